Context: an optimization exercise on an open-source flow, tuned for small area and a short achievable clock period. The choices shown serve that exercise and are no tape-out recipe.
Where RTL was checked, it was by simulation tests only, not by an equivalence proof against the original.
Order is by start time. A run may have started before the one above it ended, and the first run may already hold edits.
Not every run is shown, and edits may drop behaviour that the tests do not exercise.
The RTL of runs 1 to 3 and 5 was laid out without a check of its function.

==> design.v <==
module radd #(parameter W = 8) (input [W-1:0] a, input [W-1:0] b, input ci, output [W-1:0] s, output co);
  wire [W:0] c;
  assign c[0] = ci;
  genvar i;
  generate for (i = 0; i < W; i = i + 1) begin : g
    assign s[i]   = a[i] ^ b[i] ^ c[i];
    assign c[i+1] = (a[i] & b[i]) | (a[i] & c[i]) | (b[i] & c[i]);
  end endgenerate
  assign co = c[W];
endmodule
module fadd (
    input  wire [31:0] a,
    input  wire [31:0] b,
    input  wire        sub,
    output wire [31:0] r
);
  wire        sa = a[31];
  wire        sb = b[31] ^ sub;
  wire [30:0] dummy0;
  wire        gt;
  radd #(31) cmp(.a(a[30:0]), .b(~b[30:0]), .ci(1'b0), .s(dummy0), .co(gt));
  wire [30:0] big = gt ? a[30:0] : b[30:0];
  wire [30:0] sml = gt ? b[30:0] : a[30:0];
  wire [7:0]  d; wire dco;
  radd #(8) ed0(.a(big[30:23]), .b(~sml[30:23]), .ci(1'b1), .s(d), .co(dco));
  wire [23:0] al  = (|d[7:5]) ? 24'd0 : ({1'b1, sml[22:0]} >> d[4:0]);
  wire        es  = sa ^ sb;
  wire [24:0] s; wire sco;
  radd #(25) ad(.a({2'b01, big[22:0]}), .b({1'b0, al} ^ {25{es}}), .ci(es), .s(s), .co(sco));
  wire        z16 = ~|s[24:9];
  wire [24:0] n1  = z16 ? {s[8:0], 16'd0} : s;
  wire        z8  = ~|n1[24:17];
  wire [24:0] n2  = z8 ? {n1[16:0], 8'd0} : n1;
  wire        z4  = ~|n2[24:21];
  wire [24:0] n3  = z4 ? {n2[20:0], 4'd0} : n2;
  wire        z2  = ~|n3[24:23];
  wire [24:0] n4  = z2 ? {n3[22:0], 2'd0} : n3;
  wire        z1  = ~n4[24];
  wire [24:0] n5  = z1 ? {n4[23:0], 1'd0} : n4;
  wire [4:0]  z   = {z16, z8, z4, z2, z1};
  wire [9:0]  ed; wire edco;
  radd #(10) ed1(.a({2'b00, big[30:23]}), .b(~{5'd0, z}), .ci(1'b1), .s(ed), .co(edco));
  wire [9:0]  ee = ed + 10'd1;
  wire [30:0] mag = ee[9] ? 31'd0 : {ee[7:0], n5[23:1]};
  wire zero = ~|s;
  wire sign = gt ? sa : sb;
  assign r = zero ? 32'd0 : {sign, mag};
endmodule
module fmul (
    input  wire [31:0] a,
    input  wire [31:0] b,
    output wire [31:0] r
);
  wire [13:0] ma = {1'b1, a[22:10]};
  wire [13:0] mb = {1'b1, b[22:10]};
  wire [27:0] p;
  wire [13:0] sum [0:13];
  wire [13:0] car [0:13];
  genvar i, j;
  generate
    for (j = 0; j < 14; j = j + 1) begin : r0
      assign sum[0][j] = ma[j] & mb[0];
      assign car[0][j] = 1'b0;
    end
    for (i = 1; i < 14; i = i + 1) begin : rows
      for (j = 0; j < 14; j = j + 1) begin : cols
        wire x = ma[j] & mb[i];
        wire y = (j == 13) ? 1'b0 : sum[i-1][j+1];
        wire z = car[i-1][j];
        assign sum[i][j] = x ^ y ^ z;
        assign car[i][j] = (x & y) | (x & z) | (y & z);
      end
    end
    for (i = 0; i < 14; i = i + 1) begin : lo
      assign p[i] = sum[i][0];
    end
  endgenerate
  wire [14:0] c;
  assign c[0] = 1'b0;
  generate
    for (j = 0; j < 13; j = j + 1) begin : fin
      wire y = sum[13][j+1];
      wire z = car[13][j];
      assign p[14+j] = y ^ z ^ c[j];
      assign c[j+1] = (y & z) | (y & c[j]) | (z & c[j]);
    end
  endgenerate
  assign p[27] = car[13][13] ^ c[13];
  wire [8:0]  es = {1'b0, a[30:23]} + {1'b0, b[30:23]};
  wire [7:0]  e  = p[27] ? (es[7:0] - 8'd126) : (es[7:0] - 8'd127);
  assign r = {a[31] ^ b[31], e, p[27] ? p[26:4] : p[25:3]};
endmodule
module FFT_R4_16p (
    input wire clk, reset,
    input wire in_valid,
    input wire signed [31:0] in_data_real,
    input wire signed [31:0] in_data_im,
    output wire out_valid,
    output wire signed [31:0] bf2_output_0_real, bf2_output_1_real, bf2_output_2_real, bf2_output_3_real,
    output wire signed [31:0] bf2_output_0_im, bf2_output_1_im, bf2_output_2_im, bf2_output_3_im
);
  reg  [3:0]  cnt;                  
  reg  [63:0] t0d, t1d, t2d, t3d;   
  reg  [3:0]  t0n, t1n, t2n, t3n;   
  reg         t0v, t1v, t2v, t3v;
  reg  [1:0]  hc;                   
  always @(posedge clk or posedge reset) begin
    if (reset) begin
      cnt <= 4'd0;
      t0v <= 1'b0; t1v <= 1'b0; t2v <= 1'b0; t3v <= 1'b0;
      hc  <= 2'd0;
    end else begin
      if (in_valid) cnt <= cnt + 4'd1;
      t0v <= in_valid;
      t1v <= t0v; t2v <= t1v; t3v <= t2v;
      hc  <= hc + 2'd1;
    end
  end
  always @(posedge clk) begin
    t0d <= {in_data_real, in_data_im};
    t0n <= cnt;
    t1d <= t0d; t1n <= t0n;
    t2d <= t1d; t2n <= t1n;
    t3d <= t2d; t3n <= t2n;
  end
  wire s0 = t0v & (t0n[1:0] == hc);
  wire s1 = t1v & (t1n[1:0] == hc);
  wire s2 = t2v & (t2n[1:0] == hc);
  wire s3 = t3v & (t3n[1:0] == hc);
  wire        sv  = s0 | s1 | s2 | s3;
  wire [63:0] sx  = s0 ? t0d : s1 ? t1d : s2 ? t2d : t3d;
  wire [1:0]  sn1 = s0 ? t0n[3:2] : s1 ? t1n[3:2] : s2 ? t2n[3:2] : t3n[3:2];
  reg [63:0] r0_0, r0_1, r0_2, r0_3;
  reg [63:0] r1_0, r1_1, r1_2, r1_3;
  reg [63:0] r2_0, r2_1, r2_2, r2_3;
  reg [63:0] r3_0, r3_1, r3_2, r3_3;    
  reg [63:0] y2_0, y2_1, y2_2, y2_3;    
  reg [63:0] y3_0, y3_1, y3_2, y3_3;    
  wire [31:0] xr = sx[63:32], xi = sx[31:0];
  wire first = (sn1 == 2'd1);
  wire [63:0] a0 = r3_0;
  wire [63:0] a1 = first ? r3_0 : r3_1;
  wire [63:0] a2 = first ? r3_0 : r3_2;
  wire [63:0] a3 = first ? r3_0 : r3_3;
  wire [31:0] u0r, u0i, u1r, u1i, u2r, u2i, u3r, u3i;
  fadd f1_0r(.a(a0[63:32]), .b(xr), .sub(1'b0), .r(u0r));
  fadd f1_0i(.a(a0[31:0]),  .b(xi), .sub(1'b0), .r(u0i));
  fadd f1_1r(.a(a1[63:32]), .b(sn1[0] ? xi : xr), .sub(sn1 != 2'd1), .r(u1r));
  fadd f1_1i(.a(a1[31:0]),  .b(sn1[0] ? xr : xi), .sub(sn1 != 2'd3), .r(u1i));
  fadd f1_2r(.a(a2[63:32]), .b(xr), .sub(sn1[0]), .r(u2r));
  fadd f1_2i(.a(a2[31:0]),  .b(xi), .sub(sn1[0]), .r(u2i));
  fadd f1_3r(.a(a3[63:32]), .b(sn1[0] ? xi : xr), .sub(sn1 != 2'd3), .r(u3r));
  fadd f1_3i(.a(a3[31:0]),  .b(sn1[0] ? xr : xi), .sub(sn1 != 2'd1), .r(u3i));
  wire upd  = sv & (sn1 != 2'd0);
  wire init = sv & (sn1 == 2'd0);
  wire last = sv & (sn1 == 2'd3);
  always @(posedge clk) begin
    r1_0 <= r0_0; r1_1 <= r0_1; r1_2 <= r0_2; r1_3 <= r0_3;
    r2_0 <= r1_0; r2_1 <= r1_1; r2_2 <= r1_2; r2_3 <= r1_3;
    r3_0 <= r2_0; r3_1 <= r2_1; r3_2 <= r2_2; r3_3 <= r2_3;
    r0_0 <= upd ? {u0r, u0i} : init ? sx : r3_0;
    r0_1 <= upd ? {u1r, u1i} : r3_1;
    r0_2 <= upd ? {u2r, u2i} : r3_2;
    r0_3 <= upd ? {u3r, u3i} : r3_3;
    y2_1 <= y2_0; y2_2 <= y2_1; y2_3 <= y2_2;
    y3_1 <= y3_0; y3_2 <= y3_1; y3_3 <= y3_2;
    y2_0 <= last ? {u2r, u2i} : y2_3;
    y3_0 <= last ? {u3r, u3i} : y3_3;
  end
  reg        dact;        
  reg [3:0]  dc;          
  wire done = last & (hc == 2'd3);    
  always @(posedge clk or posedge reset) begin
    if (reset) begin
      dact <= 1'b0;
      dc   <= 4'd0;
    end else begin
      if (done) begin
        dact <= 1'b1;
        dc   <= 4'd0;
      end else if (dact) begin
        dc <= dc + 4'd1;
        if (dc == 4'd15) dact <= 1'b0;
      end
    end
  end
  reg [63:0] yv;
  always @(*) begin
    case (dc[3:2])
      2'd0: yv = r3_0;
      2'd1: yv = r3_1;
      2'd2: yv = y2_3;
      default: yv = y3_3;
    endcase
  end
  reg [31:0] c_lmm, c_lpm, c_l;
  always @(*) begin
    case (dc)
      4'd5:  begin c_lmm = 32'h3fa73eab; c_lpm = 32'h3f0a8c16; c_l = 32'h3f6c84b6; end  
      4'd6,
      4'd9:  begin c_lmm = 32'h3fb50481; c_lpm = 32'h00000000; c_l = 32'h3f350481; end  
      4'd7,
      4'd13: begin c_lmm = 32'h3fa73eab; c_lpm = 32'hbf0a8c16; c_l = 32'h3ec3f141; end  
      4'd10: begin c_lmm = 32'h3f800000; c_lpm = 32'hbf800000; c_l = 32'h00000000; end  
      4'd11,
      4'd14: begin c_lmm = 32'h00000000; c_lpm = 32'hbfb50481; c_l = 32'hbf350481; end  
      4'd15: begin c_lmm = 32'hbfa73eab; c_lpm = 32'hbf0a8c16; c_l = 32'hbf6c84b6; end  
      default: begin c_lmm = 32'h3f800000; c_lpm = 32'h3f800000; c_l = 32'h3f800000; end  
    endcase
  end
  wire [31:0] w_diff, w_m1, w_m2;
  fadd tw_d (.a(yv[63:32]), .b(yv[31:0]), .sub(1'b1), .r(w_diff));    
  fmul tw_m1(.a(c_lmm), .b(yv[31:0]),  .r(w_m1));                     
  fmul tw_m2(.a(c_lpm), .b(yv[63:32]), .r(w_m2));                     
  reg [31:0] p_diff, p_m1, p_m2, p_l;
  reg        p_v;
  reg [1:0]  p_q;
  always @(posedge clk or posedge reset) begin
    if (reset) p_v <= 1'b0;
    else       p_v <= dact;
  end
  always @(posedge clk) begin
    p_diff <= w_diff; p_m1 <= w_m1; p_m2 <= w_m2; p_l <= c_l; p_q <= dc[1:0];
  end
  wire [31:0] w_m3, w_zr, w_zi;
  fmul tw_m3(.a(p_diff), .b(p_l), .r(w_m3));                           
  reg [31:0] q_m1, q_m2, q_m3;
  reg        q_v;
  reg [1:0]  q_q;
  always @(posedge clk or posedge reset) begin
    if (reset) q_v <= 1'b0;
    else       q_v <= p_v;
  end
  always @(posedge clk) begin
    q_m1 <= p_m1; q_m2 <= p_m2; q_m3 <= w_m3; q_q <= p_q;
  end
  fadd tw_r (.a(q_m1), .b(q_m3), .sub(1'b0), .r(w_zr));
  fadd tw_i (.a(q_m2), .b(q_m3), .sub(1'b1), .r(w_zi));
  reg [31:0] zr, zi;
  reg        z_v;
  reg [1:0]  z_q;
  always @(posedge clk or posedge reset) begin
    if (reset) z_v <= 1'b0;
    else       z_v <= q_v;
  end
  always @(posedge clk) begin
    zr <= w_zr; zi <= w_zi; z_q <= q_q;
  end
  reg [63:0] o0, o1, o2, o3;
  reg        ov;
  wire sfirst = (z_q == 2'd1);
  wire [63:0] b0 = o0;
  wire [63:0] b1 = sfirst ? o0 : o1;
  wire [63:0] b2 = sfirst ? o0 : o2;
  wire [63:0] b3 = sfirst ? o0 : o3;
  wire [31:0] v0r, v0i, v1r, v1i, v2r, v2i, v3r, v3i;
  fadd f2_0r(.a(b0[63:32]), .b(zr), .sub(1'b0), .r(v0r));
  fadd f2_0i(.a(b0[31:0]),  .b(zi), .sub(1'b0), .r(v0i));
  fadd f2_1r(.a(b1[63:32]), .b(z_q[0] ? zi : zr), .sub(z_q != 2'd1), .r(v1r));
  fadd f2_1i(.a(b1[31:0]),  .b(z_q[0] ? zr : zi), .sub(z_q != 2'd3), .r(v1i));
  fadd f2_2r(.a(b2[63:32]), .b(zr), .sub(z_q[0]), .r(v2r));
  fadd f2_2i(.a(b2[31:0]),  .b(zi), .sub(z_q[0]), .r(v2i));
  fadd f2_3r(.a(b3[63:32]), .b(z_q[0] ? zi : zr), .sub(z_q != 2'd3), .r(v3r));
  fadd f2_3i(.a(b3[31:0]),  .b(z_q[0] ? zr : zi), .sub(z_q != 2'd1), .r(v3i));
  wire supd = z_v & (z_q != 2'd0);
  wire sini = z_v & (z_q == 2'd0);
  always @(posedge clk) begin
    if (supd) begin
      o0 <= {v0r, v0i}; o1 <= {v1r, v1i}; o2 <= {v2r, v2i}; o3 <= {v3r, v3i};
    end else if (sini) begin
      o0 <= {zr, zi};
    end
  end
  always @(posedge clk or posedge reset) begin
    if (reset) ov <= 1'b0;
    else       ov <= z_v & (z_q == 2'd3);
  end
  assign out_valid = ov;
  assign bf2_output_0_real = o0[63:32];
  assign bf2_output_0_im   = o0[31:0];
  assign bf2_output_1_real = o1[63:32];
  assign bf2_output_1_im   = o1[31:0];
  assign bf2_output_2_real = o2[63:32];
  assign bf2_output_2_im   = o2[31:0];
  assign bf2_output_3_real = o3[63:32];
  assign bf2_output_3_im   = o3[31:0];
endmodule
==> run.sh <==
#!/bin/bash
# synth_recipe.tcl (not shown) runs the flow's synth.tcl, then flattens the netlist and writes it again
# the make line also repeats each setting of config.mk as NAME=value (left out here)
make -C /OpenROAD-flow-scripts/flow DESIGN_CONFIG=/design/flow/config.mk WORK_HOME=/design/flow/orfs CLKGATE_MAP_FILE= SYNTH_SCRIPT=/design/flow/synth_recipe.tcl finish
==> config.mk <==
export PLATFORM = sky130hd
export DESIGN_NAME = FFT_R4_16p
export DESIGN_NICKNAME = FFT_R4_16p
export VERILOG_FILES = /design/flow/design.v
export SDC_FILE = /design/flow/constraint.sdc
export NUM_CORES = 8
export LEC_CHECK = 0
export ABC_AREA = 1
export CAP_MARGIN = 50
export CORE_MARGIN = 2
export CORE_UTILIZATION = 40
export PLACE_DENSITY = 0.45
export SETUP_SLACK_MARGIN = 0.5
export SLEW_MARGIN = 50
==> constraint.sdc <==
create_clock -name core_clock -period 100.0 [get_ports {clk}]
set_input_delay 20.0000 -clock core_clock [delete_from_list [all_inputs] [get_ports {clk}]]
set_output_delay 20.0000 -clock core_clock [all_outputs]
set_load 0.01 [all_outputs]
==> summary.txt, run 1 <==
Setup path
  – CP peak stage delay: 0.50 ns
  – Highest fanout seen on the critical path: 111
  – WS Path Type: flop to flop
  – Most frequent CP cell: nand2_1
  – CP Capture Type: flop
  – Crit-path slowest cell: nand2_1
  – CP required: 100.85 ns
  – Worst r2r path cells: 120
  – CP arrival: 27.15 ns
  – Launching element type of the critical path: flop

Global route
  – Largest net degree at the start of global routing: 113
  – Total grt overflow: 0
  – Gr usage total: 34.29%
  – Vias in the first global route: 158,800
  – First-pass GRT wire length: 1,116,000 µm
  – Initial antenna violation count: 41

Detailed routing
  – Number of remaining DRC errors: 0
  – Uppermost layer routed: met5
  – Drt wl/cell: 24.40 µm
  – Drt first-iter violations: 16,430
  – Routed met2 length: 351,500 µm
  – Post-DRT Antenna Nets: 0
  – Vias: 170,500
  – Vias/cell: 5.318
  – DR WL met3: 49,540 µm
  – WL final: 782,600 µm
  – DR pass1 iterations: 8
  – Met1 wire length: 323,900 µm

CTS
  – TritonCTS Sinks: 2,345
  – Cts hold-fix bufs: 0
  – Reg clk slew, reported paths: 0.07 ns
  – Post-cts resize count: 0
  – Clk buf depth: 4
  – Total number of H-tree levels: 5
  – CTS Root Cell: clkbuf_16
  – Clock Latency Late Sink: 0.99 ns
  – CTS tree: yes
  – Total clock buffers created by CTS: 270
  – Setup bufs post-CTS: 0

STA
  – Worst slew pin tran: 0.8235 ns
  – Final Skew: 0.1096 ns
  – Relative slew margins: 44.73%
  – Number of setup violations in the final report: 0
  – Final period utilization: 26.31%
  – Setup TNS: 0 ns
  – RSZ-0062 raised after global routing: no
  – Achievable Freq: 38.01 MHz
  – Slew Viols, Final: 0
  – Crit path time final: 26.31 ns
  – Fin. Hold Viols: 0

Place
  – Post-placement cell count: 31,560
  – Port bufs: 323
  – Dpl hpwl: 644,800 µm
  – Placed cell area: 183,700 µm²
  – Final estimated routing congestion in global placement: 1.014

Synth
  – Ys Warns: 2
  – Yosys top cell by area: dfxtp_1
  – Synth async-reset ratio: 0.8102%
  – Synth Net Count: 27,620
  – Most frequent cell after synthesis: nand2_1
  – Syn Inst Count: 26,340
  – Seq cells post-synth: 2,345
  – Leading post-synthesis cells by cell area: dfxtp_1, nand2_1, fa_1, o21ai_0, inv_1
  – Post-synthesis sequential area ratio: 28.37%
  – Synth cell types: 80
  – Avg Cell Area, Syn: 6.638 µm²
  – Post-synth top flop: dfxtp_1
  – Yosys top cell area share: 23.70%
  – Commonest cells post-synth: nand2_1, inv_1, o21ai_0
  – Mapped Area: 174,800 µm²
  – Number of synthesized flops with an enable pin: 256

Floorplanning
  – Site row count: 242
  – Initial Utilization: 40.21%
  – Die area: 442,400 µm²
  – Core Area: 434,800 µm²
  – Chip height: 665.1 µm
  – Io pins: 324
  – Die Width: 665.1 µm

Final layout
  – Filler cells: 46,490
  – Fin cells: 32,070
  – Area growth, synth to finish: 10.56%
  – Final nets: 27,390
  – Layout cells sized above 1: 6.065%
  – Final instance area: 193,300 µm²

Flow run
  – Max-cap viol count: 0

Hold path
  – Worst Hold Class: flop to flop
  – Hold depth: 0

Outcome
  – Outcome: timing/DRC/antenna clean
-- area by class of cell --
cell class	instances	area [µm²]	share of cell area (%)
Sequential cell	2345	49630	25.68
Clock buffer	359	7664	3.965
Tap cell	5734	7174	3.712
Clock inverter	122	1608	0.8319
Inverter	3660	13780	7.128
Timing Repair Buffer	715	6437	3.331
Antenna cell	21	52.55	0.02719
Multi-Input combinational cell	19110	106900	55.33
-- final timing paths --
kind / to / slack, ns / from
hold / removal: r3_3[53] / 0.29 / r2_3[53]
max in group asynchronous: dc[3] / 80.08 / reset
min in group asynchronous: z_v / 19.47 / reset
setup / recovery: r0_2[22] / 73.69 / hc[0]
hold reg to reg: r3_3[53] / 0.29 / r2_3[53]
setup reg to reg: r0_2[22] / 73.69 / hc[0]
-- cell families (layout without fill, tap and decap cells) --
group	Yosys count	count (layout)	synth area share (%)
other	0	21	0
muxes	147	147	0.8832
and+or+nand+nor	12810	12810	30.15
AOI/OAI and AO/OA	4287	4287	13.93
DFF	2345	2345	28.37
buffers and inverters	4879	4856	11.01
xor gates and xnor gates	646	646	3.275
adders and majority gates	1219	1219	12.38
-- critical path: cells and delay by family (launching register included) --
kind | cells | cell delay (ns)
adder cells (fa/ha/maj) | 29 | 10.84
AND/OR/NAND/NOR | 61 | 8.21
buffers and inverters | 16 | 3.73
AO/OA/AOI/OAI | 11 | 1.91
XOR/XNOR | 2 | 0.62
flip-flops | 1 | 0.42
multiplexers | 1 | 0.34
-- metal layers --
| metal | vias to the layer above | track usage, % |
|---|---|---|
| li1 | 83340 | - |
| met1 | 80000 | 43.09 |
| met2 | 5750 | 55.43 |
| met3 | 1422 | 5.226 |
| met4 | 18 | 20.88 |
| met5 | - | 0 |
-- cells in the final DEF, fill, tap and decap left out, drive strengths merged, types with 47 or more instances in the layout --
master	Yosys	routed
nand2	8539	8539
inv	3627	3653
o21ai	2963	2963
dfxtp	2070	2070
nand3	1805	1805
nor2	1730	1730
fa	851	851
xor2	567	567
buf	476	389
ha	368	368
clkbuf	743	362
o211ai	331	331
nand4	331	331
clkdlybuf4s50	0	323
o22ai	305	305
edfxtp	256	256
a21oi	227	227
or2	174	174
a211oi	112	112
nor3	109	109
clkinv	33	96
mux2i	89	89
o221ai	85	85
xnor2	79	79
a31oi	74	74
mux2	58	58
nor4	56	56
a221oi	54	54
o21a	47	47
-- stage by stage --
stage	hold slack (ns)	util, %	setup slack (ns)
floorplan	0.3096	-	79.52
global placement	0.3095	42.06	72.60
detailed placement	0.3121	42.24	73.63
CTS	0.2869	44.38	73.50
global route	0.2934	44.44	71.44
finish	0.2906	44.45	73.69
Power of run 1 is not shown: default switching activity piles up to over one toggle a cycle in this logic, so the estimate is an artifact.
==> run 2: changes to the inputs <==
==> design.v (replaced) <==
module radd #(parameter W = 8) (input [W-1:0] a, input [W-1:0] b, input ci, output [W-1:0] s, output co);
  wire [W:0] c;
  assign c[0] = ci;
  genvar i;
  generate for (i = 0; i < W; i = i + 1) begin : g
    assign s[i]   = a[i] ^ b[i] ^ c[i];
    assign c[i+1] = (a[i] & b[i]) | (a[i] & c[i]) | (b[i] & c[i]);
  end endgenerate
  assign co = c[W];
endmodule
module cmpgt31(input [30:0] a, input [30:0] b, output gt);
  wire [31:0] aa = {1'b0, a}, bb = {1'b0, b};
  wire [3:0] g, e;
  genvar k;
  generate for (k = 0; k < 4; k = k + 1) begin : blk
    wire [7:0] x = aa[8*k+7:8*k], y = bb[8*k+7:8*k];
    wire [7:0] d; wire co;
    radd #(8) r(.a(x), .b(~y), .ci(1'b0), .s(d), .co(co));    
    assign g[k] = co;
    assign e[k] = (x == y);
  end endgenerate
  assign gt = g[3] | (e[3] & (g[2] | (e[2] & (g[1] | (e[1] & g[0])))));
endmodule
module csel3 (input [24:0] a, input [24:0] b, input ci, output [24:0] s);
  wire c8, c16;
  wire [7:0] s1a, s1b; wire c1a, c1b;
  wire [8:0] s2a, s2b; wire c2a, c2b;
  radd #(8) lo(.a(a[7:0]), .b(b[7:0]), .ci(ci), .s(s[7:0]), .co(c8));
  radd #(8) m0(.a(a[15:8]), .b(b[15:8]), .ci(1'b0), .s(s1a), .co(c1a));
  radd #(8) m1(.a(a[15:8]), .b(b[15:8]), .ci(1'b1), .s(s1b), .co(c1b));
  radd #(9) h0(.a(a[24:16]), .b(b[24:16]), .ci(1'b0), .s(s2a), .co(c2a));
  radd #(9) h1(.a(a[24:16]), .b(b[24:16]), .ci(1'b1), .s(s2b), .co(c2b));
  assign s[15:8] = c8 ? s1b : s1a;
  assign c16 = c8 ? c1b : c1a;
  assign s[24:16] = c16 ? s2b : s2a;
endmodule
module fadd (
    input  wire [31:0] a,
    input  wire [31:0] b,
    input  wire        sub,
    output wire [31:0] r
);
  wire        sa = a[31];
  wire        sb = b[31] ^ sub;
  wire        gt;
  cmpgt31 cmp(.a(a[30:0]), .b(b[30:0]), .gt(gt));
  wire [30:0] big = gt ? a[30:0] : b[30:0];
  wire [22:0] smm = gt ? b[22:0] : a[22:0];
  wire [7:0]  dab, dba; wire dco1, dco2;
  radd #(8) ed0(.a(a[30:23]), .b(~b[30:23]), .ci(1'b1), .s(dab), .co(dco1));
  radd #(8) ed2(.a(b[30:23]), .b(~a[30:23]), .ci(1'b1), .s(dba), .co(dco2));
  wire [7:0]  d = gt ? dab : dba;
  wire [23:0] al = (|d[7:5]) ? 24'd0 : ({1'b1, smm} >> d[4:0]);
  wire        es = sa ^ sb;
  wire [24:0] s;
  csel3 ad(.a({2'b01, big[22:0]}), .b({1'b0, al} ^ {25{es}}), .ci(es), .s(s));
  reg [4:0] z;
  integer i;
  always @(*) begin
    z = 5'd24;
    for (i = 0; i <= 24; i = i + 1)
      if (s[i]) z = 5'd24 - i[4:0];
  end
  wire [24:0] n5 = s << z;
  wire [8:0]  e1 = {1'b0, big[30:23]} + 9'd1;
  wire [9:0]  ed; wire edco;
  radd #(10) ed1(.a({1'b0, e1}), .b(~{5'd0, z}), .ci(1'b1), .s(ed), .co(edco));
  wire [30:0] mag = ed[9] ? 31'd0 : {ed[7:0], n5[23:1]};
  assign r = (~|s) ? 32'd0 : {gt ? sa : sb, mag};
endmodule
module fadd_a (
    input  wire [31:0] a,
    input  wire [31:0] b,
    input  wire        sub,
    output wire [33:0] m
);
  wire        sa = a[31];
  wire        sb = b[31] ^ sub;
  wire [30:0] dummy0;
  wire        gt;
  radd #(31) cmp(.a(a[30:0]), .b(~b[30:0]), .ci(1'b0), .s(dummy0), .co(gt));
  wire [30:0] big = gt ? a[30:0] : b[30:0];
  wire [22:0] smm = gt ? b[22:0] : a[22:0];
  wire [7:0]  dab, dba; wire dco1, dco2;
  radd #(8) ed0(.a(a[30:23]), .b(~b[30:23]), .ci(1'b1), .s(dab), .co(dco1));
  radd #(8) ed2(.a(b[30:23]), .b(~a[30:23]), .ci(1'b1), .s(dba), .co(dco2));
  wire [7:0]  d = gt ? dab : dba;
  wire [23:0] al = (|d[7:5]) ? 24'd0 : ({1'b1, smm} >> d[4:0]);
  wire        es = sa ^ sb;
  wire [24:0] s; wire sco;
  csel3 ad(.a({2'b01, big[22:0]}), .b({1'b0, al} ^ {25{es}}), .ci(es), .s(s));
  assign m = {gt ? sa : sb, big[30:23], s};
endmodule
module fadd_b (
    input  wire [33:0] m,
    output wire [31:0] r
);
  wire [24:0] s = m[24:0];
  wire [7:0]  eb = m[32:25];
  wire        z16 = ~|s[24:9];
  wire [24:0] n1  = z16 ? {s[8:0], 16'd0} : s;
  wire        z8  = ~|n1[24:17];
  wire [24:0] n2  = z8 ? {n1[16:0], 8'd0} : n1;
  wire        z4  = ~|n2[24:21];
  wire [24:0] n3  = z4 ? {n2[20:0], 4'd0} : n2;
  wire        z2  = ~|n3[24:23];
  wire [24:0] n4  = z2 ? {n3[22:0], 2'd0} : n3;
  wire        z1  = ~n4[24];
  wire [24:0] n5  = z1 ? {n4[23:0], 1'd0} : n4;
  wire [4:0]  z   = {z16, z8, z4, z2, z1};
  wire [9:0]  ed; wire edco;
  radd #(10) ed1(.a({2'b00, eb}), .b(~{5'd0, z}), .ci(1'b1), .s(ed), .co(edco));
  wire [9:0]  ee = ed + 10'd1;
  wire [30:0] mag = ee[9] ? 31'd0 : {ee[7:0], n5[23:1]};
  assign r = (~|s) ? 32'd0 : {m[33], mag};
endmodule
module fmul (
    input  wire [31:0] a,
    input  wire [31:0] b,
    output wire [31:0] r
);
  wire [13:0] ma = {1'b1, a[22:10]};
  wire [13:0] mb = {1'b1, b[22:10]};
  wire [27:0] p;
  wire [13:0] sum [0:13];
  wire [13:0] car [0:13];
  genvar i, j;
  generate
    for (j = 0; j < 14; j = j + 1) begin : r0
      assign sum[0][j] = ma[j] & mb[0];
      assign car[0][j] = 1'b0;
    end
    for (i = 1; i < 14; i = i + 1) begin : rows
      for (j = 0; j < 14; j = j + 1) begin : cols
        wire x = ma[j] & mb[i];
        wire y = (j == 13) ? 1'b0 : sum[i-1][j+1];
        wire z = car[i-1][j];
        assign sum[i][j] = x ^ y ^ z;
        assign car[i][j] = (x & y) | (x & z) | (y & z);
      end
    end
    for (i = 0; i < 14; i = i + 1) begin : lo
      assign p[i] = sum[i][0];
    end
  endgenerate
  wire [14:0] c;
  assign c[0] = 1'b0;
  generate
    for (j = 0; j < 13; j = j + 1) begin : fin
      wire y = sum[13][j+1];
      wire z = car[13][j];
      assign p[14+j] = y ^ z ^ c[j];
      assign c[j+1] = (y & z) | (y & c[j]) | (z & c[j]);
    end
  endgenerate
  assign p[27] = car[13][13] ^ c[13];
  wire [8:0]  es = {1'b0, a[30:23]} + {1'b0, b[30:23]};
  wire [7:0]  e  = p[27] ? (es[7:0] - 8'd126) : (es[7:0] - 8'd127);
  assign r = {a[31] ^ b[31], e, p[27] ? p[26:4] : p[25:3]};
endmodule
module FFT_R4_16p (
    input wire clk, reset,
    input wire in_valid,
    input wire signed [31:0] in_data_real,
    input wire signed [31:0] in_data_im,
    output wire out_valid,
    output wire signed [31:0] bf2_output_0_real, bf2_output_1_real, bf2_output_2_real, bf2_output_3_real,
    output wire signed [31:0] bf2_output_0_im, bf2_output_1_im, bf2_output_2_im, bf2_output_3_im
);
  reg  [3:0]  cnt;                  
  reg  [63:0] t0d, t1d, t2d, t3d;   
  reg  [3:0]  t0n, t1n, t2n;        
  reg         t0v, t1v, t2v;
  reg  [1:0]  hc;                   
  reg  [3:0]  sel;                  
  reg  [1:0]  sn1;                  
  wire [1:0] hn = hc + 2'd1;
  wire ns0 = in_valid & (cnt[1:0] == hn);
  wire ns1 = t0v & (t0n[1:0] == hn);
  wire ns2 = t1v & (t1n[1:0] == hn);
  wire ns3 = t2v & (t2n[1:0] == hn);
  always @(posedge clk or posedge reset) begin
    if (reset) begin
      cnt <= 4'd0;
      t0v <= 1'b0; t1v <= 1'b0; t2v <= 1'b0;
      hc  <= 2'd0;
      sel <= 4'd0;
    end else begin
      if (in_valid) cnt <= cnt + 4'd1;
      t0v <= in_valid;
      t1v <= t0v; t2v <= t1v;
      hc  <= hn;
      sel <= {ns3, ns2, ns1, ns0};
    end
  end
  always @(posedge clk) begin
    t0d <= {in_data_real, in_data_im};
    t0n <= cnt;
    t1d <= t0d; t1n <= t0n;
    t2d <= t1d; t2n <= t1n;
    t3d <= t2d;
    sn1 <= ns0 ? cnt[3:2] : ns1 ? t0n[3:2] : ns2 ? t1n[3:2] : t2n[3:2];
  end
  wire        sv = |sel;
  wire [63:0] sx = ({64{sel[0]}} & t0d) | ({64{sel[1]}} & t1d) |
                   ({64{sel[2]}} & t2d) | ({64{sel[3]}} & t3d);
  reg [67:0] m0_0, m0_1, m0_2, m0_3;
  reg [63:0] r1_0, r1_1, r1_2, r1_3;
  reg [63:0] r2_0, r2_1, r2_2, r2_3;
  reg [63:0] r3_0, r3_1, r3_2, r3_3;    
  reg [63:0] y2_0, y2_1, y2_2, y2_3;    
  reg [63:0] y3_0, y3_1, y3_2, y3_3;    
  wire [31:0] xr = sx[63:32], xi = sx[31:0];
  wire first = (sn1 == 2'd1);
  wire [63:0] a0 = r3_0;
  wire [63:0] a1 = first ? r3_0 : r3_1;
  wire [63:0] a2 = first ? r3_0 : r3_2;
  wire [63:0] a3 = first ? r3_0 : r3_3;
  wire [33:0] u0r, u0i, u1r, u1i, u2r, u2i, u3r, u3i;
  fadd_a f1_0r(.a(a0[63:32]), .b(xr), .sub(1'b0), .m(u0r));
  fadd_a f1_0i(.a(a0[31:0]),  .b(xi), .sub(1'b0), .m(u0i));
  fadd_a f1_1r(.a(a1[63:32]), .b(sn1[0] ? xi : xr), .sub(sn1 != 2'd1), .m(u1r));
  fadd_a f1_1i(.a(a1[31:0]),  .b(sn1[0] ? xr : xi), .sub(sn1 != 2'd3), .m(u1i));
  fadd_a f1_2r(.a(a2[63:32]), .b(xr), .sub(sn1[0]), .m(u2r));
  fadd_a f1_2i(.a(a2[31:0]),  .b(xi), .sub(sn1[0]), .m(u2i));
  fadd_a f1_3r(.a(a3[63:32]), .b(sn1[0] ? xi : xr), .sub(sn1 != 2'd3), .m(u3r));
  fadd_a f1_3i(.a(a3[31:0]),  .b(sn1[0] ? xr : xi), .sub(sn1 != 2'd1), .m(u3i));
  wire upd  = sv & (sn1 != 2'd0);
  wire init = sv & (sn1 == 2'd0);
  wire last = sv & (sn1 == 2'd3);
  reg  last_d;
  wire [63:0] p0 = init ? sx : r3_0;
  wire [31:0] w0r, w0i, w1r, w1i, w2r, w2i, w3r, w3i;
  fadd_b g0r(.m(m0_0[67:34]), .r(w0r));
  fadd_b g0i(.m(m0_0[33:0]),  .r(w0i));
  fadd_b g1r(.m(m0_1[67:34]), .r(w1r));
  fadd_b g1i(.m(m0_1[33:0]),  .r(w1i));
  fadd_b g2r(.m(m0_2[67:34]), .r(w2r));
  fadd_b g2i(.m(m0_2[33:0]),  .r(w2i));
  fadd_b g3r(.m(m0_3[67:34]), .r(w3r));
  fadd_b g3i(.m(m0_3[33:0]),  .r(w3i));
  always @(posedge clk) begin
    m0_0 <= upd ? {u0r, u0i} : {p0[63:55], 2'b01, p0[54:32], p0[31:23], 2'b01, p0[22:0]};
    m0_1 <= upd ? {u1r, u1i} : {r3_1[63:55], 2'b01, r3_1[54:32], r3_1[31:23], 2'b01, r3_1[22:0]};
    m0_2 <= upd ? {u2r, u2i} : {r3_2[63:55], 2'b01, r3_2[54:32], r3_2[31:23], 2'b01, r3_2[22:0]};
    m0_3 <= upd ? {u3r, u3i} : {r3_3[63:55], 2'b01, r3_3[54:32], r3_3[31:23], 2'b01, r3_3[22:0]};
    r1_0 <= {w0r, w0i}; r1_1 <= {w1r, w1i}; r1_2 <= {w2r, w2i}; r1_3 <= {w3r, w3i};
    r2_0 <= r1_0; r2_1 <= r1_1; r2_2 <= r1_2; r2_3 <= r1_3;
    r3_0 <= r2_0; r3_1 <= r2_1; r3_2 <= r2_2; r3_3 <= r2_3;
    last_d <= last;
    y2_0 <= y2_3; y3_0 <= y3_3;
    y2_1 <= last_d ? {w2r, w2i} : y2_0;
    y3_1 <= last_d ? {w3r, w3i} : y3_0;
    y2_2 <= y2_1; y3_2 <= y3_1;
    y2_3 <= y2_2; y3_3 <= y3_2;
  end
  reg        dact;        
  reg [3:0]  dc;          
  wire done = last & (hc == 2'd3);    
  always @(posedge clk or posedge reset) begin
    if (reset) begin
      dact <= 1'b0;
      dc   <= 4'd0;
    end else begin
      if (done) begin
        dact <= 1'b1;
        dc   <= 4'd0;
      end else if (dact) begin
        dc <= dc + 4'd1;
        if (dc == 4'd15) dact <= 1'b0;
      end
    end
  end
  reg [63:0] yv;
  always @(*) begin
    case (dc[3:2])
      2'd0: yv = r3_0;
      2'd1: yv = r3_1;
      2'd2: yv = y2_3;
      default: yv = y3_3;
    endcase
  end
  reg [31:0] c_lmm, c_lpm;
  always @(*) begin
    case (dc)
      4'd5:  begin c_lmm = 32'h3fa73eab; c_lpm = 32'h3f0a8c16; end  
      4'd6,
      4'd9:  begin c_lmm = 32'h3fb50481; c_lpm = 32'h00000000; end  
      4'd7,
      4'd13: begin c_lmm = 32'h3fa73eab; c_lpm = 32'hbf0a8c16; end  
      4'd10: begin c_lmm = 32'h3f800000; c_lpm = 32'hbf800000; end  
      4'd11,
      4'd14: begin c_lmm = 32'h00000000; c_lpm = 32'hbfb50481; end  
      4'd15: begin c_lmm = 32'hbfa73eab; c_lpm = 32'hbf0a8c16; end  
      default: begin c_lmm = 32'h3f800000; c_lpm = 32'h3f800000; end  
    endcase
  end
  wire [31:0] w_diff, w_m1, w_m2;
  fadd tw_d (.a(yv[63:32]), .b(yv[31:0]), .sub(1'b1), .r(w_diff));    
  fmul tw_m1(.a(c_lmm), .b(yv[31:0]),  .r(w_m1));                     
  fmul tw_m2(.a(c_lpm), .b(yv[63:32]), .r(w_m2));                     
  reg [31:0] p_diff, p_m1, p_m2;
  reg [3:0]  p_dc;
  reg        p_v;
  reg [1:0]  p_q;
  always @(posedge clk or posedge reset) begin
    if (reset) p_v <= 1'b0;
    else       p_v <= dact;
  end
  always @(posedge clk) begin
    p_diff <= w_diff; p_m1 <= w_m1; p_m2 <= w_m2; p_dc <= dc; p_q <= dc[1:0];
  end
  wire [31:0] w_m3, w_zr, w_zi;
  reg [31:0] p_l;
  always @(*) begin
    case (p_dc)
      4'd5, 4'd15:  p_l = {p_dc[3], 31'h3f6c84b6};    
      4'd6, 4'd9:   p_l = 32'h3f350481;               
      4'd7, 4'd13:  p_l = 32'h3ec3f141;               
      4'd10:        p_l = 32'h00000000;               
      4'd11, 4'd14: p_l = 32'hbf350481;               
      default:      p_l = 32'h3f800000;               
    endcase
  end
  fmul tw_m3(.a(p_l), .b(p_diff), .r(w_m3));                           
  reg [31:0] q_m1, q_m2, q_m3;
  reg        q_v;
  reg [1:0]  q_q;
  always @(posedge clk or posedge reset) begin
    if (reset) q_v <= 1'b0;
    else       q_v <= p_v;
  end
  always @(posedge clk) begin
    q_m1 <= p_m1; q_m2 <= p_m2; q_m3 <= w_m3; q_q <= p_q;
  end
  fadd tw_r (.a(q_m1), .b(q_m3), .sub(1'b0), .r(w_zr));
  fadd tw_i (.a(q_m2), .b(q_m3), .sub(1'b1), .r(w_zi));
  reg [31:0] zr, zi;
  reg        z_v;
  reg [1:0]  z_q;
  always @(posedge clk or posedge reset) begin
    if (reset) z_v <= 1'b0;
    else       z_v <= q_v;
  end
  always @(posedge clk) begin
    zr <= w_zr; zi <= w_zi; z_q <= q_q;
  end
  reg [63:0] o0, o1, o2, o3;
  reg        ov;
  wire [31:0] v0r, v0i, v1r, v1i, v2r, v2i, v3r, v3i;
  fadd f2_0r(.a(o0[63:32]), .b(zr), .sub(1'b0), .r(v0r));
  fadd f2_0i(.a(o0[31:0]),  .b(zi), .sub(1'b0), .r(v0i));
  fadd f2_1r(.a(o1[63:32]), .b(z_q[0] ? zi : zr), .sub(z_q != 2'd1), .r(v1r));
  fadd f2_1i(.a(o1[31:0]),  .b(z_q[0] ? zr : zi), .sub(z_q != 2'd3), .r(v1i));
  fadd f2_2r(.a(o2[63:32]), .b(zr), .sub(z_q[0]), .r(v2r));
  fadd f2_2i(.a(o2[31:0]),  .b(zi), .sub(z_q[0]), .r(v2i));
  fadd f2_3r(.a(o3[63:32]), .b(z_q[0] ? zi : zr), .sub(z_q != 2'd3), .r(v3r));
  fadd f2_3i(.a(o3[31:0]),  .b(z_q[0] ? zr : zi), .sub(z_q != 2'd1), .r(v3i));
  wire sini = (z_q == 2'd0);
  always @(posedge clk) begin
    o0 <= sini ? {zr, zi} : {v0r, v0i};
    o1 <= sini ? {zr, zi} : {v1r, v1i};
    o2 <= sini ? {zr, zi} : {v2r, v2i};
    o3 <= sini ? {zr, zi} : {v3r, v3i};
  end
  always @(posedge clk or posedge reset) begin
    if (reset) ov <= 1'b0;
    else       ov <= z_v & (z_q == 2'd3);
  end
  assign out_valid = ov;
  assign bf2_output_0_real = o0[63:32];
  assign bf2_output_0_im   = o0[31:0];
  assign bf2_output_1_real = o1[63:32];
  assign bf2_output_1_im   = o1[31:0];
  assign bf2_output_2_real = o2[63:32];
  assign bf2_output_2_im   = o2[31:0];
  assign bf2_output_3_real = o3[63:32];
  assign bf2_output_3_im   = o3[31:0];
endmodule
==> summary.txt, run 2 <==
Floorplanning
  – Initial Utilization: 40.12% (was 40.21%)
  – Die area: 458,900 µm² (was 442,400 µm²)
  – Io pins: 324 (unchanged)
  – Chip height: 677.4 µm (was 665.1 µm)
  – Site row count: 247 (was 242)
  – Core Area: 452,100 µm² (was 434,800 µm²)
  – Die Width: 677.4 µm (was 665.1 µm)

Detailed routing
  – Post-DRT Antenna Nets: 0 (unchanged)
  – Drt wl/cell: 25.11 µm (was 24.40 µm)
  – Number of remaining DRC errors: 0 (unchanged)
  – Vias: 181,300 (was 170,500)
  – WL final: 832,300 µm (was 782,600 µm)
  – DR pass1 iterations: 7 (was 8)
  – Drt first-iter violations: 17,680 (was 16,430)
  – Vias/cell: 5.469 (was 5.318)

STA
  – Final Worst Setup Slack: 77.57 ns (was 73.69 ns)
  – Number of setup violations in the final report: 0 (unchanged)
  – Final Skew: 0.08855 ns (was 0.1096 ns)
  – Final period utilization: 22.44% (was 26.31%)
  – Worst slew pin tran: 0.8392 ns (was 0.8235 ns)
  – Crit path time final: 22.44 ns (was 26.31 ns)
  – Achievable Freq: 44.57 MHz (was 38.01 MHz)
  – Relative slew margins: 43.46% (was 44.73%)
  – Slew Viols, Final: 0 (unchanged)
  – Setup TNS: 0 ns (unchanged)
  – RSZ-0062 raised after global routing: no (unchanged)
  – Fin. Hold Viols: 0 (unchanged)

Synth
  – Mapped Area: 181,400 µm² (was 174,800 µm²)
  – Leading post-synthesis cells by cell area: dfxtp_1, nand2_1, fa_1, o21ai_0, inv_1 (unchanged)
  – Post-synthesis sequential area ratio: 26.09% (was 28.37%)
  – Yosys top cell area share: 25.66% (was 23.70%)
  – Syn Inst Count: 27,030 (was 26,340)
  – Synth cell types: 83 (was 80)
  – Number of synthesized flops with an enable pin: 8 (was 256)
  – Commonest cells post-synth: nand2_1, inv_1, o21ai_0 (unchanged)
  – Most frequent cell after synthesis: nand2_1 (unchanged)
  – Post-synth top flop: dfxtp_1 (unchanged)
  – Synth async-reset ratio: 0.9342% (was 0.8102%)
  – Seq cells post-synth: 2,355 (was 2,345)
  – Ys Warns: 3 (was 2)
  – Yosys top cell by area: dfxtp_1 (unchanged)
  – Synth Net Count: 28,840 (was 27,620)
  – Avg Cell Area, Syn: 6.711 µm² (was 6.638 µm²)

Global route
  – Total grt overflow: 0 (unchanged)
  – First-pass GRT wire length: 1,188,000 µm (was 1,116,000 µm)
  – Gr usage total: 34.94% (was 34.29%)
  – Vias in the first global route: 169,800 (was 158,800)
  – Initial antenna violation count: 67 (was 41)
  – Largest net degree at the start of global routing: 110 (was 113)

CTS
  – TritonCTS Sinks: 2,355 (was 2,345)
  – Clk buf depth: 4 (unchanged)
  – Total clock buffers created by CTS: 277 (was 270)
  – Total number of H-tree levels: 5 (unchanged)
  – CTS Root Cell: clkbuf_16 (unchanged)
  – Reg clk slew, reported paths: 0.06 ns (was 0.07 ns)
  – CTS tree: yes (unchanged)
  – Cts hold-fix bufs: 0 (unchanged)
  – Post-cts resize count: 0 (unchanged)
  – Clock Latency Late Sink: 0.99 ns (about the same)
  – Setup bufs post-CTS: 0 (unchanged)

Setup path
  – WS Path Type: flop to output pin (was flop to flop)
  – CP required: 80.00 ns (was 100.85 ns)
  – CP peak stage delay: 0.76 ns (was 0.50 ns)
  – Worst path buffer plus inverter count: 1 (was 16)
  – CP arrival: 2.43 ns (was 27.15 ns)
  – Worst Setup SP: o3[33] (was hc[0])
  – Crit Reg-Reg Startpoint: z_q[0] (was hc[0])
  – Internal reg-to-reg setup slack: 82.18 ns (was 73.69 ns)
  – Launching element type of the critical path: flop (unchanged)
  – CP Cell Sequence: clkdlybuf4s50_1
  – Highest fanout seen on the critical path: 4 (was 111)
  – CP Capture Type: output pin (was flop)
  – Crit-path slowest cell: clkdlybuf4s50_1 (was nand2_1)
  – Cell family with most CP delay: buffers and inverters (was adder cells)

Place
  – Dpl hpwl: 682,100 µm (was 644,800 µm)
  – Post-placement cell count: 32,600 (was 31,560)
  – Port bufs: 323 (unchanged)
  – Final estimated routing congestion in global placement: 1.013 (was 1.014)
  – Dpl ws: 78.56 ns (was 73.63 ns)

Final layout
  – Area growth, synth to finish: 10.74% (was 10.56%)
  – Final core utilization: 44.43% (was 44.45%)
  – Final nets: 28,730 (was 27,390)
  – Area of the multi-input gates: 116,800 µm² (was 106,900 µm²)
  – Filler cells: 48,110 (was 46,490)
  – Register area: 47,360 µm² (was 49,630 µm²)
  – Fin cells: 33,140 (was 32,070)
  – Most common cell after layout, fill and taps aside: nand2_1 (unchanged)
  – Leading cell types in the layout, fill and taps excluded: nand2_1, inv_1, o21ai_0 (unchanged)
  – Layout cells sized above 1: 5.734% (was 6.065%)

Hold path
  – Worst Hold Class: flop to flop (unchanged)
  – Min-delay src: p_m1[8] (was r2_3[53])

Flow run
  – Max-cap viol count: 0 (unchanged)

Outcome
  – Outcome: timing/DRC/antenna clean (unchanged)
==> run 2: changes by cell type in the layout (fill, tap and decap cells not counted), sizes merged, moves of 242 or more <==
cell    before   now
a21oi      227   679
nor2      1730  1488
ha         368   933
nand3     1805  2302
edfxtp     256     8
nand2     8539  7732
dfxtp     2070  2325
==> run 2: worst paths after layout <==
check                      cells after the start                    to
max                                            1  bf2_output_3_real[1]
min                                            0               q_m1[8]
max reg2reg                                   73                o1[12]
min reg2reg                                    0               q_m1[8]
max in group asynchronous                      2                   z_v
min in group asynchronous                      2                cnt[1]
==> run 2: cell families (layout without fill, tap and decap cells) <==
kind of cell	Yosys count	after routing	share of synthesized area, %
muxes	130	130	0.7180
and+or+nand+nor	12310	12310	28.34
adders and majority gates	1744	1744	15.37
other	1	31	0.002067
buffers and inverters	4637	4743	9.960
AOI/OAI and AO/OA	5165	5165	16.15
xor gates and xnor gates	688	688	3.357
DFF	2355	2355	26.09
==> run 2: area by class of cell <==
class | instances | area share (%)
repair buffers | 792 | 3.449
clock inverters | 127 | 0.7511
clock buffers | 369 | 3.868
well taps | 5976 | 3.722
multi-input cells | 20040 | 58.13
inverters | 3455 | 6.467
diodes | 30 | 0.03737
flip-flops and latches | 2355 | 23.57
==> run 2: per-layer routing <==
metal | global-route usage [%] | up-vias | wire length [µm]
li1 | - | 87480 | -
met5 | 0 | - | 231
met2 | 55.86 | 6504 | 370200
met3 | 5.285 | 1650 | 54120
met1 | 44.80 | 85600 | 350500
met4 | 20.19 | 34 | 57200
==> run 2: per-stage QoR <==
step	hold slack [ns]	instance area (µm²)
2_1_floorplan	0.3096	181400
3_3_place_gp	0.3096	190600
3_5_place_dp	0.3121	191300
4_1_cts	0.2900	200500
5_1_grt	0.2963	200800
6_report	0.2919	200900
Power of run 2 is left out for the same reason.
==> run 3: changes to the inputs <==
--- a/design.v
+++ b/design.v
@@ -34,6 +34,13 @@
   assign c16 = c8 ? c1b : c1a;
   assign s[24:16] = c16 ? s2b : s2a;
 endmodule
+module csel2 #(parameter L = 13, parameter H = 12) (input [L+H-1:0] a, input [L+H-1:0] b, input ci, output [L+H-1:0] s);
+  wire cl; wire [H-1:0] s0, s1; wire c0, c1;
+  radd #(L) lo(.a(a[L-1:0]), .b(b[L-1:0]), .ci(ci), .s(s[L-1:0]), .co(cl));
+  radd #(H) h0(.a(a[L+H-1:L]), .b(b[L+H-1:L]), .ci(1'b0), .s(s0), .co(c0));
+  radd #(H) h1(.a(a[L+H-1:L]), .b(b[L+H-1:L]), .ci(1'b1), .s(s1), .co(c1));
+  assign s[L+H-1:L] = cl ? s1 : s0;
+endmodule
 module fadd (
     input  wire [31:0] a,
     input  wire [31:0] b,
@@ -42,31 +49,38 @@
 );
   wire        sa = a[31];
   wire        sb = b[31] ^ sub;
+  wire [30:0] dummy0;
   wire        gt;
-  cmpgt31 cmp(.a(a[30:0]), .b(b[30:0]), .gt(gt));
+  radd #(31) cmp(.a(a[30:0]), .b(~b[30:0]), .ci(1'b0), .s(dummy0), .co(gt));
   wire [30:0] big = gt ? a[30:0] : b[30:0];
   wire [22:0] smm = gt ? b[22:0] : a[22:0];
+  wire [30:23] sml;
   wire [7:0]  dab, dba; wire dco1, dco2;
   radd #(8) ed0(.a(a[30:23]), .b(~b[30:23]), .ci(1'b1), .s(dab), .co(dco1));
   radd #(8) ed2(.a(b[30:23]), .b(~a[30:23]), .ci(1'b1), .s(dba), .co(dco2));
   wire [7:0]  d = gt ? dab : dba;
-  wire [23:0] al = (|d[7:5]) ? 24'd0 : ({1'b1, smm} >> d[4:0]);
-  wire        es = sa ^ sb;
-  wire [24:0] s;
-  csel3 ad(.a({2'b01, big[22:0]}), .b({1'b0, al} ^ {25{es}}), .ci(es), .s(s));
-  reg [4:0] z;
-  integer i;
-  always @(*) begin
-    z = 5'd24;
-    for (i = 0; i <= 24; i = i + 1)
-      if (s[i]) z = 5'd24 - i[4:0];
-  end
-  wire [24:0] n5 = s << z;
-  wire [8:0]  e1 = {1'b0, big[30:23]} + 9'd1;
+  wire [23:0] al  = (|d[7:5]) ? 24'd0 : ({1'b1, smm} >> d[4:0]);
+  wire        es  = sa ^ sb;
+  wire [24:0] s; wire sco;
+  csel2 #(13,12) ad(.a({2'b01, big[22:0]}), .b({1'b0, al} ^ {25{es}}), .ci(es), .s(s));
+  wire        z16 = ~|s[24:9];
+  wire [24:0] n1  = z16 ? {s[8:0], 16'd0} : s;
+  wire        z8  = ~|n1[24:17];
+  wire [24:0] n2  = z8 ? {n1[16:0], 8'd0} : n1;
+  wire        z4  = ~|n2[24:21];
+  wire [24:0] n3  = z4 ? {n2[20:0], 4'd0} : n2;
+  wire        z2  = ~|n3[24:23];
+  wire [24:0] n4  = z2 ? {n3[22:0], 2'd0} : n3;
+  wire        z1  = ~n4[24];
+  wire [24:0] n5  = z1 ? {n4[23:0], 1'd0} : n4;
+  wire [4:0]  z   = {z16, z8, z4, z2, z1};
   wire [9:0]  ed; wire edco;
-  radd #(10) ed1(.a({1'b0, e1}), .b(~{5'd0, z}), .ci(1'b1), .s(ed), .co(edco));
-  wire [30:0] mag = ed[9] ? 31'd0 : {ed[7:0], n5[23:1]};
-  assign r = (~|s) ? 32'd0 : {gt ? sa : sb, mag};
+  radd #(10) ed1(.a({2'b00, big[30:23]}), .b(~{5'd0, z}), .ci(1'b1), .s(ed), .co(edco));
+  wire [9:0]  ee = ed + 10'd1;
+  wire [30:0] mag = ee[9] ? 31'd0 : {ee[7:0], n5[23:1]};
+  wire zero = ~|s;
+  wire sign = gt ? sa : sb;
+  assign r = zero ? 32'd0 : {sign, mag};
 endmodule
 module fadd_a (
     input  wire [31:0] a,
@@ -88,7 +102,7 @@
   wire [23:0] al = (|d[7:5]) ? 24'd0 : ({1'b1, smm} >> d[4:0]);
   wire        es = sa ^ sb;
   wire [24:0] s; wire sco;
-  csel3 ad(.a({2'b01, big[22:0]}), .b({1'b0, al} ^ {25{es}}), .ci(es), .s(s));
+  csel2 #(13,12) ad(.a({2'b01, big[22:0]}), .b({1'b0, al} ^ {25{es}}), .ci(es), .s(s));
   assign m = {gt ? sa : sb, big[30:23], s};
 endmodule
 module fadd_b (
==> flow/run.sh (new file) <==
#!/bin/bash
# Own layout flow: the standard flow (standard.sh, unchanged synthesis),
# with two changes to how the layout is made:
#  - the port buffers are buf_4 cells instead of the resizer's default pick;
#  - timing repair (floorplan, CTS, global route) works to a setup slack
#    margin, so that it speeds up the slowest paths although the 100 ns
#    clock is met anyway. The SDC (clock period, I/O delays) is the standard flow's.
# Each tool's full output goes to a log file in this folder.
set -euo pipefail
export BUFFER_PORTS_ARGS="-buffer_cell sky130_fd_sc_hd__buf_4"
export SETUP_SLACK_MARGIN=78.5
bash standard.sh synth > synth.log 2>&1
bash standard.sh > layout.log 2>&1
==> standard.sh (new file) <==
#!/bin/bash
# synth_recipe.tcl (not shown) runs the flow's synth.tcl, then flattens the netlist and writes it again
# the make line also repeats each setting of config.mk as NAME=value (left out here)
make -C /OpenROAD-flow-scripts/flow DESIGN_CONFIG=/design/flow/config.mk WORK_HOME=/design/flow/orfs CLKGATE_MAP_FILE= SYNTH_SCRIPT=/design/flow/synth_recipe.tcl "${@:-finish}"
--- a/config.mk
+++ b/config.mk
@@ -10,5 +10,4 @@
 export CORE_MARGIN = 2
 export CORE_UTILIZATION = 40
 export PLACE_DENSITY = 0.45
-export SETUP_SLACK_MARGIN = 0.5
 export SLEW_MARGIN = 50
removed: run.sh
==> summary.txt, run 3 <==
STA
  – Slew Viols, Final: 0 (unchanged)
  – Relative slew margins: 44.70% (was 43.46%)
  – Final Skew: 0.1254 ns (was 0.08855 ns)
  – RSZ-0062 raised after global routing: yes (was no)
  – Worst slew pin tran: 0.8286 ns (was 0.8392 ns)
  – Crit path time final: 21.59 ns (was 22.44 ns)
  – Number of setup violations in the final report: 0 (unchanged)
  – Achievable Freq: 46.31 MHz (was 44.57 MHz)
  – Setup TNS: 0 ns (unchanged)
  – Final period utilization: 21.59% (was 22.44%)
  – Fin. Hold Viols: 0 (unchanged)

Setup path
  – WS Path Type: flop to output pin (unchanged)
  – Internal reg-to-reg setup slack: 79.95 ns (was 82.18 ns)
  – Cell family with most CP delay: flip-flops (was buffers and inverters)
  – Crit-path slowest cell: edfxtp_1 (was clkdlybuf4s50_1)
  – Highest fanout seen on the critical path: 2 (was 4)
  – CP Cell Sequence: buf_6 (was clkdlybuf4s50_1)
  – CP peak stage delay: 0.52 ns (was 0.76 ns)
  – CP required: 80.00 ns (about the same)
  – Crit Reg-Reg Startpoint: z_q[0] (unchanged)
  – Launching element type of the critical path: flop (unchanged)
  – CP Capture Type: output pin (unchanged)
  – Worst r2r path cells: 122 (was 73)
  – Worst path buffer plus inverter count: 1 (unchanged)
  – Reg2reg end: o3[0] (was o1[12])
  – CP arrival: 1.59 ns (was 2.43 ns)

Floorplanning
  – Die Width: 662.8 µm (was 677.4 µm)
  – Core Area: 431,500 µm² (was 452,100 µm²)
  – Chip height: 662.8 µm (was 677.4 µm)
  – Die area: 439,400 µm² (was 458,900 µm²)
  – Io pins: 324 (unchanged)
  – Initial Utilization: 40.24% (was 40.12%)
  – Site row count: 241 (was 247)

Final layout
  – Layout cells sized above 1: 9.276% (was 5.734%)
  – Filler cells: 45,780 (was 48,110)
  – Leading cell types in the layout, fill and taps excluded: nand2_1, inv_1, o21ai_0 (unchanged)
  – Final nets: 27,190 (was 28,730)
  – Area growth, synth to finish: 12.27% (was 10.74%)
  – Final core utilization: 45.18% (was 44.43%)
  – Register area: 48,180 µm² (was 47,360 µm²)
  – Area of the multi-input gates: 109,900 µm² (was 116,800 µm²)
  – Most common cell after layout, fill and taps aside: nand2_1 (unchanged)

Synth
  – Most frequent cell after synthesis: nand2_1 (unchanged)
  – Commonest cells post-synth: nand2_1, inv_1, o21ai_0 (unchanged)
  – Synth cell types: 92 (was 83)
  – Seq cells post-synth: 2,355 (unchanged)
  – Number of synthesized flops with an enable pin: 8 (unchanged)
  – Synth async-reset ratio: 0.9342% (unchanged)
  – Synth Net Count: 27,130 (was 28,840)
  – Yosys top cell area share: 26.81% (was 25.66%)
  – Ys Warns: 2 (was 3)
  – Post-synth top flop: dfxtp_1 (unchanged)
  – Leading post-synthesis cells by cell area: dfxtp_1, nand2_1, fa_1, o21ai_0, inv_1 (unchanged)
  – Avg Cell Area, Syn: 6.797 µm² (was 6.711 µm²)
  – Mapped Area: 173,600 µm² (was 181,400 µm²)
  – Post-synthesis sequential area ratio: 27.26% (was 26.09%)
  – Yosys top cell by area: dfxtp_1 (unchanged)
  – Syn Inst Count: 25,550 (was 27,030)

Place
  – Dpl hpwl: 605,800 µm (was 682,100 µm)
  – Port bufs: 323 (unchanged)
  – Final estimated routing congestion in global placement: 1.010 (was 1.013)

Detailed routing
  – DR pass1 iterations: 7 (unchanged)
  – Routed met2 length: 335,300 µm (was 370,200 µm)
  – Number of remaining DRC errors: 0 (unchanged)
  – DR WL met3: 47,220 µm (was 54,120 µm)
  – Uppermost layer routed: met5 (unchanged)
  – Post-DRT Antenna Nets: 0 (unchanged)
  – WL final: 752,000 µm (was 832,300 µm)
  – Drt wl/cell: 23.83 µm (was 25.11 µm)
  – Drt first-iter violations: 15,910 (was 17,680)
  – Vias/cell: 5.393 (was 5.469)
  – Met1 wire length: 318,500 µm (was 350,500 µm)
  – Vias: 170,200 (was 181,300)

Global route
  – Largest net degree at the start of global routing: 136 (was 110)
  – Total grt overflow: 0 (unchanged)
  – Initial antenna violation count: 23 (was 67)
  – Gr usage total: 32.98% (was 34.94%)
  – Vias in the first global route: 160,900 (was 169,800)
  – First-pass GRT wire length: 1,087,000 µm (was 1,188,000 µm)

Hold path
  – Hold depth: 0 (unchanged)
  – Min-delay src: y3_2[43] (was p_m1[8])
  – Worst Hold Class: flop to flop (unchanged)
  – Hold endpoint: y3_3[43] (was q_m1[8])

CTS
  – Total number of H-tree levels: 5 (unchanged)
  – Clock Latency Late Sink: 0.99 ns (about the same)
  – CTS tree: yes (unchanged)
  – CTS Root Cell: clkbuf_16 (unchanged)
  – Reg clk slew, reported paths: 0.06 ns (about the same)
  – Clk buf depth: 4 (unchanged)
  – TritonCTS Sinks: 2,355 (unchanged)
  – Total clock buffers created by CTS: 277 (unchanged)

Outcome
  – Outcome: timing/DRC/antenna clean (unchanged)

Flow run
  – Max-cap viol count: 0 (unchanged)
-- run 3: cell count changes after synthesis, sizes merged, moves of 56 or more --
cell,before,now
nor2,1488,1594
o221ai,158,214
inv,3412,3135
a21oi,679,549
nand3,2302,1936
ha,933,607
a22oi,68,11
nand2,7732,7508
fa,809,904
nand4,211,110
o211ai,299,224
-- run 3: timing repair --
item                                    CTS  global route
buffers inserted                        163             1
gates cloned                              0             2
hold buffers                              0             0
endpoints found under the setup margin  253           174
resized for setup                       566            40
pin swaps                                 0             1
-- run 3: how the worst max path moves through the flow --
stage | start | to | cells after the start
final | o0[63] | bf2_output_0_real[31] | 1
after global routing | o0[63] | bf2_output_0_real[31] | 1
after CTS | o0[63] | bf2_output_0_real[31] | 1
after detailed placement | in_valid | sn1[0] | 4
after global placement | z_q[0] | o1[2] | 100
after floorplan | in_valid | sn1[0] | 3
-- run 3: metrics by stage --
| stage | setup slack, ns | area (µm²) | hold WS (ns) | std cells |
|---|---|---|---|---|
| final | 78.41 | 194900 | 0.2957 | 31560 |
| after global routing | 78.38 | 194900 | 0.3069 | 31550 |
| after floorplan | 79.28 | 173600 | 0.3096 | 25550 |
| after CTS | 78.33 | 194400 | 0.2959 | 31520 |
| after detailed placement | 78.96 | 182300 | 0.3121 | 30860 |
| after global placement | 78.35 | 181600 | 0.3095 | 30840 |
-- run 3: area by class of cell --
| class | instances | area share [%] |
|---|---|---|
| Multi-Input combinational cell | 18830 | 56.40 |
| Sequential cell | 2355 | 24.72 |
| Inverter | 3186 | 6.158 |
| Timing Repair Buffer | 958 | 4.080 |
| Clock buffer | 368 | 3.982 |
| Tap cell | 5710 | 3.665 |
| Clock inverter | 134 | 0.9666 |
| Antenna cell | 23 | 0.02952 |
| Timing Repair inverter | 1 | 0.003851 |
-- run 3: logic make-up (layout without fill, tap and decap cells) --
family	after synthesis	in the layout	share of synthesized area, %
simple gates	11680	11680	28.02
compound gates	4790	4790	15.62
buf+inv	4365	4647	9.937
flops	2355	2355	27.26
fa+ha+maj	1522	1522	14.86
xor+xnor	735	735	3.716
mux	99	99	0.5736
other cells	1	24	0.002160
-- run 3: per-layer routing --
metal,global-route usage (%),vias up
li1,-,82310
met1,42.59,80440
met2,52.89,6082
met3,4.309,1381
met4,19.15,6
met5,0,-
Power of run 3 is left out for the same reason.
==> run 4: changes to the inputs <==
--- a/design.v
+++ b/design.v
@@ -1,12 +1,13 @@
-module radd #(parameter W = 8) (input [W-1:0] a, input [W-1:0] b, input ci, output [W-1:0] s, output co);
-  wire [W:0] c;
+module radd #(parameter W = 8, parameter K = 2) (input [W-1:0] a, input [W-1:0] b, input ci, output [W-1:0] s, output co);
+  localparam N = (W + K - 1) / K;
+  wire [N:0] c;
   assign c[0] = ci;
   genvar i;
-  generate for (i = 0; i < W; i = i + 1) begin : g
-    assign s[i]   = a[i] ^ b[i] ^ c[i];
-    assign c[i+1] = (a[i] & b[i]) | (a[i] & c[i]) | (b[i] & c[i]);
+  generate for (i = 0; i < N; i = i + 1) begin : g
+    localparam L = (i == N-1) ? (W - K*(N-1)) : K;
+    assign {c[i+1], s[i*K +: L]} = {1'b0, a[i*K +: L]} + {1'b0, b[i*K +: L]} + {{L{1'b0}}, c[i]};
   end endgenerate
-  assign co = c[W];
+  assign co = c[N];
 endmodule
 module cmpgt31(input [30:0] a, input [30:0] b, output gt);
   wire [31:0] aa = {1'b0, a}, bb = {1'b0, b};
==> summary.txt, run 4 <==
Outcome
  – Outcome: timing/DRC/antenna clean (unchanged)

CTS
  – Reg clk slew, reported paths: 0.06 ns (about the same)
  – Total number of H-tree levels: 5 (unchanged)
  – Total clock buffers created by CTS: 276 (was 277)
  – Clk buf depth: 4 (unchanged)
  – Clock Latency Late Sink: 0.98 ns (was 0.99 ns)
  – CTS tree: yes (unchanged)
  – TritonCTS Sinks: 2,355 (unchanged)
  – CTS Root Cell: clkbuf_16 (unchanged)

Setup path
  – CP peak stage delay: 0.53 ns (was 0.52 ns)
  – Reg2reg end: o3[38] (was o3[0])
  – Worst Setup SP: o3[31] (was o0[63])
  – CP Capture Type: output pin (unchanged)
  – Setup crit end: bf2_output_3_im[31] (was bf2_output_0_real[31])
  – Highest fanout seen on the critical path: 2 (unchanged)
  – WS Path Type: flop to output pin (unchanged)
  – CP Cell Sequence: buf_6 (unchanged)
  – Crit Reg-Reg Startpoint: z_q[0] (unchanged)
  – CP required: 80.00 ns (about the same)
  – Launching element type of the critical path: flop (unchanged)
  – Critical path depth: 1 (unchanged)
  – Worst r2r path cells: 120 (was 122)
  – Worst path buffer plus inverter count: 1 (unchanged)
  – CP arrival: 1.65 ns (was 1.59 ns)
  – Crit-path slowest cell: edfxtp_1 (unchanged)
  – Internal reg-to-reg setup slack: 80.23 ns (was 79.95 ns)
  – Cell family with most CP delay: flip-flops (unchanged)

Flow run
  – Max-cap viol count: 0 (unchanged)

Global route
  – Vias in the first global route: 155,900 (was 160,900)
  – Total grt overflow: 0 (unchanged)
  – Initial antenna violation count: 56 (was 23)
  – First-pass GRT wire length: 1,074,000 µm (was 1,087,000 µm)
  – Largest net degree at the start of global routing: 121 (was 136)
  – Gr usage total: 32.52% (was 32.98%)

STA
  – Final Skew: 0.1057 ns (was 0.1254 ns)
  – Number of setup violations in the final report: 0 (unchanged)
  – Crit path time final: 21.65 ns (was 21.59 ns)
  – Slew Viols, Final: 0 (unchanged)
  – Final period utilization: 21.65% (was 21.59%)
  – RSZ-0062 raised after global routing: yes (unchanged)
  – Final Worst Setup Slack: 78.35 ns (was 78.41 ns)
  – Worst slew pin tran: 0.8534 ns (was 0.8286 ns)
  – Setup TNS: 0 ns (unchanged)
  – Relative slew margins: 42.51% (was 44.70%)
  – Achievable Freq: 46.19 MHz (was 46.31 MHz)
  – Fin. Hold Viols: 0 (unchanged)

Synth
  – Seq cells post-synth: 2,355 (unchanged)
  – Synth cell types: 85 (was 92)
  – Ys Warns: 2 (unchanged)
  – Main combinational cell family by area after synthesis: adder cells (was simple AND/OR/NAND/NOR gates)
  – Syn Inst Count: 24,770 (was 25,550)
  – Synth Net Count: 27,170 (was 27,130)
  – Synth async-reset ratio: 0.9342% (unchanged)
  – Post-synthesis adder-cell area fraction: 20.84% (was 14.86%)
  – Avg Cell Area, Syn: 7.116 µm² (was 6.797 µm²)
  – Post-synthesis sequential area ratio: 26.86% (was 27.26%)
  – Simple-gate share of the synthesized area: 20.05% (was 28.02%)
  – Yosys top cell by area: dfxtp_1 (unchanged)
  – Post-synthesis mux area share: 1.101% (was 0.5736%)
  – Most frequent cell after synthesis: nand2_1 (unchanged)
  – Commonest cells post-synth: nand2_1, o21ai_0, inv_1 (was nand2_1, inv_1, o21ai_0)
  – Xor/xnor share of the synthesized area: 3.885% (was 3.716%)
  – Yosys top cell area share: 26.41% (was 26.81%)
  – Mapped Area: 176,200 µm² (was 173,600 µm²)
  – Leading post-synthesis cells by cell area: dfxtp_1, nand2_1, fa_1, o21ai_0, ha_1 (was dfxtp_1, nand2_1, fa_1, o21ai_0, inv_1)
  – Number of synthesized flops with an enable pin: 8 (unchanged)
  – Post-synth top flop: dfxtp_1 (unchanged)
  – Post-synthesis compound-gate area fraction: 17.55% (was 15.62%)

Detailed routing
  – Drt first-iter violations: 14,620 (was 15,910)
  – Vias/cell: 5.246 (was 5.393)
  – Number of remaining DRC errors: 0 (unchanged)
  – DR pass1 iterations: 7 (unchanged)
  – Post-DRT Antenna Nets: 0 (unchanged)
  – WL final: 744,300 µm (was 752,000 µm)
  – Vias: 163,000 (was 170,200)
  – Drt wl/cell: 23.96 µm (was 23.83 µm)

Floorplanning
  – Io pins: 324 (unchanged)
  – Chip height: 667.8 µm (was 662.8 µm)
  – Core Area: 438,400 µm² (was 431,500 µm²)
  – Initial Utilization: 40.20% (was 40.24%)
  – Site row count: 243 (was 241)
  – Die Width: 667.8 µm (was 662.8 µm)
  – Die area: 446,000 µm² (was 439,400 µm²)

Final layout
  – Leading cell types in the layout, fill and taps excluded: nand2_1, o21ai_0, inv_1 (was nand2_1, inv_1, o21ai_0)
  – Final core utilization: 45.42% (was 45.18%)
  – Area growth, synth to finish: 12.99% (was 12.27%)
  – Final nets: 27,350 (was 27,190)
  – Layout cells sized above 1: 9.195% (was 9.276%)
  – Most common cell after layout, fill and taps aside: nand2_1 (unchanged)
  – Fin cells: 31,060 (was 31,560)

Place
  – Dpl ws: 78.56 ns (was 78.96 ns)
  – Port bufs: 323 (unchanged)
  – Final estimated routing congestion in global placement: 0.9607 (was 1.010)
  – Post-placement cell count: 30,310 (was 30,860)
  – Dpl hpwl: 602,100 µm (was 605,800 µm)

Hold path
  – Worst Hold Class: flop to flop (unchanged)
run 4: stage by stage:
stage               hold slack [ns]  area, µm²
finish                       0.2725     199100
global route                 0.2968     199100
CTS                          0.2734     198500
detailed placement           0.3121     186000
global placement             0.3096     185200
floorplan                    0.3096     176200
run 4: layout make-up:
type | count | area [µm²]
repair inverters | 2 | 12.51
flip-flops and latches | 2355 | 48280
inverters | 3339 | 12610
repair buffers | 1071 | 8855
well taps | 5880 | 7357
clock buffers | 376 | 7923
diodes | 18 | 45.04
multi-input cells | 17910 | 112600
fillers | 46040 | 239300
clock inverters | 118 | 1471
run 4: cells by family (layout without fill, tap and decap cells):
family | Yosys count | in the layout
AOI/OAI and AO/OA | 5631 | 5631
buffers and inverters | 4509 | 4906
muxes | 190 | 190
DFF | 2355 | 2355
and+or+nand+nor | 8969 | 8970
xor gates and xnor gates | 777 | 777
other | 1 | 19
adders and majority gates | 2336 | 2336
run 4: worst min path at each step:
stage / from / to / slack [ns] / cells after the start
2_1_floorplan: p_m1[0] / q_m1[0] / 0.31 / 0
3_3_place_gp: y3_2[8] / y3_3[8] / 0.31 / 0
3_5_place_dp: r1_2[7] / r2_2[7] / 0.31 / 0
4_1_cts: r2_0[44] / r3_0[44] / 0.27 / 0
5_1_grt: r2_0[44] / r3_0[44] / 0.30 / 0
6_report: r1_1[63] / r2_1[63] / 0.27 / 0
run 4: per-layer routing:
layer  part of all wire [%]  global-route usage (%)  up-vias
li1                       -                       -    79690
met1                     43                   41.82    76990
met2                     45                   53.26     5001
met3                    5.4                   4.112     1254
met4                    6.3                   17.10       20
met5                  0.017                       0        -
run 4: what timing repair did:
item,in CTS,in global routing
gates cloned,0,3
hold buffers,0,0
setup buffers,221,9
resized for setup,620,62
setup endpoints to repair,266,281
pin swaps,0,1
Power of run 4 is left out for the same reason.
==> run 5: changes to the inputs <==
--- a/design.v
+++ b/design.v
@@ -1,117 +1,27 @@
-module radd #(parameter W = 8, parameter K = 2) (input [W-1:0] a, input [W-1:0] b, input ci, output [W-1:0] s, output co);
-  localparam N = (W + K - 1) / K;
-  wire [N:0] c;
-  assign c[0] = ci;
-  genvar i;
-  generate for (i = 0; i < N; i = i + 1) begin : g
-    localparam L = (i == N-1) ? (W - K*(N-1)) : K;
-    assign {c[i+1], s[i*K +: L]} = {1'b0, a[i*K +: L]} + {1'b0, b[i*K +: L]} + {{L{1'b0}}, c[i]};
-  end endgenerate
-  assign co = c[N];
-endmodule
-module cmpgt31(input [30:0] a, input [30:0] b, output gt);
-  wire [31:0] aa = {1'b0, a}, bb = {1'b0, b};
-  wire [3:0] g, e;
-  genvar k;
-  generate for (k = 0; k < 4; k = k + 1) begin : blk
-    wire [7:0] x = aa[8*k+7:8*k], y = bb[8*k+7:8*k];
-    wire [7:0] d; wire co;
-    radd #(8) r(.a(x), .b(~y), .ci(1'b0), .s(d), .co(co));    
-    assign g[k] = co;
-    assign e[k] = (x == y);
-  end endgenerate
-  assign gt = g[3] | (e[3] & (g[2] | (e[2] & (g[1] | (e[1] & g[0])))));
-endmodule
-module csel3 (input [24:0] a, input [24:0] b, input ci, output [24:0] s);
-  wire c8, c16;
-  wire [7:0] s1a, s1b; wire c1a, c1b;
-  wire [8:0] s2a, s2b; wire c2a, c2b;
-  radd #(8) lo(.a(a[7:0]), .b(b[7:0]), .ci(ci), .s(s[7:0]), .co(c8));
-  radd #(8) m0(.a(a[15:8]), .b(b[15:8]), .ci(1'b0), .s(s1a), .co(c1a));
-  radd #(8) m1(.a(a[15:8]), .b(b[15:8]), .ci(1'b1), .s(s1b), .co(c1b));
-  radd #(9) h0(.a(a[24:16]), .b(b[24:16]), .ci(1'b0), .s(s2a), .co(c2a));
-  radd #(9) h1(.a(a[24:16]), .b(b[24:16]), .ci(1'b1), .s(s2b), .co(c2b));
-  assign s[15:8] = c8 ? s1b : s1a;
-  assign c16 = c8 ? c1b : c1a;
-  assign s[24:16] = c16 ? s2b : s2a;
-endmodule
-module csel2 #(parameter L = 13, parameter H = 12) (input [L+H-1:0] a, input [L+H-1:0] b, input ci, output [L+H-1:0] s);
-  wire cl; wire [H-1:0] s0, s1; wire c0, c1;
-  radd #(L) lo(.a(a[L-1:0]), .b(b[L-1:0]), .ci(ci), .s(s[L-1:0]), .co(cl));
-  radd #(H) h0(.a(a[L+H-1:L]), .b(b[L+H-1:L]), .ci(1'b0), .s(s0), .co(c0));
-  radd #(H) h1(.a(a[L+H-1:L]), .b(b[L+H-1:L]), .ci(1'b1), .s(s1), .co(c1));
-  assign s[L+H-1:L] = cl ? s1 : s0;
-endmodule
-module fadd (
-    input  wire [31:0] a,
-    input  wire [31:0] b,
-    input  wire        sub,
-    output wire [31:0] r
-);
-  wire        sa = a[31];
-  wire        sb = b[31] ^ sub;
-  wire [30:0] dummy0;
-  wire        gt;
-  radd #(31) cmp(.a(a[30:0]), .b(~b[30:0]), .ci(1'b0), .s(dummy0), .co(gt));
-  wire [30:0] big = gt ? a[30:0] : b[30:0];
-  wire [22:0] smm = gt ? b[22:0] : a[22:0];
-  wire [30:23] sml;
-  wire [7:0]  dab, dba; wire dco1, dco2;
-  radd #(8) ed0(.a(a[30:23]), .b(~b[30:23]), .ci(1'b1), .s(dab), .co(dco1));
-  radd #(8) ed2(.a(b[30:23]), .b(~a[30:23]), .ci(1'b1), .s(dba), .co(dco2));
-  wire [7:0]  d = gt ? dab : dba;
-  wire [23:0] al  = (|d[7:5]) ? 24'd0 : ({1'b1, smm} >> d[4:0]);
-  wire        es  = sa ^ sb;
-  wire [24:0] s; wire sco;
-  csel2 #(13,12) ad(.a({2'b01, big[22:0]}), .b({1'b0, al} ^ {25{es}}), .ci(es), .s(s));
-  wire        z16 = ~|s[24:9];
-  wire [24:0] n1  = z16 ? {s[8:0], 16'd0} : s;
-  wire        z8  = ~|n1[24:17];
-  wire [24:0] n2  = z8 ? {n1[16:0], 8'd0} : n1;
-  wire        z4  = ~|n2[24:21];
-  wire [24:0] n3  = z4 ? {n2[20:0], 4'd0} : n2;
-  wire        z2  = ~|n3[24:23];
-  wire [24:0] n4  = z2 ? {n3[22:0], 2'd0} : n3;
-  wire        z1  = ~n4[24];
-  wire [24:0] n5  = z1 ? {n4[23:0], 1'd0} : n4;
-  wire [4:0]  z   = {z16, z8, z4, z2, z1};
-  wire [9:0]  ed; wire edco;
-  radd #(10) ed1(.a({2'b00, big[30:23]}), .b(~{5'd0, z}), .ci(1'b1), .s(ed), .co(edco));
-  wire [9:0]  ee = ed + 10'd1;
-  wire [30:0] mag = ee[9] ? 31'd0 : {ee[7:0], n5[23:1]};
-  wire zero = ~|s;
-  wire sign = gt ? sa : sb;
-  assign r = zero ? 32'd0 : {sign, mag};
-endmodule
 module fadd_a (
     input  wire [31:0] a,
     input  wire [31:0] b,
     input  wire        sub,
     output wire [33:0] m
 );
-  wire        sa = a[31];
-  wire        sb = b[31] ^ sub;
-  wire [30:0] dummy0;
-  wire        gt;
-  radd #(31) cmp(.a(a[30:0]), .b(~b[30:0]), .ci(1'b0), .s(dummy0), .co(gt));
+  wire        sa  = a[31];
+  wire        sb  = b[31] ^ sub;
+  wire        gt  = a[30:0] > b[30:0];
   wire [30:0] big = gt ? a[30:0] : b[30:0];
   wire [22:0] smm = gt ? b[22:0] : a[22:0];
-  wire [7:0]  dab, dba; wire dco1, dco2;
-  radd #(8) ed0(.a(a[30:23]), .b(~b[30:23]), .ci(1'b1), .s(dab), .co(dco1));
-  radd #(8) ed2(.a(b[30:23]), .b(~a[30:23]), .ci(1'b1), .s(dba), .co(dco2));
-  wire [7:0]  d = gt ? dab : dba;
-  wire [23:0] al = (|d[7:5]) ? 24'd0 : ({1'b1, smm} >> d[4:0]);
-  wire        es = sa ^ sb;
-  wire [24:0] s; wire sco;
-  csel2 #(13,12) ad(.a({2'b01, big[22:0]}), .b({1'b0, al} ^ {25{es}}), .ci(es), .s(s));
+  wire [7:0]  dab = a[30:23] - b[30:23];
+  wire [7:0]  dba = b[30:23] - a[30:23];
+  wire [7:0]  d   = gt ? dab : dba;
+  wire [23:0] al  = (|d[7:5]) ? 24'd0 : ({1'b1, smm} >> d[4:0]);
+  wire        es  = sa ^ sb;
+  wire [24:0] s   = {2'b01, big[22:0]} + ({1'b0, al} ^ {25{es}}) + {24'd0, es};
   assign m = {gt ? sa : sb, big[30:23], s};
 endmodule
 module fadd_b (
     input  wire [33:0] m,
     output wire [31:0] r
 );
-  wire [24:0] s = m[24:0];
-  wire [7:0]  eb = m[32:25];
+  wire [24:0] s   = m[24:0];
   wire        z16 = ~|s[24:9];
   wire [24:0] n1  = z16 ? {s[8:0], 16'd0} : s;
   wire        z8  = ~|n1[24:17];
@@ -122,13 +32,20 @@
   wire [24:0] n4  = z2 ? {n3[22:0], 2'd0} : n3;
   wire        z1  = ~n4[24];
   wire [24:0] n5  = z1 ? {n4[23:0], 1'd0} : n4;
-  wire [4:0]  z   = {z16, z8, z4, z2, z1};
-  wire [9:0]  ed; wire edco;
-  radd #(10) ed1(.a({2'b00, eb}), .b(~{5'd0, z}), .ci(1'b1), .s(ed), .co(edco));
-  wire [9:0]  ee = ed + 10'd1;
+  wire [9:0]  ee  = {2'b00, m[32:25]} + 10'd1 - {5'd0, z16, z8, z4, z2, z1};
   wire [30:0] mag = ee[9] ? 31'd0 : {ee[7:0], n5[23:1]};
   assign r = (~|s) ? 32'd0 : {m[33], mag};
 endmodule
+module fadd (
+    input  wire [31:0] a,
+    input  wire [31:0] b,
+    input  wire        sub,
+    output wire [31:0] r
+);
+  wire [33:0] m;
+  fadd_a u_a(.a(a), .b(b), .sub(sub), .m(m));
+  fadd_b u_b(.m(m), .r(r));
+endmodule
 module fmul (
     input  wire [31:0] a,
     input  wire [31:0] b,
==> flow/run.sh (replaced) <==
#!/bin/bash
# Own layout flow: the standard flow (standard.sh) with these changes to
# how the layout is made:
#  - synthesis is ORFS's, run through synth_recipe.tcl as standard (so
#    -nofsm -noshare, flattening and renaming as standard), with two
#    changes to the mapping of the combinational logic: ABC uses
#    flow/abc_area.script (area-oriented amap) instead of ORFS's
#    abc_area.script, and adders keep Yosys's default carry network
#    (SYNTH_OPERATIONS_ARGS set, so no Kogge-Stone -extra-map). Registers
#    are mapped before either step, as in the standard synthesis, so they
#    keep their names, count and cell types;
#  - the port buffers are buf_4 cells instead of the resizer's default pick;
#  - timing repair (floorplan, CTS, global route) works to a setup slack
#    margin, so that it speeds up the slowest paths although the 100 ns
#    clock is met anyway. The SDC (clock period, I/O delays) is the standard flow's.
# Each tool's full output goes to a log file in this folder.
set -euo pipefail
HERE=$(pwd)
rm -rf "$HERE/scripts_abc"
cp -r "$FLOW_HOME/scripts" "$HERE/scripts_abc"
cp "$HERE/flow/abc_area.script" "$HERE/scripts_abc/abc_area.script"
SCRIPTS_DIR="$HERE/scripts_abc" SYNTH_OPERATIONS_ARGS="-nofsm" bash standard.sh synth > synth.log 2>&1
export BUFFER_PORTS_ARGS="-buffer_cell sky130_fd_sc_hd__buf_4"
export SETUP_SLACK_MARGIN=78.4
bash standard.sh > layout.log 2>&1
==> flow/abc_area.script (new file) <==
&get -n
&st
&syn3
&dch -f
&put
amap
strash
dch -f
amap
topo
stime -c
buffer -c
upsize -c
dnsize -c
==> summary.txt, run 5 <==
Outcome
  – Outcome: timing/DRC/antenna clean (unchanged)

Final layout
  – Final core utilization: 45.24% (was 45.42%)
  – Final instance area: 181,000 µm² (was 199,100 µm²)
  – Most common cell after layout, fill and taps aside: o22ai_1 (was nand2_1)
  – Layout cells sized above 1: 10.14% (was 9.195%)
  – Final nets: 22,100 (was 27,350)
  – Leading cell types in the layout, fill and taps excluded: o22ai_1, dfxtp_1, inv_1 (was nand2_1, o21ai_0, inv_1)
  – Area growth, synth to finish: 12.48% (was 12.99%)

Floorplanning
  – Site row count: 232 (was 243)
  – Die Width: 638.2 µm (was 667.8 µm)
  – Die area: 407,300 µm² (was 446,000 µm²)
  – Core Area: 400,000 µm² (was 438,400 µm²)
  – Initial Utilization: 40.22% (was 40.20%)
  – Io pins: 324 (unchanged)
  – Chip height: 638.2 µm (was 667.8 µm)

Global route
  – Total grt overflow: 0 (unchanged)
  – Initial antenna violation count: 33 (was 56)
  – Gr usage total: 33.77% (was 32.52%)
  – Largest net degree at the start of global routing: 121 (unchanged)
  – Vias in the first global route: 144,000 (was 155,900)
  – First-pass GRT wire length: 1,021,000 µm (was 1,074,000 µm)

Synth
  – Seq cells post-synth: 2,355 (unchanged)
  – Yosys top cell by area: dfxtp_1 (unchanged)
  – Yosys top cell area share: 28.93% (was 26.41%)
  – Post-synth top flop: dfxtp_1 (unchanged)
  – Ys Warns: 2 (unchanged)
  – Synth cell types: 104 (was 85)
  – Synth Net Count: 22,080 (was 27,170)
  – Avg Cell Area, Syn: 8.137 µm² (was 7.116 µm²)
  – Syn Inst Count: 19,770 (was 24,770)
  – Synth async-reset ratio: 0.9342% (unchanged)
  – Commonest cells post-synth: o22ai_1, dfxtp_1, inv_1 (was nand2_1, o21ai_0, inv_1)
  – Post-synthesis sequential area ratio: 29.42% (was 26.86%)
  – Mapped Area: 160,900 µm² (was 176,200 µm²)
  – Number of synthesized flops with an enable pin: 8 (unchanged)
  – Leading post-synthesis cells by cell area: dfxtp_1, o22ai_1, ha_1, fa_1, inv_1 (was dfxtp_1, nand2_1, fa_1, o21ai_0, ha_1)
  – Most frequent cell after synthesis: o22ai_1 (was nand2_1)

Place
  – Final estimated routing congestion in global placement: 1.012 (was 0.9607)
  – Dpl hpwl: 577,600 µm (was 602,100 µm)
  – Port bufs: 323 (unchanged)
  – Placed cell area: 171,100 µm² (was 186,000 µm²)

STA
  – Slew Viols, Final: 0 (unchanged)
  – Final Skew: 0.06745 ns (was 0.1057 ns)
  – Worst slew pin tran: 0.8328 ns (was 0.8534 ns)
  – Final period utilization: 21.59% (was 21.65%)
  – Setup TNS: 0 ns (unchanged)
  – Achievable Freq: 46.32 MHz (was 46.19 MHz)
  – Crit path time final: 21.59 ns (was 21.65 ns)
  – Number of setup violations in the final report: 0 (unchanged)
  – RSZ-0062 raised after global routing: no (was yes)
  – Fin. Hold Viols: 0 (unchanged)
  – Relative slew margins: 44.48% (was 42.51%)

CTS
  – TritonCTS Sinks: 2,355 (unchanged)
  – Total number of H-tree levels: 5 (unchanged)
  – Cts hold-fix bufs: 0 (unchanged)
  – Clock Latency Late Sink: 0.96 ns (was 0.98 ns)
  – CTS tree: yes (unchanged)
  – Reg clk slew, reported paths: 0.06 ns (about the same)
  – CTS Root Cell: clkbuf_16 (unchanged)
  – Total clock buffers created by CTS: 273 (was 276)
  – Clk buf depth: 4 (unchanged)

Detailed routing
  – DR pass1 iterations: 7 (unchanged)
  – Drt wl/cell: 28.20 µm (was 23.96 µm)
  – Post-DRT Antenna Nets: 0 (unchanged)
  – WL final: 713,000 µm (was 744,300 µm)
  – Number of remaining DRC errors: 0 (unchanged)
  – Vias/cell: 6.024 (was 5.246)
  – Drt first-iter violations: 15,460 (was 14,620)
  – Vias: 152,300 (was 163,000)

Setup path
  – CP peak stage delay: 0.48 ns (was 0.53 ns)
  – Worst path buffer plus inverter count: 1 (unchanged)
  – CP arrival: 1.59 ns (was 1.65 ns)
  – CP Cell Sequence: buf_4 (was buf_6)
  – CP required: 80.00 ns (about the same)
  – Launching element type of the critical path: flop (unchanged)
  – CP Capture Type: output pin (unchanged)
  – Highest fanout seen on the critical path: 4 (was 2)
  – Worst r2r path cells: 83 (was 120)
  – Critical path depth: 1 (unchanged)
  – WS Path Type: flop to output pin (unchanged)
  – Cell family with most CP delay: flip-flops (unchanged)
  – Crit-path slowest cell: dfxtp_1 (was edfxtp_1)

Hold path
  – Worst Hold Class: flop to flop (unchanged)
  – Hold depth: 0 (unchanged)

Flow run
  – Max-cap viol count: 0 (unchanged)
==> run 5: cell types whose count changed after synthesis, moves of 637 or more <==
| cell | before | now |
|---|---|---|
| a21oi_1 | 622 | 1352 |
| inv_1 | 3195 | 2131 |
| nand2_1 | 6489 | 1175 |
| o21ai_0 | 3681 | 1192 |
| o22ai_1 | 27 | 3008 |
| xor2_1 | 644 | 7 |
==> run 5: kinds of logic after synthesis <==
logic type	count (synthesis)	share of synthesized area [%]
fa+ha+maj	2244	21.27
buf+inv	3340	7.853
xor+xnor	8	0.04355
flops	2355	29.42
compound gates	7501	29.72
other cells	1	0.002331
simple gates	4322	11.69
==> run 5: repair_timing <==
| item | 4_1_cts | 5_1_grt |
|---|---|---|
| cloned | 0 | 0 |
| gates resized for setup | 46 | 3 |
| setup endpoints to repair | 47 | 3 |
| buffers inserted | 1 | 1 |
==> run 5: area by class of cell <==
type	instances	area (µm²)
flip-flops and latches	2355	47420
inverters	2236	8431
repair buffers	848	6479
well taps	5265	6588
diodes	13	32.53
clock inverters	124	1704
clock buffers	369	7801
multi-input cells	14080	102500
fillers	40430	219100
==> run 5: worst paths after layout <==
kind / start / to / slack [ns]
setup / recovery: o3[34] / bf2_output_3_real[2] / 78.41
hold reg to reg: r2_3[53] / r3_3[53] / 0.28
min in group asynchronous: reset / dc[2] / 19.19
hold / removal: r2_3[53] / r3_3[53] / 0.28
setup reg to reg: z_q[0] / o1[32] / 80.42
max in group asynchronous: reset / dc[3] / 80.44
==> run 5: metal layers <==
layer / GRT usage (%) / vias to the layer above / share of wire [%]
met5: 0 / - / 0.013
met4: 20.61 / 10 / 7.2
met3: 5.222 / 1436 / 6.8
met2: 52.10 / 6208 / 43
met1: 44.41 / 72700 / 43
li1: - / 71970 / -
==> run 5: through the flow <==
step / hold slack (ns) / instances / setup WS [ns]
2_1_floorplan: 0.3096 / 19770 / 78.95
3_3_place_gp: 0.3096 / 24750 / 78.76
3_5_place_dp: 0.3121 / 24770 / 78.96
4_1_cts: 0.2891 / 25260 / 78.36
5_1_grt: 0.2992 / 25280 / 78.40
6_report: 0.2827 / 25290 / 78.41
Power of run 5 is left out for the same reason.
==> run 6: changes to the inputs <==
--- a/design.v
+++ b/design.v
@@ -15,7 +15,7 @@
   wire [23:0] al  = (|d[7:5]) ? 24'd0 : ({1'b1, smm} >> d[4:0]);
   wire        es  = sa ^ sb;
   wire [24:0] s   = {2'b01, big[22:0]} + ({1'b0, al} ^ {25{es}}) + {24'd0, es};
-  assign m = {gt ? sa : sb, big[30:23], s};
+  assign m = {sa ^ (~gt & es), big[30:23], s};
 endmodule
 module fadd_b (
     input  wire [33:0] m,
==> summary.txt, run 6 <==
CTS
  – Clk buf depth: 4 (unchanged)
  – TritonCTS Sinks: 2,355 (unchanged)
  – CTS Root Cell: clkbuf_16 (unchanged)
  – CTS tree: yes (unchanged)
  – Reg clk slew, reported paths: 0.06 ns (about the same)
  – Total number of H-tree levels: 5 (unchanged)
  – Clock Latency Late Sink: 0.97 ns (was 0.96 ns)
  – Total clock buffers created by CTS: 273 (unchanged)

Setup path
  – CP peak stage delay: 0.50 ns (was 0.48 ns)
  – Launching element type of the critical path: flop (unchanged)
  – Worst path buffer plus inverter count: 1 (unchanged)
  – CP required: 80.00 ns (about the same)
  – Highest fanout seen on the critical path: 4 (unchanged)
  – Internal reg-to-reg setup slack: 80.55 ns (was 80.42 ns)
  – CP Capture Type: output pin (unchanged)
  – WS Path Type: flop to output pin (unchanged)
  – Cell family with most CP delay: flip-flops (unchanged)
  – Crit-path slowest cell: dfxtp_1 (unchanged)
  – CP arrival: 1.57 ns (was 1.59 ns)
  – CP Cell Sequence: buf_4 (unchanged)

Synth
  – Post-synth top flop: dfxtp_1 (unchanged)
  – Syn Inst Count: 19,830 (was 19,770)
  – Yosys top cell area share: 28.89% (was 28.93%)
  – Leading post-synthesis cells by cell area: dfxtp_1, o22ai_1, ha_1, fa_1, nor2_1 (was dfxtp_1, o22ai_1, ha_1, fa_1, inv_1)
  – Yosys top cell by area: dfxtp_1 (unchanged)
  – Synth cell types: 118 (was 104)
  – Ys Warns: 2 (unchanged)
  – Mapped Area: 161,600 µm² (was 160,900 µm²)
  – Most frequent cell after synthesis: o22ai_1 (unchanged)
  – Avg Cell Area, Syn: 8.152 µm² (was 8.137 µm²)
  – Commonest cells post-synth: o22ai_1, dfxtp_1, nor2_1 (was o22ai_1, dfxtp_1, inv_1)
  – Synth async-reset ratio: 0.9342% (unchanged)
  – Post-synthesis sequential area ratio: 29.23% (was 29.42%)
  – Number of synthesized flops with an enable pin: 0 (was 8)
  – Seq cells post-synth: 2,355 (unchanged)
  – Synth Net Count: 22,140 (was 22,080)

Hold path
  – Worst Hold Class: flop to flop (unchanged)

Global route
  – Vias in the first global route: 142,400 (was 144,000)
  – First-pass GRT wire length: 1,005,000 µm (was 1,021,000 µm)
  – Initial antenna violation count: 34 (was 33)
  – Largest net degree at the start of global routing: 148 (was 121)
  – Total grt overflow: 0 (unchanged)
  – Gr usage total: 33.10% (was 33.77%)

Place
  – Final estimated routing congestion in global placement: 0.9919 (was 1.012)
  – Post-placement cell count: 24,940 (was 24,770)
  – Dpl hpwl: 569,900 µm (was 577,600 µm)
  – Port bufs: 323 (unchanged)

Detailed routing
  – Vias/cell: 5.928 (was 6.024)
  – Vias: 150,900 (was 152,300)
  – Drt first-iter violations: 14,440 (was 15,460)
  – Drt wl/cell: 27.59 µm (was 28.20 µm)
  – Post-DRT Antenna Nets: 0 (unchanged)
  – DR pass1 iterations: 10 (was 7)
  – Number of remaining DRC errors: 0 (unchanged)
  – WL final: 702,400 µm (was 713,000 µm)

STA
  – Slew Viols, Final: 0 (unchanged)
  – Fin. Hold Viols: 0 (unchanged)
  – Final period utilization: 21.57% (was 21.59%)
  – RSZ-0062 raised after global routing: no (unchanged)
  – Final Skew: 0.09000 ns (was 0.06745 ns)
  – Number of setup violations in the final report: 0 (unchanged)
  – Worst slew pin tran: 0.7938 ns (was 0.8328 ns)
  – Setup TNS: 0 ns (unchanged)
  – Relative slew margins: 46.52% (was 44.48%)
  – Achievable Freq: 46.35 MHz (was 46.32 MHz)
  – Crit path time final: 21.57 ns (was 21.59 ns)

Final layout
  – Most common cell after layout, fill and taps aside: o22ai_1 (unchanged)
  – Area growth, synth to finish: 12.23% (was 12.48%)
  – Leading cell types in the layout, fill and taps excluded: o22ai_1, dfxtp_1, nor2_1 (was o22ai_1, dfxtp_1, inv_1)
  – Fin cells: 25,450 (was 25,290)
  – Layout cells sized above 1: 9.968% (was 10.14%)
  – Final nets: 22,140 (was 22,100)

Floorplanning
  – Site row count: 233 (was 232)
  – Io pins: 324 (unchanged)
  – Initial Utilization: 40.15% (was 40.22%)
  – Core Area: 402,600 µm² (was 400,000 µm²)
  – Die Width: 639.7 µm (was 638.2 µm)
  – Chip height: 639.7 µm (was 638.2 µm)
  – Die area: 409,200 µm² (was 407,300 µm²)

Flow run
  – Max-cap viol count: 0 (unchanged)

Outcome
  – Outcome: timing/DRC/antenna clean (unchanged)
## run 6: cell types whose count changed in the layout (fill, tap and decap cells not counted), sizes merged, moves of 25 or more
cell and change:
o22ai -62, nor3 -29, o22a -32, o21ai +26
nand2 -37, nand4 +25, nand3 -34, nor2 +129
## run 6: logic make-up after synthesis
family          synth area share [%]
compound gates                 29.68
xor+xnor                     0.04335
fa+ha+maj                      21.15
buf+inv                        7.953
flops                          29.23
other cells                 0.002320
simple gates                   11.93
## run 6: area by class of cell
cell class | instances | area (µm²)
inverter | 2228 | 8427
multi-input combinational | 14140 | 103100
clock inverter | 123 | 1733
timing repair buffer | 831 | 6399
clock buffer | 358 | 7677
sequential | 2355 | 47320
antenna | 14 | 35.03
tap | 5405 | 6763
fill | 40370 | 221200
## run 6: repair_timing
item / 4_1_cts / 5_1_grt
hold buffers: 0 / 0
buffers inserted: 0 / 0
setup endpoints to repair: 35 / 0
gates resized for setup: 35 / 0
## run 6: final timing paths
kind | startpoint | endpoint | depth (start not counted)
hold / removal | r1_1[32] | r2_1[32] | 0
setup reg to reg | z_q[0] | o3[51] | 86
setup / recovery | o3[42] | bf2_output_3_real[10] | 1
max in group asynchronous | reset | dc[2] | 3
hold reg to reg | r1_1[32] | r2_1[32] | 0
min in group asynchronous | reset | t1v | 3
## run 6: metrics by stage
| stage | setup slack, ns | util, % | hold WS, ns | cell area, µm² |
|---|---|---|---|---|
| floorplan | 79.37 | - | 0.3096 | 161600 |
| global placement | 79.08 | 42.38 | 0.3095 | 170600 |
| detailed placement | 79.04 | 42.61 | 0.3120 | 171500 |
| CTS | 78.38 | 44.96 | 0.2865 | 181000 |
| global route | 78.41 | 45.05 | 0.3058 | 181400 |
| finish | 78.43 | 45.06 | 0.2815 | 181400 |
## run 6: routing by layer
layer  up-vias  wire length [µm]  share of wire, %  global-route usage [%]
met2      5699            313700                45                   52.79
met5         -               166             0.024                       0
met3      1314             43490               6.2                   4.203
met1     71710            295500                42                   42.77
li1      72150                 -                 -                       -
met4        24             49600               7.1                   19.89
Power of run 6 is left out for the same reason.
==> run 7: changes to the inputs <==
--- a/config.mk
+++ b/config.mk
@@ -6,8 +6,10 @@
 export NUM_CORES = 8
 export LEC_CHECK = 0
 export ABC_AREA = 1
-export CAP_MARGIN = 50
+export CAP_MARGIN = 20
 export CORE_MARGIN = 2
 export CORE_UTILIZATION = 40
+export CTS_CLUSTER_DIAMETER = 60
+export CTS_CLUSTER_SIZE = 30
 export PLACE_DENSITY = 0.45
-export SLEW_MARGIN = 50
+export SLEW_MARGIN = 20
==> summary.txt, run 7 <==
Outcome
  – Outcome: timing/DRC/antenna clean (unchanged)

STA
  – Setup TNS: 0 ns (unchanged)
  – Worst slew pin tran: 1.314 ns (was 0.7938 ns)
  – Crit path time final: 21.60 ns (was 21.57 ns)
  – Fin. Hold Viols: 0 (unchanged)
  – Achievable Freq: 46.30 MHz (was 46.35 MHz)
  – Number of setup violations in the final report: 0 (unchanged)
  – Slew Viols, Final: 0 (unchanged)
  – Final Worst Setup Slack: 78.40 ns (was 78.43 ns)
  – Final Skew: 0.1303 ns (was 0.09000 ns)
  – RSZ-0062 raised after global routing: no (unchanged)
  – Final period utilization: 21.60% (was 21.57%)
  – Relative slew margins: 12.43% (was 46.52%)

Setup path
  – CP arrival: 1.60 ns (was 1.57 ns)
  – Crit Reg-Reg Startpoint: z_q[0] (unchanged)
  – Crit-path slowest cell: dfxtp_2 (was dfxtp_1)
  – WS Path Type: flop to output pin (unchanged)
  – CP required: 80.00 ns (about the same)
  – CP Capture Type: output pin (unchanged)
  – Critical path depth: 1 (unchanged)
  – Cell family with most CP delay: flip-flops (unchanged)
  – Reg2reg end: o3[12] (was o3[51])
  – Highest fanout seen on the critical path: 4 (unchanged)
  – CP peak stage delay: 0.42 ns (was 0.50 ns)
  – Worst path buffer plus inverter count: 1 (unchanged)
  – Worst r2r path cells: 80 (was 86)
  – Launching element type of the critical path: flop (unchanged)
  – Internal reg-to-reg setup slack: 79.99 ns (was 80.55 ns)
  – CP Cell Sequence: buf_4 (unchanged)

Place
  – Dpl ws: 79.06 ns (was 79.04 ns)
  – Placed cell area: 170,600 µm² (was 171,500 µm²)
  – Port bufs: 323 (unchanged)
  – Dpl hpwl: 569,100 µm (was 569,900 µm)
  – Final estimated routing congestion in global placement: 0.9919 (unchanged)

CTS
  – CTS tree: yes (unchanged)
  – Cts hold-fix bufs: 0 (unchanged)
  – Reg clk slew, reported paths: 0.09 ns (was 0.06 ns)
  – TritonCTS Sinks: 2,355 (unchanged)
  – Total clock buffers created by CTS: 225 (was 273)
  – Total number of H-tree levels: 4 (was 5)
  – CTS Root Cell: clkbuf_16 (unchanged)
  – Clk buf depth: 4 (unchanged)
  – Clock Latency Late Sink: 1.00 ns (was 0.97 ns)

Synth
  – Avg Cell Area, Syn: 8.152 µm² (unchanged)
  – Leading post-synthesis cells by cell area: dfxtp_1, o22ai_1, ha_1, fa_1, nor2_1 (unchanged)
  – Post-synth top flop: dfxtp_1 (unchanged)
  – Most frequent cell after synthesis: o22ai_1 (unchanged)
  – Mapped Area: 161,600 µm² (unchanged)
  – Post-synthesis sequential area ratio: 29.23% (unchanged)
  – Ys Warns: 2 (unchanged)
  – Commonest cells post-synth: o22ai_1, dfxtp_1, nor2_1 (unchanged)
  – Seq cells post-synth: 2,355 (unchanged)
  – Syn Inst Count: 19,830 (unchanged)
  – Yosys top cell area share: 28.89% (unchanged)
  – Synth Net Count: 22,140 (unchanged)
  – Synth cell types: 118 (unchanged)
  – Yosys top cell by area: dfxtp_1 (unchanged)
  – Number of synthesized flops with an enable pin: 0 (unchanged)
  – Synth async-reset ratio: 0.9342% (unchanged)

Global route
  – Total grt overflow: 0 (unchanged)
  – Vias in the first global route: 141,900 (was 142,400)
  – Largest net degree at the start of global routing: 148 (unchanged)
  – Initial antenna violation count: 27 (was 34)
  – Gr usage total: 33.01% (was 33.10%)
  – First-pass GRT wire length: 1,003,000 µm (was 1,005,000 µm)

Hold path
  – Worst Hold Class: flop to flop (unchanged)
  – Hold depth: 0 (unchanged)
  – Hold endpoint: r2_2[32] (was r2_1[32])
  – Min-delay src: r1_2[32] (was r1_1[32])

Floorplanning
  – Io pins: 324 (unchanged)
  – Site row count: 233 (unchanged)
  – Die Width: 639.7 µm (unchanged)
  – Initial Utilization: 40.15% (unchanged)
  – Core Area: 402,600 µm² (unchanged)
  – Die area: 409,200 µm² (unchanged)
  – Chip height: 639.7 µm (unchanged)

Detailed routing
  – WL final: 699,700 µm (was 702,400 µm)
  – Post-DRT Antenna Nets: 0 (unchanged)
  – Number of remaining DRC errors: 0 (unchanged)
  – Drt wl/cell: 27.59 µm (about the same)
  – Vias/cell: 5.950 (was 5.928)
  – DR pass1 iterations: 7 (was 10)
  – Vias: 150,900 (about the same)
  – Drt first-iter violations: 15,290 (was 14,440)

Final layout
  – Most common cell after layout, fill and taps aside: o22ai_1 (unchanged)
  – Final core utilization: 44.61% (was 45.06%)
  – Layout cells sized above 1: 9.183% (was 9.968%)
  – Filler cells: 40,720 (was 40,370)
  – Final nets: 22,060 (was 22,140)
  – Register area: 47,390 µm² (was 47,320 µm²)
  – Area growth, synth to finish: 11.11% (was 12.23%)
  – Final instance area: 179,600 µm² (was 181,400 µm²)
  – Area of the multi-input gates: 102,300 µm² (was 103,100 µm²)
  – Leading cell types in the layout, fill and taps excluded: o22ai_1, dfxtp_1, nor2_1 (unchanged)

Flow run
  – Max-cap viol count: 0 (unchanged)
==> run 7: cell counts after synthesis <==
Identical to the previous run, type by type.
==> run 7: worst max-delay path by stage <==
stage / start / end / slack [ns]
floorplan: in_valid / sn1[0] / 79.37
global placement: in_valid / sn1[0] / 79.08
detailed placement: in_valid / sn1[1] / 79.06
CTS: o1[54] / bf2_output_1_real[22] / 78.36
global route: o3[10] / bf2_output_3_im[10] / 78.40
finish: o1[54] / bf2_output_1_real[22] / 78.40
==> run 7: cells by family (layout without fill, tap and decap cells) <==
kind of cell	after synthesis	count (layout)	synth area share, %
AO/OA/AOI/OAI	7501	7501	29.68
XOR/XNOR	8	8	0.04335
adder cells (fa/ha/maj)	2242	2242	21.15
buffers and inverters	3334	3444	7.953
flip-flops	2355	2355	29.23
other	1	18	0.002320
AND/OR/NAND/NOR	4388	4388	11.93
==> run 7: through the flow <==
step	hold slack, ns	std cells
2_1_floorplan	0.3096	19830
3_3_place_gp	0.3095	24910
3_5_place_dp	0.3121	24920
4_1_cts	0.2586	25340
5_1_grt	0.2623	25350
6_report	0.2680	25360
==> run 7: repair_timing <==
| item | in CTS | in global routing |
|---|---|---|
| buffers inserted | 0 | 5 |
| resized for setup | 89 | 6 |
| pin swaps | 0 | 1 |
| setup endpoints to repair | 81 | 29 |
| gates cloned | 0 | 1 |
==> run 7: metal layers <==
metal  up-vias  part of all wire, %  track usage (%)
met5         -               0.0087                0
met4         8                  7.1            19.81
met3      1308                  6.1            3.830
met2      5715                   45            52.71
met1     71890                   42            42.84
li1      71980                    -                -
==> run 7: cell type report <==
class | count | share of cell area (%)
Clock buffer | 241 | 3.230
Sequential cell | 2355 | 26.38
Timing Repair inverter | 1 | 0.002787
Multi-Input combinational cell | 14140 | 56.97
Clock inverter | 179 | 1.595
Tap cell | 5405 | 3.765
Inverter | 2228 | 4.689
Timing Repair Buffer | 795 | 3.344
Antenna cell | 17 | 0.02369
Power of run 7 is left out for the same reason.
==> run 8: changes to the inputs <==
--- a/flow/run.sh
+++ b/flow/run.sh
@@ -21,5 +21,5 @@
 cp "$HERE/flow/abc_area.script" "$HERE/scripts_abc/abc_area.script"
 SCRIPTS_DIR="$HERE/scripts_abc" SYNTH_OPERATIONS_ARGS="-nofsm" bash standard.sh synth > synth.log 2>&1
 export BUFFER_PORTS_ARGS="-buffer_cell sky130_fd_sc_hd__buf_4"
-export SETUP_SLACK_MARGIN=78.4
+export SETUP_SLACK_MARGIN=78.65
 bash standard.sh > layout.log 2>&1
==> summary.txt, run 8 <==
Setup path
  – CP Capture Type: output pin (unchanged)
  – Crit Reg-Reg Startpoint: z_q[0] (unchanged)
  – Worst path buffer plus inverter count: 1 (unchanged)
  – Internal reg-to-reg setup slack: 80.14 ns (was 79.99 ns)
  – CP arrival: 1.50 ns (was 1.60 ns)
  – WS Path Type: flop to output pin (unchanged)
  – Highest fanout seen on the critical path: 2 (was 4)
  – CP required: 80.00 ns (about the same)
  – Crit-path slowest cell: dfxtp_4 (was dfxtp_2)
  – Worst r2r path cells: 86 (was 80)
  – Critical path depth: 1 (unchanged)
  – Worst Setup SP: o1[54] (unchanged)
  – Cell family with most CP delay: flip-flops (unchanged)
  – CP peak stage delay: 0.38 ns (was 0.42 ns)
  – CP Cell Sequence: buf_6 (was buf_4)
  – Reg2reg end: o3[51] (was o3[12])
  – Launching element type of the critical path: flop (unchanged)

Place
  – Port bufs: 323 (unchanged)
  – Final estimated routing congestion in global placement: 0.9919 (unchanged)
  – Dpl hpwl: 569,100 µm (unchanged)
  – Post-placement cell count: 24,920 (unchanged)

Detailed routing
  – Drt first-iter violations: 14,780 (was 15,290)
  – Post-DRT Antenna Nets: 0 (unchanged)
  – DR pass1 iterations: 7 (unchanged)
  – Vias: 151,800 (was 150,900)
  – WL final: 702,300 µm (was 699,700 µm)
  – Number of remaining DRC errors: 0 (unchanged)
  – Drt wl/cell: 27.42 µm (was 27.59 µm)
  – Vias/cell: 5.926 (was 5.950)

Hold path
  – Hold depth: 0 (unchanged)
  – Min-delay src: r1_2[32] (unchanged)
  – Worst Hold Class: flop to flop (unchanged)
  – Hold endpoint: r2_2[32] (unchanged)

STA
  – Final Skew: 0.1268 ns (was 0.1303 ns)
  – Achievable Freq: 46.52 MHz (was 46.30 MHz)
  – Crit path time final: 21.50 ns (was 21.60 ns)
  – RSZ-0062 raised after global routing: yes (was no)
  – Relative slew margins: 14.16% (was 12.43%)
  – Worst slew pin tran: 1.288 ns (was 1.314 ns)
  – Slew Viols, Final: 0 (unchanged)
  – Final period utilization: 21.50% (was 21.60%)
  – Fin. Hold Viols: 0 (unchanged)
  – Setup TNS: 0 ns (unchanged)
  – Number of setup violations in the final report: 0 (unchanged)
  – Hold WS: 0.2666 ns (was 0.2680 ns)

Final layout
  – Fin cells: 25,610 (was 25,360)
  – Leading cell types in the layout, fill and taps excluded: o22ai_1, nor2_1, inv_1 (was o22ai_1, dfxtp_1, nor2_1)
  – Final nets: 22,310 (was 22,060)
  – Filler cells: 40,520 (was 40,720)
  – Layout cells sized above 1: 11.19% (was 9.183%)
  – Most common cell after layout, fill and taps aside: o22ai_1 (unchanged)
  – Area growth, synth to finish: 13.16% (was 11.11%)

Synth
  – Leading post-synthesis cells by cell area: dfxtp_1, o22ai_1, ha_1, fa_1, nor2_1 (unchanged)
  – Synth async-reset ratio: 0.9342% (unchanged)
  – Most frequent cell after synthesis: o22ai_1 (unchanged)
  – Commonest cells post-synth: o22ai_1, dfxtp_1, nor2_1 (unchanged)
  – Post-synth top flop: dfxtp_1 (unchanged)
  – Number of synthesized flops with an enable pin: 0 (unchanged)
  – Yosys top cell by area: dfxtp_1 (unchanged)
  – Post-synthesis sequential area ratio: 29.23% (unchanged)
  – Syn Inst Count: 19,830 (unchanged)
  – Ys Warns: 2 (unchanged)
  – Synth cell types: 118 (unchanged)
  – Seq cells post-synth: 2,355 (unchanged)
  – Avg Cell Area, Syn: 8.152 µm² (unchanged)
  – Synth Net Count: 22,140 (unchanged)
  – Yosys top cell area share: 28.89% (unchanged)
  – Mapped Area: 161,600 µm² (unchanged)

Global route
  – Largest net degree at the start of global routing: 148 (unchanged)
  – First-pass GRT wire length: 1,007,000 µm (was 1,003,000 µm)
  – Vias in the first global route: 143,300 (was 141,900)
  – Initial antenna violation count: 30 (was 27)
  – Gr usage total: 33.14% (was 33.01%)
  – Total grt overflow: 0 (unchanged)

CTS
  – Reg clk slew, reported paths: 0.09 ns (about the same)
  – Cts hold-fix bufs: 0 (unchanged)
  – TritonCTS Sinks: 2,355 (unchanged)
  – Clk buf depth: 4 (unchanged)
  – CTS Root Cell: clkbuf_16 (unchanged)
  – Total clock buffers created by CTS: 225 (unchanged)
  – Clock Latency Late Sink: 0.99 ns (was 1.00 ns)
  – Total number of H-tree levels: 4 (unchanged)
  – CTS tree: yes (unchanged)

Outcome
  – Outcome: timing/DRC/antenna clean (unchanged)

Floorplanning
  – Die Width: 639.7 µm (unchanged)
  – Core Area: 402,600 µm² (unchanged)
  – Chip height: 639.7 µm (unchanged)
  – Die area: 409,200 µm² (unchanged)
  – Initial Utilization: 40.15% (unchanged)
  – Io pins: 324 (unchanged)
  – Site row count: 233 (unchanged)

Flow run
  – Max-cap viol count: 0 (unchanged)
run 8: how the worst max path moves through the flow:
stage                             to  slack (ns)
6_report       bf2_output_1_real[22]       78.50
5_1_grt                       o3[51]       78.45
4_1_cts                    out_valid       78.44
3_5_place_dp                  sn1[1]       79.06
3_3_place_gp                  sn1[0]       79.08
2_1_floorplan                 sn1[0]       79.37
run 8: what timing repair did:
item / CTS / global route
pin swaps: 0 / 1
endpoints found under the setup margin: 257 / 323
gates cloned: 0 / 1
gates resized for setup: 610 / 9
buffers inserted: 242 / 17
run 8: logic make-up after synthesis:
family                   Yosys count  share of synthesized area (%)
AO/OA/AOI/OAI                   7501                          29.68
adder cells (fa/ha/maj)         2242                          21.15
other                              1                       0.002320
XOR/XNOR                           8                        0.04335
flip-flops                      2355                          29.23
AND/OR/NAND/NOR                 4388                          11.93
buffers and inverters           3334                          7.953
run 8: layout make-up:
cell class	instances	area, µm²	share of cell area [%]
multi-input cells	14140	102300	55.94
clock buffers	241	5802	3.172
repair inverters	1	5.005	0.002736
flip-flops and latches	2355	47840	26.16
well taps	5405	6763	3.697
diodes	14	35.03	0.01915
clock inverters	179	2864	1.566
inverters	2228	8422	4.604
repair buffers	1049	8866	4.847
run 8: per-stage QoR:
step                worst slack (ns)  utilization [%]  area [µm²]
detailed placement             79.06            42.38      170600
floorplan                      79.37                -      161600
global route                   78.45            45.43      182900
CTS                            78.44            45.37      182600
finish                         78.50            45.43      182900
global placement               79.08            42.38      170600
run 8: routing by layer:
metal	vias to the layer above	wire length [µm]	global-route usage [%]	share of wire, %
met5	-	170	0	0.024
met4	22	50150	20.06	7.1
met3	1359	43120	4.021	6.1
met2	5881	313600	52.94	45
met1	71990	295200	42.82	42
li1	72520	-	-	-
Power of run 8 is left out for the same reason.
==> run 9: changes to the inputs <==
--- a/design.v
+++ b/design.v
@@ -6,12 +6,11 @@
 );
   wire        sa  = a[31];
   wire        sb  = b[31] ^ sub;
-  wire        gt  = a[30:0] > b[30:0];
+  wire        gt  = (a[30:23] > b[30:23]) | ((a[30:23] == b[30:23]) & (a[22:0] > b[22:0]));
   wire [30:0] big = gt ? a[30:0] : b[30:0];
   wire [22:0] smm = gt ? b[22:0] : a[22:0];
-  wire [7:0]  dab = a[30:23] - b[30:23];
-  wire [7:0]  dba = b[30:23] - a[30:23];
-  wire [7:0]  d   = gt ? dab : dba;
+  wire [7:0]  se  = gt ? b[30:23] : a[30:23];
+  wire [7:0]  d   = big[30:23] - se;
   wire [23:0] al  = (|d[7:5]) ? 24'd0 : ({1'b1, smm} >> d[4:0]);
   wire        es  = sa ^ sb;
   wire [24:0] s   = {2'b01, big[22:0]} + ({1'b0, al} ^ {25{es}}) + {24'd0, es};
--- a/flow/run.sh
+++ b/flow/run.sh
@@ -21,5 +21,5 @@
 cp "$HERE/flow/abc_area.script" "$HERE/scripts_abc/abc_area.script"
 SCRIPTS_DIR="$HERE/scripts_abc" SYNTH_OPERATIONS_ARGS="-nofsm" bash standard.sh synth > synth.log 2>&1
 export BUFFER_PORTS_ARGS="-buffer_cell sky130_fd_sc_hd__buf_4"
-export SETUP_SLACK_MARGIN=78.65
+export SETUP_SLACK_MARGIN=78.4
 bash standard.sh > layout.log 2>&1
--- a/config.mk
+++ b/config.mk
@@ -8,8 +8,9 @@
 export ABC_AREA = 1
 export CAP_MARGIN = 20
 export CORE_MARGIN = 2
-export CORE_UTILIZATION = 40
+export CORE_UTILIZATION = 55
 export CTS_CLUSTER_DIAMETER = 60
 export CTS_CLUSTER_SIZE = 30
-export PLACE_DENSITY = 0.45
+export GPL_TIMING_DRIVEN = 0
+export PLACE_DENSITY = 0.6
 export SLEW_MARGIN = 20
==> summary.txt, run 9 <==
Global route
  – Total grt overflow: 0 (unchanged)
  – Vias in the first global route: 149,700 (was 143,300)
  – First-pass GRT wire length: 1,002,000 µm (was 1,007,000 µm)
  – Largest net degree at the start of global routing: 31 (was 148)
  – Initial antenna violation count: 47 (was 30)
  – Gr usage total: 46.47% (was 33.14%)

Setup path
  – Worst path buffer plus inverter count: 1 (unchanged)
  – CP peak stage delay: 0.55 ns (was 0.38 ns)
  – CP Cell Sequence: buf_4 (was buf_6)
  – Highest fanout seen on the critical path: 3 (was 2)
  – CP required: 80.00 ns (about the same)
  – Launching element type of the critical path: flop (unchanged)
  – Crit-path slowest cell: dfxtp_1 (was dfxtp_4)
  – Cell family with most CP delay: flip-flops (unchanged)
  – CP arrival: 1.64 ns (was 1.50 ns)
  – WS Path Type: flop to output pin (unchanged)
  – CP Capture Type: output pin (unchanged)

STA
  – Final Skew: 0.08824 ns (was 0.1268 ns)
  – Number of setup violations in the final report: 0 (unchanged)
  – Achievable Freq: 46.20 MHz (was 46.52 MHz)
  – Final period utilization: 21.64% (was 21.50%)
  – Setup TNS: 0 ns (unchanged)
  – RSZ-0062 raised after global routing: yes (unchanged)
  – Slew Viols, Final: 2 (was 0)
  – Crit path time final: 21.64 ns (was 21.50 ns)
  – Worst slew pin tran: 1.596 ns (was 1.288 ns)
  – Fin. Hold Viols: 0 (unchanged)
  – Hold WS: 0.2808 ns (was 0.2666 ns)
  – Final Worst Setup Slack: 78.36 ns (was 78.50 ns)
  – Relative slew margins: -6.368% (was 14.16%)

Floorplanning
  – Die Width: 538.6 µm (was 639.7 µm)
  – Initial Utilization: 55.20% (was 40.15%)
  – Die area: 290,100 µm² (was 409,200 µm²)
  – Core Area: 284,700 µm² (was 402,600 µm²)
  – Io pins: 324 (unchanged)
  – Site row count: 196 (was 233)
  – Chip height: 538.6 µm (was 639.7 µm)

Synth
  – Synth cell types: 104 (was 118)
  – Mapped Area: 157,200 µm² (was 161,600 µm²)
  – Synth Net Count: 21,630 (was 22,140)
  – Seq cells post-synth: 2,355 (unchanged)
  – Syn Inst Count: 19,540 (was 19,830)
  – Post-synth top flop: dfxtp_1 (unchanged)
  – Leading post-synthesis cells by cell area: dfxtp_1, o22ai_1, ha_1, fa_1, inv_1 (was dfxtp_1, o22ai_1, ha_1, fa_1, nor2_1)
  – Post-synthesis sequential area ratio: 30.07% (was 29.23%)
  – Yosys top cell area share: 29.72% (was 28.89%)
  – Synth async-reset ratio: 0.9342% (unchanged)
  – Most frequent cell after synthesis: o22ai_1 (unchanged)
  – Ys Warns: 2 (unchanged)
  – Yosys top cell by area: dfxtp_1 (unchanged)
  – Number of synthesized flops with an enable pin: 0 (unchanged)
  – Commonest cells post-synth: o22ai_1, dfxtp_1, inv_1 (was o22ai_1, dfxtp_1, nor2_1)
  – Avg Cell Area, Syn: 8.043 µm² (was 8.152 µm²)

CTS
  – CTS tree: yes (unchanged)
  – Clk buf depth: 4 (unchanged)
  – CTS Root Cell: clkbuf_16 (unchanged)
  – Reg clk slew, reported paths: 0.10 ns (was 0.09 ns)
  – Clock Latency Late Sink: 0.96 ns (was 0.99 ns)
  – Post-cts resize count: 75 (was 610)
  – Total clock buffers created by CTS: 156 (was 225)
  – Setup bufs post-CTS: 0 (was 242)
  – Cts hold-fix bufs: 0 (unchanged)
  – TritonCTS Sinks: 2,355 (unchanged)
  – Total number of H-tree levels: 4 (unchanged)

Final layout
  – Area of the multi-input gates: 98,250 µm² (was 102,300 µm²)
  – Most common cell after layout, fill and taps aside: o22ai_1 (unchanged)
  – Final nets: 22,240 (was 22,310)
  – Leading cell types in the layout, fill and taps excluded: o22ai_1, dfxtp_1, inv_1 (was o22ai_1, nor2_1, inv_1)
  – Register area: 47,370 µm² (was 47,840 µm²)
  – Area growth, synth to finish: 10.01% (was 13.16%)
  – Layout cells sized above 1: 7.368% (was 11.19%)
  – Filler cells: 25,630 (was 40,520)

Outcome
  – Outcome: finished with violations (was timing/DRC/antenna clean)
  – Failed Checks: capacitance limit

Detailed routing
  – WL final: 706,300 µm (was 702,300 µm)
  – Drt first-iter violations: 23,080 (was 14,780)
  – Post-DRT Antenna Nets: 0 (unchanged)
  – Vias: 162,500 (was 151,800)
  – Vias/cell: 6.753 (was 5.926)
  – DR pass1 iterations: 13 (was 7)
  – Drt wl/cell: 29.35 µm (was 27.42 µm)
  – Number of remaining DRC errors: 0 (unchanged)

Place
  – Dpl hpwl: 572,400 µm (was 569,100 µm)
  – Port bufs: 323 (unchanged)
  – Final estimated routing congestion in global placement: 1.129 (was 0.9919)
  – Dpl ws: 77.09 ns (was 79.06 ns)

Flow run
  – Max-cap viol count: 1 (was 0)

Hold path
  – Worst Hold Class: flop to flop (unchanged)
[run 9: changes by cell type in the layout (fill, tap and decap cells not counted), moves of 75 or more]
cell,change
dfxtp_1,+172
fa_1,-152
nand2_1,+88
dfxtp_4,-97
buf_1,+130
clkbuf_1,+852
o22ai_1,-140
dfxtp_2,-75
o32ai_1,+77
buf_4,-404
nor2_1,-83
buf_6,-213
[run 9: layout make-up]
type / instances / share of cell area, %
multi-input combinational: 13830 / 56.82
antenna: 38 / 0.05499
buffer: 1137 / 2.621
sequential: 2355 / 27.40
inverter: 2218 / 4.818
tap: 3762 / 2.722
timing repair buffer: 450 / 2.179
clock inverter: 109 / 1.100
clock buffer: 162 / 2.289
[run 9: through the flow]
stage          utilization (%)  cell area, µm²  instances
2_1_floorplan                -          157200      19540
3_3_place_gp             57.71          164300      23630
3_5_place_dp             58.50          166600      23750
4_1_cts                  60.59          172500      24020
5_1_grt                  60.70          172800      24030
6_report                 60.73          172900      24060
[run 9: path summary, 6_finish.rpt]
kind	start	endpoint	slack, ns	cells past startpoint
worst min-delay path	r1_2[27]	r2_2[27]	0.28	0
worst min register to register	r1_2[27]	r2_2[27]	0.28	0
worst max-delay path	o3[25]	bf2_output_3_im[25]	78.36	1
max in group asynchronous	reset	dc[1]	80.55	3
min in group asynchronous	reset	sel[3]	18.96	2
worst max register to register	dc[2]	p_diff[18]	79.29	88
[run 9: worst register-to-register path, delay by kind of cell (launching register included)]
kind / cells / cell delay [ns]
adders and majority gates: 7 / 2.30
DFF: 1 / 0.53
AOI/OAI and AO/OA: 30 / 6.17
buffers and inverters: 21 / 5.94
and+or+nand+nor: 30 / 5.68
[run 9: layer usage]
metal | global-route usage [%] | routed length (µm) | up-vias
li1 | - | - | 72550
met1 | 53.97 | 250600 | 75510
met2 | 69.74 | 293800 | 11120
met3 | 13.36 | 83650 | 3303
met4 | 41.45 | 78020 | 24
met5 | 0 | 196 | -
[run 9: kinds of logic after synthesis]
family / synth area share (%)
buf+inv: 8.114
compound gates: 30.61
xor+xnor: 0.07244
simple gates: 11.85
other cells: 0.002386
flops: 30.07
fa+ha+maj: 19.28
Power of run 9 is left out for the same reason.
==> run 10: changes to the inputs <==
--- a/config.mk
+++ b/config.mk
@@ -8,9 +8,8 @@
 export ABC_AREA = 1
 export CAP_MARGIN = 20
 export CORE_MARGIN = 2
-export CORE_UTILIZATION = 55
+export CORE_UTILIZATION = 40
 export CTS_CLUSTER_DIAMETER = 60
 export CTS_CLUSTER_SIZE = 30
-export GPL_TIMING_DRIVEN = 0
-export PLACE_DENSITY = 0.6
+export PLACE_DENSITY = 0.45
 export SLEW_MARGIN = 20
==> summary.txt, run 10 <==
Synth
  – Commonest cells post-synth: o22ai_1, dfxtp_1, inv_1 (unchanged)
  – Most frequent cell after synthesis: o22ai_1 (unchanged)
  – Ys Warns: 2 (unchanged)
  – Avg Cell Area, Syn: 8.043 µm² (unchanged)
  – Number of synthesized flops with an enable pin: 0 (unchanged)
  – Synth async-reset ratio: 0.9342% (unchanged)
  – Seq cells post-synth: 2,355 (unchanged)
  – Mapped Area: 157,200 µm² (unchanged)
  – Yosys top cell area share: 29.72% (unchanged)
  – Leading post-synthesis cells by cell area: dfxtp_1, o22ai_1, ha_1, fa_1, inv_1 (unchanged)
  – Post-synth top flop: dfxtp_1 (unchanged)
  – Yosys top cell by area: dfxtp_1 (unchanged)
  – Syn Inst Count: 19,540 (unchanged)
  – Synth cell types: 104 (unchanged)
  – Post-synthesis sequential area ratio: 30.07% (unchanged)
  – Synth Net Count: 21,630 (unchanged)

Setup path
  – Cell family with most CP delay: flip-flops (unchanged)
  – CP Cell Sequence: buf_4 (unchanged)
  – Worst path buffer plus inverter count: 1 (unchanged)
  – Crit-path slowest cell: dfxtp_1 (unchanged)
  – Highest fanout seen on the critical path: 4 (was 3)
  – CP Capture Type: output pin (unchanged)
  – WS Path Type: flop to output pin (unchanged)
  – Internal reg-to-reg setup slack: 79.91 ns (was 79.29 ns)
  – CP arrival: 1.56 ns (was 1.64 ns)
  – CP peak stage delay: 0.46 ns (was 0.55 ns)
  – Launching element type of the critical path: flop (unchanged)
  – CP required: 80.00 ns (about the same)

Floorplanning
  – Core Area: 392,000 µm² (was 284,700 µm²)
  – Die Width: 630.8 µm (was 538.6 µm)
  – Io pins: 324 (unchanged)
  – Site row count: 230 (was 196)
  – Die area: 398,000 µm² (was 290,100 µm²)
  – Chip height: 630.8 µm (was 538.6 µm)
  – Initial Utilization: 40.10% (was 55.20%)

Place
  – Dpl hpwl: 561,400 µm (was 572,400 µm)
  – Port bufs: 323 (unchanged)
  – Final estimated routing congestion in global placement: 1.020 (was 1.129)

Detailed routing
  – Drt first-iter violations: 15,410 (was 23,080)
  – Drt wl/cell: 28.11 µm (was 29.35 µm)
  – DR pass1 iterations: 9 (was 13)
  – WL final: 698,200 µm (was 706,300 µm)
  – Number of remaining DRC errors: 0 (unchanged)
  – Vias: 149,900 (was 162,500)
  – Post-DRT Antenna Nets: 0 (unchanged)
  – Vias/cell: 6.036 (was 6.753)

Final layout
  – Most common cell after layout, fill and taps aside: o22ai_1 (unchanged)
  – Final nets: 21,490 (was 22,240)
  – Area growth, synth to finish: 11.28% (was 10.01%)
  – Layout cells sized above 1: 8.801% (was 7.368%)
  – Leading cell types in the layout, fill and taps excluded: o22ai_1, dfxtp_1, inv_1 (unchanged)

Global route
  – First-pass GRT wire length: 996,200 µm (was 1,002,000 µm)
  – Gr usage total: 33.77% (was 46.47%)
  – Initial antenna violation count: 35 (was 47)
  – Largest net degree at the start of global routing: 160 (was 31)
  – Total grt overflow: 0 (unchanged)
  – Vias in the first global route: 140,100 (was 149,700)

Outcome
  – Outcome: timing/DRC/antenna clean (was finished with violations)

STA
  – Worst slew pin tran: 1.207 ns (was 1.596 ns)
  – Slew Viols, Final: 0 (was 2)
  – Relative slew margins: 19.54% (was -6.368%)
  – Final period utilization: 21.56% (was 21.64%)
  – Setup TNS: 0 ns (unchanged)
  – Crit path time final: 21.56 ns (was 21.64 ns)
  – Number of setup violations in the final report: 0 (unchanged)
  – Achievable Freq: 46.39 MHz (was 46.20 MHz)
  – RSZ-0062 raised after global routing: no (was yes)
  – Final Skew: 0.1483 ns (was 0.08824 ns)
  – Fin. Hold Viols: 0 (unchanged)

CTS
  – Total number of H-tree levels: 4 (unchanged)
  – Total clock buffers created by CTS: 230 (was 156)
  – CTS Root Cell: clkbuf_16 (unchanged)
  – Clock Latency Late Sink: 1.04 ns (was 0.96 ns)
  – Reg clk slew, reported paths: 0.09 ns (was 0.10 ns)
  – CTS tree: yes (unchanged)
  – Clk buf depth: 4 (unchanged)
  – TritonCTS Sinks: 2,355 (unchanged)

Hold path
  – Worst Hold Class: flop to flop (unchanged)

Flow run
  – Max-cap viol count: 0 (was 1)
[run 10: cell type report]
class	count	area [µm²]
timing repair inverter	1	7.507
inverter	2218	8349
sequential	2355	47350
timing repair buffer	762	5769
tap	5220	6531
fill	39890	217100
clock buffer	243	5897
clock inverter	191	3196
multi-input combinational	13830	97760
antenna	14	35.03
[run 10: layer usage]
layer / GRT usage [%] / wire, µm / part of all wire (%) / vias up
met1: 44.60 / 299400 / 43 / 71440
met2: 53.31 / 307300 / 44 / 5990
li1: - / - / - / 71130
met4: 18.88 / 46180 / 6.6 / 20
met5: 0.09662 / 208 / 0.030 / -
met3: 4.338 / 45120 / 6.5 / 1321
[run 10: final timing paths]
kind,startpoint,end,depth (start not counted)
min in group asynchronous,reset,t1v,2
max reg2reg,zr[6],o0[48],78
max in group asynchronous,reset,dc[3],2
min reg2reg,y2_1[6],y2_2[6],0
min,y2_1[6],y2_2[6],0
max,o1[56],bf2_output_1_real[24],1
[run 10: logic make-up after synthesis]
logic type,count (synthesis),synth area share [%]
AO/OA/AOI/OAI,7493,30.61
other,1,0.002386
adder cells (fa/ha/maj),2022,19.28
XOR/XNOR,13,0.07244
AND/OR/NAND/NOR,4302,11.85
buffers and inverters,3355,8.114
flip-flops,2355,30.07
[run 10: through the flow]
step / util [%] / setup WS [ns] / cells / hold WS, ns / instance area [µm²]
after floorplan: - / 79.29 / 19540 / 0.3096 / 157200
after global placement: 42.23 / 79.07 / 24380 / 0.3096 / 165500
after detailed placement: 42.25 / 79.04 / 24390 / 0.3121 / 165600
after CTS: 44.59 / 78.36 / 24820 / 0.2662 / 174800
after global routing: 44.61 / 78.33 / 24820 / 0.2763 / 174900
final: 44.62 / 78.44 / 24840 / 0.2659 / 174900
[run 10: what timing repair did]
action	4_1_cts	5_1_grt
buffers inserted	0	0
hold buffers	0	0
setup endpoints to repair	50	47
gates resized for setup	56	13
gates cloned	0	1
Power of run 10 is left out for the same reason.
==> run 11: changes to the inputs <==
--- a/config.mk
+++ b/config.mk
@@ -6,10 +6,11 @@
 export NUM_CORES = 8
 export LEC_CHECK = 0
 export ABC_AREA = 1
-export CAP_MARGIN = 20
+export CAP_MARGIN = 30
 export CORE_MARGIN = 2
-export CORE_UTILIZATION = 40
+export CORE_UTILIZATION = 50
 export CTS_CLUSTER_DIAMETER = 60
 export CTS_CLUSTER_SIZE = 30
-export PLACE_DENSITY = 0.45
+export GPL_TIMING_DRIVEN = 0
+export PLACE_DENSITY = 0.55
 export SLEW_MARGIN = 20
==> summary.txt, run 11 <==
Outcome
  – Outcome: timing/DRC/antenna clean (unchanged)

Place
  – Final estimated routing congestion in global placement: 1.140 (was 1.020)
  – Dpl hpwl: 588,400 µm (was 561,400 µm)
  – Dpl ws: 77.90 ns (was 79.04 ns)
  – Port bufs: 323 (unchanged)

STA
  – RSZ-0062 raised after global routing: yes (was no)
  – Final Skew: 0.1180 ns (was 0.1483 ns)
  – Setup TNS: 0 ns (unchanged)
  – Final period utilization: 21.71% (was 21.56%)
  – Number of setup violations in the final report: 0 (unchanged)
  – Final Worst Setup Slack: 78.29 ns (was 78.44 ns)
  – Worst slew pin tran: 1.293 ns (was 1.207 ns)
  – Hold WS: 0.3004 ns (was 0.2659 ns)
  – Achievable Freq: 46.07 MHz (was 46.39 MHz)
  – Relative slew margins: 13.81% (was 19.54%)
  – Slew Viols, Final: 0 (unchanged)
  – Fin. Hold Viols: 0 (unchanged)
  – Crit path time final: 21.71 ns (was 21.56 ns)

Floorplanning
  – Die Width: 564.7 µm (was 630.8 µm)
  – Chip height: 564.7 µm (was 630.8 µm)
  – Io pins: 324 (unchanged)
  – Core Area: 312,400 µm² (was 392,000 µm²)
  – Site row count: 205 (was 230)
  – Initial Utilization: 50.31% (was 40.10%)
  – Die area: 318,800 µm² (was 398,000 µm²)

Synth
  – Synth cell types: 104 (unchanged)
  – Number of synthesized flops with an enable pin: 0 (unchanged)
  – Yosys top cell area share: 29.72% (unchanged)
  – Syn Inst Count: 19,540 (unchanged)
  – Yosys top cell by area: dfxtp_1 (unchanged)
  – Seq cells post-synth: 2,355 (unchanged)
  – Commonest cells post-synth: o22ai_1, dfxtp_1, inv_1 (unchanged)
  – Leading post-synthesis cells by cell area: dfxtp_1, o22ai_1, ha_1, fa_1, inv_1 (unchanged)
  – Post-synth top flop: dfxtp_1 (unchanged)
  – Post-synthesis sequential area ratio: 30.07% (unchanged)
  – Mapped Area: 157,200 µm² (unchanged)
  – Ys Warns: 2 (unchanged)
  – Avg Cell Area, Syn: 8.043 µm² (unchanged)
  – Synth async-reset ratio: 0.9342% (unchanged)
  – Synth Net Count: 21,630 (unchanged)
  – Most frequent cell after synthesis: o22ai_1 (unchanged)

Final layout
  – Layout cells sized above 1: 7.837% (was 8.801%)
  – Area of the multi-input gates: 98,170 µm² (was 97,760 µm²)
  – Most common cell after layout, fill and taps aside: o22ai_1 (unchanged)
  – Area growth, synth to finish: 11.17% (was 11.28%)
  – Leading cell types in the layout, fill and taps excluded: o22ai_1, dfxtp_1, inv_1 (unchanged)
  – Final nets: 22,310 (was 21,490)
  – Final core utilization: 55.93% (was 44.62%)
  – Register area: 47,460 µm² (was 47,350 µm²)
  – Filler cells: 29,460 (was 39,890)

CTS
  – Setup bufs post-CTS: 0 (unchanged)
  – TritonCTS Sinks: 2,355 (unchanged)
  – Clk buf depth: 4 (unchanged)
  – Total clock buffers created by CTS: 170 (was 230)
  – CTS Root Cell: clkbuf_16 (unchanged)
  – Clock Latency Late Sink: 0.97 ns (was 1.04 ns)
  – Total number of H-tree levels: 4 (unchanged)
  – CTS tree: yes (unchanged)
  – Reg clk slew, reported paths: 0.11 ns (was 0.09 ns)

Global route
  – Met2 GRT Util: 66.09% (was 53.31%)
  – Met1 GRT Util: 51.63% (was 44.60%)
  – Vias in the first global route: 148,300 (was 140,100)
  – Met3 usage: 11.51% (was 4.338%)
  – Most used routing layer: met2 (unchanged)
  – Largest net degree at the start of global routing: 31 (was 160)
  – First-pass GRT wire length: 1,020,000 µm (was 996,200 µm)
  – Initial antenna violation count: 53 (was 35)
  – Total grt overflow: 0 (unchanged)
  – Gr usage total: 43.53% (was 33.77%)

Setup path
  – CP peak stage delay: 0.62 ns (was 0.46 ns)
  – Worst path buffer plus inverter count: 1 (unchanged)
  – Crit-path slowest cell: dfrtp_4 (was dfxtp_1)
  – WS Path Type: flop to output pin (unchanged)
  – CP Cell Sequence: buf_6 (was buf_4)
  – Highest fanout seen on the critical path: 1 (was 4)
  – CP arrival: 1.71 ns (was 1.56 ns)
  – Cell family with most CP delay: flip-flops (unchanged)
  – Launching element type of the critical path: flop (unchanged)
  – CP required: 80.00 ns (about the same)
  – CP Capture Type: output pin (unchanged)

Detailed routing
  – Drt first-iter violations: 22,430 (was 15,410)
  – Post-DRT Antenna Nets: 0 (unchanged)
  – WL final: 721,400 µm (was 698,200 µm)
  – Number of remaining DRC errors: 0 (unchanged)
  – Drt wl/cell: 29.40 µm (was 28.11 µm)
  – DR pass1 iterations: 8 (was 9)
  – Vias/cell: 6.572 (was 6.036)
  – Vias: 161,300 (was 149,900)

Flow run
  – Max-cap viol count: 0 (unchanged)

Hold path
  – Worst Hold Class: flop to flop (unchanged)
-- run 11: cell counts after synthesis --
No cell type changed its count.
-- run 11: worst paths after layout --
path                       startpoint         end  slack, ns  cells after the start
max                                ov   out_valid      78.29                      1
min                          y3_2[31]    y3_3[31]       0.30                      0
max reg2reg                     dc[2]  p_diff[22]      79.64                     87
min reg2reg                  y3_2[31]    y3_3[31]       0.30                      0
max in group asynchronous       reset       dc[0]      80.44                      3
min in group asynchronous       reset      cnt[2]      19.00                      2
-- run 11: cells by family after synthesis --
logic type	after synthesis	share of synthesized area (%)
compound gates	7493	30.61
simple gates	4302	11.85
buf+inv	3355	8.114
flops	2355	30.07
fa+ha+maj	2022	19.28
xor+xnor	13	0.07244
other cells	1	0.002386
-- run 11: layout make-up --
class,count,share of cell area (%)
Timing Repair Buffer,508,2.460
Buffer,1137,2.585
Antenna cell,42,0.06015
Multi-Input combinational cell,13830,56.18
Inverter,2218,4.766
Clock inverter,123,1.319
Clock buffer,181,2.501
Sequential cell,2355,27.16
Tap cell,4140,2.965
-- run 11: routing by layer --
| metal | wire (µm) | part of all wire (%) |
|---|---|---|
| met2 | 303300 | 42 |
| met4 | 74720 | 10 |
| met5 | 175 | 0.024 |
| met1 | 265300 | 37 |
| met3 | 77960 | 11 |
-- run 11: stage by stage --
step                cells  instance area [µm²]
floorplan           19540               157200
global placement    24000               164800
detailed placement  24170               167400
CTS                 24470               174200
global route        24500               174600
finish              24540               174700
-- run 11: what timing repair did --
item                                    4_1_cts  5_1_grt
endpoints found under the setup margin      138      103
resized for setup                           133       69
hold buffers                                  0        0
Power of run 11 is left out for the same reason.
==> run 12: changes to the inputs <==
--- a/design.v
+++ b/design.v
@@ -1,26 +1,115 @@
-module fadd_a (
+module radd #(parameter W = 8, parameter K = 2) (input [W-1:0] a, input [W-1:0] b, input ci, output [W-1:0] s, output co);
+  localparam N = (W + K - 1) / K;
+  wire [N:0] c;
+  assign c[0] = ci;
+  genvar i;
+  generate for (i = 0; i < N; i = i + 1) begin : g
+    localparam L = (i == N-1) ? (W - K*(N-1)) : K;
+    assign {c[i+1], s[i*K +: L]} = {1'b0, a[i*K +: L]} + {1'b0, b[i*K +: L]} + {{L{1'b0}}, c[i]};
+  end endgenerate
+  assign co = c[N];
+endmodule
+module cmpgt31(input [30:0] a, input [30:0] b, output gt);
+  wire [31:0] aa = {1'b0, a}, bb = {1'b0, b};
+  wire [3:0] g, e;
+  genvar k;
+  generate for (k = 0; k < 4; k = k + 1) begin : blk
+    wire [7:0] x = aa[8*k+7:8*k], y = bb[8*k+7:8*k];
+    wire [7:0] d; wire co;
+    radd #(8) r(.a(x), .b(~y), .ci(1'b0), .s(d), .co(co));    
+    assign g[k] = co;
+    assign e[k] = (x == y);
+  end endgenerate
+  assign gt = g[3] | (e[3] & (g[2] | (e[2] & (g[1] | (e[1] & g[0])))));
+endmodule
+module csel3 (input [24:0] a, input [24:0] b, input ci, output [24:0] s);
+  wire c8, c16;
+  wire [7:0] s1a, s1b; wire c1a, c1b;
+  wire [8:0] s2a, s2b; wire c2a, c2b;
+  radd #(8) lo(.a(a[7:0]), .b(b[7:0]), .ci(ci), .s(s[7:0]), .co(c8));
+  radd #(8) m0(.a(a[15:8]), .b(b[15:8]), .ci(1'b0), .s(s1a), .co(c1a));
+  radd #(8) m1(.a(a[15:8]), .b(b[15:8]), .ci(1'b1), .s(s1b), .co(c1b));
+  radd #(9) h0(.a(a[24:16]), .b(b[24:16]), .ci(1'b0), .s(s2a), .co(c2a));
+  radd #(9) h1(.a(a[24:16]), .b(b[24:16]), .ci(1'b1), .s(s2b), .co(c2b));
+  assign s[15:8] = c8 ? s1b : s1a;
+  assign c16 = c8 ? c1b : c1a;
+  assign s[24:16] = c16 ? s2b : s2a;
+endmodule
+module csel2 #(parameter L = 13, parameter H = 12) (input [L+H-1:0] a, input [L+H-1:0] b, input ci, output [L+H-1:0] s);
+  wire cl; wire [H-1:0] s0, s1; wire c0, c1;
+  radd #(L) lo(.a(a[L-1:0]), .b(b[L-1:0]), .ci(ci), .s(s[L-1:0]), .co(cl));
+  radd #(H) h0(.a(a[L+H-1:L]), .b(b[L+H-1:L]), .ci(1'b0), .s(s0), .co(c0));
+  radd #(H) h1(.a(a[L+H-1:L]), .b(b[L+H-1:L]), .ci(1'b1), .s(s1), .co(c1));
+  assign s[L+H-1:L] = cl ? s1 : s0;
+endmodule
+module fadd (
     input  wire [31:0] a,
     input  wire [31:0] b,
     input  wire        sub,
-    output wire [33:0] m
+    output wire [31:0] r
 );
-  wire        sa  = a[31];
-  wire        sb  = b[31] ^ sub;
-  wire        gt  = (a[30:23] > b[30:23]) | ((a[30:23] == b[30:23]) & (a[22:0] > b[22:0]));
+  wire        sa = a[31];
+  wire        sb = b[31] ^ sub;
+  wire [30:0] dummy0;
+  wire        gt;
+  radd #(31) cmp(.a(a[30:0]), .b(~b[30:0]), .ci(1'b0), .s(dummy0), .co(gt));
   wire [30:0] big = gt ? a[30:0] : b[30:0];
   wire [22:0] smm = gt ? b[22:0] : a[22:0];
-  wire [7:0]  se  = gt ? b[30:23] : a[30:23];
-  wire [7:0]  d   = big[30:23] - se;
+  wire [30:23] sml;
+  wire [7:0]  se = gt ? b[30:23] : a[30:23];
+  wire [7:0]  d; wire dco1;
+  radd #(8) ed0(.a(big[30:23]), .b(~se), .ci(1'b1), .s(d), .co(dco1));
   wire [23:0] al  = (|d[7:5]) ? 24'd0 : ({1'b1, smm} >> d[4:0]);
   wire        es  = sa ^ sb;
-  wire [24:0] s   = {2'b01, big[22:0]} + ({1'b0, al} ^ {25{es}}) + {24'd0, es};
+  wire [24:0] s; wire sco;
+  csel2 #(13,12) ad(.a({2'b01, big[22:0]}), .b({1'b0, al} ^ {25{es}}), .ci(es), .s(s));
+  wire        z16 = ~|s[24:9];
+  wire [24:0] n1  = z16 ? {s[8:0], 16'd0} : s;
+  wire        z8  = ~|n1[24:17];
+  wire [24:0] n2  = z8 ? {n1[16:0], 8'd0} : n1;
+  wire        z4  = ~|n2[24:21];
+  wire [24:0] n3  = z4 ? {n2[20:0], 4'd0} : n2;
+  wire        z2  = ~|n3[24:23];
+  wire [24:0] n4  = z2 ? {n3[22:0], 2'd0} : n3;
+  wire        z1  = ~n4[24];
+  wire [24:0] n5  = z1 ? {n4[23:0], 1'd0} : n4;
+  wire [4:0]  z   = {z16, z8, z4, z2, z1};
+  wire [9:0]  ed; wire edco;
+  radd #(10) ed1(.a({2'b00, big[30:23]}), .b(~{5'd0, z}), .ci(1'b1), .s(ed), .co(edco));
+  wire [9:0]  ee = ed + 10'd1;
+  wire [30:0] mag = ee[9] ? 31'd0 : {ee[7:0], n5[23:1]};
+  wire zero = ~|s;
+  wire sign = sa ^ (~gt & es);
+  assign r = zero ? 32'd0 : {sign, mag};
+endmodule
+module fadd_a (
+    input  wire [31:0] a,
+    input  wire [31:0] b,
+    input  wire        sub,
+    output wire [33:0] m
+);
+  wire        sa = a[31];
+  wire        sb = b[31] ^ sub;
+  wire [30:0] dummy0;
+  wire        gt;
+  radd #(31) cmp(.a(a[30:0]), .b(~b[30:0]), .ci(1'b0), .s(dummy0), .co(gt));
+  wire [30:0] big = gt ? a[30:0] : b[30:0];
+  wire [22:0] smm = gt ? b[22:0] : a[22:0];
+  wire [7:0]  se = gt ? b[30:23] : a[30:23];
+  wire [7:0]  d; wire dco1;
+  radd #(8) ed0(.a(big[30:23]), .b(~se), .ci(1'b1), .s(d), .co(dco1));
+  wire [23:0] al = (|d[7:5]) ? 24'd0 : ({1'b1, smm} >> d[4:0]);
+  wire        es = sa ^ sb;
+  wire [24:0] s; wire sco;
+  radd #(25) ad(.a({2'b01, big[22:0]}), .b({1'b0, al} ^ {25{es}}), .ci(es), .s(s), .co(sco));
   assign m = {sa ^ (~gt & es), big[30:23], s};
 endmodule
 module fadd_b (
     input  wire [33:0] m,
     output wire [31:0] r
 );
-  wire [24:0] s   = m[24:0];
+  wire [24:0] s = m[24:0];
+  wire [7:0]  eb = m[32:25];
   wire        z16 = ~|s[24:9];
   wire [24:0] n1  = z16 ? {s[8:0], 16'd0} : s;
   wire        z8  = ~|n1[24:17];
@@ -31,20 +120,13 @@
   wire [24:0] n4  = z2 ? {n3[22:0], 2'd0} : n3;
   wire        z1  = ~n4[24];
   wire [24:0] n5  = z1 ? {n4[23:0], 1'd0} : n4;
-  wire [9:0]  ee  = {2'b00, m[32:25]} + 10'd1 - {5'd0, z16, z8, z4, z2, z1};
+  wire [4:0]  z   = {z16, z8, z4, z2, z1};
+  wire [9:0]  ed; wire edco;
+  radd #(10) ed1(.a({2'b00, eb}), .b(~{5'd0, z}), .ci(1'b1), .s(ed), .co(edco));
+  wire [9:0]  ee = ed + 10'd1;
   wire [30:0] mag = ee[9] ? 31'd0 : {ee[7:0], n5[23:1]};
   assign r = (~|s) ? 32'd0 : {m[33], mag};
 endmodule
-module fadd (
-    input  wire [31:0] a,
-    input  wire [31:0] b,
-    input  wire        sub,
-    output wire [31:0] r
-);
-  wire [33:0] m;
-  fadd_a u_a(.a(a), .b(b), .sub(sub), .m(m));
-  fadd_b u_b(.m(m), .r(r));
-endmodule
 module fmul (
     input  wire [31:0] a,
     input  wire [31:0] b,
==> flow/run.sh (replaced) <==
#!/bin/bash
# Own layout flow: the standard flow (standard.sh, with the standard
# synthesis unchanged), with two changes to how the layout is made:
#  - the port buffers are buf_4 cells instead of the resizer's default pick;
#  - timing repair (floorplan, CTS, global route) works to a setup slack
#    margin, so that it speeds up the slowest paths although the 100 ns
#    clock is met anyway. The SDC (clock period, I/O delays) is the standard flow's.
# Each tool's full output goes to a log file in this folder.
set -euo pipefail
export BUFFER_PORTS_ARGS="-buffer_cell sky130_fd_sc_hd__buf_4"
export SETUP_SLACK_MARGIN=78.4
bash standard.sh synth > synth.log 2>&1
bash standard.sh > layout.log 2>&1
--- a/config.mk
+++ b/config.mk
@@ -6,11 +6,10 @@
 export NUM_CORES = 8
 export LEC_CHECK = 0
 export ABC_AREA = 1
-export CAP_MARGIN = 30
+export CAP_MARGIN = 50
 export CORE_MARGIN = 2
-export CORE_UTILIZATION = 50
+export CORE_UTILIZATION = 40
 export CTS_CLUSTER_DIAMETER = 60
 export CTS_CLUSTER_SIZE = 30
-export GPL_TIMING_DRIVEN = 0
-export PLACE_DENSITY = 0.55
+export PLACE_DENSITY = 0.45
 export SLEW_MARGIN = 20
removed: flow/abc_area.script
==> summary.txt, run 12 <==
Setup path
  – WS Path Type: flop to output pin (unchanged)
  – CP Cell Sequence: buf_6 (unchanged)
  – Worst r2r path cells: 117 (was 87)
  – Internal reg-to-reg setup slack: 79.65 ns (was 79.64 ns)
  – Launching element type of the critical path: flop (unchanged)
  – Crit-path slowest cell: dfrtp_1 (was dfrtp_4)
  – Worst Setup SP: ov (unchanged)
  – Worst path buffer plus inverter count: 1 (unchanged)
  – Highest fanout seen on the critical path: 1 (unchanged)
  – CP peak stage delay: 0.38 ns (was 0.62 ns)
  – Reg2reg end: m0_2[23] (was p_diff[22])
  – Cell family with most CP delay: flip-flops (unchanged)
  – CP arrival: 1.57 ns (was 1.71 ns)
  – CP Capture Type: output pin (unchanged)
  – Crit Reg-Reg Startpoint: sn1[0] (was dc[2])
  – CP required: 80.00 ns (about the same)
  – Critical path depth: 1 (unchanged)

STA
  – Slew Viols, Final: 0 (unchanged)
  – Achievable Freq: 46.36 MHz (was 46.07 MHz)
  – Fin. Hold Viols: 0 (unchanged)
  – Number of setup violations in the final report: 0 (unchanged)
  – Final Worst Setup Slack: 78.43 ns (was 78.29 ns)
  – Hold WS: 0.2094 ns (was 0.3004 ns)
  – Crit path time final: 21.57 ns (was 21.71 ns)
  – Final period utilization: 21.57% (was 21.71%)
  – RSZ-0062 raised after global routing: yes (unchanged)
  – Relative slew margins: 44.30% (was 13.81%)
  – Final Skew: 0.1335 ns (was 0.1180 ns)
  – Setup TNS: 0 ns (unchanged)
  – Worst slew pin tran: 0.8268 ns (was 1.293 ns)

Synth
  – Simple-gate share of the synthesized area: 21.21% (was 11.85%)
  – Leading post-synthesis cells by cell area: dfxtp_1, nand2_1, o21ai_0, fa_1, ha_1 (was dfxtp_1, o22ai_1, ha_1, fa_1, inv_1)
  – Post-synthesis compound-gate area fraction: 18.16% (was 30.61%)
  – Number of synthesized flops with an enable pin: 0 (unchanged)
  – Avg Cell Area, Syn: 7.015 µm² (was 8.043 µm²)
  – Ys Warns: 2 (unchanged)
  – Synth Net Count: 25,900 (was 21,630)
  – Post-synthesis mux area share: 1.286% (was 0%)
  – Mapped Area: 167,600 µm² (was 157,200 µm²)
  – Main combinational cell family by area after synthesis: simple AND/OR/NAND/NOR gates (was compound AO/OA/AOI/OAI gates)
  – Most frequent cell after synthesis: nand2_1 (was o22ai_1)
  – Xor/xnor share of the synthesized area: 3.646% (was 0.07244%)
  – Synth cell types: 81 (was 104)
  – Syn Inst Count: 23,890 (was 19,540)
  – Yosys top cell by area: dfxtp_1 (unchanged)
  – Yosys top cell area share: 27.87% (was 29.72%)
  – Commonest cells post-synth: nand2_1, o21ai_0, inv_1 (was o22ai_1, dfxtp_1, inv_1)
  – Synth async-reset ratio: 0.9342% (unchanged)
  – Post-synth top flop: dfxtp_1 (unchanged)
  – Seq cells post-synth: 2,355 (unchanged)
  – Post-synthesis adder-cell area fraction: 18.12% (was 19.28%)
  – Post-synthesis sequential area ratio: 28.20% (was 30.07%)

Final layout
  – Final instance area: 188,600 µm² (was 174,700 µm²)
  – Area growth, synth to finish: 12.55% (was 11.17%)
  – Leading cell types in the layout, fill and taps excluded: nand2_1, o21ai_0, inv_1 (was o22ai_1, dfxtp_1, inv_1)
  – Area of the multi-input gates: 105,300 µm² (was 98,170 µm²)
  – Layout cells sized above 1: 8.539% (was 7.837%)
  – Filler cells: 43,950 (was 29,460)
  – Final nets: 25,960 (was 22,310)
  – Register area: 47,870 µm² (was 47,460 µm²)
  – Most common cell after layout, fill and taps aside: nand2_1 (was o22ai_1)

CTS
  – Reg clk slew, reported paths: 0.10 ns (was 0.11 ns)
  – CTS tree: yes (unchanged)
  – Total number of H-tree levels: 4 (unchanged)
  – Total clock buffers created by CTS: 229 (was 170)
  – Clock Latency Late Sink: 1.04 ns (was 0.97 ns)
  – TritonCTS Sinks: 2,355 (unchanged)
  – Clk buf depth: 4 (unchanged)
  – Cts hold-fix bufs: 0 (unchanged)
  – CTS Root Cell: clkbuf_16 (unchanged)

Detailed routing
  – Drt first-iter violations: 13,710 (was 22,430)
  – Drt wl/cell: 23.90 µm (was 29.40 µm)
  – Vias: 157,700 (was 161,300)
  – DR pass1 iterations: 7 (was 8)
  – Post-DRT Antenna Nets: 0 (unchanged)
  – Vias/cell: 5.317 (was 6.572)
  – Number of remaining DRC errors: 0 (unchanged)
  – WL final: 708,900 µm (was 721,400 µm)

Floorplanning
  – Die Width: 651.3 µm (was 564.7 µm)
  – Initial Utilization: 40.19% (was 50.31%)
  – Io pins: 324 (unchanged)
  – Site row count: 237 (was 205)
  – Chip height: 651.3 µm (was 564.7 µm)
  – Die area: 424,100 µm² (was 318,800 µm²)
  – Core Area: 416,900 µm² (was 312,400 µm²)

Global route
  – Total grt overflow: 0 (unchanged)
  – Largest net degree at the start of global routing: 97 (was 31)
  – First-pass GRT wire length: 1,018,000 µm (was 1,020,000 µm)
  – Vias in the first global route: 148,500 (was 148,300)
  – Gr usage total: 32.21% (was 43.53%)
  – Initial antenna violation count: 21 (was 53)

Place
  – Port bufs: 323 (unchanged)
  – Dpl hpwl: 576,300 µm (was 588,400 µm)
  – Final estimated routing congestion in global placement: 0.9889 (was 1.140)
  – Dpl ws: 76.97 ns (was 77.90 ns)
  – Placed cell area: 176,900 µm² (was 167,400 µm²)

Hold path
  – Hold endpoint: y3_3[4] (was y3_3[31])
  – Min-delay src: y3_2[4] (was y3_2[31])
  – Hold depth: 0 (unchanged)
  – Worst Hold Class: flop to flop (unchanged)

Outcome
  – Outcome: timing/DRC/antenna clean (unchanged)

Flow run
  – Max-cap viol count: 0 (unchanged)
-- run 12: timing repair --
action	4_1_cts	5_1_grt
setup endpoints to repair	438	352
setup buffers	25	105
gates cloned	5	26
gates resized for setup	397	203
pin swaps	1	30
-- run 12: cell type report --
type	count	area share (%)
Antenna cell	16	0.02123
Clock buffer	237	3.075
Clock inverter	192	1.706
Inverter	2995	6.046
Multi-Input combinational cell	17390	55.85
Sequential cell	2355	25.38
Tap cell	5497	3.647
Timing Repair Buffer	962	4.198
Timing Repair inverter	21	0.07297
-- run 12: stage by stage --
stage	cells	utilization, %
final	29660	45.24
after global routing	29650	45.23
after CTS	29510	44.82
after detailed placement	29060	42.43
after global placement	28890	42.05
after floorplan	23890	-
-- run 12: kinds of logic (layout without fill, tap and decap cells) --
| logic type | after synthesis | count (layout) |
|---|---|---|
| buffers and inverters | 4155 | 4407 |
| other | 1 | 17 |
| AO/OA/AOI/OAI | 5494 | 5494 |
| adder cells (fa/ha/maj) | 1940 | 1940 |
| AND/OR/NAND/NOR | 9038 | 9045 |
| multiplexers | 212 | 212 |
| flip-flops | 2355 | 2355 |
| XOR/XNOR | 695 | 695 |
-- run 12: worst max path at each step --
stage / endpoint / slack [ns]
3_3_place_gp: zr[0] / 77.24
4_1_cts: out_valid / 78.34
2_1_floorplan: sn1[0] / 79.50
3_5_place_dp: o3[22] / 76.97
6_report: out_valid / 78.43
5_1_grt: o0[18] / 78.30
-- run 12: metal layers --
metal	global-route usage (%)	part of all wire, %	vias to the layer above
met5	0	0.0062	-
met4	16.54	6.1	6
met3	3.052	5.1	1196
met2	53.46	46	5018
met1	41.64	43	74440
li1	-	-	77070
Power of run 12 is left out for the same reason.
==> run 13: changes to the inputs <==
==> flow/run.sh (replaced) <==
#!/bin/bash
# Own layout flow: the standard flow (standard.sh) with these changes to
# how the layout is made:
#  - synthesis is ORFS's, run through synth_recipe.tcl as standard (so
#    -nofsm -noshare, flattening and renaming as standard), with one change:
#    ABC maps the combinational logic with flow/abc_area.script (area-
#    oriented amap) instead of ORFS's abc_area.script. Registers are mapped
#    before ABC, as in the standard synthesis, so they keep their names,
#    count and cell types;
#  - the port buffers are buf_4 cells instead of the resizer's default pick;
#  - timing repair (floorplan, CTS, global route) works to a setup slack
#    margin, so that it speeds up the slowest paths although the 100 ns
#    clock is met anyway. The SDC (clock period, I/O delays) is the standard flow's.
# Each tool's full output goes to a log file in this folder.
set -euo pipefail
HERE=$(pwd)
rm -rf "$HERE/scripts_abc"
cp -r "$FLOW_HOME/scripts" "$HERE/scripts_abc"
cp "$HERE/flow/abc_area.script" "$HERE/scripts_abc/abc_area.script"
SCRIPTS_DIR="$HERE/scripts_abc" bash standard.sh synth > synth.log 2>&1
export BUFFER_PORTS_ARGS="-buffer_cell sky130_fd_sc_hd__buf_4"
export SETUP_SLACK_MARGIN=78.4
bash standard.sh > layout.log 2>&1
==> flow/abc_area.script (new file) <==
&get -n
&st
&syn3
&dch -f
&put
amap
strash
dch -f
amap
topo
stime -c
buffer -c
upsize -c
dnsize -c
==> summary.txt, run 13 <==
Final layout
  – Area of the multi-input gates: 97,920 µm² (was 105,300 µm²)
  – Area growth, synth to finish: 18.27% (was 12.55%)
  – Filler cells: 37,590 (was 43,950)
  – Final nets: 21,090 (was 25,960)
  – Most common cell after layout, fill and taps aside: o22ai_1 (was nand2_1)
  – Fin cells: 24,310 (was 29,660)
  – Final instance area: 180,500 µm² (was 188,600 µm²)
  – Layout cells sized above 1: 15.57% (was 8.539%)
  – Register area: 47,890 µm² (was 47,870 µm²)
  – Leading cell types in the layout, fill and taps excluded: o22ai_1, dfxtp_1, nor2_1 (was nand2_1, o21ai_0, inv_1)

Setup path
  – Highest fanout seen on the critical path: 4 (was 1)
  – CP arrival: 1.60 ns (was 1.57 ns)
  – CP required: 80.00 ns (about the same)
  – CP peak stage delay: 0.51 ns (was 0.38 ns)
  – Worst path buffer plus inverter count: 1 (unchanged)
  – Cell family with most CP delay: flip-flops (unchanged)
  – CP Capture Type: output pin (unchanged)
  – WS Path Type: flop to output pin (unchanged)
  – Crit-path slowest cell: dfxtp_1 (was dfrtp_1)
  – Launching element type of the critical path: flop (unchanged)
  – CP Cell Sequence: buf_4 (was buf_6)

Synth
  – Yosys top cell by area: dfxtp_1 (unchanged)
  – Commonest cells post-synth: o22ai_1, dfxtp_1, nor2_1 (was nand2_1, o21ai_0, inv_1)
  – Synth cell types: 85 (was 81)
  – Synth async-reset ratio: 0.9342% (unchanged)
  – Syn Inst Count: 18,630 (was 23,890)
  – Mapped Area: 152,600 µm² (was 167,600 µm²)
  – Avg Cell Area, Syn: 8.191 µm² (was 7.015 µm²)
  – Synth Net Count: 20,630 (was 25,900)
  – Most frequent cell after synthesis: o22ai_1 (was nand2_1)
  – Seq cells post-synth: 2,355 (unchanged)
  – Post-synth top flop: dfxtp_1 (unchanged)
  – Ys Warns: 2 (unchanged)
  – Leading post-synthesis cells by cell area: dfxtp_1, o22ai_1, fa_1, ha_1, nor2_1 (was dfxtp_1, nand2_1, o21ai_0, fa_1, ha_1)
  – Number of synthesized flops with an enable pin: 0 (unchanged)
  – Yosys top cell area share: 30.61% (was 27.87%)
  – Post-synthesis sequential area ratio: 30.97% (was 28.20%)

Place
  – Port bufs: 323 (unchanged)
  – Post-placement cell count: 23,380 (was 29,060)
  – Final estimated routing congestion in global placement: 0.9784 (was 0.9889)
  – Dpl hpwl: 524,200 µm (was 576,300 µm)
  – Placed cell area: 162,300 µm² (was 176,900 µm²)

CTS
  – Total number of H-tree levels: 4 (unchanged)
  – TritonCTS Sinks: 2,355 (unchanged)
  – CTS tree: yes (unchanged)
  – Clock Latency Late Sink: 0.99 ns (was 1.04 ns)
  – CTS Root Cell: clkbuf_16 (unchanged)
  – Clk buf depth: 4 (unchanged)
  – Reg clk slew, reported paths: 0.09 ns (was 0.10 ns)
  – Total clock buffers created by CTS: 230 (was 229)

Floorplanning
  – Initial Utilization: 40.24% (was 40.19%)
  – Die area: 386,400 µm² (was 424,100 µm²)
  – Site row count: 226 (was 237)
  – Chip height: 621.6 µm (was 651.3 µm)
  – Io pins: 324 (unchanged)
  – Core Area: 379,200 µm² (was 416,900 µm²)
  – Die Width: 621.6 µm (was 651.3 µm)

STA
  – Slew Viols, Final: 0 (unchanged)
  – RSZ-0062 raised after global routing: yes (unchanged)
  – Crit path time final: 21.60 ns (was 21.57 ns)
  – Fin. Hold Viols: 0 (unchanged)
  – Worst slew pin tran: 1.077 ns (was 0.8268 ns)
  – Final period utilization: 21.60% (was 21.57%)
  – Achievable Freq: 46.30 MHz (was 46.36 MHz)
  – Relative slew margins: 27.25% (was 44.30%)
  – Number of setup violations in the final report: 0 (unchanged)
  – Final Skew: 0.1014 ns (was 0.1335 ns)
  – Setup TNS: 0 ns (unchanged)

Detailed routing
  – Vias: 145,700 (was 157,700)
  – Drt first-iter violations: 14,360 (was 13,710)
  – Number of remaining DRC errors: 0 (unchanged)
  – DR pass1 iterations: 10 (was 7)
  – WL final: 676,700 µm (was 708,900 µm)
  – Post-DRT Antenna Nets: 0 (unchanged)
  – Drt wl/cell: 27.84 µm (was 23.90 µm)
  – Vias/cell: 5.993 (was 5.317)

Global route
  – First-pass GRT wire length: 948,300 µm (was 1,018,000 µm)
  – Vias in the first global route: 136,400 (was 148,500)
  – Initial antenna violation count: 31 (was 21)
  – Gr usage total: 32.84% (was 32.21%)
  – Total grt overflow: 0 (unchanged)
  – Largest net degree at the start of global routing: 210 (was 97)

Hold path
  – Worst Hold Class: flop to flop (unchanged)

Outcome
  – Outcome: timing/DRC/antenna clean (unchanged)

Flow run
  – Max-cap viol count: 0 (unchanged)
run 13: logic make-up after synthesis:
| group | synth area share (%) |
|---|---|
| DFF | 30.97 |
| xor gates and xnor gates | 0.02870 |
| adders and majority gates | 19.90 |
| AOI/OAI and AO/OA | 28.65 |
| other | 0.002458 |
| and+or+nand+nor | 13.24 |
| buffers and inverters | 7.198 |
run 13: final cells by class:
class                   count  share of cell area (%)
multi-input cells       13380                   54.26
well taps                5016                   3.478
diodes                      9                 0.01248
flip-flops and latches   2355                   26.54
inverters                1768                   3.913
repair buffers           1322                   6.635
repair inverters           21                 0.07419
clock buffers             240                   3.249
clock inverters           195                   1.842
run 13: timing repair:
action / 4_1_cts / 5_1_grt
hold buffers: 0 / 0
setup buffers: 99 / 294
setup endpoints to repair: 591 / 369
resized for setup: 605 / 764
gates cloned: 22 / 67
pin swaps: 26 / 236
run 13: layer usage:
metal | GRT usage, % | share of wire, %
met2 | 53.51 | 45
met3 | 4.710 | 6.5
met1 | 41.88 | 42
met4 | 17.95 | 6.6
met5 | 0 | 0.010
run 13: stage by stage:
| step | hold WS [ns] | utilization, % | worst slack [ns] |
|---|---|---|---|
| floorplan | 0.3096 | - | 78.35 |
| global placement | 0.3095 | 42.39 | 75.75 |
| detailed placement | 0.3121 | 42.79 | 75.65 |
| CTS | 0.2605 | 45.90 | 78.28 |
| global route | 0.2564 | 47.58 | 78.17 |
| finish | 0.2430 | 47.59 | 78.40 |
run 13: final timing paths:
path / from / to / slack (ns) / cells after the start
worst max-delay path: o3[33] / bf2_output_3_real[1] / 78.40 / 1
worst min-delay path: r1_2[16] / r2_2[16] / 0.24 / 0
worst max register to register: sel[0] / m0_1[23] / 79.32 / 107
worst min register to register: r1_2[16] / r2_2[16] / 0.24 / 0
max in group asynchronous: reset / ov / 80.19 / 3
min in group asynchronous: reset / sel[2] / 19.18 / 3
Power of run 13 is left out for the same reason.
==> run 14: changes to the inputs <==
--- a/design.v
+++ b/design.v
@@ -62,7 +62,7 @@
   wire [23:0] al  = (|d[7:5]) ? 24'd0 : ({1'b1, smm} >> d[4:0]);
   wire        es  = sa ^ sb;
   wire [24:0] s; wire sco;
-  csel2 #(13,12) ad(.a({2'b01, big[22:0]}), .b({1'b0, al} ^ {25{es}}), .ci(es), .s(s));
+  csel3 ad(.a({2'b01, big[22:0]}), .b({1'b0, al} ^ {25{es}}), .ci(es), .s(s));
   wire        z16 = ~|s[24:9];
   wire [24:0] n1  = z16 ? {s[8:0], 16'd0} : s;
   wire        z8  = ~|n1[24:17];
==> summary.txt, run 14 <==
CTS
  – Clk buf depth: 4 (unchanged)
  – Cts hold-fix bufs: 0 (unchanged)
  – Total clock buffers created by CTS: 214 (was 230)
  – Reg clk slew, reported paths: 0.09 ns (about the same)
  – TritonCTS Sinks: 2,355 (unchanged)
  – CTS tree: yes (unchanged)
  – Clock Latency Late Sink: 1.06 ns (was 0.99 ns)
  – Total number of H-tree levels: 4 (unchanged)
  – CTS Root Cell: clkbuf_16 (unchanged)

Setup path
  – CP arrival: 1.57 ns (was 1.60 ns)
  – Launching element type of the critical path: flop (unchanged)
  – Highest fanout seen on the critical path: 4 (unchanged)
  – WS Path Type: flop to output pin (unchanged)
  – Crit-path slowest cell: dfxtp_2 (was dfxtp_1)
  – CP required: 80.00 ns (about the same)
  – CP peak stage delay: 0.48 ns (was 0.51 ns)
  – CP Cell Sequence: buf_4 (unchanged)
  – Cell family with most CP delay: flip-flops (unchanged)
  – Worst path buffer plus inverter count: 1 (unchanged)
  – CP Capture Type: output pin (unchanged)

Final layout
  – Most common cell after layout, fill and taps aside: o22ai_1 (unchanged)
  – Area growth, synth to finish: 15.79% (was 18.27%)
  – Final nets: 21,530 (was 21,090)
  – Filler cells: 38,930 (was 37,590)
  – Fin cells: 24,780 (was 24,310)
  – Layout cells sized above 1: 13.55% (was 15.57%)
  – Final core utilization: 46.59% (was 47.59%)
  – Area of the multi-input gates: 99,280 µm² (was 97,920 µm²)
  – Leading cell types in the layout, fill and taps excluded: o22ai_1, nor2_1, dfxtp_1 (was o22ai_1, dfxtp_1, nor2_1)
  – Register area: 47,770 µm² (was 47,890 µm²)

Synth
  – Synth cell types: 86 (was 85)
  – Post-synthesis sequential area ratio: 30.40% (was 30.97%)
  – Commonest cells post-synth: o22ai_1, dfxtp_1, nor2_1 (unchanged)
  – Leading post-synthesis cells by cell area: dfxtp_1, o22ai_1, ha_1, fa_1, nor2_1 (was dfxtp_1, o22ai_1, fa_1, ha_1, nor2_1)
  – Most frequent cell after synthesis: o22ai_1 (unchanged)
  – Seq cells post-synth: 2,355 (unchanged)
  – Yosys top cell by area: dfxtp_1 (unchanged)
  – Syn Inst Count: 19,130 (was 18,630)
  – Number of synthesized flops with an enable pin: 0 (unchanged)
  – Synth Net Count: 21,250 (was 20,630)
  – Post-synth top flop: dfxtp_1 (unchanged)
  – Yosys top cell area share: 30.05% (was 30.61%)
  – Ys Warns: 2 (unchanged)
  – Synth async-reset ratio: 0.9342% (unchanged)
  – Avg Cell Area, Syn: 8.123 µm² (was 8.191 µm²)
  – Mapped Area: 155,400 µm² (was 152,600 µm²)

Detailed routing
  – DR pass1 iterations: 9 (was 10)
  – Drt wl/cell: 27.67 µm (was 27.84 µm)
  – Number of remaining DRC errors: 0 (unchanged)
  – Drt first-iter violations: 13,640 (was 14,360)
  – Vias/cell: 5.954 (was 5.993)
  – WL final: 685,600 µm (was 676,700 µm)
  – Post-DRT Antenna Nets: 0 (unchanged)
  – Vias: 147,500 (was 145,700)

Flow run
  – Max-cap viol count: 0 (unchanged)

Floorplanning
  – Chip height: 627.3 µm (was 621.6 µm)
  – Io pins: 324 (unchanged)
  – Site row count: 228 (was 226)
  – Die Width: 627.3 µm (was 621.6 µm)
  – Die area: 393,600 µm² (was 386,400 µm²)
  – Core Area: 386,300 µm² (was 379,200 µm²)
  – Initial Utilization: 40.24% (about the same)

Global route
  – Gr usage total: 33.00% (was 32.84%)
  – Initial antenna violation count: 25 (was 31)
  – Vias in the first global route: 137,500 (was 136,400)
  – Total grt overflow: 0 (unchanged)
  – Largest net degree at the start of global routing: 91 (was 210)
  – First-pass GRT wire length: 959,200 µm (was 948,300 µm)

STA
  – Achievable Freq: 46.35 MHz (was 46.30 MHz)
  – Final Skew: 0.1680 ns (was 0.1014 ns)
  – RSZ-0062 raised after global routing: yes (unchanged)
  – Relative slew margins: 41.23% (was 27.25%)
  – Slew Viols, Final: 0 (unchanged)
  – Final Worst Setup Slack: 78.43 ns (was 78.40 ns)
  – Fin. Hold Viols: 0 (unchanged)
  – Final period utilization: 21.57% (was 21.60%)
  – Number of setup violations in the final report: 0 (unchanged)
  – Crit path time final: 21.57 ns (was 21.60 ns)
  – Setup TNS: 0 ns (unchanged)
  – Worst slew pin tran: 0.8815 ns (was 1.077 ns)

Place
  – Dpl ws: 76.34 ns (was 75.65 ns)
  – Dpl hpwl: 542,100 µm (was 524,200 µm)
  – Port bufs: 323 (unchanged)
  – Post-placement cell count: 24,020 (was 23,380)
  – Final estimated routing congestion in global placement: 1.001 (was 0.9784)

Hold path
  – Worst Hold Class: flop to flop (unchanged)

Outcome
  – Outcome: timing/DRC/antenna clean (unchanged)
run 14: cell type report:
type | instances | area share (%)
diodes | 10 | 0.01390
well taps | 5175 | 3.598
repair inverters | 9 | 0.03754
flip-flops and latches | 2355 | 26.55
multi-input cells | 13810 | 55.17
clock buffers | 224 | 3.024
repair buffers | 1201 | 5.994
inverters | 1824 | 4.016
clock inverters | 178 | 1.605
run 14: kinds of logic (layout without fill, tap and decap cells):
group	count (synthesis)	after routing	share of synthesized area [%]
AOI/OAI and AO/OA	6989	6989	28.62
adders and majority gates	2048	2048	20.25
buffers and inverters	2975	3436	7.240
other	1	11	0.002413
DFF	2355	2355	30.40
xor gates and xnor gates	6	6	0.03381
and+or+nand+nor	4759	4762	13.45
run 14: repair_timing:
item                                    CTS  global route
pin swaps                                10            98
resized for setup                       465           585
buffers inserted                         31           252
endpoints found under the setup margin  540           369
cloned                                    6            57
run 14: worst paths after layout:
path	startpoint	end	slack [ns]	cells after the start
worst max-delay path	o1[39]	bf2_output_1_real[7]	78.43	1
max in group asynchronous	reset	sel[3]	80.23	3
min in group asynchronous	reset	dc[0]	19.16	3
worst max register to register	sel[0]	m0_1[58]	79.42	109
worst min-delay path	r2_2[15]	r3_2[15]	0.26	0
worst min register to register	r2_2[15]	r3_2[15]	0.26	0
run 14: metrics by stage:
stage	hold WS (ns)	instance area, µm²
6_report	0.2615	180000
5_1_grt	0.2541	179900
4_1_cts	0.2419	174700
3_5_place_dp	0.3121	164900
3_3_place_gp	0.3097	163500
2_1_floorplan	0.3096	155400
run 14: layer usage:
metal	GRT usage, %	part of all wire, %
met2	53.88	46
met1	41.01	41
met3	4.610	6.2
met4	20.65	7.6
met5	0	0.033
Power of run 14 is left out for the same reason.
==> run 15: changes to the inputs <==
--- a/design.v
+++ b/design.v
@@ -52,7 +52,7 @@
   wire        sb = b[31] ^ sub;
   wire [30:0] dummy0;
   wire        gt;
-  radd #(31) cmp(.a(a[30:0]), .b(~b[30:0]), .ci(1'b0), .s(dummy0), .co(gt));
+  cmpgt31 cmp(.a(a[30:0]), .b(b[30:0]), .gt(gt));
   wire [30:0] big = gt ? a[30:0] : b[30:0];
   wire [22:0] smm = gt ? b[22:0] : a[22:0];
   wire [30:23] sml;
@@ -92,7 +92,7 @@
   wire        sb = b[31] ^ sub;
   wire [30:0] dummy0;
   wire        gt;
-  radd #(31) cmp(.a(a[30:0]), .b(~b[30:0]), .ci(1'b0), .s(dummy0), .co(gt));
+  cmpgt31 cmp(.a(a[30:0]), .b(b[30:0]), .gt(gt));
   wire [30:0] big = gt ? a[30:0] : b[30:0];
   wire [22:0] smm = gt ? b[22:0] : a[22:0];
   wire [7:0]  se = gt ? b[30:23] : a[30:23];
@@ -101,7 +101,7 @@
   wire [23:0] al = (|d[7:5]) ? 24'd0 : ({1'b1, smm} >> d[4:0]);
   wire        es = sa ^ sb;
   wire [24:0] s; wire sco;
-  radd #(25) ad(.a({2'b01, big[22:0]}), .b({1'b0, al} ^ {25{es}}), .ci(es), .s(s), .co(sco));
+  csel2 #(13,12) ad(.a({2'b01, big[22:0]}), .b({1'b0, al} ^ {25{es}}), .ci(es), .s(s));
   assign m = {sa ^ (~gt & es), big[30:23], s};
 endmodule
 module fadd_b (
==> summary.txt, run 15 <==
Synth
  – Syn Inst Count: 19,390 (was 19,130)
  – Seq cells post-synth: 2,355 (unchanged)
  – Number of synthesized flops with an enable pin: 0 (unchanged)
  – Mapped Area: 157,800 µm² (was 155,400 µm²)
  – Post-synthesis sequential area ratio: 29.94% (was 30.40%)
  – Avg Cell Area, Syn: 8.140 µm² (was 8.123 µm²)
  – Synth cell types: 91 (was 86)
  – Synth async-reset ratio: 0.9342% (unchanged)
  – Ys Warns: 2 (unchanged)
  – Post-synth top flop: dfxtp_1 (unchanged)
  – Yosys top cell area share: 29.59% (was 30.05%)
  – Most frequent cell after synthesis: o22ai_1 (unchanged)
  – Yosys top cell by area: dfxtp_1 (unchanged)
  – Leading post-synthesis cells by cell area: dfxtp_1, ha_1, o22ai_1, fa_1, nor2_1 (was dfxtp_1, o22ai_1, ha_1, fa_1, nor2_1)
  – Synth Net Count: 21,640 (was 21,250)
  – Commonest cells post-synth: o22ai_1, dfxtp_1, nor2_1 (unchanged)

STA
  – Worst slew pin tran: 0.9703 ns (was 0.8815 ns)
  – Fin. Hold Viols: 0 (unchanged)
  – Slew Viols, Final: 0 (unchanged)
  – Achievable Freq: 46.15 MHz (was 46.35 MHz)
  – Relative slew margins: 35.31% (was 41.23%)
  – Crit path time final: 21.67 ns (was 21.57 ns)
  – Final Skew: 0.1791 ns (was 0.1680 ns)
  – RSZ-0062 raised after global routing: yes (unchanged)
  – Setup TNS: 0 ns (unchanged)
  – Final period utilization: 21.67% (was 21.57%)
  – Number of setup violations in the final report: 0 (unchanged)

Detailed routing
  – Vias: 149,300 (was 147,500)
  – Vias/cell: 6.005 (was 5.954)
  – Drt wl/cell: 27.35 µm (was 27.67 µm)
  – DR pass1 iterations: 10 (was 9)
  – Post-DRT Antenna Nets: 0 (unchanged)
  – Number of remaining DRC errors: 0 (unchanged)
  – WL final: 679,900 µm (was 685,600 µm)
  – Drt first-iter violations: 15,560 (was 13,640)

Floorplanning
  – Io pins: 324 (unchanged)
  – Core Area: 392,500 µm² (was 386,300 µm²)
  – Site row count: 230 (was 228)
  – Die area: 399,700 µm² (was 393,600 µm²)
  – Chip height: 632.2 µm (was 627.3 µm)
  – Die Width: 632.2 µm (was 627.3 µm)
  – Initial Utilization: 40.21% (was 40.24%)

Setup path
  – CP arrival: 1.67 ns (was 1.57 ns)
  – Reg2reg end: o3[18] (was m0_1[58])
  – Highest fanout seen on the critical path: 1 (was 4)
  – CP required: 80.00 ns (about the same)
  – Internal reg-to-reg setup slack: 79.53 ns (was 79.42 ns)
  – CP Cell Sequence: buf_6 (was buf_4)
  – Critical path depth: 1 (unchanged)
  – Crit-path slowest cell: dfrtp_2 (was dfxtp_2)
  – Crit Reg-Reg Startpoint: z_q[0] (was sel[0])
  – WS Path Type: flop to output pin (unchanged)
  – Launching element type of the critical path: flop (unchanged)
  – Setup crit end: out_valid (was bf2_output_1_real[7])
  – Cell family with most CP delay: flip-flops (unchanged)
  – CP Capture Type: output pin (unchanged)
  – CP peak stage delay: 0.50 ns (was 0.48 ns)
  – Worst r2r path cells: 84 (was 109)
  – Worst path buffer plus inverter count: 1 (unchanged)
  – Worst Setup SP: ov (was o1[39])

Global route
  – Total grt overflow: 0 (unchanged)
  – Gr usage total: 32.84% (was 33.00%)
  – First-pass GRT wire length: 976,600 µm (was 959,200 µm)
  – Largest net degree at the start of global routing: 111 (was 91)
  – Initial antenna violation count: 46 (was 25)
  – Vias in the first global route: 139,200 (was 137,500)

Place
  – Dpl hpwl: 550,600 µm (was 542,100 µm)
  – Port bufs: 323 (unchanged)
  – Final estimated routing congestion in global placement: 0.9865 (was 1.001)

Final layout
  – Final nets: 21,660 (was 21,530)
  – Area growth, synth to finish: 12.62% (was 15.79%)
  – Most common cell after layout, fill and taps aside: o22ai_1 (unchanged)
  – Area of the multi-input gates: 99,420 µm² (was 99,280 µm²)
  – Leading cell types in the layout, fill and taps excluded: o22ai_1, dfxtp_1, nor2_1 (was o22ai_1, nor2_1, dfxtp_1)
  – Filler cells: 39,680 (was 38,930)
  – Layout cells sized above 1: 10.89% (was 13.55%)
  – Register area: 47,790 µm² (was 47,770 µm²)

CTS
  – Cts hold-fix bufs: 0 (unchanged)
  – Clock Latency Late Sink: 1.05 ns (was 1.06 ns)
  – Clk buf depth: 4 (unchanged)
  – Total number of H-tree levels: 4 (unchanged)
  – CTS Root Cell: clkbuf_16 (unchanged)
  – TritonCTS Sinks: 2,355 (unchanged)
  – Total clock buffers created by CTS: 228 (was 214)
  – Reg clk slew, reported paths: 0.09 ns (about the same)
  – CTS tree: yes (unchanged)

Flow run
  – Max-cap viol count: 0 (unchanged)

Outcome
  – Outcome: timing/DRC/antenna clean (unchanged)

Hold path
  – Worst Hold Class: flop to flop (unchanged)
-- run 15: layer usage --
metal | share of wire (%) | global-route usage [%] | vias up
li1 | - | - | 71000
met1 | 44 | 44.50 | 71000
met2 | 44 | 51.49 | 5959
met3 | 6.6 | 4.162 | 1271
met4 | 5.9 | 16.21 | 25
met5 | 0.030 | 0 | -
-- run 15: worst min path at each step --
stage	depth (start not counted)	end	start
after floorplan	0	q_m1[0]	p_m1[0]
after detailed placement	0	y3_3[26]	y3_2[26]
final	0	y2_3[28]	y2_2[28]
after CTS	0	y2_3[28]	y2_2[28]
after global routing	0	y2_3[28]	y2_2[28]
after global placement	0	y3_3[32]	y3_2[32]
-- run 15: cells by family (layout without fill, tap and decap cells) --
family | Yosys count | count (layout) | share of synthesized area, %
AOI/OAI and AO/OA | 7270 | 7270 | 29.53
xor gates and xnor gates | 12 | 12 | 0.06658
adders and majority gates | 2181 | 2181 | 20.80
buffers and inverters | 3093 | 3319 | 7.448
DFF | 2355 | 2355 | 29.94
other | 1 | 21 | 0.002376
and+or+nand+nor | 4479 | 4479 | 12.22
-- run 15: final cells by class --
class                      instances  share of cell area (%)
antenna                           20                 0.02815
clock buffer                     233                   3.249
clock inverter                   198                   1.914
inverter                        1931                   4.091
multi-input combinational      13940                   55.92
sequential                      2355                   26.88
tap                             5220                   3.674
timing repair buffer             957                   4.237
-- run 15: stage by stage --
step / setup WS (ns) / cell area (µm²) / hold WS [ns] / util (%) / instances
floorplan: 79.00 / 157800 / 0.3096 / - / 19390
global placement: 76.17 / 165800 / 0.3095 / 42.24 / 24170
detailed placement: 78.57 / 167600 / 0.3121 / 42.69 / 24370
CTS: 78.25 / 177300 / 0.1943 / 45.18 / 24810
global route: 78.31 / 177700 / 0.2020 / 45.28 / 24840
finish: 78.33 / 177800 / 0.2040 / 45.29 / 24860
-- run 15: timing repair --
| action | CTS | global route |
|---|---|---|
| gates cloned | 0 | 0 |
| resized for setup | 323 | 47 |
| endpoints found under the setup margin | 234 | 280 |
| pin swaps | 0 | 3 |
| setup buffers | 11 | 20 |
Power of run 15 is left out for the same reason.
==> run 16: changes to the inputs <==
--- a/flow/run.sh
+++ b/flow/run.sh
@@ -19,5 +19,5 @@
 cp "$HERE/flow/abc_area.script" "$HERE/scripts_abc/abc_area.script"
 SCRIPTS_DIR="$HERE/scripts_abc" bash standard.sh synth > synth.log 2>&1
 export BUFFER_PORTS_ARGS="-buffer_cell sky130_fd_sc_hd__buf_4"
-export SETUP_SLACK_MARGIN=78.4
+export SETUP_SLACK_MARGIN=78.3
 bash standard.sh > layout.log 2>&1
==> summary.txt, run 16 <==
Floorplanning
  – Die Width: 632.2 µm (unchanged)
  – Chip height: 632.2 µm (unchanged)
  – Io pins: 324 (unchanged)
  – Site row count: 230 (unchanged)
  – Die area: 399,700 µm² (unchanged)
  – Initial Utilization: 40.21% (unchanged)
  – Core Area: 392,500 µm² (unchanged)

Synth
  – Post-synthesis sequential area ratio: 29.94% (unchanged)
  – Leading post-synthesis cells by cell area: dfxtp_1, ha_1, o22ai_1, fa_1, nor2_1 (unchanged)
  – Avg Cell Area, Syn: 8.140 µm² (unchanged)
  – Syn Inst Count: 19,390 (unchanged)
  – Synth async-reset ratio: 0.9342% (unchanged)
  – Commonest cells post-synth: o22ai_1, dfxtp_1, nor2_1 (unchanged)
  – Number of synthesized flops with an enable pin: 0 (unchanged)
  – Synth Net Count: 21,640 (unchanged)
  – Most frequent cell after synthesis: o22ai_1 (unchanged)
  – Post-synth top flop: dfxtp_1 (unchanged)
  – Seq cells post-synth: 2,355 (unchanged)
  – Yosys top cell by area: dfxtp_1 (unchanged)
  – Mapped Area: 157,800 µm² (unchanged)
  – Yosys top cell area share: 29.59% (unchanged)
  – Ys Warns: 2 (unchanged)
  – Synth cell types: 91 (unchanged)

STA
  – RSZ-0062 raised after global routing: yes (unchanged)
  – Relative slew margins: 35.88% (was 35.31%)
  – Slew Viols, Final: 0 (unchanged)
  – Setup TNS: 0 ns (unchanged)
  – Achievable Freq: 46.12 MHz (was 46.15 MHz)
  – Crit path time final: 21.68 ns (was 21.67 ns)
  – Number of setup violations in the final report: 0 (unchanged)
  – Worst slew pin tran: 0.9618 ns (was 0.9703 ns)
  – Final Skew: 0.1793 ns (was 0.1791 ns)
  – Final period utilization: 21.68% (was 21.67%)
  – Fin. Hold Viols: 0 (unchanged)

CTS
  – Total number of H-tree levels: 4 (unchanged)
  – Reg clk slew, reported paths: 0.08 ns (was 0.09 ns)
  – Clk buf depth: 4 (unchanged)
  – Clock Latency Late Sink: 1.05 ns (about the same)
  – Total clock buffers created by CTS: 228 (unchanged)
  – CTS Root Cell: clkbuf_16 (unchanged)
  – CTS tree: yes (unchanged)
  – TritonCTS Sinks: 2,355 (unchanged)

Setup path
  – Worst Setup SP: o0[0] (was ov)
  – CP required: 80.00 ns (about the same)
  – Cell family with most CP delay: flip-flops (unchanged)
  – CP peak stage delay: 0.55 ns (was 0.50 ns)
  – WS Path Type: flop to output pin (unchanged)
  – Launching element type of the critical path: flop (unchanged)
  – CP arrival: 1.68 ns (was 1.67 ns)
  – Highest fanout seen on the critical path: 4 (was 1)
  – Worst path buffer plus inverter count: 1 (unchanged)
  – CP Capture Type: output pin (unchanged)
  – CP Cell Sequence: buf_4 (was buf_6)
  – Crit-path slowest cell: dfxtp_1 (was dfrtp_2)
  – Crit Reg-Reg Startpoint: z_q[0] (unchanged)

Final layout
  – Filler cells: 39,700 (was 39,680)
  – Final nets: 21,650 (was 21,660)
  – Most common cell after layout, fill and taps aside: o22ai_1 (unchanged)
  – Register area: 47,440 µm² (was 47,790 µm²)
  – Area of the multi-input gates: 99,420 µm² (about the same)
  – Leading cell types in the layout, fill and taps excluded: o22ai_1, dfxtp_1, nor2_1 (unchanged)
  – Layout cells sized above 1: 10.27% (was 10.89%)
  – Area growth, synth to finish: 12.35% (was 12.62%)

Detailed routing
  – Post-DRT Antenna Nets: 0 (unchanged)
  – DR pass1 iterations: 9 (was 10)
  – DR WL met3: 45,790 µm (was 45,200 µm)
  – Vias/cell: 6.010 (was 6.005)
  – WL final: 680,100 µm (was 679,900 µm)
  – Drt first-iter violations: 15,510 (was 15,560)
  – Vias: 149,300 (about the same)
  – Number of remaining DRC errors: 0 (unchanged)
  – Drt wl/cell: 27.37 µm (was 27.35 µm)
  – Met1 wire length: 296,900 µm (was 297,300 µm)
  – Uppermost layer routed: met5 (unchanged)
  – Routed met2 length: 298,200 µm (was 297,100 µm)

Place
  – Dpl hpwl: 550,600 µm (unchanged)
  – Port bufs: 323 (unchanged)
  – Final estimated routing congestion in global placement: 0.9865 (unchanged)

Global route
  – Vias in the first global route: 139,100 (was 139,200)
  – Total grt overflow: 0 (unchanged)
  – Initial antenna violation count: 45 (was 46)
  – Largest net degree at the start of global routing: 111 (unchanged)
  – Gr usage total: 32.83% (was 32.84%)
  – First-pass GRT wire length: 976,300 µm (was 976,600 µm)

Flow run
  – Max-cap viol count: 0 (unchanged)

Hold path
  – Min-delay src: y2_2[28] (unchanged)
  – Worst Hold Class: flop to flop (unchanged)

Outcome
  – Outcome: timing/DRC/antenna clean (unchanged)
[run 16: cell counts after synthesis]
No cell type changed its count.
[run 16: stage by stage]
stage	utilization [%]	worst slack [ns]	instances	hold slack, ns	area [µm²]
after global routing	45.17	78.27	24830	0.2020	177300
after detailed placement	42.69	78.57	24370	0.3121	167600
after floorplan	-	79.00	19390	0.3096	157800
final	45.18	78.32	24840	0.2016	177300
after CTS	45.07	78.25	24800	0.1943	176900
after global placement	42.24	76.17	24170	0.3095	165800
[run 16: layout make-up]
| class | count | area share [%] |
|---|---|---|
| multi-input combinational | 13940 | 56.06 |
| antenna | 18 | 0.02540 |
| sequential | 2355 | 26.75 |
| inverter | 1931 | 4.102 |
| timing repair buffer | 945 | 4.199 |
| tap | 5220 | 3.683 |
| clock buffer | 233 | 3.257 |
| clock inverter | 198 | 1.919 |
[run 16: per-layer routing]
layer / vias up / global-route usage [%]
li1: 70960 / -
met1: 71190 / 44.50
met2: 5898 / 51.61
met3: 1237 / 4.153
met4: 18 / 15.90
met5: - / 0
[run 16: cells by family after synthesis]
| group | count (synthesis) | share of synthesized area [%] |
|---|---|---|
| xor+xnor | 12 | 0.06658 |
| simple gates | 4479 | 12.22 |
| flops | 2355 | 29.94 |
| buf+inv | 3093 | 7.448 |
| compound gates | 7270 | 29.53 |
| fa+ha+maj | 2181 | 20.80 |
| other cells | 1 | 0.002376 |
[run 16: worst paths after layout]
kind                                            to  slack, ns  depth (start not counted)
worst min-delay path                      y2_3[28]       0.20                          0
min in group asynchronous                   sel[2]      18.99                          2
worst max-delay path            bf2_output_0_im[0]      78.32                          1
max in group asynchronous                      q_v      80.49                          3
worst max register to register              o3[18]      79.32                         84
worst min register to register            y2_3[28]       0.20                          0
[run 16: timing repair]
action | in CTS | in global routing
hold buffers | 0 | 0
endpoints found under the setup margin | 125 | 263
hold endpoints to repair | 0 | 0
pin swaps | 0 | 3
buffers inserted | 0 | 19
gates resized for setup | 129 | 44
Power of run 16 is left out for the same reason.

[static timing again, ports no longer ideal]
No port has a modelled driver above. Below, the same layouts with a new extraction and two added sets of constraints. Step 1: set_driving_cell puts a clkbuf_16 on clk and a buf_2 on each other input, an assumption about the parent block. Step 2 adds t to the input delays and takes it off the output delays; t is the mean of the earliest and latest rising clock arrival at the registers after step 1. Input paths then give back, and output paths get back, about the clock's delay inside the block. a / b / c = ideal ports / drivers / drivers and shift; a / b = the first two.
run	t, ns	slack for setup (ns)	worst hold slack (ns)
run 1	1.056	73.694 / 73.694 / 73.694	0.291 / 0.291 / 0.291
run 2	1.062	77.565 / 77.446 / 78.507	0.292 / 0.292 / 0.292
run 3	1.038	78.407 / 78.294 / 79.035	0.296 / 0.296 / 0.296
run 4	1.046	78.352 / 78.235 / 79.231	0.272 / 0.272 / 0.272
run 5	1.054	78.411 / 78.292 / 78.926	0.283 / 0.283 / 0.283
run 6	1.037	78.426 / 78.311 / 79.086	0.282 / 0.282 / 0.282
run 7	1.060	78.401 / 78.282 / 79.086	0.268 / 0.268 / 0.268
run 8	1.059	78.504 / 78.384 / 79.094	0.267 / 0.267 / 0.267
run 9	1.036	78.356 / 78.236 / 79.003	0.281 / 0.281 / 0.281
run 10	1.083	78.442 / 78.328 / 79.100	0.266 / 0.266 / 0.266
run 11	1.020	78.293 / 78.182 / 79.095	0.300 / 0.300 / 0.300
run 12	1.088	78.431 / 78.312 / 78.730	0.209 / 0.209 / 0.209
run 13	1.051	78.402 / 78.293 / 78.542	0.243 / 0.243 / 0.243
run 14	1.099	78.425 / 78.298 / 78.450	0.262 / 0.262 / 0.262
run 15	1.077	78.332 / 78.216 / 78.780	0.204 / 0.204 / 0.204
run 16	1.083	78.320 / 78.201 / 78.774	0.202 / 0.202 / 0.202
